Source: an optimization exercise on an open RTL-to-GDS flow (aim: small area, a short achievable clock period and few clock cycles per item). Production flows keep margins and buffers that such runs may drop.
Where RTL was checked, it was by simulation tests only, not by an equivalence proof against the original.
The runs stand in the order in which they began. Some may have run side by side, so a run need not build on the results above it, and the first need not be the original design.
The series may have gaps, and a smaller design here may also do less where the tests do not look.
The RTL of run 13 was laid out without a check of its function.
No activity file was given, so power comes from the tool's default toggle rates.

==> flow/design.v <==
`timescale 1ns / 1ps
module transition_detect #(
        parameter NA = 6
    )(
        input   wire [NA-1:0]     A_in,                              
        output  wire [NA-1:0]     P_out,                             
        output  wire [NA-1:0]     N_out                              
    );
    assign P_out[0] = 0;                                             
    assign N_out[0] = A_in[0];                                       
    genvar i;
    generate
        for (i = 1; i < NA; i = i + 1) begin : MSB
            assign P_out[i] = ~A_in[i] &  A_in[i-1];                 
            assign N_out[i] =  A_in[i] & ~A_in[i-1];                 
        end
    endgenerate
endmodule
`timescale 1ns / 1ps
module ripple_penf_last #(
        parameter integer WIDTH = 4
    )( 
        input  wire                 stop_in,
        input  wire [WIDTH-1:0]     A_in,
        input  wire                 trailing1_in,
        output wire [WIDTH-1:0]     B_out,
        output wire                 stop_out,
        output wire                 last_out,
        output wire                 slicestop_out
    );
    wire [WIDTH-1:0] stop;
    wire [WIDTH-1:0] trailing;
    wire [WIDTH-1:0] last;
    genvar i;
    generate
        assign stop[WIDTH-1] = stop_in;
        for (i = WIDTH-1; i > 0; i = i - 1) begin
        assign B_out[i] = A_in[i] & ~stop[i];
        assign stop[i-1] = stop[i] | A_in[i];
        end
        assign B_out[0] = A_in[0] & ~stop[0];
        assign slicestop_out = stop[0] | A_in[0];
        assign stop_out = |A_in;
        assign trailing[0] = trailing1_in;
        assign last[0] = B_out[0] & ~trailing[0];
        for (i = 1; i < WIDTH; i = i + 1) begin
            assign trailing[i] = A_in[i-1] | trailing[i-1];
            assign last[i] = B_out[i] & ~trailing[i];
        end
        assign last_out = |last;
    endgenerate
endmodule
module lookahead_penf_last #(
        parameter integer WIDTH = 29
    )(
        input  wire [WIDTH-1:0] A_in,
        output wire [WIDTH-1:0] OH_out,
        output wire last
    );
    localparam integer NUM_4BIT_MODULES = WIDTH / 4;
    localparam integer REMAINING_BITS = WIDTH % 4;
    wire [NUM_4BIT_MODULES:0] stop;
    wire [NUM_4BIT_MODULES:0] lastSlice;
    wire finalStop;
    genvar i;
    generate
        if (REMAINING_BITS > 0) begin
        ripple_penf_last #(.WIDTH(REMAINING_BITS))
        u0 (.stop_in(1'b0),
            .A_in(A_in[WIDTH-1 -: REMAINING_BITS]),
            .B_out(OH_out[WIDTH-1 -: REMAINING_BITS]),
            .stop_out(stop[NUM_4BIT_MODULES]),
            .slicestop_out(),
            .trailing1_in(|stop[NUM_4BIT_MODULES-1:0]),
            .last_out(lastSlice[NUM_4BIT_MODULES])
            );
        end else begin
        assign stop[NUM_4BIT_MODULES] = 1'b0;
        assign lastSlice[NUM_4BIT_MODULES] = 1'b0;
        end
        for (i = NUM_4BIT_MODULES-1; i >= 0; i = i - 1) begin : gen4bslice
        if (i > 0) begin
            ripple_penf_last #(.WIDTH(4))
            u4b (.stop_in(|stop[NUM_4BIT_MODULES:i+1]),
                .A_in(A_in[i*4 +: 4]),
                .B_out(OH_out[i*4 +: 4]),
                .stop_out(stop[i]),
                .slicestop_out(),   
                .trailing1_in(|stop[i-1:0]),
                .last_out(lastSlice[i])
                );
        end else begin
            ripple_penf_last #(.WIDTH(4))
            u4b (.stop_in(|stop[NUM_4BIT_MODULES:i+1]),
                .A_in(A_in[i*4 +: 4]),
                .B_out(OH_out[i*4 +: 4]),
                .stop_out(stop[i]),
                .slicestop_out(finalStop),
                .trailing1_in(1'b0),
                .last_out(lastSlice[i])
                );
        end
        end
        assign last = |lastSlice | ~finalStop;
    endgenerate
endmodule
`timescale 1ns / 1ps
module barrel_shifter #(
        parameter integer NA=8,
        parameter integer NB=8
    )(
        input  wire [NB-1:0]      B_in,
        input  wire [NA-1:0]      S_in,
        output wire [NA+NB-2:0]   N_out
    );
    wire [NA+NB-2:0] B_ext = {{(NA-1){B_in[NB-1]}}, B_in};           
    wire [NA+NB-2:0] shift_results[0:NA-1];                          
    reg  [NA+NB-2:0] shifted_value;                                  
    genvar i;
    generate
        for (i = 0; i < NA; i = i + 1) begin : Shift_Logic           
            assign shift_results[i] = B_ext << i;
        end
    endgenerate
    integer j;
    always @(*) begin                                                
        shifted_value = {NA+NB-1{1'b0}};                             
        for (j = 0; j < NA; j = j + 1) begin
            if (S_in[j]) begin                                       
                shifted_value = shifted_value | shift_results[j];
            end
        end
    end
    assign N_out = shifted_value;
endmodule
`timescale 1ns / 1ps
module axc_booth #(
        parameter integer NA=32,                                     
        parameter integer NB=32,                                     
        parameter integer NC=$clog2(NA)+1                            
    )(
        input   wire                 CLK,                            
        input   wire                 RST,                            
        input   wire                 START,                          
        input   wire  [NA-1:0]       A_in,                           
        input   wire  [NB-1:0]       B_in,                           
        input   wire  [NC-1:0]       C_in,                           
        output  wire  [NA+NB-1:0]    N_out,                          
        output  wire                 Done_out                        
    );
reg  [NB-1:0]       B_reg;                                           
reg  [NC-1:0]       C_reg;                                           
wire [NA-1:0]       Pos_trans_wire;                                  
wire [NA-1:0]       Neg_trans_wire;                                  
reg  [NA-1:0]       Pos_trans_reg;                                   
reg  [NA-1:0]       Neg_trans_reg;                                   
wire [NA-1:0]       PE_in_wire;                                      
wire [NA-1:0]       OH_wire;                                         
reg                 Polarity_reg;                                    
reg  [NA-1:0]       PE_mask_reg;                                     
wire [NA+NB-2:0]    PP_wire;                                         
reg  [NA+NB-1:0]    Res_reg;                                         
localparam integer SC = 3;                                           
localparam STATE_IDLE   = 3'b001;
localparam STATE_START  = 3'b010;
localparam STATE_MULT   = 3'b100;
reg  [SC-1:0]       State_reg;                                       
transition_detect #( .NA(NA) ) TD_inst (.A_in(A_in), .P_out(Pos_trans_wire), .N_out(Neg_trans_wire));
wire                PE_last;                                         
reg [1:0]           Prev_PE_done;                                    
reg                 Done_reg;                                        
assign PE_in_wire = Polarity_reg ? Neg_trans_reg & PE_mask_reg : Pos_trans_reg & PE_mask_reg;
lookahead_penf_last #( .WIDTH(NA) ) PE_inst (.A_in(PE_in_wire), .OH_out(OH_wire), .last(PE_last));
assign Done_out = Done_reg;
always @( posedge CLK ) begin
    if(RST) begin                                                    
        Prev_PE_done <= 0;
        Done_reg <= 0;
    end
    else case(State_reg) 
        STATE_IDLE: begin                                            
            Prev_PE_done <= 0; 
            if(START) Done_reg <= 0;
        end
        STATE_MULT: begin                                            
            if(Prev_PE_done[0]==0 & PE_last==1) begin                
                Prev_PE_done[0] <= 1;                                
                Prev_PE_done[1] <= Polarity_reg;                     
            end                                                      
            Done_reg <= Done_reg | ((C_reg==0) | (Prev_PE_done[0] & PE_last & (Polarity_reg!=Prev_PE_done[1])));
        end
        default: Prev_PE_done <= 0;  
    endcase
end
barrel_shifter #( .NA(NA), .NB(NB) ) BS_inst (.B_in(B_reg), .S_in(OH_wire), .N_out(PP_wire));
always @( posedge CLK ) begin
    if(START) begin                                                  
        Res_reg <= 0;
    end
    else if(State_reg==STATE_MULT) begin                             
        if(!Polarity_reg) begin                                      
            Res_reg <= Res_reg + {PP_wire[NA+NB-2], PP_wire};       
        end
        else begin
            Res_reg <= Res_reg - {PP_wire[NA+NB-2], PP_wire};
        end
    end
end
assign N_out = Res_reg;
always @( posedge CLK ) begin
    if(RST) begin                                                    
        State_reg <= STATE_IDLE;
    end
    else case(State_reg) 
        STATE_IDLE: begin                                       
            if(START) begin                                          
                State_reg <= STATE_START;                            
                B_reg <= B_in;                                       
                C_reg <= C_in;
                PE_mask_reg <= {NA{1'b1}};                           
                Polarity_reg <= 0;
            end
        end
        STATE_START: begin                                           
            State_reg <= STATE_MULT;                                 
            Pos_trans_reg <= Pos_trans_wire;                         
            Neg_trans_reg <= Neg_trans_wire;                    
        end
        STATE_MULT: begin                                       
            if(Done_out) begin                                       
                State_reg <= STATE_IDLE;                             
                Pos_trans_reg <= 0;
                Neg_trans_reg <= 0;
                C_reg <= 0;                                          
            end
            else begin
                PE_mask_reg <= ~OH_wire & PE_mask_reg;
                Polarity_reg <= !Polarity_reg;                       
                C_reg <= C_reg - 1;                                  
            end
        end
        default: State_reg <= STATE_IDLE;                            
    endcase
end
endmodule
==> flow/run.sh <==
#!/bin/bash
# synth_recipe.tcl (not shown) runs the flow's synth.tcl, then flattens the netlist and writes it again
# the make line also repeats each setting of config.mk as NAME=value (left out here)
make -C /OpenROAD-flow-scripts/flow DESIGN_CONFIG=/design/flow/config.mk WORK_HOME=/design/flow/orfs CLKGATE_MAP_FILE= SYNTH_SCRIPT=/design/flow/synth_recipe.tcl finish
==> flow/config.mk <==
export PLATFORM = sky130hd
export DESIGN_NAME = axc_booth
export DESIGN_NICKNAME = axc_booth
export VERILOG_FILES = /design/flow/design.v
export SDC_FILE = /design/flow/constraint.sdc
export NUM_CORES = 4
export LEC_CHECK = 0
export CAP_MARGIN = 20
export CORE_MARGIN = 2
export CORE_UTILIZATION = 40
export SLEW_MARGIN = 20
==> flow/constraint.sdc <==
create_clock -name core_clock -period 11.0 [get_ports {CLK}]
set_input_delay 2.2000 -clock core_clock [delete_from_list [all_inputs] [get_ports {CLK}]]
set_output_delay 2.2000 -clock core_clock [all_outputs]
set_load 0.01 [all_outputs]
==> impl_metrics.tcl, run 1 <==
set metrics [dict create \
    status "finished clean" \
    dp_hpwl_um 69500 \
    ctsHoldBuffers 0 \
    nets 2980 \
    numCtsBuffers 24 \
    ys_seq_elements 204 \
    htreeDepth 1 \
    wire_per_inst_um 29.0 \
    pwr-share-comb_pct 20.5 \
    io_buffers 137 \
    fp.coreArea_sq_um 55000 \
    yosys.area_share.xor_xnor_pct 4.49 \
    antenna_found_initial 4 \
    power_density_nw_per_um2 81.4 \
    async_reset_ff_share_pct 0 \
    critPathArrivalTime_ps 9820 \
    grt_pass1_wl_um 155000 \
    power_frac_seq_pct 40.9 \
    layout_commonest_cell "nand2_1" \
    die_x_um 240 \
    dp.cells 3561 \
    post_cts_buffers 0 \
    cpMostUsedCell "buf_4" \
    power.leakage_nw 8.81 \
    cp.required_ps 11500 \
    final_cell_mix "nand2_1 (312), a21oi_1 (210), nor2_1 (176), clkdlybuf4s50_1 (136), edfxtp_1 (134)" \
    synth_area_sq_um 22200 \
    clock.fmax_mhz 107 \
    yosys_warnings 2 \
    critPathLaunchType "register" \
    place_ws_ps 1930 \
    first_global_vias 24300 \
    synth_adder_area_share_pct 3.81 \
    worst_pin_slew_ps 1270 \
    synthSimpleGateAreaFrac_pct 24.0 \
    cts_tree "built" \
    synthCells 2854 \
    clock_power_share_pct 38.7 \
    finalSetupViolCount 0 \
    drtPass1Iterations 14 \
    ant_nets 0 \
    avgSynthCellArea_sq_um 7.79 \
    power_mw 2.04 \
    clock_skew_ps 15.8 \
    hold_violations 0 \
    fp.dieH_um 240 \
    hold_class "reg2reg" \
    min_path_cells 2 \
    syn_nets 2994 \
    vdd_drop_max_mv 0.0797 \
    worstRegToRegCells 30 \
    cts_root_buf "clkbuf_16" \
    synth_compound_area_share_pct 33.8 \
    grt.overflow.total 0 \
    worst-path-max-fanout 58 \
    period_needed_ps 9330 \
    cts_buffer_depth 3 \
    pin_count 138 \
    synth_top_family_by_area "compound AO/OA/AOI/OAI gates" \
    synth_mux_area_share_pct 2.79 \
    setup_ws_ps 1670 \
    synth_seq_area_share_pct 24.4 \
    grt_use_total_pct 35.2 \
    grt_max_degree 88 \
    dieArea_sq_um 57500 \
    max_slew_margin_pct 15.1 \
    rsz0062_at_grt "no" \
    routed_wirelength_um 105000 \
    swShare_pct 30.0 \
    initial_core_util_pct 40.4 \
    drtIter0Drc 4076 \
    largest_reg_flops 64 \
    hold_path_startpoint "Res_reg[39]$_SDFFE_PP0P_" \
    fin_crit_sh_pct 84.8 \
    slowest_delay_ps 760 \
    drive_gt1_share_pct 8.58 \
    final.setup.tns_ps 0 \
    cts_resized 0 \
    r2r_slack_ps 1670 \
    p_sw_mw 0.611 \
    crit_path_end_kind "register" \
    fin_hold_ws_ps 481 \
    synth-main-ff-cell "edfxtp_1" \
    clk_latency_ps 560 \
    synth-edff-count 134 \
    stdcell_count 3605 \
    whs_endpoint "Res_reg[39]$_SDFFE_PP0P_" \
    p_int_mw 1.43 \
    cap_violations 0 \
    synthDistinctLibCells 110 \
    vias 25700 \
    numClockSinks 204 \
    globalplace.congestion 1.05 \
    area_delta_synth_final_pct 12.5 \
    drcViolationCount 0 \
    cts.clk_slew.worst_paths_ps 60 \
    r2r-end "Res_reg[62]$_SDFFE_PP0P_" \
    rows 86 \
    cp_slowest_cell "nand4_2" \
    drv_slew 0 \
    viasPerCell 7.13 \
    critPathKind "reg2reg" \
    r2r-start "Polarity_reg$_SDFFCE_PN0P_" \
]
==> logic make-up after synthesis <==
kind of cell | count (synthesis)
AOI/OAI and AO/OA | 1035
and+or+nand+nor | 1025
buffers and inverters | 358
DFF | 204
xor gates and xnor gates | 114
adders and majority gates | 67
muxes | 51
==> power groups by stage <==
| stage | combinational [mW] | clock, mW | sequential [mW] |
|---|---|---|---|
| after floorplan | 0.250 | 0 | 0.851 |
| after global placement | 0.392 | 0 | 0.848 |
| after detailed placement | 0.395 | 0 | 0.849 |
| after CTS | 0.396 | 0.807 | 0.832 |
| after global routing | 0.433 | 0.831 | 0.833 |
| final | 0.417 | 0.788 | 0.832 |
==> cell type report <==
cell class	instances	area [sq um]
Sequential cell	204	5430
Inverter	81	304
Antenna cell	1	2.50
Timing Repair Buffer	237	2130
Clock inverter	11	101
Clock buffer	31	648
Fill cell	5470	30000
Tap cell	748	936
Multi-Input combinational cell	2292	15500
==> per-stage QoR <==
stage | area, sq um | util, %
after floorplan | 22200 | -
after global placement | 24200 | 44.0
after detailed placement | 24200 | 44.1
after CTS | 25000 | 45.4
after global routing | 25000 | 45.5
final | 25000 | 45.5
==> worst max-delay path, delay by kind of cell (launching register included) <==
kind,cells,cell delay (ps)
compound gates,15,3570
xor+xnor,1,100
buf+inv,4,1780
flops,1,510
simple gates,8,2550
fa+ha+maj,1,250
mux,1,430
==> routing by layer <==
metal  up-vias  global-route usage [%]  routed length, um
met5         -                       0                 47
met1     12100                    46.5              41800
met2      2003                    50.5              42200
met3       555                    10.6              13700
met4         8                    19.8               6950
li1      11100                       -                  -
==> Yosys cell counts, types with 59 or more instances <==
cell	number	area, sq um
a21oi_1	210	1050
a22o_1	59	517
a22oi_1	124	931
clkbuf_1	211	792
dfxtp_1	70	1400
edfxtp_1	134	4020
ha_1	66	826
inv_1	80	300
nand2_1	312	1170
nand3_1	115	576
nor2_1	180	676
nor3_1	70	350
nor3b_1	61	458
o21ai_0	122	611
xnor2_1	76	666
==> worst max-delay path by stage <==
stage	from	endpoint	slack [ps]	cells after the start
3_5_place_dp	Polarity_reg$_SDFFCE_PN0P_	Res_reg[62]$_SDFFE_PP0P_	1930	30
6_report	Polarity_reg$_SDFFCE_PN0P_	Res_reg[62]$_SDFFE_PP0P_	1670	30
4_1_cts	Polarity_reg$_SDFFCE_PN0P_	Res_reg[62]$_SDFFE_PP0P_	1890	30
3_3_place_gp	Polarity_reg$_SDFFCE_PN0P_	Res_reg[62]$_SDFFE_PP0P_	1910	27
2_1_floorplan	RST	Neg_trans_reg[0]$_SDFFCE_PP0P_	3710	2
5_1_grt	Polarity_reg$_SDFFCE_PN0P_	Res_reg[62]$_SDFFE_PP0P_	1120	28
Testbench counts, summed over its fixed seeds: cycles 209,141, items 12,000.
==> inputs of run 2 (changes only) <==
==> flow/design.v (replaced) <==
module transition_detect (
        input  wire [15:0] a,         
        input  wire        a_below,   
        input  wire [5:0]  q,
        input  wire        skip,
        output wire [7:0]  one,
        output wire [7:0]  two,
        output wire [7:0]  neg,
        output wire [5:0]  q_next
    );
    wire [15:0] t = a ^ {a[14:0], a_below};
    wire [2:0] c3 = t[15] + t[14] + t[13] + t[12];
    wire [2:0] c2 = t[11] + t[10] + t[9] + t[8];
    wire [2:0] c1 = t[7] + t[6] + t[5] + t[4];
    wire [2:0] c0 = t[3] + t[2] + t[1] + t[0];
    wire [3:0] e1 = c3 + c2;
    wire [3:0] e0 = e1 + c1;
    wire [4:0] cnt = e0 + c0;
    assign q_next = (q > cnt) ? q - cnt : 6'd0;
    wire [6:0] d3 = q + 7'd16;
    wire [6:0] d2 = q + 7'd16 - c3;
    wire [6:0] d1 = q + 7'd16 - e1;
    wire [6:0] d0 = q + 7'd16 - e0;
    function [3:0] win;
        input [6:0] d;
        input       s;
        integer u;
        begin
            for (u = 0; u < 4; u = u + 1)
                win[u] = s ? ((d >= u + 19) | (d == u + 17)) : (d >= u + 18);
        end
    endfunction
    function [3:0] nib;
        input [3:0] tt;
        input [3:0] w;
        begin
            nib[3] = tt[3] & w[0];
            nib[2] = tt[2] & (tt[3] ? w[1] : w[0]);
            case ({tt[3], tt[2]})
                2'b00: nib[1] = tt[1] & w[0];
                2'b11: nib[1] = tt[1] & w[2];
                default: nib[1] = tt[1] & w[1];
            endcase
            case ({tt[3], tt[2], tt[1]})
                3'b000: nib[0] = tt[0] & w[0];
                3'b111: nib[0] = tt[0] & w[3];
                3'b001, 3'b010, 3'b100: nib[0] = tt[0] & w[1];
                default: nib[0] = tt[0] & w[2];
            endcase
        end
    endfunction
    wire [15:0] keep = {nib(t[15:12], win(d3, skip)), nib(t[11:8], win(d2, skip)),
                        nib(t[7:4], win(d1, skip)), nib(t[3:0], win(d0, skip))};
    genvar j;
    generate
        for (j = 0; j < 8; j = j + 1) begin : pairs
            assign two[j] = keep[2*j+1] & ~keep[2*j];
            assign one[j] = keep[2*j];
            assign neg[j] = keep[2*j+1] ? a[2*j+1] : (keep[2*j] & a[2*j]);
        end
    endgenerate
endmodule
module barrel_shifter (
        input  wire [31:0] b,
        input  wire        one,
        input  wire        two,
        input  wire        neg,
        output wire [33:0] row
    );
    wire [32:0] bx = {b[31], b};
    wire [32:0] m  = ({33{one}} & bx) | ({33{two}} & {bx[31:0], 1'b0});
    wire [32:0] x  = m ^ {33{neg}};
    assign row = {~x[32], x};
endmodule
module axc_booth #(
        parameter integer NA=32,
        parameter integer NB=32,
        parameter integer NC=$clog2(NA)+1
    )(
        input   wire                 CLK,
        input   wire                 RST,
        input   wire                 START,
        input   wire  [NA-1:0]       A_in,
        input   wire  [NB-1:0]       B_in,
        input   wire  [NC-1:0]       C_in,
        output  wire  [NA+NB-1:0]    N_out,
        output  wire                 Done_out
    );
    localparam [63:0] Z = 64'hffff555555560000;
    reg  [31:0] A_reg;                   
    reg  [5:0]  C_reg;
    reg  [31:0] B_reg;
    reg  [5:0]  qlo_reg;                 
    reg  [7:0]  one_reg, two_reg, neg_reg;
    reg         pre, st1, st2, Done_reg;
    reg  [63:0] acc;
    wire fast = (C_in >= 6'd31);
    wire        skip = A_reg[31] & C_reg[0];
    wire [5:0]  q0   = (C_reg > 6'd32) ? 6'd35 : C_reg + 6'd3;
    wire [7:0]  d_one, d_two, d_neg;
    wire [5:0]  d_q;
    transition_detect TD (.a(pre ? A_reg[31:16] : A_reg[15:0]), .a_below(pre & A_reg[15]),
                          .q(pre ? q0 : qlo_reg), .skip(skip),
                          .one(d_one), .two(d_two), .neg(d_neg), .q_next(d_q));
    wire [7:0] r_one, r_two, r_neg;
    genvar j;
    generate
        for (j = 0; j < 8; j = j + 1) begin : raw
            wire b1 = A_in[17+2*j], b0 = A_in[16+2*j], bm = A_in[15+2*j];
            assign r_one[j] = b0 ^ bm;
            assign r_two[j] = (b1 ^ b0) & ~(b0 ^ bm);
            assign r_neg[j] = b1 & ~(b0 & bm);
        end
    endgenerate
    always @(posedge CLK) begin
        A_reg <= A_in;
        C_reg <= C_in;
        if (START) begin
            B_reg    <= B_in;
            qlo_reg  <= 6'd35;
            one_reg  <= r_one; two_reg <= r_two; neg_reg <= r_neg;
        end else begin
            if (pre) qlo_reg <= d_q;
            one_reg  <= d_one; two_reg <= d_two; neg_reg <= d_neg;
        end
    end
    wire [33:0] row [0:7];
    generate
        for (j = 0; j < 8; j = j + 1) begin : rows
            barrel_shifter BS (.b(B_reg), .one(one_reg[j]), .two(two_reg[j]), .neg(neg_reg[j]), .row(row[j]));
        end
    endgenerate
    wire [15:0] negbits = {1'b0, neg_reg[7], 1'b0, neg_reg[6], 1'b0, neg_reg[5], 1'b0, neg_reg[4],
                           1'b0, neg_reg[3], 1'b0, neg_reg[2], 1'b0, neg_reg[1], 1'b0, neg_reg[0]};
    wire [63:0] acc_in = {(st1 ? Z[63:16] : acc[47:0]), negbits};
    wire [63:0] sum = acc_in + {30'd0, row[0]} + {28'd0, row[1], 2'd0} + {26'd0, row[2], 4'd0}
                    + {24'd0, row[3], 6'd0} + {22'd0, row[4], 8'd0} + {20'd0, row[5], 10'd0}
                    + {18'd0, row[6], 12'd0} + {16'd0, row[7], 14'd0};
    always @(posedge CLK) begin
        if (st1 | st2) acc <= sum;
    end
    always @(posedge CLK) begin
        if (RST) begin
            pre <= 1'b0; st1 <= 1'b0; st2 <= 1'b0; Done_reg <= 1'b0;
        end else if (START) begin
            pre <= ~fast; st1 <= fast; st2 <= 1'b0; Done_reg <= 1'b0;
        end else begin
            pre <= 1'b0;
            st1 <= pre;
            st2 <= st1;
            if (st1) Done_reg <= 1'b1;
        end
    end
    assign N_out = acc;
    assign Done_out = Done_reg;
endmodule
==> impl_metrics.tcl, run 2 <==
set metrics [dict create \
    critPathArrivalTime_ps 7560 \
    cts_resized 0 \
    place_ws_ps 3810 \
    critPathKind "reg2reg" \
    clk_latency_ps 500 \
    ctsHoldBuffers 0 \
    avgSynthCellArea_sq_um 9.71 \
    syn_nets 2687 \
    cts_tree "built" \
    globalplace.congestion 0.924 \
    clock_skew_ps 21.8 \
    drive_gt1_share_pct 6.05 \
    max_slew_margin_pct 33.2 \
    wire_per_inst_um 23.2 \
    rsz0062_at_grt "no" \
    ys_seq_elements 168 \
    routed_wirelength_um 68400 \
    fillers 5080 \
    synthTopCellsByArea "fa_1 (21%), edfxtp_1 (13%), xnor2_1 (9.1%), ha_1 (8.9%), a22oi_1 (8.7%)" \
    critPathLaunchType "register" \
    dp.cells 2913 \
    fin_crit_sh_pct 66.4 \
    fin_hold_ws_ps 483 \
    area_delta_synth_final_pct 10.9 \
    drtPass1Iterations 8 \
    synth_seq_area_share_pct 19.9 \
    cts.clk_slew.worst_paths_ps 80 \
    multi_input_area_sq_um 16000 \
    synth_commonest_cells "a22oi_1 (251), fa_1 (227), xnor2_1 (226)" \
    die_x_um 237 \
    numClockSinks 168 \
    cp.required_ps 11250 \
    ff_latch_area_sq_um 4340 \
    clock.fmax_mhz 137 \
    fp.coreArea_sq_um 53700 \
    drv_slew 0 \
    largest_reg_flops 64 \
    period_needed_ps 7300 \
    whs_endpoint "qlo_reg[2]$_SDFFE_PP0P_" \
    synthMostInstantiatedCell "a22oi_1" \
    r2r_slack_ps 3700 \
    first_global_vias 18300 \
    synthCells 2233 \
    status "finished clean" \
    synth-main-ff-cell "edfxtp_1" \
    worst_pin_slew_ps 1000 \
    pin_count 138 \
    worst-path-max-fanout 16 \
    stdcell_count 2945 \
    post_cts_buffers 0 \
    antenna_found_initial 0 \
    rows 85 \
    grt_max_degree 65 \
    synth_area_sq_um 21700 \
    cts_root_buf "clkbuf_16" \
    initial_core_util_pct 40.4 \
    insertedDiodeCount 0 \
    layout_commonest_cell "a22oi_1" \
    cts_buffer_depth 2 \
    cap_violations 0 \
    grt_use_total_pct 24.6 \
    synth_top_area_share_pct 21.0 \
    ant_nets 0 \
    vias 17500 \
    cp-startpoint "B_reg[30]$_DFFE_PP_" \
    hold_class "reg2reg" \
    hold_path_startpoint "qlo_reg[2]$_SDFFE_PP0P_" \
    yosys_warnings 2 \
    r2r-start "B_reg[30]$_DFFE_PP_" \
    min_path_cells 2 \
    dieArea_sq_um 56100 \
    drcViolationCount 0 \
    io_buffers 137 \
    viasPerCell 5.94 \
    final.setup.tns_ps 0 \
    grt_pass1_wl_um 106000 \
    async_reset_ff_share_pct 0 \
    hold_violations 0 \
    nets 2690 \
    final_cell_mix "a22oi_1 (251), fa_1 (227), xnor2_1 (226), inv_1 (181), ha_1 (154)" \
    synth-edff-count 96 \
    setup_ws_ps 3700 \
    finalSetupViolCount 0 \
    crit_path_end_kind "register" \
    htreeDepth 4 \
    fp.dieH_um 237 \
    synth.largest_area_cell "fa_1" \
    drtIter0Drc 1508 \
    synthDistinctLibCells 92 \
    grt.overflow.total 0 \
    worstRegToRegCells 16 \
    r2r-end "acc[56]$_DFFE_PP_" \
    dp_hpwl_um 48900 \
    numCtsBuffers 17 \
]
run 2: cell count changes after synthesis, sizes merged, moves of 62 or more:
cell and change:
nand2 -227, fa +226, xnor2 +152, a21oi -130, a22oi +126, nor2 -117, inv +108, xor2 +91
nand3 -90, ha +88, o21ai -62
run 2: logic make-up (layout without fill, tap and decap cells):
group | Yosys count | count (layout) | synth area share, %
AO/OA/AOI/OAI | 592 | 592 | 19.4
XOR/XNOR | 357 | 357 | 14.5
adder cells (fa/ha/maj) | 381 | 381 | 29.9
buffers and inverters | 366 | 382 | 6.47
flip-flops | 168 | 168 | 19.9
multiplexers | 30 | 30 | 1.62
AND/OR/NAND/NOR | 339 | 339 | 8.18
run 2: layer usage:
layer	share of wire [%]	track usage, %	vias to the layer above
li1	-	-	7822
met1	40	30.6	8716
met2	48	41.4	812
met3	7.8	5.00	154
met4	3.7	10.8	0
met5	0	0	-
run 2: worst max path at each step:
stage	end	slack, ps	cells after the start
detailed placement	acc[56]$_DFFE_PP_	3810	16
CTS	acc[56]$_DFFE_PP_	3770	16
finish	acc[56]$_DFFE_PP_	3700	16
global route	neg_reg[0]$_DFF_P_	3260	23
floorplan	neg_reg[0]$_DFF_P_	4640	25
global placement	acc[59]$_DFFE_PP_	3530	18
run 2: layout make-up:
cell class,instances,area share [%]
Multi-Input combinational cell,1699,66.4
Sequential cell,168,18.1
Tap cell,696,3.62
Clock inverter,14,0.625
Clock buffer,18,1.83
Timing Repair Buffer,162,6.53
Inverter,188,2.95
run 2: worst max-delay path: stages, from the launching register on:
cell and delay (ps):
edfxtp_1 850, a22oi_1 300, xnor2_1 610, fa_1 570
fa_1 520, fa_1 530, fa_1 570, ha_1 440
and3_1 190, nand4_1 240, or2_2 390, a2111oi_1 750
nor3_2 150, nor2_1 190, o41a_1 510, o21a_1 200
nor2_1 40
run 2: per-stage QoR:
stage                     util, %  instance area (sq um)
after floorplan                 -                  21700
after CTS                    44.7                  24000
after global routing         44.7                  24000
after detailed placement     43.6                  23400
final                        44.7                  24000
after global placement       43.6                  23400
Testbench counts for the RTL of run 2, summed over its fixed seeds: cycles 41,712, items 12,000.
Power of run 2 is left out: the tool's default activity adds up to more than one toggle a clock period on the data nets, which glitch-free logic cannot reach.
==> inputs of run 3 (changes only) <==
--- a/flow/config.mk
+++ b/flow/config.mk
@@ -6,4 +6,5 @@
 export NUM_CORES = 4
 export LEC_CHECK = 0
+export ABC_CLOCK_PERIOD_IN_PS = 5000
 export CAP_MARGIN = 20
 export CORE_MARGIN = 2
==> impl_metrics.tcl, run 3 <==
set metrics [dict create \
    first_global_vias 18300 \
    fp.coreArea_sq_um 53700 \
    crit_path_end_kind "register" \
    fp.dieH_um 237 \
    fin_crit_sh_pct 66.4 \
    status "finished clean" \
    initial_core_util_pct 40.4 \
    clock_skew_ps 21.8 \
    synth_top_area_share_pct 21.0 \
    grt.overflow.total 0 \
    ys_seq_elements 168 \
    critPathArrivalTime_ps 7560 \
    vias 17500 \
    viasPerCell 5.94 \
    dieArea_sq_um 56100 \
    synth_area_sq_um 21700 \
    synthTopCellsByArea "fa_1 (21%), edfxtp_1 (13%), xnor2_1 (9.1%), ha_1 (8.9%), a22oi_1 (8.7%)" \
    worst_pin_slew_ps 1000 \
    critPathKind "reg2reg" \
    synth-main-ff-cell "edfxtp_1" \
    final.setup.tns_ps 0 \
    cts.clk_slew.worst_paths_ps 80 \
    critPathLaunchType "register" \
    cts_tree "built" \
    async_reset_ff_share_pct 0 \
    final_cell_mix "a22oi_1 (251), fa_1 (227), xnor2_1 (226), inv_1 (181), ha_1 (154)" \
    synth.largest_area_cell "fa_1" \
    finalSetupViolCount 0 \
    yosys_warnings 2 \
    hold_path_startpoint "qlo_reg[2]$_SDFFE_PP0P_" \
    ant_nets 0 \
    worst-path-max-fanout 16 \
    antenna_found_initial 0 \
    syn_nets 2687 \
    drv_slew 0 \
    synth_commonest_cells "a22oi_1 (251), fa_1 (227), xnor2_1 (226)" \
    grt_pass1_wl_um 106000 \
    drtPass1Iterations 8 \
    cap_violations 0 \
    insertedDiodeCount 0 \
    numCtsBuffers 17 \
    die_x_um 237 \
    cts_root_buf "clkbuf_16" \
    cp.required_ps 11250 \
    grt_max_degree 65 \
    layout_commonest_cell "a22oi_1" \
    period_needed_ps 7300 \
    clock.fmax_mhz 137 \
    hold_class "reg2reg" \
    cts_buffer_depth 2 \
    max_slew_margin_pct 33.2 \
    wire_per_inst_um 23.2 \
    rows 85 \
    hold_violations 0 \
    io_buffers 137 \
    synth-edff-count 96 \
    synth_seq_area_share_pct 19.9 \
    avgSynthCellArea_sq_um 9.71 \
    cts_resized 0 \
    synthCells 2233 \
    synthDistinctLibCells 92 \
    dp_hpwl_um 48900 \
    drtIter0Drc 1508 \
    routed_wirelength_um 68400 \
    r2r-start "B_reg[30]$_DFFE_PP_" \
    globalplace.congestion 0.924 \
    largest_reg_flops 64 \
    rsz0062_at_grt "no" \
    numClockSinks 168 \
    area_delta_synth_final_pct 10.9 \
    drcViolationCount 0 \
    nets 2690 \
    grt_use_total_pct 24.6 \
    pin_count 138 \
    post_cts_buffers 0 \
    drive_gt1_share_pct 6.05 \
    synthMostInstantiatedCell "a22oi_1" \
    fillers 5080 \
    clk_latency_ps 500 \
    htreeDepth 4 \
    cp-startpoint "B_reg[30]$_DFFE_PP_" \
    ctsHoldBuffers 0 \
]
==> run 3: cell counts in the layout (fill, tap and decap cells not counted) <==
No cell type changed its count.
==> run 3: final cells by class <==
type / instances / area [sq um] / share of cell area (%)
multi-input cells: 1699 / 16000 / 66.4
flip-flops and latches: 168 / 4340 / 18.1
repair buffers: 162 / 1570 / 6.53
well taps: 696 / 871 / 3.62
inverters: 188 / 708 / 2.95
clock buffers: 18 / 439 / 1.83
clock inverters: 14 / 150 / 0.625
==> run 3: metal layers <==
| layer | up-vias | track usage (%) | share of wire [%] |
|---|---|---|---|
| met1 | 8716 | 30.6 | 40 |
| met2 | 812 | 41.4 | 48 |
| met3 | 154 | 5.00 | 7.8 |
| met5 | - | 0 | 0 |
| met4 | 0 | 10.8 | 3.7 |
| li1 | 7822 | - | - |
==> run 3: worst max-delay path, cell delays in order (launching register included) <==
cell       delay (ps)
edfxtp_1          850
a22oi_1           300
xnor2_1           610
fa_1              570
fa_1              520
fa_1              530
fa_1              570
ha_1              440
and3_1            190
nand4_1           240
or2_2             390
a2111oi_1         750
nor3_2            150
nor2_1            190
o41a_1            510
o21a_1            200
nor2_1             40
==> run 3: per-stage QoR <==
stage | area (sq um) | setup slack [ps] | util, % | std cells | hold slack [ps]
after floorplan | 21700 | 4640 | - | 2233 | 444
after global placement | 23400 | 3530 | 43.6 | 2912 | 455
after detailed placement | 23400 | 3810 | 43.6 | 2913 | 476
after CTS | 24000 | 3770 | 44.7 | 2945 | 488
after global routing | 24000 | 3260 | 44.7 | 2945 | 502
final | 24000 | 3700 | 44.7 | 2945 | 483
==> run 3: kinds of logic after synthesis <==
kind of cell               share of synthesized area [%]
AOI/OAI and AO/OA                                   19.4
xor gates and xnor gates                            14.5
adders and majority gates                           29.9
buffers and inverters                               6.47
DFF                                                 19.9
muxes                                               1.62
and+or+nand+nor                                     8.18
==> run 3: worst paths after layout <==
path / slack (ps) / end / depth (start not counted)
max: 3700 / acc[56]$_DFFE_PP_ / 16
min: 480 / qlo_reg[2]$_SDFFE_PP0P_ / 2
max reg2reg: 3700 / acc[56]$_DFFE_PP_ / 16
min reg2reg: 480 / qlo_reg[2]$_SDFFE_PP0P_ / 2
Power of run 3 is left out for the same reason.
==> inputs of run 4 (changes only) <==
--- a/flow/config.mk
+++ b/flow/config.mk
@@ -10,3 +10,4 @@
 export CORE_MARGIN = 2
 export CORE_UTILIZATION = 40
+export SETUP_SLACK_MARGIN = 5
 export SLEW_MARGIN = 20
==> impl_metrics.tcl, run 4 <==
set metrics [dict create \
    status "finished clean" \
    worst-path-max-fanout 5 \
    critPathLaunchType "register" \
    synthMostInstantiatedCell "a22oi_1" \
    pin_count 138 \
    synth.largest_area_cell "fa_1" \
    worstRegToRegCells 21 \
    clk_latency_ps 510 \
    clock_skew_ps 21.8 \
    rsz0062_at_grt "yes" \
    dieArea_sq_um 56100 \
    die_x_um 237 \
    synth_top_area_share_pct 21.0 \
    cts.clk_slew.worst_paths_ps 80 \
    min_path_cells 2 \
    fin_crit_sh_pct 54.7 \
    fin_util_pct 51.0 \
    viasPerCell 6.01 \
    grt_use_total_pct 26.6 \
    area_delta_synth_final_pct 26.3 \
    ant_nets 0 \
    cp-startpoint "B_reg[5]$_DFFE_PP_" \
    synthDistinctLibCells 92 \
    critPathArrivalTime_ps 6270 \
    grtUsageMet1_pct 33.1 \
    synthCells 2233 \
    r2r-end "acc[54]$_DFFE_PP_" \
    htreeDepth 4 \
    r2r-start "B_reg[5]$_DFFE_PP_" \
    finalSetupViolCount 0 \
    fillers 4728 \
    drive_gt1_share_pct 19.4 \
    io_buffers 137 \
    rows 85 \
    first_global_vias 19000 \
    hold_class "reg2reg" \
    avgSynthCellArea_sq_um 9.71 \
    use_met2_pct 43.2 \
    fp.dieH_um 237 \
    hold_violations 0 \
    whs_endpoint "qlo_reg[2]$_SDFFE_PP0P_" \
    busiest_layer "met2" \
    drv_slew 0 \
    largest_reg_flops 64 \
    numCtsBuffers 17 \
    insertedDiodeCount 0 \
    final.setup.tns_ps 0 \
    syn_nets 2687 \
    cts_root_buf "clkbuf_16" \
    cts_tree "built" \
    synth_commonest_cells "a22oi_1 (251), fa_1 (227), xnor2_1 (226)" \
    layout_commonest_cell "a22oi_1" \
    ff_latch_area_sq_um 4380 \
    crit_path_end_kind "register" \
    fp.coreArea_sq_um 53700 \
    multi_input_area_sq_um 17000 \
    synth-main-ff-cell "edfxtp_1" \
    grt.overflow.total 0 \
    synth_area_sq_um 21700 \
    hold_path_startpoint "qlo_reg[2]$_SDFFE_PP0P_" \
    drtPass1Iterations 6 \
    critPathKind "reg2reg" \
    vias 18800 \
    worst_pin_slew_ps 985 \
    clock.fmax_mhz 166 \
    antenna_found_initial 1 \
    max_slew_margin_pct 34.3 \
    ctsHoldBuffers 0 \
    nets 2876 \
    async_reset_ff_share_pct 0 \
    synth-edff-count 96 \
    routed_wirelength_um 76700 \
    yosys_warnings 2 \
    r2r_slack_ps 4980 \
    synthTopCellsByArea "fa_1 (21%), edfxtp_1 (13%), xnor2_1 (9.1%), ha_1 (8.9%), a22oi_1 (8.7%)" \
    cts_buffer_depth 2 \
    final_cell_mix "a22oi_1 (227), xnor2_1 (215), fa_1 (214), inv_1 (176), buf_4 (138)" \
    period_needed_ps 6020 \
    dp_hpwl_um 48600 \
    synth_seq_area_share_pct 19.9 \
    drcViolationCount 0 \
    drtIter0Drc 1767 \
    grt_pass1_wl_um 113000 \
    ys_seq_elements 168 \
    wire_per_inst_um 24.5 \
    cp.required_ps 11250 \
    initial_core_util_pct 40.4 \
    numClockSinks 168 \
    grtUsageMet3_pct 6.40 \
    globalplace.congestion 0.963 \
    grt_max_degree 65 \
    cap_violations 0 \
]
run 4: cell counts after synthesis:
Identical to the previous run, type by type.
run 4: layout make-up:
| type | instances | area share (%) |
|---|---|---|
| Clock buffer | 17 | 1.55 |
| Clock inverter | 15 | 0.759 |
| Inverter | 188 | 2.64 |
| Multi-Input combinational cell | 1699 | 61.9 |
| Sequential cell | 168 | 16.0 |
| Tap cell | 696 | 3.18 |
| Timing Repair Buffer | 348 | 14.0 |
run 4: how the worst max path moves through the flow:
stage,endpoint,slack (ps)
after global placement,acc[56]$_DFFE_PP_,3850
final,acc[54]$_DFFE_PP_,4980
after global routing,neg_reg[0]$_DFF_P_,4810
after floorplan,neg_reg[0]$_DFF_P_,4980
after detailed placement,neg_reg[0]$_DFF_P_,3840
after CTS,neg_reg[0]$_DFF_P_,4890
run 4: metrics by stage:
step | hold slack, ps | cell area [sq um] | setup slack [ps] | cells
after CTS | 500 | 26000 | 4890 | 3070
after detailed placement | 485 | 23500 | 3840 | 2914
final | 494 | 27400 | 4980 | 3131
after global routing | 528 | 27400 | 4810 | 3131
after floorplan | 444 | 21700 | 4980 | 2233
after global placement | 470 | 23500 | 3850 | 2914
run 4: timing repair:
item	CTS	global route
gates resized for setup	119	167
buffers inserted	118	54
endpoints found under the hold margin	0	0
gates cloned	6	7
pin swaps	17	95
setup endpoints to repair	47	26
run 4: metal layers:
metal  up-vias  part of all wire, %  routed length (um)
li1       8213                    -                   -
met1      9331                   38               29400
met2      1007                   47               36000
met3       249                  9.4                7190
met4         2                  5.3                4070
met5         -                0.017                  13
run 4: cell families after synthesis:
family          Yosys count  share of synthesized area, %
buf+inv                 366                          6.47
flops                   168                          19.9
mux                      30                          1.62
xor+xnor                357                          14.5
fa+ha+maj               381                          29.9
compound gates          592                          19.4
simple gates            339                          8.18
run 4: worst max-delay path, cell delays in order, from the launching register on:
cell and delay [ps]:
edfxtp_1 490, buf_4 190, a22oi_2 220, xnor2_2 100, fa_1 490, inv_1 60, fa_1 510, inv_2 50
fa_1 480, fa_1 550, ha_4 230, and2_4 150, a221o_1 290, o21a_2 220, o31ai_4 270, a2111oi_4 130
nor3_2 280, nor2_2 90, o41a_4 470, buf_4 150, a311oi_2 240, a21oi_1 70
Power of run 4 is left out for the same reason.
==> inputs of run 5 (changes only) <==
==> flow/design.v (replaced) <==
module transition_detect (
        input  wire [7:0]  a,         
        input  wire        a_below,   
        input  wire [5:0]  q,
        input  wire        skip,
        output wire [3:0]  one,
        output wire [3:0]  two,
        output wire [3:0]  neg,
        output wire [3:0]  cnt
    );
    wire [7:0] t = a ^ {a[6:0], a_below};
    wire [2:0] c1 = {2'b00, t[7]} + {2'b00, t[6]} + {2'b00, t[5]} + {2'b00, t[4]};
    wire [2:0] c0 = {2'b00, t[3]} + {2'b00, t[2]} + {2'b00, t[1]} + {2'b00, t[0]};
    assign cnt = {1'b0, c1} + {1'b0, c0};
    wire [5:0] q1 = q;
    wire [5:0] q0 = (q > {3'b000, c1}) ? q - {3'b000, c1} : 6'd0;
    function [3:0] win;
        input [5:0] qq;
        input       s;
        integer u;
        begin
            for (u = 0; u < 4; u = u + 1)
                win[u] = s ? ((qq >= u + 3) | (qq == u + 1)) : (qq >= u + 2);
        end
    endfunction
    function [3:0] nib;
        input [3:0] tt;
        input [3:0] w;
        begin
            nib[3] = tt[3] & w[0];
            nib[2] = tt[2] & (tt[3] ? w[1] : w[0]);
            case ({tt[3], tt[2]})
                2'b00: nib[1] = tt[1] & w[0];
                2'b11: nib[1] = tt[1] & w[2];
                default: nib[1] = tt[1] & w[1];
            endcase
            case ({tt[3], tt[2], tt[1]})
                3'b000: nib[0] = tt[0] & w[0];
                3'b111: nib[0] = tt[0] & w[3];
                3'b001, 3'b010, 3'b100: nib[0] = tt[0] & w[1];
                default: nib[0] = tt[0] & w[2];
            endcase
        end
    endfunction
    wire [7:0] keep = {nib(t[7:4], win(q1, skip)), nib(t[3:0], win(q0, skip))};
    genvar j;
    generate
        for (j = 0; j < 4; j = j + 1) begin : pairs
            assign two[j] = keep[2*j+1] & ~keep[2*j];
            assign one[j] = keep[2*j];
            assign neg[j] = keep[2*j+1] ? a[2*j+1] : (keep[2*j] & a[2*j]);
        end
    endgenerate
endmodule
module barrel_shifter (
        input  wire [31:0] b,
        input  wire        one,
        input  wire        two,
        input  wire        neg,
        output wire [33:0] row
    );
    wire [32:0] bx = {b[31], b};
    wire [32:0] m  = ({33{one}} & bx) | ({33{two}} & {bx[31:0], 1'b0});
    wire [32:0] x  = m ^ {33{neg}};
    assign row = {~x[32], x};
endmodule
module axc_booth #(
        parameter integer NA=32,
        parameter integer NB=32,
        parameter integer NC=$clog2(NA)+1
    )(
        input   wire                 CLK,
        input   wire                 RST,
        input   wire                 START,
        input   wire  [NA-1:0]       A_in,
        input   wire  [NB-1:0]       B_in,
        input   wire  [NC-1:0]       C_in,
        output  wire  [NA+NB-1:0]    N_out,
        output  wire                 Done_out
    );
    localparam [63:0] Z = 64'hffffff5555555600;
    reg  [31:0] B_reg;
    reg  [31:0] A_reg;                   
    reg  [5:0]  q_reg;                   
    reg  [3:0]  cnt_reg;                 
    reg         skip_reg;
    reg  [3:0]  one_reg, two_reg, neg_reg;
    reg         pre;                     
    reg  [3:0]  st;                      
    reg         Done_reg;
    reg  [63:0] acc;
    wire        fast    = (C_in >= 6'd7);
    wire        skip_in = A_in[31] & C_in[0];
    wire [5:0]  q_in    = (C_in > 6'd32) ? 6'd35 : C_in + 6'd3;
    wire [7:0]  t_top   = A_in[31:24] ^ A_in[30:23];
    wire [3:0]  cnt_top = {3'b000, t_top[0]} + {3'b000, t_top[1]} + {3'b000, t_top[2]} + {3'b000, t_top[3]}
                        + {3'b000, t_top[4]} + {3'b000, t_top[5]} + {3'b000, t_top[6]} + {3'b000, t_top[7]};
    wire [3:0]  a_one, a_two, a_neg;
    genvar j;
    generate
        for (j = 0; j < 4; j = j + 1) begin : raw
            wire b1 = A_in[25+2*j], b0 = A_in[24+2*j], bm = A_in[23+2*j];
            assign a_one[j] = b0 ^ bm;
            assign a_two[j] = (b1 ^ b0) & ~(b0 ^ bm);
            assign a_neg[j] = b1 & ~(b0 & bm);
        end
    endgenerate
    wire [5:0]  q_run = (q_reg > {2'b00, cnt_reg}) ? q_reg - {2'b00, cnt_reg} : 6'd0;
    wire [3:0]  r_one, r_two, r_neg, r_cnt;
    transition_detect TD (.a(A_reg[31:24]), .a_below(A_reg[23]), .q(q_run), .skip(skip_reg),
                          .one(r_one), .two(r_two), .neg(r_neg), .cnt(r_cnt));
    always @(posedge CLK) begin
        if (START) begin
            B_reg    <= B_in;
            A_reg    <= fast ? {A_in[23:0], 8'd0} : A_in;
            skip_reg <= skip_in;
            q_reg    <= q_in;
            cnt_reg  <= fast ? cnt_top : 4'd0;
            one_reg  <= a_one; two_reg <= a_two; neg_reg <= a_neg;
        end else begin
            A_reg    <= {A_reg[23:0], 8'd0};
            q_reg    <= q_run;
            cnt_reg  <= r_cnt;
            one_reg  <= r_one; two_reg <= r_two; neg_reg <= r_neg;
        end
    end
    wire [33:0] row [0:3];
    generate
        for (j = 0; j < 4; j = j + 1) begin : rows
            barrel_shifter BS (.b(B_reg), .one(one_reg[j]), .two(two_reg[j]), .neg(neg_reg[j]), .row(row[j]));
        end
    endgenerate
    wire [7:0]  negbits = {1'b0, neg_reg[3], 1'b0, neg_reg[2], 1'b0, neg_reg[1], 1'b0, neg_reg[0]};
    wire [63:0] acc_in  = {(st[0] ? Z[63:8] : acc[55:0]), negbits};
    wire [63:0] sum = acc_in + {30'd0, row[0]} + {28'd0, row[1], 2'd0} + {26'd0, row[2], 4'd0}
                    + {24'd0, row[3], 6'd0};
    always @(posedge CLK) begin
        if (|st) acc <= sum;
    end
    always @(posedge CLK) begin
        if (RST) begin
            pre <= 1'b0;
            st <= 4'd0;
            Done_reg <= 1'b0;
        end else if (START) begin
            pre <= ~fast;
            st <= {3'b000, fast};
            Done_reg <= 1'b0;
        end else begin
            pre <= 1'b0;
            st <= {st[2:0], pre};
            if (st[2]) Done_reg <= 1'b1;
        end
    end
    assign N_out = acc;
    assign Done_out = Done_reg;
endmodule
--- a/flow/config.mk
+++ b/flow/config.mk
@@ -6,5 +6,4 @@
 export NUM_CORES = 4
 export LEC_CHECK = 0
-export ABC_CLOCK_PERIOD_IN_PS = 5000
 export CAP_MARGIN = 20
 export CORE_MARGIN = 2
==> impl_metrics.tcl, run 5 <==
set metrics [dict create \
    status "finished clean" \
    synth_top_area_share_pct 20.0 \
    rsz0062_at_grt "no" \
    synthMostInstantiatedCell "xnor2_1" \
    critPathLaunchType "register" \
    wl_met1_um 17700 \
    fp.coreArea_sq_um 35700 \
    grt.overflow.total 0 \
    finalSetupViolCount 0 \
    cp-startpoint "one_reg[0]$_DFF_P_" \
    numCtsBuffers 17 \
    stdcell_count 2020 \
    initial_core_util_pct 40.7 \
    worstRegToRegCells 16 \
    critPathKind "reg2reg" \
    vias 11500 \
    dp.cells 1977 \
    synth_area_sq_um 14600 \
    routed_wirelength_um 40300 \
    grt_pass1_wl_um 62700 \
    final_cell_mix "xnor2_1 (137), clkdlybuf4s50_1 (136), a22oi_1 (126), fa_1 (101), edfxtp_1 (97)" \
    globalplace.congestion 0.939 \
    clk_latency_ps 460 \
    drive_gt1_share_pct 7.44 \
    grt_use_total_pct 21.0 \
    cts_root_buf "clkbuf_16" \
    synth_commonest_cells "xnor2_1 (138), a22oi_1 (126), fa_1 (101)" \
    die_x_um 195 \
    drtPass1Iterations 5 \
    avgSynthCellArea_sq_um 9.84 \
    max_slew_margin_pct 32.6 \
    r2r-start "one_reg[0]$_DFF_P_" \
    rows 69 \
    layout_commonest_cell "xnor2_1" \
    final.setup.tns_ps 0 \
    cts.clk_slew.worst_paths_ps 70 \
    fin_util_pct 47.2 \
    yosys_warnings 2 \
    area_delta_synth_final_pct 15.9 \
    synth-main-ff-cell "edfxtp_1" \
    hold_violations 0 \
    clock.fmax_mhz 174 \
    drtIter0Drc 906 \
    dr.max_layer_used "met4" \
    dp_hpwl_um 29900 \
    io_buffers 137 \
    wl_met2_um 18900 \
    nets 1810 \
    ys_seq_elements 157 \
    wire_per_inst_um 19.9 \
    setup_ws_ps 5240 \
    first_global_vias 11400 \
    fillers 3405 \
    pin_count 138 \
    async_reset_ff_share_pct 0 \
    htreeDepth 4 \
    hold_class "reg2reg" \
    fin_crit_sh_pct 52.4 \
    ant_nets 0 \
    synth.largest_area_cell "edfxtp_1" \
    clock_skew_ps 11.8 \
    r2r_slack_ps 5240 \
    period_needed_ps 5760 \
    syn_nets 1744 \
    crit_path_end_kind "register" \
    synthDistinctLibCells 84 \
    drcViolationCount 0 \
    cp.required_ps 11210 \
    dieArea_sq_um 37900 \
    critPathCapture "acc[57]$_DFFE_PP_" \
    synth_seq_area_share_pct 28.3 \
    place_ws_ps 4640 \
    synthTopCellsByArea "edfxtp_1 (20%), fa_1 (14%), xnor2_1 (8.3%), dfxtp_1 (8.3%), ha_1 (7.7%)" \
    r2r-end "acc[57]$_DFFE_PP_" \
    viasPerCell 5.69 \
    cap_violations 0 \
    cts_tree "built" \
    worst_pin_slew_ps 1010 \
    worst-path-max-fanout 31 \
    numClockSinks 157 \
    antenna_found_initial 0 \
    synthCells 1480 \
    drv_slew 0 \
    synth-edff-count 97 \
    cts_buffer_depth 2 \
    insertedDiodeCount 0 \
    grt_max_degree 102 \
    fp.dieH_um 195 \
    critPathArrivalTime_ps 5970 \
    wl_met3_um 2070 \
    largest_reg_flops 64 \
]
## run 5: changes by cell type in the layout (fill, tap and decap cells not counted), sizes merged, moves of 64 or more
cell / before / now
buf: 200 / 23
fa: 227 / 101
a22oi: 251 / 126
xnor2: 228 / 138
inv: 194 / 106
xor2: 129 / 52
ha: 154 / 90
## run 5: repair_timing
action | 4_1_cts | 5_1_grt
setup buffers | 0 | 10
hold buffers | 0 | 0
gates cloned | 0 | 1
hold endpoints to repair | 0 | 0
setup endpoints to repair | 24 | 24
resized for setup | 4 | 11
pin swaps | 0 | 1
## run 5: worst min path at each step
stage | startpoint | slack (ps) | to | cells after the start
after floorplan | st[1]$_SDFF_PP0_ | 420 | st[2]$_SDFF_PP0_ | 1
after global placement | st[1]$_SDFF_PP0_ | 430 | st[2]$_SDFF_PP0_ | 1
after detailed placement | A_reg[7]$_SDFF_PP0_ | 450 | A_reg[15]$_DFF_P_ | 2
after CTS | A_reg[9]$_DFF_P_ | 460 | A_reg[17]$_DFF_P_ | 2
after global routing | A_reg[2]$_SDFF_PP0_ | 470 | A_reg[10]$_DFF_P_ | 2
final | A_reg[9]$_DFF_P_ | 450 | A_reg[17]$_DFF_P_ | 2
## run 5: logic make-up (layout without fill, tap and decap cells)
| kind of cell | Yosys count | after routing | share of synthesized area [%] |
|---|---|---|---|
| muxes | 34 | 34 | 2.36 |
| xor gates and xnor gates | 190 | 190 | 11.4 |
| and+or+nand+nor | 301 | 301 | 10.8 |
| adders and majority gates | 192 | 192 | 21.7 |
| buffers and inverters | 211 | 289 | 5.82 |
| AOI/OAI and AO/OA | 395 | 396 | 19.7 |
| DFF | 157 | 157 | 28.3 |
## run 5: area by class of cell
type	count	area, sq um	area share (%)
multi-input combinational	1113	9630	57.1
sequential	157	4130	24.5
timing repair buffer	159	1570	9.31
tap	461	577	3.42
clock buffer	17	425	2.52
inverter	98	372	2.20
clock inverter	15	170	1.01
## run 5: worst max-delay path: stages (launching register included)
cell and delay (ps):
dfxtp_1 360, buf_4 340, a22oi_1 140, xnor2_1 240
fa_1 490, fa_1 520, fa_1 490, ha_1 400
a21o_1 200, a221o_1 360, a31o_1 250, a221oi_2 330
o41ai_1 150, o31a_1 360, a31oi_4 420, nor3_1 130
o32a_1 310
## run 5: stage by stage
| step | area [sq um] | hold WS [ps] |
|---|---|---|
| floorplan | 14600 | 422 |
| global placement | 16100 | 433 |
| detailed placement | 16100 | 446 |
| CTS | 16700 | 459 |
| global route | 16900 | 472 |
| finish | 16900 | 455 |
## run 5: per-layer routing
| layer | track usage (%) | vias up |
|---|---|---|
| met4 | 9.98 | 0 |
| li1 | - | 5410 |
| met1 | 28.0 | 5607 |
| met5 | 0 | - |
| met2 | 33.6 | 397 |
| met3 | 3.31 | 87 |
Testbench counts for the RTL of run 5, summed over its fixed seeds: cycles 61,294, items 12,000.
Power of run 5 is left out for the same reason.
==> inputs of run 6 (changes only) <==
--- a/flow/config.mk
+++ b/flow/config.mk
@@ -9,4 +9,3 @@
 export CORE_MARGIN = 2
 export CORE_UTILIZATION = 40
-export SETUP_SLACK_MARGIN = 5
 export SLEW_MARGIN = 20
==> impl_metrics.tcl, run 6 <==
set metrics [dict create \
    fillers 3420 \
    yosys_warnings 2 \
    synthDistinctLibCells 84 \
    fin_crit_sh_pct 55.6 \
    cp.required_ps 11210 \
    first_global_vias 11400 \
    r2r-end "acc[57]$_DFFE_PP_" \
    synth_area_sq_um 14600 \
    cap_violations 0 \
    synth-main-ff-cell "edfxtp_1" \
    hold_class "reg2reg" \
    nets 1799 \
    multi_input_area_sq_um 9610 \
    htreeDepth 4 \
    clock.fmax_mhz 163 \
    final_cell_mix "xnor2_1 (138), clkdlybuf4s50_1 (136), a22oi_1 (126), fa_1 (101), edfxtp_1 (97)" \
    critPathKind "reg2reg" \
    worst_pin_slew_ps 1090 \
    grt_max_degree 102 \
    wire_per_inst_um 19.7 \
    synthMostInstantiatedCell "xnor2_1" \
    numCtsBuffers 17 \
    r2r_slack_ps 4880 \
    insertedDiodeCount 0 \
    cts_tree "built" \
    grt.overflow.total 0 \
    status "finished clean" \
    clock_skew_ps 12.1 \
    worstRegToRegCells 14 \
    globalplace.congestion 0.939 \
    initial_core_util_pct 40.7 \
    area_delta_synth_final_pct 14.9 \
    whs_endpoint "A_reg[17]$_DFF_P_" \
    cts.clk_slew.worst_paths_ps 70 \
    critPathArrivalTime_ps 6330 \
    ctsHoldBuffers 0 \
    grt_use_total_pct 21.0 \
    antenna_found_initial 0 \
    drive_gt1_share_pct 6.59 \
    max_slew_margin_pct 27.3 \
    final.setup.tns_ps 0 \
    r2r-start "neg_reg[0]$_DFF_P_" \
    finalSetupViolCount 0 \
    synthCells 1480 \
    synthTopCellsByArea "edfxtp_1 (20%), fa_1 (14%), xnor2_1 (8.3%), dfxtp_1 (8.3%), ha_1 (7.7%)" \
    rsz0062_at_grt "no" \
    viasPerCell 5.67 \
    dp_hpwl_um 29900 \
    grt_pass1_wl_um 62700 \
    fp.dieH_um 195 \
    synth-edff-count 97 \
    synth_seq_area_share_pct 28.3 \
    crit_path_end_kind "register" \
    async_reset_ff_share_pct 0 \
    critPathLaunchType "register" \
    routed_wirelength_um 39600 \
    rows 69 \
    fp.coreArea_sq_um 35700 \
    clk_latency_ps 460 \
    syn_nets 1744 \
    die_x_um 195 \
    synth_commonest_cells "xnor2_1 (138), a22oi_1 (126), fa_1 (101)" \
    worst-path-max-fanout 34 \
    period_needed_ps 6120 \
    pin_count 138 \
    synth_top_area_share_pct 20.0 \
    hold_violations 0 \
    cts_root_buf "clkbuf_16" \
    ff_latch_area_sq_um 4120 \
    io_buffers 137 \
    post_cts_buffers 0 \
    drv_slew 0 \
    avgSynthCellArea_sq_um 9.84 \
    dieArea_sq_um 37900 \
    synth.largest_area_cell "edfxtp_1" \
    largest_reg_flops 64 \
    vias 11400 \
    ant_nets 0 \
    drtIter0Drc 989 \
    cts_buffer_depth 2 \
    drtPass1Iterations 5 \
    min_path_cells 2 \
    hold_path_startpoint "A_reg[9]$_DFF_P_" \
    drcViolationCount 0 \
    numClockSinks 157 \
    layout_commonest_cell "xnor2_1" \
    ys_seq_elements 157 \
    cts_resized 0 \
]
[run 6: cell counts after synthesis]
No cell type changed its count.
[run 6: stage by stage]
step	cells	hold WS, ps	setup WS, ps	utilization, %	cell area (sq um)
global placement	1977	433	4740	45.1	16100
floorplan	1480	422	5610	-	14600
CTS	2009	459	4590	46.8	16700
global route	2009	472	4570	46.8	16700
detailed placement	1977	446	4640	45.1	16100
finish	2009	455	4880	46.8	16700
[run 6: layout make-up]
cell class              instances  share of cell area, %
well taps                     461                   3.45
flip-flops and latches        157                   24.6
clock buffers                  17                   2.54
repair buffers                149                   8.72
clock inverters                15                   1.02
inverters                      98                   2.20
multi-input cells            1112                   57.4
[run 6: cell families (layout without fill, tap and decap cells)]
family	Yosys count	in the layout	synth area share, %
AOI/OAI and AO/OA	395	395	19.7
and+or+nand+nor	301	301	10.8
DFF	157	157	28.3
muxes	34	34	2.36
xor gates and xnor gates	190	190	11.4
adders and majority gates	192	192	21.7
buffers and inverters	211	279	5.82
[run 6: layer usage]
layer	global-route usage, %	routed length, um	vias to the layer above	share of wire [%]
li1	-	-	5377	-
met1	28.0	17500	5537	44
met2	33.6	18500	385	47
met3	3.31	1980	92	5.0
met4	9.98	1580	0	4.0
met5	0	0	-	0
[run 6: worst max path at each step]
stage	depth (start not counted)	slack (ps)	startpoint	to
after floorplan	19	5610	neg_reg[0]$_DFF_P_	acc[40]$_DFFE_PP_
after global placement	18	4740	two_reg[0]$_DFF_P_	acc[59]$_DFFE_PP_
after detailed placement	16	4640	two_reg[0]$_DFF_P_	acc[59]$_DFFE_PP_
after CTS	16	4590	two_reg[0]$_DFF_P_	acc[59]$_DFFE_PP_
after global routing	15	4570	neg_reg[0]$_DFF_P_	acc[57]$_DFFE_PP_
final	14	4880	neg_reg[0]$_DFF_P_	acc[57]$_DFFE_PP_
[run 6: critical path: stages (launching register included)]
cell,delay [ps]
dfxtp_2,1040
xnor2_1,230
fa_1,540
fa_1,520
fa_1,480
ha_1,400
a21o_1,200
a221o_1,360
a31o_1,250
a221oi_2,330
o41ai_1,150
o31a_1,310
a31oi_4,560
nor3_1,150
o32a_1,320
Power of run 6 is left out for the same reason.
==> inputs of run 7 (changes only) <==
==> flow/flow/run.sh (new file) <==
#!/bin/bash
# Standard layout, with timing repair aiming at a setup slack of 6 ns
# (the clock and constraints are the design's, unchanged).
bash standard.sh SETUP_SLACK_MARGIN=6 finish > standard.log 2>&1
==> flow/standard.sh (new file) <==
#!/bin/bash
# synth_recipe.tcl (not shown) runs the flow's synth.tcl, then flattens the netlist and writes it again
# the make line also repeats each setting of config.mk as NAME=value (left out here)
make -C /OpenROAD-flow-scripts/flow DESIGN_CONFIG=/design/flow/config.mk WORK_HOME=/design/flow/orfs CLKGATE_MAP_FILE= SYNTH_SCRIPT=/design/flow/synth_recipe.tcl "${@:-finish}"
removed: flow/run.sh
==> impl_metrics.tcl, run 7 <==
set metrics [dict create \
    numClockSinks 157 \
    worst-path-max-fanout 6 \
    synth_commonest_cells "xnor2_1 (138), a22oi_1 (126), fa_1 (101)" \
    htreeDepth 4 \
    fin_hold_ws_ps 454 \
    synth-edff-count 97 \
    rsz0062_at_grt "yes" \
    grt_use_total_pct 21.9 \
    status "finished clean" \
    fin_crit_sh_pct 48.6 \
    r2r-end "acc[59]$_DFFE_PP_" \
    path_delay_family "compound AO/OA/AOI/OAI gates" \
    final_cell_mix "xnor2_1 (132), clkdlybuf4s50_1 (131), a22oi_1 (107), edfxtp_1 (97), fa_1 (95)" \
    grt_pass1_wl_um 64800 \
    drtPass1Iterations 5 \
    clock.fmax_mhz 187 \
    hold_violations 0 \
    syn_nets 1744 \
    dp_hpwl_um 29400 \
    clock_skew_ps 14.7 \
    cp_num_buf_inv 4 \
    critPathKind "reg2reg" \
    cts_root_buf "clkbuf_16" \
    fp.dieH_um 195 \
    io_buffers 137 \
    synth-main-ff-cell "edfxtp_1" \
    antenna_found_initial 1 \
    period_needed_ps 5340 \
    cts_buffer_depth 2 \
    insertedDiodeCount 0 \
    layout_commonest_cell "xnor2_1" \
    synthMostInstantiatedCell "xnor2_1" \
    clk_latency_ps 460 \
    pin_count 138 \
    grt_max_degree 78 \
    initial_core_util_pct 40.7 \
    numCtsBuffers 17 \
    max_slew_margin_pct 38.8 \
    drcViolationCount 0 \
    cts.clk_slew.worst_paths_ps 70 \
    fp.coreArea_sq_um 35700 \
    drv_slew 0 \
    r2r-start "B_reg[9]$_DFFE_PP_" \
    rows 69 \
    synth_top_area_share_pct 20.0 \
    cpMostUsedCell "fa_1" \
    first_global_vias 11700 \
    worst_pin_slew_ps 917 \
    synthCells 1480 \
    cap_violations 0 \
    routed_wirelength_um 41700 \
    synth.largest_area_cell "edfxtp_1" \
    slowest_delay_ps 600 \
    final.setup.tns_ps 0 \
    dp.cells 1978 \
    ant_nets 0 \
    drtIter0Drc 786 \
    fin_util_pct 51.2 \
    synth_seq_area_share_pct 28.3 \
    finalSetupViolCount 0 \
    grt.overflow.total 0 \
    synthTopCellsByArea "edfxtp_1 (20%), fa_1 (14%), xnor2_1 (8.3%), dfxtp_1 (8.3%), ha_1 (7.7%)" \
    dieArea_sq_um 37900 \
    critPathCapture "acc[59]$_DFFE_PP_" \
    critPathLaunchType "register" \
    die_x_um 195 \
    cp_num_cells 19 \
    vias 11800 \
    async_reset_ff_share_pct 0 \
    area_delta_synth_final_pct 25.7 \
    drive_gt1_share_pct 17.2 \
    cp.required_ps 11210 \
    stdcell_count 2081 \
    synth_area_sq_um 14600 \
    cts_tree "built" \
    wire_per_inst_um 20.0 \
    largest_reg_flops 64 \
    crit_path_end_kind "register" \
    avgSynthCellArea_sq_um 9.84 \
    worstRegToRegCells 19 \
    r2r_slack_ps 5660 \
    hold_class "reg2reg" \
    critPathArrivalTime_ps 5550 \
    synthDistinctLibCells 84 \
    ctsHoldBuffers 0 \
    cp_slowest_cell "fa_1" \
    ys_seq_elements 157 \
    nets 1871 \
    globalplace.congestion 0.924 \
    cp-startpoint "B_reg[9]$_DFFE_PP_" \
    viasPerCell 5.69 \
    crit_chain "buf_4 > a22oi_2 > xor2_1 > fa_1 > inv_2 > fa_1 > fa_1 > ha_4 > and3_4 > a221o_1 > a31o_4 > a221oi_4 > o41ai_2 > o31a_1 > a31oi_4 > buf_6 > buf_12 > nor4_1 > o32a_1" \
    yosys_warnings 2 \
]
run 7: cell counts after synthesis:
Identical to the previous run, type by type.
run 7: worst min path at each step:
stage / start / endpoint / cells after the start
after detailed placement: A_reg[20]$_DFF_P_ / A_reg[28]$_DFF_P_ / 2
after CTS: A_reg[15]$_DFF_P_ / A_reg[23]$_DFF_P_ / 2
after global placement: st[1]$_SDFF_PP0_ / st[2]$_SDFF_PP0_ / 1
final: A_reg[15]$_DFF_P_ / A_reg[23]$_DFF_P_ / 2
after floorplan: st[1]$_SDFF_PP0_ / st[2]$_SDFF_PP0_ / 1
after global routing: A_reg[20]$_DFF_P_ / A_reg[28]$_DFF_P_ / 2
run 7: worst reg2reg max path: cells and delay by family, from the launching register on:
| family | cells | cell delay, ps |
|---|---|---|
| compound gates | 8 | 1990 |
| xor+xnor | 1 | 200 |
| fa+ha+maj | 4 | 1700 |
| buf+inv | 4 | 500 |
| flops | 1 | 500 |
| simple gates | 2 | 220 |
run 7: cells by family (layout without fill, tap and decap cells):
kind of cell / after synthesis / count (layout) / synth area share, %
and+or+nand+nor: 301 / 301 / 10.8
xor gates and xnor gates: 190 / 190 / 11.4
muxes: 34 / 34 / 2.36
adders and majority gates: 192 / 192 / 21.7
AOI/OAI and AO/OA: 395 / 397 / 19.7
DFF: 157 / 157 / 28.3
buffers and inverters: 211 / 349 / 5.82
run 7: layer usage:
| metal | share of wire, % | routed length [um] | vias up | global-route usage (%) |
|---|---|---|---|---|
| met5 | 0.034 | 14 | - | 0 |
| met4 | 3.4 | 1400 | 2 | 8.91 |
| met3 | 5.7 | 2360 | 84 | 4.81 |
| met2 | 48 | 19900 | 435 | 36.0 |
| met1 | 43 | 18000 | 5793 | 28.2 |
| li1 | - | - | 5529 | - |
run 7: final cells by class:
cell class,instances,area (sq um)
well taps,461,577
flip-flops and latches,157,4150
repair buffers,219,2270
inverters,98,372
fillers,3261,17400
clock inverters,13,150
clock buffers,19,454
multi-input cells,1114,10300
run 7: through the flow:
step,setup slack [ps],instance area (sq um)
2_1_floorplan,6000,14700
3_3_place_gp,4990,16200
3_5_place_dp,4850,16200
4_1_cts,5710,17900
5_1_grt,5550,18300
6_report,5660,18300
run 7: timing repair:
action	4_1_cts	5_1_grt
buffers inserted	45	19
gates cloned	6	1
pin swaps	38	39
resized for setup	112	66
setup endpoints to repair	49	43
Power of run 7 is left out for the same reason.
==> inputs of run 8 (changes only) <==
==> flow/flow/run.sh (replaced) <==
#!/bin/bash
# Standard layout, with timing repair aiming at a setup slack of 7 ns
# (the clock and constraints are the design's, unchanged).
bash standard.sh SETUP_SLACK_MARGIN=7 finish > standard.log 2>&1
==> impl_metrics.tcl, run 8 <==
set metrics [dict create \
    drive_gt1_share_pct 25.7 \
    routed_wirelength_um 44700 \
    rsz0062_at_grt "yes" \
    final_cell_mix "clkdlybuf4s50_1 (131), xnor2_1 (120), buf_4 (106), a22oi_1 (105), edfxtp_1 (97)" \
    layout_commonest_cell "clkdlybuf4s50_1" \
    crit_chain "buf_6 > buf_16 > buf_4 > a22oi_2 > xnor2_2 > fa_1 > fa_1 > fa_1 > ha_4 > a21o_1 > a21oi_1 > a21oi_4 > a221oi_4 > o41ai_2 > o31a_1 > a31oi_4 > buf_4 > nor2_1 > o32a_1" \
    insertedDiodeCount 0 \
    grt_max_degree 73 \
    grt.overflow.total 0 \
    final.setup.tns_ps 0 \
    io_buffers 137 \
    async_reset_ff_share_pct 0 \
    synthTopCellsByArea "edfxtp_1 (20%), fa_1 (14%), xnor2_1 (8.3%), dfxtp_1 (8.3%), ha_1 (7.7%)" \
    clock_skew_ps 15.0 \
    cts_buffer_depth 2 \
    cp.required_ps 11210 \
    synth_area_sq_um 14600 \
    cp_num_cells 19 \
    viasPerCell 5.73 \
    cap_violations 0 \
    synth_commonest_cells "xnor2_1 (138), a22oi_1 (126), fa_1 (101)" \
    critPathKind "reg2reg" \
    worst-path-max-fanout 8 \
    vias 12300 \
    grt_pass1_wl_um 68400 \
    largest_reg_flops 64 \
    cp_slowest_cell "fa_1" \
    critPathLaunchType "register" \
    drtPass1Iterations 6 \
    synth-main-ff-cell "edfxtp_1" \
    drcViolationCount 0 \
    synth_seq_area_share_pct 28.3 \
    cts_root_buf "clkbuf_16" \
    ctsHoldBuffers 0 \
    numClockSinks 157 \
    clock.fmax_mhz 188 \
    nets 1943 \
    cts.clk_slew.worst_paths_ps 70 \
    synthDistinctLibCells 84 \
    worst_pin_slew_ps 921 \
    die_x_um 195 \
    drv_slew 0 \
    antenna_found_initial 0 \
    htreeDepth 4 \
    grt_use_total_pct 23.0 \
    cp_num_buf_inv 4 \
    critPathArrivalTime_ps 5540 \
    max_slew_margin_pct 38.6 \
    hold_class "reg2reg" \
    synthCells 1480 \
    globalplace.congestion 0.912 \
    clk_latency_ps 460 \
    finalSetupViolCount 0 \
    drtIter0Drc 776 \
    wire_per_inst_um 20.7 \
    dp_hpwl_um 29500 \
    cts_tree "built" \
    yosys_warnings 2 \
    ys_seq_elements 157 \
    first_global_vias 12200 \
    fp.coreArea_sq_um 35700 \
    fin_crit_sh_pct 48.5 \
    worstRegToRegCells 19 \
    synth.largest_area_cell "edfxtp_1" \
    cpMostUsedCell "fa_1" \
    pin_count 138 \
    numCtsBuffers 17 \
    synth-edff-count 97 \
    avgSynthCellArea_sq_um 9.84 \
    hold_violations 0 \
    dieArea_sq_um 37900 \
    area_delta_synth_final_pct 34.0 \
    slowest_delay_ps 600 \
    ant_nets 0 \
    crit_path_end_kind "register" \
    min_path_cells 1 \
    period_needed_ps 5330 \
    synth_top_area_share_pct 20.0 \
    syn_nets 1744 \
    rows 69 \
    status "finished clean" \
    initial_core_util_pct 40.7 \
    fp.dieH_um 195 \
    fin_util_pct 54.6 \
    path_delay_family "compound AO/OA/AOI/OAI gates" \
    synthMostInstantiatedCell "xnor2_1" \
]
run 8: cell counts after synthesis:
No cell type changed its count.
run 8: stage by stage:
step	setup WS (ps)	cell area (sq um)	instances	hold WS [ps]
2_1_floorplan	6080	14900	1480	422
3_3_place_gp	4820	16300	1979	435
3_5_place_dp	4670	16300	1979	441
4_1_cts	5740	18500	2097	454
5_1_grt	5500	19500	2153	471
6_report	5670	19500	2153	448
run 8: logic make-up (layout without fill, tap and decap cells):
logic type / Yosys count / after routing / share of synthesized area (%)
compound gates: 395 / 397 / 19.7
simple gates: 301 / 301 / 10.8
buf+inv: 211 / 421 / 5.82
fa+ha+maj: 192 / 192 / 21.7
xor+xnor: 190 / 190 / 11.4
flops: 157 / 157 / 28.3
mux: 34 / 34 / 2.36
run 8: worst paths after layout:
path / endpoint / slack (ps) / from
worst max register to register: acc[45]$_DFFE_PP_ / 5670 / two_reg[0]$_DFF_P_
worst min-delay path: st[2]$_SDFF_PP0_ / 450 / st[1]$_SDFF_PP0_
worst max-delay path: acc[45]$_DFFE_PP_ / 5670 / two_reg[0]$_DFF_P_
worst min register to register: st[2]$_SDFF_PP0_ / 450 / st[1]$_SDFF_PP0_
run 8: timing repair:
| item | CTS | global route |
|---|---|---|
| resized for setup | 199 | 115 |
| cloned | 5 | 0 |
| pin swaps | 63 | 82 |
| buffers inserted | 81 | 56 |
| endpoints found under the hold margin | 0 | 0 |
| endpoints found under the setup margin | 88 | 89 |
run 8: area by class of cell:
class,count,area [sq um]
Fill cell,3079,16200
Clock inverter,11,111
Inverter,98,377
Tap cell,461,577
Clock buffer,21,493
Multi-Input combinational cell,1114,10900
Timing Repair Buffer,291,2890
Sequential cell,157,4150
run 8: layer usage:
layer  GRT usage [%]  up-vias  routed length (um)
li1                -     5684                   -
met1            29.6     6070               18700
met2            39.0      479               22000
met3            3.54      103                2470
met4            8.82        0                1470
met5               0        -                   0
Power of run 8 is left out for the same reason.
==> inputs of run 9 (changes only) <==
==> flow/run.sh (new file) <==
#!/bin/bash
# synth_recipe.tcl (not shown) runs the flow's synth.tcl, then flattens the netlist and writes it again
# the make line also repeats each setting of config.mk as NAME=value (left out here)
make -C /OpenROAD-flow-scripts/flow DESIGN_CONFIG=/design/flow/config.mk WORK_HOME=/design/flow/orfs CLKGATE_MAP_FILE= SYNTH_SCRIPT=/design/flow/synth_recipe.tcl finish
--- a/flow/config.mk
+++ b/flow/config.mk
@@ -8,4 +8,5 @@
 export CAP_MARGIN = 20
 export CORE_MARGIN = 2
-export CORE_UTILIZATION = 40
+export CORE_UTILIZATION = 60
+export SETUP_SLACK_MARGIN = 5
 export SLEW_MARGIN = 20
removed: flow/flow/run.sh
removed: flow/standard.sh
==> impl_metrics.tcl, run 9 <==
set metrics [dict create \
    path_delay_family "compound AO/OA/AOI/OAI gates" \
    fin_hold_ws_ps 455 \
    htreeDepth 4 \
    ff_latch_area_sq_um 4120 \
    vias 11500 \
    async_reset_ff_share_pct 0 \
    insertedDiodeCount 0 \
    synth-main-ff-cell "edfxtp_1" \
    stdcell_count 1878 \
    cts_buffer_depth 2 \
    synthTopCellsByArea "edfxtp_1 (20%), fa_1 (14%), xnor2_1 (8.3%), dfxtp_1 (8.3%), ha_1 (7.7%)" \
    avgSynthCellArea_sq_um 9.84 \
    synth_commonest_cells "xnor2_1 (138), a22oi_1 (126), fa_1 (101)" \
    cts_root_buf "clkbuf_16" \
    nets 1805 \
    dieArea_sq_um 25500 \
    critPathKind "reg2reg" \
    cts_tree "built" \
    multi_input_area_sq_um 9620 \
    grt_use_total_pct 28.7 \
    synth_top_area_share_pct 20.0 \
    synthDistinctLibCells 84 \
    cp_slowest_cell "edfxtp_1" \
    synthMostInstantiatedCell "xnor2_1" \
    largest_reg_flops 64 \
    crit_chain "a22oi_1 > xor2_1 > fa_1 > fa_1 > fa_1 > inv_1 > ha_1 > and3_1 > a221o_1 > a31o_1 > a221oi_2 > o41ai_1 > o31a_1 > a31oi_4 > nor3_1 > o32a_1" \
    syn_nets 1744 \
    viasPerCell 6.10 \
    pin_count 138 \
    slowest_delay_ps 570 \
    status "finished clean" \
    yosys_warnings 2 \
    crit_path_end_kind "register" \
    drive_gt1_share_pct 7.01 \
    initial_core_util_pct 60.6 \
    grt_pass1_wl_um 58400 \
    cpMostUsedCell "fa_1" \
    drtPass1Iterations 5 \
    synth_seq_area_share_pct 28.3 \
    fp.coreArea_sq_um 24000 \
    worst_pin_slew_ps 989 \
    clock.fmax_mhz 173 \
    numClockSinks 157 \
    grt.overflow.total 0 \
    dp_hpwl_um 27000 \
    rsz0062_at_grt "no" \
    finalSetupViolCount 0 \
    cts.clk_slew.worst_paths_ps 90 \
    fin_util_pct 69.2 \
    synthCells 1480 \
    first_global_vias 11000 \
    fp.dieH_um 160 \
    routed_wirelength_um 36700 \
    area_delta_synth_final_pct 14.3 \
    cp.required_ps 11180 \
    synth-edff-count 97 \
    period_needed_ps 5770 \
    synth.largest_area_cell "edfxtp_1" \
    clock_skew_ps 24.3 \
    io_buffers 137 \
    final_cell_mix "xnor2_1 (138), clkdlybuf4s50_1 (136), a22oi_1 (126), fa_1 (101), edfxtp_1 (97)" \
    antenna_found_initial 0 \
    synth_area_sq_um 14600 \
    worst-path-max-fanout 11 \
    hold_violations 0 \
    fin_crit_sh_pct 52.4 \
    ant_nets 0 \
    numCtsBuffers 17 \
    max_slew_margin_pct 34.1 \
    critPathLaunchType "register" \
    cp_num_buf_inv 1 \
    die_x_um 160 \
    drcViolationCount 0 \
    wire_per_inst_um 19.5 \
    layout_commonest_cell "xnor2_1" \
    rows 57 \
    ctsHoldBuffers 0 \
    fillers 1960 \
    drtIter0Drc 1043 \
    final.setup.tns_ps 0 \
    grt_max_degree 103 \
    drv_slew 0 \
    critPathArrivalTime_ps 5950 \
    globalplace.congestion 0.934 \
    cap_violations 0 \
    clk_latency_ps 450 \
    hold_class "reg2reg" \
    ys_seq_elements 157 \
    dp.cells 1844 \
]
run 9: tightest hold or removal path: stages, from the launching register on:
cell and delay, ps:
dfxtp_1 300, nor2_1 70, a21oi_1 40
run 9: layout make-up:
type	count	share of cell area (%)
well taps	324	2.44
repair buffers	154	9.11
multi-input cells	1113	57.8
inverters	98	2.21
clock inverters	14	1.01
clock buffers	18	2.64
flip-flops and latches	157	24.8
run 9: routing by layer:
metal	GRT usage, %	part of all wire, %	wire length, um	vias up
met1	39.3	43	15700	5504
met3	4.78	7.0	2550	74
met5	0	0	0	-
met4	10.9	3.3	1210	0
met2	46.1	47	17200	469
li1	-	-	-	5413
run 9: path summary, 6_finish.rpt:
path / start / to / slack, ps / depth (start not counted)
max reg2reg: B_reg[9]$_DFFE_PP_ / acc[55]$_DFFE_PP_ / 5230 / 16
max: B_reg[9]$_DFFE_PP_ / acc[55]$_DFFE_PP_ / 5230 / 16
min reg2reg: A_reg[13]$_DFF_P_ / A_reg[21]$_DFF_P_ / 450 / 2
min: A_reg[13]$_DFF_P_ / A_reg[21]$_DFF_P_ / 450 / 2
run 9: logic make-up (layout without fill, tap and decap cells):
group                    Yosys count  count (layout)  synth area share, %
multiplexers                      34              34                 2.36
buffers and inverters            211             284                 5.82
adder cells (fa/ha/maj)          192             192                 21.7
AO/OA/AOI/OAI                    395             396                 19.7
flip-flops                       157             157                 28.3
AND/OR/NAND/NOR                  301             301                 10.8
XOR/XNOR                         190             190                 11.4
run 9: what timing repair did:
action                                  4_1_cts  5_1_grt
buffers inserted                              0        1
endpoints found under the setup margin        0       22
gates resized for setup                       0        8
run 9: through the flow:
step,cell area (sq um),setup slack [ps]
2_1_floorplan,14600,5610
3_3_place_gp,16000,5230
3_5_place_dp,16000,5130
4_1_cts,16600,5100
5_1_grt,16600,5010
6_report,16600,5230
Power of run 9 is left out for the same reason.
==> inputs of run 10 (changes only) <==
--- a/flow/config.mk
+++ b/flow/config.mk
@@ -8,5 +8,5 @@
 export CAP_MARGIN = 20
 export CORE_MARGIN = 2
-export CORE_UTILIZATION = 60
+export CORE_UTILIZATION = 75
 export SETUP_SLACK_MARGIN = 5
 export SLEW_MARGIN = 20
==> impl_metrics.tcl, run 10 <==
set metrics [dict create \
    grt_use_total_pct 39.9 \
    min_path_cells 2 \
    cts.clk_slew.worst_paths_ps 80 \
    path_delay_family "adder cells" \
    synthTopCellsByArea "edfxtp_1 (20%), fa_1 (14%), xnor2_1 (8.3%), dfxtp_1 (8.3%), ha_1 (7.7%)" \
    drtPass1Iterations 7 \
    synth-main-ff-cell "edfxtp_1" \
    synth_seq_area_share_pct 28.3 \
    grt_pass1_wl_um 63300 \
    worst-path-max-fanout 19 \
    slowest_delay_ps 560 \
    cp-startpoint "one_reg[0]$_DFF_P_" \
    finalSetupViolCount 0 \
    synthMostInstantiatedCell "xnor2_1" \
    stdcell_count 1812 \
    final.setup.tns_ps 0 \
    hold_class "reg2reg" \
    viasPerCell 6.93 \
    period_needed_ps 5950 \
    dieArea_sq_um 20500 \
    pin_count 138 \
    wire_per_inst_um 23.0 \
    worst_pin_slew_ps 1010 \
    whs_endpoint "A_reg[17]$_DFF_P_" \
    cp_num_buf_inv 1 \
    synth_top_area_share_pct 20.0 \
    initial_core_util_pct 77.1 \
    cp_slowest_cell "fa_1" \
    hold_path_startpoint "A_reg[9]$_DFF_P_" \
    clock_skew_ps 20.6 \
    hold_violations 0 \
    routed_wirelength_um 41800 \
    rsz0062_at_grt "no" \
    layout_commonest_cell "xnor2_1" \
    fillers 964 \
    vias 12600 \
    cts_buffer_depth 2 \
    area_delta_synth_final_pct 13.8 \
    globalplace.congestion 0.946 \
    fin_crit_sh_pct 54.1 \
    drcViolationCount 0 \
    synthCells 1480 \
    grt_max_degree 105 \
    critPathLaunchType "register" \
    synthDistinctLibCells 84 \
    numClockSinks 157 \
    insertedDiodeCount 0 \
    max_slew_margin_pct 32.8 \
    drive_gt1_share_pct 6.70 \
    ant_nets 0 \
    fp.coreArea_sq_um 18900 \
    r2r-start "one_reg[0]$_DFF_P_" \
    first_global_vias 12300 \
    cpMostUsedCell "fa_1" \
    largest_reg_flops 64 \
    r2r_slack_ps 5050 \
    antenna_found_initial 0 \
    final_cell_mix "xnor2_1 (138), clkdlybuf4s50_1 (136), a22oi_1 (126), fa_1 (101), edfxtp_1 (97)" \
    drtIter0Drc 1547 \
    ctsHoldBuffers 0 \
    critPathArrivalTime_ps 6270 \
    synth_commonest_cells "xnor2_1 (138), a22oi_1 (126), fa_1 (101)" \
    grt.overflow.total 0 \
    critPathKind "reg2reg" \
    avgSynthCellArea_sq_um 9.84 \
    numCtsBuffers 17 \
    synth.largest_area_cell "edfxtp_1" \
    nets 1803 \
    synth_area_sq_um 14600 \
    yosys_warnings 2 \
    fp.dieH_um 143 \
    dp.cells 1778 \
    cts_root_buf "clkbuf_16" \
    status "finished clean" \
    cts_tree "built" \
    drv_slew 0 \
    htreeDepth 4 \
    async_reset_ff_share_pct 0 \
    syn_nets 1744 \
    ys_seq_elements 157 \
    worstRegToRegCells 15 \
    cp.required_ps 11320 \
    clock.fmax_mhz 168 \
    clk_latency_ps 460 \
    dp_hpwl_um 28000 \
    r2r-end "acc[56]$_DFFE_PP_" \
    io_buffers 137 \
    cap_violations 0 \
    synth-edff-count 97 \
    die_x_um 143 \
    crit_chain "buf_4 > a22oi_1 > xnor2_1 > fa_1 > fa_1 > fa_1 > ha_1 > nand4_1 > nor3_1 > o21ai_1 > a211oi_1 > o21ai_0 > a21oi_2 > and3_1 > o32a_1" \
    crit_path_end_kind "register" \
    rows 50 \
]
## run 10: cell counts after synthesis
Identical to the previous run, type by type.
## run 10: per-layer routing
layer	vias to the layer above	track usage (%)	routed length [um]
met3	262	10.2	4890
met5	-	0	0
li1	5411	-	-
met2	1023	64.5	19900
met1	5860	48.4	14500
met4	0	24.1	2540
## run 10: final cells by class
| class | count | area (sq um) | area share, % |
|---|---|---|---|
| clock buffer | 18 | 450 | 2.72 |
| timing repair buffer | 152 | 1520 | 9.15 |
| inverter | 98 | 368 | 2.22 |
| clock inverter | 14 | 160 | 0.967 |
| tap | 260 | 325 | 1.96 |
| sequential | 157 | 4120 | 24.9 |
| multi-input combinational | 1113 | 9620 | 58.1 |
## run 10: how the worst max path moves through the flow
stage | end | slack, ps | depth (start not counted)
after global placement | acc[59]$_DFFE_PP_ | 5170 | 15
after floorplan | acc[40]$_DFFE_PP_ | 5610 | 19
after detailed placement | acc[53]$_DFFE_PP_ | 4970 | 14
final | acc[56]$_DFFE_PP_ | 5050 | 15
after global routing | acc[56]$_DFFE_PP_ | 4860 | 15
after CTS | acc[53]$_DFFE_PP_ | 5020 | 17
## run 10: kinds of logic (layout without fill, tap and decap cells)
family | after synthesis | count (layout) | synth area share [%]
multiplexers | 34 | 34 | 2.36
buffers and inverters | 211 | 282 | 5.82
adder cells (fa/ha/maj) | 192 | 192 | 21.7
flip-flops | 157 | 157 | 28.3
XOR/XNOR | 190 | 190 | 11.4
AND/OR/NAND/NOR | 301 | 301 | 10.8
AO/OA/AOI/OAI | 395 | 396 | 19.7
## run 10: timing repair
item                                    in CTS  in global routing
pin swaps                                    1                  2
setup buffers                                0                  1
resized for setup                            2                  8
endpoints found under the setup margin      10                 22
gates cloned                                 0                  1
## run 10: through the flow
step	cell area, sq um	setup slack, ps	hold WS (ps)	utilization, %
floorplan	14600	5610	422	-
global placement	15900	5170	436	84.1
detailed placement	15900	4970	448	84.1
CTS	16500	5020	463	87.4
global route	16600	4860	484	87.7
finish	16600	5050	464	87.7
## run 10: worst min-delay path: cells and delay by family, from the launching register on
family | cells | cell delay, ps
flops | 1 | 300
compound gates | 1 | 40
simple gates | 1 | 70
Power of run 10 is left out for the same reason.
==> inputs of run 11 (changes only) <==
==> flow/flow/run.sh (new file) <==
#!/bin/bash
# Standard layout, with Yosys's full-adder extraction turned off (ABC maps
# the adder logic itself) and timing repair aiming at 5 ns of setup slack.
bash standard.sh ADDER_MAP_FILE= SETUP_SLACK_MARGIN=5 finish > standard.log 2>&1
==> flow/standard.sh (new file) <==
#!/bin/bash
# synth_recipe.tcl (not shown) runs the flow's synth.tcl, then flattens the netlist and writes it again
# the make line also repeats each setting of config.mk as NAME=value (left out here)
make -C /OpenROAD-flow-scripts/flow DESIGN_CONFIG=/design/flow/config.mk WORK_HOME=/design/flow/orfs CLKGATE_MAP_FILE= SYNTH_SCRIPT=/design/flow/synth_recipe.tcl "${@:-finish}"
--- a/flow/config.mk
+++ b/flow/config.mk
@@ -8,5 +8,4 @@
 export CAP_MARGIN = 20
 export CORE_MARGIN = 2
-export CORE_UTILIZATION = 75
-export SETUP_SLACK_MARGIN = 5
+export CORE_UTILIZATION = 40
 export SLEW_MARGIN = 20
removed: flow/run.sh
==> impl_metrics.tcl, run 11 <==
set metrics [dict create \
    final.setup.tns_ps 0 \
    syn_nets 1968 \
    rsz0062_at_grt "no" \
    cp.required_ps 11240 \
    ant_nets 0 \
    fillers 4128 \
    viasPerCell 5.72 \
    initial_core_util_pct 40.6 \
    synthDistinctLibCells 101 \
    finalSetupViolCount 0 \
    yosys_warnings 2 \
    use_met2_pct 35.3 \
    area_delta_synth_final_pct 11.7 \
    drv_slew 0 \
    antenna_found_initial 0 \
    synth_area_sq_um 17100 \
    io_buffers 137 \
    grt_use_total_pct 21.7 \
    drcViolationCount 0 \
    crit_path_end_kind "register" \
    synth_commonest_cells "xnor2_1 (269), nand2_1 (162), nor2_1 (145)" \
    final_cell_mix "xnor2_1 (269), nand2_1 (162), nor2_1 (145), clkdlybuf4s50_1 (136), a22oi_1 (106)" \
    numCtsBuffers 17 \
    critPathArrivalTime_ps 5680 \
    fp.dieH_um 211 \
    synthMostInstantiatedCell "xnor2_1" \
    grt_pass1_wl_um 75800 \
    clk_latency_ps 490 \
    status "finished clean" \
    first_global_vias 13600 \
    cts.clk_slew.worst_paths_ps 70 \
    insertedDiodeCount 0 \
    grt.overflow.total 0 \
    grtUsageMet3_pct 3.24 \
    worst-path-max-fanout 36 \
    vias 14300 \
    critPathKind "reg2reg" \
    post_cts_buffers 0 \
    synthTopCellsByArea "edfxtp_1 (17%), xnor2_1 (14%), dfxtp_1 (7.0%), xnor3_1 (5.1%), a22oi_1 (4.7%)" \
    largest_reg_flops 64 \
    cts_tree "built" \
    avgSynthCellArea_sq_um 9.02 \
    fp.coreArea_sq_um 42000 \
    numClockSinks 157 \
    htreeDepth 4 \
    place_ws_ps 5540 \
    layout_commonest_cell "xnor2_1" \
    max_slew_margin_pct 30.4 \
    busiest_layer "met2" \
    clock.fmax_mhz 184 \
    clock_skew_ps 15.4 \
    ff_latch_area_sq_um 4120 \
    fin_crit_sh_pct 49.5 \
    dp_hpwl_um 35100 \
    drive_gt1_share_pct 9.25 \
    async_reset_ff_share_pct 0 \
    synth_top_area_share_pct 17.0 \
    drtPass1Iterations 5 \
    synth-main-ff-cell "edfxtp_1" \
    ctsHoldBuffers 0 \
    cts_buffer_depth 2 \
    grt_max_degree 90 \
    hold_class "reg2reg" \
    multi_input_area_sq_um 12100 \
    wire_per_inst_um 19.4 \
    synth-edff-count 97 \
    routed_wirelength_um 48300 \
    drtIter0Drc 1238 \
    synthCells 1895 \
    hold_violations 0 \
    nets 2016 \
    die_x_um 211 \
    globalplace.congestion 0.902 \
    synth_seq_area_share_pct 24.1 \
    period_needed_ps 5440 \
    setup_ws_ps 5560 \
    rows 75 \
    cts_root_buf "clkbuf_16" \
    grtUsageMet1_pct 29.7 \
    ys_seq_elements 157 \
    pin_count 138 \
    cap_violations 0 \
    dieArea_sq_um 44400 \
    critPathLaunchType "register" \
    worst_pin_slew_ps 1040 \
    synth.largest_area_cell "edfxtp_1" \
    cts_resized 0 \
]
## run 11: changes by cell type after synthesis, moves of 37 or more
cell     previous run  this run
nand2_1            56       162
maj3_2              0        41
inv_1              96        44
ha_1               90         0
xnor3_1             0        39
buf_2               1        42
xnor2_1           138       269
o21ai_0            30        67
maj3_1              1        67
nor2_1             79       145
fa_1              101         0
## run 11: final timing paths
kind                           start           endpoint  slack (ps)  cells past startpoint
hold reg to reg    A_reg[14]$_DFF_P_  A_reg[22]$_DFF_P_         450                      2
hold / removal     A_reg[14]$_DFF_P_  A_reg[22]$_DFF_P_         450                      2
setup / recovery  neg_reg[0]$_DFF_P_  acc[55]$_DFFE_PP_        5560                     15
setup reg to reg  neg_reg[0]$_DFF_P_  acc[55]$_DFFE_PP_        5560                     15
## run 11: area by class of cell
cell class	count	share of cell area (%)
Inverter	46	0.905
Clock inverter	12	0.498
Multi-Input combinational cell	1569	63.3
Clock buffer	20	2.45
Tap cell	539	3.53
Timing Repair Buffer	152	7.76
Sequential cell	157	21.6
## run 11: worst max-delay path, cell delays in order, from the launching register on
cell and delay [ps]:
dfxtp_2 310, buf_4 330, xnor2_4 840, xnor2_2 210
xnor3_1 410, xnor3_1 400, xor2_2 200, and2_1 170
or4_1 530, a211oi_2 290, o21ai_1 140, a21oi_1 310
o211ai_1 270, a21boi_2 330, o22ai_2 210, o32a_1 250
## run 11: logic make-up after synthesis
logic type      Yosys count  share of synthesized area, %
flops                   157                          24.1
compound gates          490                          20.8
xor+xnor                424                          27.6
fa+ha+maj               108                          6.63
mux                       7                         0.417
simple gates            540                          15.2
buf+inv                 169                          5.25
## run 11: metal layers
metal | routed length (um) | up-vias
met1 | 22300 | 6853
met3 | 2360 | 47
met4 | 817 | 0
met5 | 0 | -
met2 | 22800 | 428
li1 | - | 6950
## run 11: stage by stage
stage                     hold slack, ps  util (%)  std cells  area, sq um
after floorplan                      422         -       1895        17100
after CTS                            456      45.4       2495        19100
final                                454      45.4       2495        19100
after detailed placement             446      44.1       2463        18500
after global routing                 474      45.4       2495        19100
after global placement               432      44.1       2463        18500
Power of run 11 is left out for the same reason.
==> inputs of run 12 (changes only) <==
==> flow/run.sh (new file) <==
#!/bin/bash
# synth_recipe.tcl (not shown) runs the flow's synth.tcl, then flattens the netlist and writes it again
# the make line also repeats each setting of config.mk as NAME=value (left out here)
make -C /OpenROAD-flow-scripts/flow DESIGN_CONFIG=/design/flow/config.mk WORK_HOME=/design/flow/orfs CLKGATE_MAP_FILE= SYNTH_SCRIPT=/design/flow/synth_recipe.tcl finish
--- a/flow/config.mk
+++ b/flow/config.mk
@@ -6,6 +6,8 @@
 export NUM_CORES = 4
 export LEC_CHECK = 0
+export ABC_AREA = 1
 export CAP_MARGIN = 20
 export CORE_MARGIN = 2
 export CORE_UTILIZATION = 40
+export SETUP_SLACK_MARGIN = 5
 export SLEW_MARGIN = 20
removed: flow/flow/run.sh
removed: flow/standard.sh
==> impl_metrics.tcl, run 12 <==
set metrics [dict create \
    clock.fmax_mhz 172 \
    routed_wirelength_um 42900 \
    cpMostUsedCell "nand3_1" \
    fin_area_sq_um 17000 \
    worst-path-max-fanout 16 \
    grt_use_total_pct 22.4 \
    fp.coreArea_sq_um 35700 \
    cts_root_buf "clkbuf_16" \
    path_delay_family "adder cells" \
    synthMostInstantiatedCell "inv_1" \
    worstRegToRegCells 20 \
    cts_tree "built" \
    synth-main-ff-cell "edfxtp_1" \
    vias 12300 \
    cts_buffer_depth 2 \
    fin_crit_sh_pct 52.7 \
    hold_class "reg2reg" \
    synth_area_sq_um 14500 \
    ys_seq_elements 157 \
    io_buffers 137 \
    synth_commonest_cells "inv_1 (255), nand2_1 (202), xor2_1 (167)" \
    dieArea_sq_um 37900 \
    ant_nets 0 \
    layout_commonest_cell "inv_1" \
    fin_util_pct 47.6 \
    final.setup.tns_ps 0 \
    area_delta_synth_final_pct 16.9 \
    cp.required_ps 11200 \
    drv_slew 0 \
    viasPerCell 5.42 \
    wire_per_inst_um 18.8 \
    rsz0062_at_grt "no" \
    finalSetupViolCount 0 \
    cp_num_buf_inv 3 \
    synth-edff-count 97 \
    grt.overflow.total 0 \
    crit_chain "clkinvlp_4 > o22ai_1 > xor2_1 > fa_1 > fa_1 > inv_1 > fa_1 > inv_1 > ha_1 > nand3_1 > nand2_1 > nand3_1 > nand2_1 > a21oi_1 > o21ai_1 > nand3_1 > nand3_1 > nor3b_2 > nand3_1 > xor2_1" \
    drcViolationCount 0 \
    drtPass1Iterations 5 \
    crit_path_end_kind "register" \
    synth.largest_area_cell "edfxtp_1" \
    drtIter0Drc 920 \
    pin_count 138 \
    grt_max_degree 65 \
    critPathArrivalTime_ps 6000 \
    grt_pass1_wl_um 65900 \
    fp.dieH_um 195 \
    numCtsBuffers 17 \
    critPathLaunchType "register" \
    insertedDiodeCount 0 \
    cp_slowest_cell "dfxtp_1" \
    dp_hpwl_um 33500 \
    max_slew_margin_pct 33.3 \
    clock_skew_ps 16.4 \
    rows 69 \
    fin_hold_ws_ps 435 \
    drive_gt1_share_pct 7.11 \
    cp_num_cells 20 \
    final_cell_mix "inv_1 (250), nand2_1 (202), xor2_1 (167), nor2_1 (136), clkdlybuf4s50_1 (136)" \
    yosys.area_share.xor_xnor_pct 12.5 \
    first_global_vias 12100 \
    largest_reg_flops 64 \
    async_reset_ff_share_pct 0 \
    synth_compound_area_share_pct 13.6 \
    cts.clk_slew.worst_paths_ps 70 \
    synth_seq_area_share_pct 28.3 \
    cap_violations 0 \
    antenna_found_initial 0 \
    yosys_warnings 2 \
    avgSynthCellArea_sq_um 8.62 \
    hold_violations 0 \
    globalplace.congestion 0.921 \
    slowest_delay_ps 580 \
    synth_adder_area_share_pct 21.7 \
    critPathKind "reg2reg" \
    status "finished clean" \
    worst_pin_slew_ps 1000 \
    clk_latency_ps 460 \
    synth_top_family_by_area "adder cells" \
    synthCells 1686 \
    initial_core_util_pct 40.8 \
    synthTopCellsByArea "edfxtp_1 (20%), fa_1 (14%), xor2_1 (10%), dfxtp_1 (8.3%), ha_1 (7.7%)" \
    synth_mux_area_share_pct 0.0775 \
    synthSimpleGateAreaFrac_pct 15.6 \
    min_path_cells 2 \
    synth_top_area_share_pct 20.0 \
    nets 2065 \
    numClockSinks 157 \
    dpl_cell_area_sq_um 16300 \
    die_x_um 195 \
    period_needed_ps 5800 \
    htreeDepth 4 \
    synthDistinctLibCells 52 \
    syn_nets 1950 \
]
-- run 12: area by class of cell --
type                            instances  area, sq um
Sequential cell                       157         4120
Clock inverter                         14          141
Inverter                              262         1000
Tap cell                              461          577
Clock buffer                           18          439
Multi-Input combinational cell       1210         9230
Timing Repair inverter                  3         17.5
Timing Repair Buffer                  150         1460
Fill cell                            3505        18700
-- run 12: stage by stage --
step / cells / setup WS (ps)
after global placement: 2237 / 5180
after detailed placement: 2237 / 5060
final: 2275 / 5200
after CTS: 2269 / 5030
after global routing: 2275 / 5000
after floorplan: 1686 / 5970
-- run 12: tightest hold or removal path, stage by stage (launching register included) --
cell and delay, ps:
dfxtp_1 320, inv_1 50, nor2_1 30
-- run 12: worst paths after layout --
check / startpoint / to / slack (ps)
max: one_reg[2]$_DFF_P_ / acc[61]$_DFFE_PP_ / 5200
min: st[1]$_SDFF_PP0_ / st[2]$_SDFF_PP0_ / 430
max reg2reg: one_reg[2]$_DFF_P_ / acc[61]$_DFFE_PP_ / 5200
min reg2reg: st[1]$_SDFF_PP0_ / st[2]$_SDFF_PP0_ / 430
-- run 12: repair_timing --
action                                  CTS  global route
setup buffers                             0             3
hold buffers                              0             0
endpoints found under the setup margin    0            25
gates resized for setup                   0             7
-- run 12: logic make-up (layout without fill, tap and decap cells) --
| logic type | after synthesis | after routing |
|---|---|---|
| AND/OR/NAND/NOR | 493 | 493 |
| flip-flops | 157 | 157 |
| XOR/XNOR | 207 | 207 |
| multiplexers | 1 | 1 |
| adder cells (fa/ha/maj) | 191 | 191 |
| AO/OA/AOI/OAI | 318 | 318 |
| buffers and inverters | 319 | 447 |
-- run 12: metal layers --
metal  part of all wire [%]  global-route usage, %  routed length [um]  vias to the layer above
met3                    6.0                   3.97                2560                       81
met2                     47                   36.6               20000                      467
met4                    3.8                   10.2                1650                        0
met1                     44                   29.0               18700                     5913
li1                       -                      -                   -                     5868
met5                      0                  0.255                   0                        -
Power of run 12 is left out for the same reason.
==> inputs of run 13 (changes only) <==
--- a/flow/design.v
+++ b/flow/design.v
@@ -90,5 +90,4 @@
     reg         Done_reg;
     reg  [63:0] acc;
-    wire        fast    = (C_in >= 6'd7);
     wire        skip_in = A_in[31] & C_in[0];
     wire [5:0]  q_in    = (C_in > 6'd32) ? 6'd35 : C_in + 6'd3;
@@ -96,4 +95,5 @@
     wire [3:0]  cnt_top = {3'b000, t_top[0]} + {3'b000, t_top[1]} + {3'b000, t_top[2]} + {3'b000, t_top[3]}
                         + {3'b000, t_top[4]} + {3'b000, t_top[5]} + {3'b000, t_top[6]} + {3'b000, t_top[7]};
+    wire        fast    = (C_in >= 6'd7) | ({2'b00, cnt_top} + {5'd0, skip_in} <= {1'b0, C_in} + 7'd2);
     wire [3:0]  a_one, a_two, a_neg;
     genvar j;
--- a/flow/config.mk
+++ b/flow/config.mk
@@ -6,5 +6,4 @@
 export NUM_CORES = 4
 export LEC_CHECK = 0
-export ABC_AREA = 1
 export CAP_MARGIN = 20
 export CORE_MARGIN = 2
==> impl_metrics.tcl, run 13 <==
set metrics [dict create \
    avgSynthCellArea_sq_um 9.63 \
    cp.required_ps 11290 \
    cp_slowest_cell "fa_2" \
    drtPass1Iterations 5 \
    synth_area_sq_um 14800 \
    worst_pin_slew_ps 957 \
    clk_latency_ps 460 \
    path_delay_family "adder cells" \
    die_x_um 196 \
    cp-startpoint "A_in[25]" \
    ys_seq_elements 157 \
    cts_root_buf "clkbuf_16" \
    drcViolationCount 0 \
    pin_count 138 \
    clock_skew_ps 12.2 \
    whs_endpoint "st[2]$_SDFF_PP0_" \
    nets 1900 \
    viasPerCell 5.69 \
    synthTopCellsByArea "edfxtp_1 (20%), fa_1 (14%), xnor2_1 (8.4%), ha_1 (8.4%), dfxtp_1 (8.1%)" \
    cts_buffer_depth 2 \
    drive_gt1_share_pct 10.4 \
    first_global_vias 11700 \
    synth.largest_area_cell "edfxtp_1" \
    fin_util_pct 48.4 \
    synth-main-ff-cell "edfxtp_1" \
    io_buffers 137 \
    finalSetupViolCount 0 \
    rsz0062_at_grt "yes" \
    hold_class "reg2reg" \
    yosys_warnings 2 \
    worst-path-max-fanout 7 \
    critPathKind "in2reg" \
    synth-edff-count 97 \
    dieArea_sq_um 38500 \
    grt_max_degree 98 \
    ant_nets 0 \
    synthCells 1534 \
    grt.overflow.total 0 \
    vias 12000 \
    layout_commonest_cell "xnor2_1" \
    grt_use_total_pct 21.3 \
    crit_path_end_kind "register" \
    dp_hpwl_um 29500 \
    final.setup.tns_ps 0 \
    insertedDiodeCount 0 \
    fillers 3369 \
    synth_top_area_share_pct 19.7 \
    drv_slew 0 \
    final_cell_mix "xnor2_1 (141), clkdlybuf4s50_1 (129), a22oi_1 (125), fa_1 (100), edfxtp_1 (97)" \
    synth_commonest_cells "xnor2_1 (142), a22oi_1 (125), fa_1 (101)" \
    cap_violations 0 \
    rows 70 \
    max_slew_margin_pct 36.2 \
    min_path_cells 1 \
    critPathLaunchType "input pin" \
    antenna_found_initial 0 \
    r2r-end "acc[48]$_DFFE_PP_" \
    numCtsBuffers 17 \
    initial_core_util_pct 40.4 \
    period_needed_ps 6270 \
    numClockSinks 157 \
    largest_reg_flops 64 \
    htreeDepth 4 \
    r2r_slack_ps 5250 \
    cp_num_buf_inv 5 \
    fp.coreArea_sq_um 36500 \
    synth_seq_area_share_pct 27.9 \
    area_delta_synth_final_pct 19.7 \
    r2r-start "neg_reg[0]$_DFF_P_" \
    routed_wirelength_um 41100 \
    slowest_delay_ps 570 \
    hold_violations 0 \
    synthDistinctLibCells 75 \
    grt_pass1_wl_um 64600 \
    worstRegToRegCells 17 \
    critPathArrivalTime_ps 6560 \
    fp.dieH_um 196 \
    dp.cells 2038 \
    crit_chain "buf_4 > xor2_4 > inv_2 > fa_1 > fa_1 > fa_1 > inv_2 > ha_4 > fa_2 > ha_4 > ha_4 > nor2b_1 > o21a_1 > o21ai_2 > nand2b_1 > a21oi_2 > nor2_4 > buf_12 > buf_12 > mux2i_1 > a21oi_1" \
    drtIter0Drc 915 \
    cts.clk_slew.worst_paths_ps 70 \
    hold_path_startpoint "st[1]$_SDFF_PP0_" \
    globalplace.congestion 0.912 \
    stdcell_count 2108 \
    async_reset_ff_share_pct 0 \
    synthMostInstantiatedCell "xnor2_1" \
    fin_crit_sh_pct 57.0 \
    cts_tree "built" \
    wire_per_inst_um 19.5 \
    status "finished clean" \
    clock.fmax_mhz 159 \
    syn_nets 1807 \
]
[run 13: how the worst max path moves through the flow]
stage	slack, ps	to	cells after the start
6_report	4730	A_reg[17]$_DFF_P_	21
5_1_grt	4580	A_reg[27]$_DFF_P_	21
4_1_cts	4530	A_reg[8]$_DFF_P_	21
3_5_place_dp	3430	A_reg[12]$_DFF_P_	20
3_3_place_gp	3220	A_reg[30]$_DFF_P_	18
2_1_floorplan	4560	A_reg[25]$_DFF_P_	20
[run 13: cells by family after synthesis]
family                   synth area share (%)
multiplexers                             1.84
flip-flops                               27.9
adder cells (fa/ha/maj)                  22.1
buffers and inverters                    5.63
AO/OA/AOI/OAI                            19.4
AND/OR/NAND/NOR                          11.4
XOR/XNOR                                 11.8
[run 13: final cells by class]
class / instances / area (sq um) / share of cell area (%)
clock inverter: 12 / 93.8 / 0.531
tap: 468 / 586 / 3.31
inverter: 93 / 352 / 1.99
timing repair buffer: 190 / 1930 / 10.9
sequential: 157 / 4130 / 23.3
multi-input combinational: 1168 / 10100 / 57.3
clock buffer: 20 / 468 / 2.65
[run 13: worst reg2reg max path: stages (launching register included)]
cell,delay (ps)
dfxtp_2,320
buf_6,350
xor2_1,220
fa_1,520
inv_1,60
fa_1,520
fa_1,490
ha_1,400
a21oi_2,230
o2111ai_1,220
a221oi_2,430
o41ai_4,180
a31oi_2,310
o31ai_2,170
a311oi_4,440
o21a_2,290
nor2_1,70
o32a_1,280
[run 13: routing by layer]
metal  track usage, %  up-vias  share of wire (%)
met4             6.43        0                2.0
met5                0        -                  0
met2             35.0      386                 49
li1                 -     5653                  -
met1             28.8     5896                 45
met3             3.49       55                4.9
[run 13: repair_timing]
action,in CTS,in global routing
setup buffers,13,21
hold buffers,0,0
resized for setup,48,49
endpoints found under the setup margin,66,61
pin swaps,24,22
cloned,3,1
[run 13: metrics by stage]
| stage | setup slack (ps) | cell area (sq um) | hold WS (ps) |
|---|---|---|---|
| floorplan | 4560 | 14800 | 422 |
| global placement | 3220 | 16400 | 432 |
| detailed placement | 3430 | 16400 | 441 |
| CTS | 4530 | 17300 | 460 |
| global route | 4580 | 17700 | 470 |
| finish | 4730 | 17700 | 455 |
Power of run 13 is left out for the same reason.
==> inputs of run 14 (changes only) <==
--- a/flow/design.v
+++ b/flow/design.v
@@ -90,4 +90,5 @@
     reg         Done_reg;
     reg  [63:0] acc;
+    wire        fast    = (C_in >= 6'd7);
     wire        skip_in = A_in[31] & C_in[0];
     wire [5:0]  q_in    = (C_in > 6'd32) ? 6'd35 : C_in + 6'd3;
@@ -95,5 +96,4 @@
     wire [3:0]  cnt_top = {3'b000, t_top[0]} + {3'b000, t_top[1]} + {3'b000, t_top[2]} + {3'b000, t_top[3]}
                         + {3'b000, t_top[4]} + {3'b000, t_top[5]} + {3'b000, t_top[6]} + {3'b000, t_top[7]};
-    wire        fast    = (C_in >= 6'd7) | ({2'b00, cnt_top} + {5'd0, skip_in} <= {1'b0, C_in} + 7'd2);
     wire [3:0]  a_one, a_two, a_neg;
     genvar j;
==> flow/flow/run.sh (new file) <==
#!/bin/bash
# Standard layout; the port buffers use the smallest buffer cell, the clock
# tree uses mid-size clock buffers, and timing repair aims at 5 ns of setup
# slack (the clock and constraints are unchanged).
bash standard.sh "BUFFER_PORTS_ARGS=-buffer_cell sky130_fd_sc_hd__buf_1" \
    "CTS_BUF_LIST=sky130_fd_sc_hd__clkbuf_4 sky130_fd_sc_hd__clkbuf_8" \
    SETUP_SLACK_MARGIN=5 finish > standard.log 2>&1
==> flow/standard.sh (new file) <==
#!/bin/bash
# synth_recipe.tcl (not shown) runs the flow's synth.tcl, then flattens the netlist and writes it again
# the make line also repeats each setting of config.mk as NAME=value (left out here)
make -C /OpenROAD-flow-scripts/flow DESIGN_CONFIG=/design/flow/config.mk WORK_HOME=/design/flow/orfs CLKGATE_MAP_FILE= SYNTH_SCRIPT=/design/flow/synth_recipe.tcl "${@:-finish}"
--- a/flow/config.mk
+++ b/flow/config.mk
@@ -9,4 +9,3 @@
 export CORE_MARGIN = 2
 export CORE_UTILIZATION = 40
-export SETUP_SLACK_MARGIN = 5
 export SLEW_MARGIN = 20
removed: flow/run.sh
==> impl_metrics.tcl, run 14 <==
set metrics [dict create \
    rsz0062_at_grt "no" \
    cts.clk_slew.worst_paths_ps 110 \
    synth_area_sq_um 14600 \
    first_global_vias 11100 \
    clock.fmax_mhz 175 \
    rows 69 \
    fp.dieH_um 195 \
    crit_chain "buf_4 > or2_2 > fa_1 > fa_1 > fa_1 > ha_1 > a21o_1 > a21o_1 > a21o_1 > a2111oi_0 > nor3_1 > o31a_1 > a31oi_4 > buf_12 > nor3_1 > o32a_1" \
    insertedDiodeCount 0 \
    hold_violations 0 \
    numCtsBuffers 17 \
    synth.largest_area_cell "edfxtp_1" \
    cts_root_buf "clkbuf_8" \
    syn_nets 1744 \
    avgSynthCellArea_sq_um 9.84 \
    vias 11300 \
    critPathLaunchType "register" \
    cp_num_buf_inv 2 \
    ys_seq_elements 157 \
    ant_nets 0 \
    slowest_delay_ps 560 \
    crit_path_end_kind "register" \
    place_ws_ps 4550 \
    routed_wirelength_um 39400 \
    cts_tree "built" \
    dp_hpwl_um 29200 \
    drive_gt1_share_pct 6.95 \
    wl_met2_um 18900 \
    cts_buffer_depth 2 \
    pin_count 138 \
    finalSetupViolCount 0 \
    drcViolationCount 0 \
    max_slew_margin_pct 29.2 \
    final_cell_mix "xnor2_1 (138), buf_1 (136), a22oi_1 (126), fa_1 (101), edfxtp_1 (97)" \
    period_needed_ps 5710 \
    grt_pass1_wl_um 61800 \
    initial_core_util_pct 40.7 \
    wl_met1_um 17600 \
    die_x_um 195 \
    critPathArrivalTime_ps 5970 \
    grt_use_total_pct 20.8 \
    setup_ws_ps 5290 \
    path_delay_family "compound AO/OA/AOI/OAI gates" \
    grt.overflow.total 0 \
    yosys_warnings 2 \
    critPathKind "reg2reg" \
    synth_top_area_share_pct 20.0 \
    ctsHoldBuffers 0 \
    synth-edff-count 97 \
    cp_slowest_cell "buf_4" \
    fp.coreArea_sq_um 35700 \
    synthTopCellsByArea "edfxtp_1 (20%), fa_1 (14%), xnor2_1 (8.3%), dfxtp_1 (8.3%), ha_1 (7.7%)" \
    drv_slew 0 \
    antenna_found_initial 0 \
    synth_commonest_cells "xnor2_1 (138), a22oi_1 (126), fa_1 (101)" \
    cap_violations 0 \
    synth_seq_area_share_pct 28.3 \
    worst-path-max-fanout 65 \
    drtPass1Iterations 5 \
    synthCells 1480 \
    dr.max_layer_used "met4" \
    fin_hold_ws_ps 459 \
    wire_per_inst_um 19.6 \
    io_buffers 137 \
    dieArea_sq_um 37900 \
    drtIter0Drc 881 \
    htreeDepth 4 \
    wl_met3_um 2000 \
    async_reset_ff_share_pct 0 \
    numClockSinks 157 \
    worst_pin_slew_ps 1060 \
    layout_commonest_cell "xnor2_1" \
    globalplace.congestion 0.882 \
    viasPerCell 5.63 \
    status "finished clean" \
    largest_reg_flops 64 \
    synth-main-ff-cell "edfxtp_1" \
    fin_crit_sh_pct 51.9 \
    final.setup.tns_ps 0 \
    clk_latency_ps 510 \
    synthDistinctLibCells 84 \
    cp.required_ps 11260 \
    nets 1804 \
    r2r_slack_ps 5290 \
    clock_skew_ps 23.7 \
    hold_class "reg2reg" \
    grt_max_degree 107 \
    synthMostInstantiatedCell "xnor2_1" \
    area_delta_synth_final_pct 8.41 \
]
[run 14: cell types whose count changed after synthesis, sizes merged, moves of 7 or more]
cell	change
a211o	-10
a211oi	-11
clkbuf	-11
ha	-9
nand2	-17
nor2	-13
nor3b	-7
o21bai	+7
o32a	+7
[run 14: metal layers]
layer	track usage, %	vias to the layer above
met2	34.4	350
li1	-	5401
met5	0	-
met3	4.10	43
met4	6.33	0
met1	27.4	5538
[run 14: final timing paths]
check | start | depth (start not counted) | endpoint
setup / recovery | st[0]$_SDFF_PP0_ | 16 | acc[55]$_DFFE_PP_
hold / removal | st[1]$_SDFF_PP0_ | 1 | st[2]$_SDFF_PP0_
setup reg to reg | st[0]$_SDFF_PP0_ | 16 | acc[55]$_DFFE_PP_
hold reg to reg | st[1]$_SDFF_PP0_ | 1 | st[2]$_SDFF_PP0_
[run 14: metrics by stage]
step | cell area [sq um] | std cells | utilization (%)
finish | 15800 | 2014 | 44.2
global placement | 15300 | 1978 | 42.8
CTS | 15700 | 2011 | 44.0
detailed placement | 15300 | 1978 | 42.8
floorplan | 14600 | 1480 | -
global route | 15800 | 2014 | 44.2
[run 14: final cells by class]
type | instances | area (sq um)
fillers | 3431 | 20000
inverters | 98 | 368
clock inverters | 15 | 190
clock buffers | 17 | 234
repair buffers | 153 | 666
multi-input cells | 1113 | 9620
well taps | 461 | 577
flip-flops and latches | 157 | 4130
[run 14: what timing repair did]
action                                 4_1_cts  5_1_grt
endpoints found under the hold margin        0        0
pin swaps                                    1        2
buffers inserted                             0        3
setup endpoints to repair                   25       23
gates resized for setup                      3        9
gates cloned                                 1        0
[run 14: kinds of logic (layout without fill, tap and decap cells)]
logic type | Yosys count | in the layout | synth area share (%)
xor gates and xnor gates | 190 | 190 | 11.4
adders and majority gates | 192 | 192 | 21.7
buffers and inverters | 211 | 283 | 5.82
DFF | 157 | 157 | 28.3
muxes | 34 | 34 | 2.36
and+or+nand+nor | 301 | 301 | 10.8
AOI/OAI and AO/OA | 395 | 396 | 19.7
Testbench counts for the RTL of run 14, summed over its fixed seeds: cycles 61,294, items 12,000.
Power of run 14 is left out for the same reason.
==> inputs of run 15 (changes only) <==
==> flow/flow/run.sh (replaced) <==
#!/bin/bash
# Standard layout; the port buffers use the smallest buffer cell, and timing
# repair aims at 5 ns of setup slack (the clock and constraints are unchanged).
bash standard.sh "BUFFER_PORTS_ARGS=-buffer_cell sky130_fd_sc_hd__buf_1" SETUP_SLACK_MARGIN=5 finish > standard.log 2>&1
==> impl_metrics.tcl, run 15 <==
set metrics [dict create \
    status "finished clean" \
    fin_util_pct 44.7 \
    drcViolationCount 0 \
    synth_area_sq_um 14600 \
    globalplace.congestion 0.882 \
    fp.coreArea_sq_um 35700 \
    synthCells 1480 \
    period_needed_ps 5710 \
    numClockSinks 157 \
    grt_pass1_wl_um 61900 \
    critPathArrivalTime_ps 5920 \
    multi_input_area_sq_um 9620 \
    pin_count 138 \
    r2r_slack_ps 5290 \
    synthMostInstantiatedCell "xnor2_1" \
    clk_latency_ps 460 \
    finalSetupViolCount 0 \
    rsz0062_at_grt "no" \
    cts_buffer_depth 2 \
    avgSynthCellArea_sq_um 9.84 \
    cp_num_cells 18 \
    slowest_delay_ps 520 \
    min_path_cells 1 \
    fin_crit_sh_pct 51.9 \
    drtIter0Drc 823 \
    synth_commonest_cells "xnor2_1 (138), a22oi_1 (126), fa_1 (101)" \
    cts_root_buf "clkbuf_16" \
    async_reset_ff_share_pct 0 \
    initial_core_util_pct 40.7 \
    critPathLaunchType "register" \
    yosys_warnings 2 \
    antenna_found_initial 0 \
    dieArea_sq_um 37900 \
    fp.dieH_um 195 \
    ys_seq_elements 157 \
    place_ws_ps 4550 \
    synthTopCellsByArea "edfxtp_1 (20%), fa_1 (14%), xnor2_1 (8.3%), dfxtp_1 (8.3%), ha_1 (7.7%)" \
    wire_per_inst_um 19.7 \
    ant_nets 0 \
    numCtsBuffers 17 \
    grt_max_degree 107 \
    cts.clk_slew.worst_paths_ps 80 \
    fillers 3413 \
    drv_slew 0 \
    drive_gt1_share_pct 6.95 \
    r2r-start "one_reg[0]$_DFF_P_" \
    setup_ws_ps 5290 \
    grt_use_total_pct 20.8 \
    final.setup.tns_ps 0 \
    area_delta_synth_final_pct 9.69 \
    hold_violations 0 \
    synth-edff-count 97 \
    synth.largest_area_cell "edfxtp_1" \
    worst-path-max-fanout 27 \
    cp_num_buf_inv 3 \
    cp.required_ps 11210 \
    cap_violations 0 \
    vias 11300 \
    crit_path_end_kind "register" \
    hold_class "reg2reg" \
    r2r-end "acc[55]$_DFFE_PP_" \
    synthDistinctLibCells 84 \
    hold_path_startpoint "st[1]$_SDFF_PP0_" \
    max_slew_margin_pct 29.6 \
    nets 1804 \
    synth_seq_area_share_pct 28.3 \
    final_cell_mix "xnor2_1 (138), buf_1 (136), a22oi_1 (126), fa_1 (101), edfxtp_1 (97)" \
    dp_hpwl_um 29200 \
    cp_slowest_cell "fa_1" \
    cpMostUsedCell "fa_1" \
    routed_wirelength_um 39600 \
    die_x_um 195 \
    htreeDepth 4 \
    layout_commonest_cell "xnor2_1" \
    insertedDiodeCount 0 \
    io_buffers 137 \
    path_delay_family "compound AO/OA/AOI/OAI gates" \
    cts_tree "built" \
    rows 69 \
    synth-main-ff-cell "edfxtp_1" \
    drtPass1Iterations 5 \
    worst_pin_slew_ps 1060 \
    viasPerCell 5.60 \
    whs_endpoint "st[2]$_SDFF_PP0_" \
    clock.fmax_mhz 175 \
    first_global_vias 11200 \
    worstRegToRegCells 18 \
    ff_latch_area_sq_um 4130 \
    largest_reg_flops 64 \
    synth_top_area_share_pct 20.0 \
    clock_skew_ps 14.6 \
    critPathKind "reg2reg" \
    grt.overflow.total 0 \
    syn_nets 1744 \
    crit_chain "buf_6 > a22oi_1 > xor2_1 > fa_1 > inv_1 > fa_1 > fa_1 > ha_1 > and3_1 > a221o_1 > a31o_1 > a221oi_2 > o41ai_1 > o31a_1 > a31oi_4 > buf_12 > nor3_1 > o32a_1" \
]
[run 15: metal layers]
metal  part of all wire (%)  up-vias  global-route usage, %
li1                       -     5401                      -
met3                    4.9       53                   4.22
met5                      0        -                      0
met2                     48      337                   34.2
met4                    2.7        0                   7.18
met1                     45     5496                   27.4
[run 15: kinds of logic after synthesis]
group | count (synthesis) | synth area share (%)
compound gates | 395 | 19.7
xor+xnor | 190 | 11.4
fa+ha+maj | 192 | 21.7
buf+inv | 211 | 5.82
flops | 157 | 28.3
mux | 34 | 2.36
simple gates | 301 | 10.8
[run 15: how the worst max path moves through the flow]
stage | start | end | slack, ps
2_1_floorplan | neg_reg[0]$_DFF_P_ | acc[40]$_DFFE_PP_ | 5610
3_3_place_gp | two_reg[0]$_DFF_P_ | acc[59]$_DFFE_PP_ | 4680
3_5_place_dp | two_reg[0]$_DFF_P_ | acc[59]$_DFFE_PP_ | 4550
4_1_cts | neg_reg[3]$_DFF_P_ | acc[60]$_DFFE_PP_ | 5050
5_1_grt | one_reg[0]$_DFF_P_ | acc[55]$_DFFE_PP_ | 5000
6_report | one_reg[0]$_DFF_P_ | acc[55]$_DFFE_PP_ | 5290
[run 15: cell type report]
cell class | count | area share, %
clock inverters | 15 | 1.19
multi-input cells | 1113 | 60.3
inverters | 98 | 2.30
repair buffers | 153 | 4.12
clock buffers | 17 | 2.66
flip-flops and latches | 157 | 25.9
well taps | 461 | 3.61
[run 15: through the flow]
step	hold WS (ps)	area (sq um)	std cells
finish	453	16000	2014
global route	481	16000	2014
CTS	456	15900	2011
detailed placement	434	15300	1978
global placement	434	15300	1978
floorplan	422	14600	1480
[run 15: what timing repair did]
action                     in CTS  in global routing
setup endpoints to repair      25                 23
hold buffers                    0                  0
setup buffers                   0                  3
gates resized for setup         4                  5
pin swaps                       1                  2
gates cloned                    1                  0
Power of run 15 is left out for the same reason.
==> inputs of run 16 (changes only) <==
==> flow/flow/run.sh (replaced) <==
#!/bin/bash
# Standard layout with the settings of config.mk; the port buffers use the
# smallest buffer cell (the clock and constraints are unchanged).
bash standard.sh "BUFFER_PORTS_ARGS=-buffer_cell sky130_fd_sc_hd__buf_1" finish > standard.log 2>&1
--- a/flow/config.mk
+++ b/flow/config.mk
@@ -8,4 +8,5 @@
 export CAP_MARGIN = 20
 export CORE_MARGIN = 2
-export CORE_UTILIZATION = 40
+export CORE_UTILIZATION = 55
+export SETUP_SLACK_MARGIN = 5
 export SLEW_MARGIN = 20
==> impl_metrics.tcl, run 16 <==
set metrics [dict create \
    synthMostInstantiatedCell "xnor2_1" \
    grt_max_degree 95 \
    synthDistinctLibCells 84 \
    dieArea_sq_um 27800 \
    syn_nets 1744 \
    critPathLaunchType "register" \
    drtIter0Drc 1210 \
    antenna_found_initial 0 \
    clock_skew_ps 17.0 \
    nets 1806 \
    grt_pass1_wl_um 60000 \
    synthTopCellsByArea "edfxtp_1 (20%), fa_1 (14%), xnor2_1 (8.3%), dfxtp_1 (8.3%), ha_1 (7.7%)" \
    grt.overflow.total 0 \
    synthCells 1480 \
    crit_chain "a22oi_1 > xor2_1 > fa_1 > inv_1 > fa_1 > inv_1 > fa_1 > inv_1 > ha_1 > a21o_1 > a221oi_2 > and3b_1 > o21ai_1 > a21oi_1 > o41ai_2 > o21ai_0 > a21oi_1 > o311ai_1" \
    ctsHoldBuffers 0 \
    rsz0062_at_grt "yes" \
    synth_top_area_share_pct 20.0 \
    routed_wirelength_um 37900 \
    async_reset_ff_share_pct 0 \
    dp_hpwl_um 27500 \
    clock.fmax_mhz 172 \
    fp.coreArea_sq_um 26100 \
    crit_path_end_kind "register" \
    cts.clk_slew.worst_paths_ps 80 \
    rows 59 \
    synth_area_sq_um 14600 \
    synth.largest_area_cell "edfxtp_1" \
    htreeDepth 4 \
    synth-main-ff-cell "edfxtp_1" \
    ff_latch_area_sq_um 4120 \
    synth_commonest_cells "xnor2_1 (138), a22oi_1 (126), fa_1 (101)" \
    initial_core_util_pct 55.9 \
    drcViolationCount 0 \
    largest_reg_flops 64 \
    hold_class "reg2reg" \
    vias 11300 \
    cts_root_buf "clkbuf_16" \
    ys_seq_elements 157 \
    worst-path-max-fanout 8 \
    numClockSinks 157 \
    layout_commonest_cell "xnor2_1" \
    slowest_delay_ps 560 \
    cap_violations 0 \
    cp.required_ps 11180 \
    max_slew_margin_pct 40.3 \
    yosys_warnings 2 \
    period_needed_ps 5810 \
    clk_latency_ps 450 \
    status "finished clean" \
    synth-edff-count 97 \
    synth_seq_area_share_pct 28.3 \
    fp.dieH_um 167 \
    avgSynthCellArea_sq_um 9.84 \
    final_cell_mix "xnor2_1 (138), buf_1 (136), a22oi_1 (126), fa_1 (101), edfxtp_1 (97)" \
    cp_slowest_cell "edfxtp_1" \
    finalSetupViolCount 0 \
    grt_use_total_pct 27.1 \
    viasPerCell 6.00 \
    io_buffers 137 \
    fin_crit_sh_pct 52.8 \
    area_delta_synth_final_pct 8.70 \
    worst_pin_slew_ps 896 \
    final.setup.tns_ps 0 \
    critPathArrivalTime_ps 5980 \
    numCtsBuffers 17 \
    hold_violations 0 \
    die_x_um 167 \
    wire_per_inst_um 20.0 \
    drtPass1Iterations 5 \
    first_global_vias 10900 \
    multi_input_area_sq_um 9630 \
    cts_tree "built" \
    critPathKind "reg2reg" \
    cts_buffer_depth 2 \
    globalplace.congestion 0.915 \
    drive_gt1_share_pct 7.01 \
    pin_count 138 \
    drv_slew 0 \
    insertedDiodeCount 0 \
    ant_nets 0 \
    fillers 2292 \
]
run 16: cell type report:
type                       count  share of cell area [%]
clock inverter                15                    1.12
clock buffer                  17                    2.69
timing repair buffer         155                    4.32
sequential                   157                    26.1
tap                          335                    2.65
inverter                      98                    2.32
multi-input combinational   1113                    60.8
run 16: layer usage:
layer / wire length, um / track usage (%) / share of wire, %
met5: 0 / 0 / 0
met4: 923 / 8.70 / 2.4
met3: 2050 / 3.92 / 5.4
met2: 17800 / 43.2 / 47
met1: 17100 / 38.2 / 45
run 16: cells by family after synthesis:
family          after synthesis  synth area share, %
compound gates              395                 19.7
simple gates                301                 10.8
buf+inv                     211                 5.82
fa+ha+maj                   192                 21.7
xor+xnor                    190                 11.4
flops                       157                 28.3
mux                          34                 2.36
run 16: worst max-delay path: cells and delay by family (launching register included):
kind	cells	cell delay [ps]
xor+xnor	1	130
simple gates	1	280
flops	1	560
fa+ha+maj	4	1940
buf+inv	3	150
compound gates	9	2460
run 16: worst paths after layout:
path                                    startpoint           endpoint  slack [ps]  cells past startpoint
worst min register to register    st[1]$_SDFF_PP0_   st[2]$_SDFF_PP0_         450                      1
worst min-delay path              st[1]$_SDFF_PP0_   st[2]$_SDFF_PP0_         450                      1
worst max register to register  B_reg[5]$_DFFE_PP_  acc[40]$_DFFE_PP_        5190                     18
worst max-delay path            B_reg[5]$_DFFE_PP_  acc[40]$_DFFE_PP_        5190                     18
run 16: timing repair:
item	4_1_cts	5_1_grt
endpoints found under the setup margin	0	24
resized for setup	0	10
setup buffers	0	3
run 16: through the flow:
| step | cells | setup WS, ps | utilization [%] | area (sq um) | hold slack (ps) |
|---|---|---|---|---|---|
| final | 1890 | 5190 | 60.7 | 15800 | 447 |
| after global placement | 1854 | 5120 | 58.1 | 15100 | 435 |
| after CTS | 1886 | 5010 | 60.4 | 15700 | 459 |
| after global routing | 1890 | 4890 | 60.7 | 15800 | 472 |
| after floorplan | 1480 | 5610 | - | 14600 | 422 |
| after detailed placement | 1854 | 5040 | 58.1 | 15100 | 447 |
Power of run 16 is left out for the same reason.
==> inputs of run 17 (changes only) <==
--- a/flow/design.v
+++ b/flow/design.v
@@ -90,5 +90,5 @@
     reg         Done_reg;
     reg  [63:0] acc;
-    wire        fast    = (C_in >= 6'd7);
+    wire        fast    = (C_in >= 6'd6);
     wire        skip_in = A_in[31] & C_in[0];
     wire [5:0]  q_in    = (C_in > 6'd32) ? 6'd35 : C_in + 6'd3;
==> flow/flow/run.sh (replaced) <==
#!/bin/bash
# Standard layout; the port buffers use the smallest buffer cell, and timing
# repair aims at 5.5 ns of setup slack (the clock and constraints are unchanged).
bash standard.sh "BUFFER_PORTS_ARGS=-buffer_cell sky130_fd_sc_hd__buf_1" SETUP_SLACK_MARGIN=5.5 finish > standard.log 2>&1
--- a/flow/config.mk
+++ b/flow/config.mk
@@ -8,5 +8,4 @@
 export CAP_MARGIN = 20
 export CORE_MARGIN = 2
-export CORE_UTILIZATION = 55
-export SETUP_SLACK_MARGIN = 5
+export CORE_UTILIZATION = 40
 export SLEW_MARGIN = 20
==> impl_metrics.tcl, run 17 <==
set metrics [dict create \
    cts.clk_slew.worst_paths_ps 80 \
    largest_reg_flops 64 \
    antenna_found_initial 0 \
    crit_chain "a22oi_2 > xor2_2 > fa_1 > inv_2 > fa_1 > inv_2 > fa_1 > inv_2 > ha_4 > buf_4 > and3_1 > a221oi_4 > o21ai_2 > a21o_1 > a2111oi_4 > nor2_1 > a21oi_2 > o221a_2 > o21ai_1 > a2111oi_2 > xnor2_1" \
    avgSynthCellArea_sq_um 9.57 \
    grt.overflow.total 0 \
    drive_gt1_share_pct 14.2 \
    fp.coreArea_sq_um 35400 \
    cts_tree "built" \
    dieArea_sq_um 37200 \
    fin_hold_ws_ps 452 \
    crit_path_end_kind "register" \
    clk_latency_ps 460 \
    numCtsBuffers 17 \
    io_buffers 137 \
    synth-main-ff-cell "edfxtp_1" \
    cp.required_ps 11200 \
    final_cell_mix "xnor2_1 (141), buf_1 (136), nand2_1 (129), a22oi_1 (106)" \
    grt_pass1_wl_um 64200 \
    first_global_vias 11300 \
    rsz0062_at_grt "yes" \
    worst_pin_slew_ps 1020 \
    routed_wirelength_um 41800 \
    htreeDepth 4 \
    insertedDiodeCount 0 \
    cp-startpoint "B_reg[6]$_DFFE_PP_" \
    critPathArrivalTime_ps 5720 \
    wl_met1_um 18200 \
    clock_skew_ps 12.6 \
    cp_slowest_cell "fa_1" \
    wl_met3_um 2700 \
    period_needed_ps 5520 \
    vias 11900 \
    drcViolationCount 0 \
    synth_seq_area_share_pct 28.8 \
    drtIter0Drc 1248 \
    globalplace.congestion 0.858 \
    critPathKind "reg2reg" \
    ys_seq_elements 157 \
    area_delta_synth_final_pct 18.2 \
    yosys_warnings 2 \
    synthMostInstantiatedCell "xnor2_1" \
    r2r-start "B_reg[6]$_DFFE_PP_" \
    synthCells 1492 \
    status "finished clean" \
    cap_violations 0 \
    wl_met2_um 19700 \
    clock.fmax_mhz 181 \
    grt_use_total_pct 22.4 \
    layout_commonest_cell "xnor2_1" \
    dr.max_layer_used "met4" \
    synth_area_sq_um 14300 \
    numClockSinks 157 \
    synthDistinctLibCells 78 \
    finalSetupViolCount 0 \
    drv_slew 0 \
    worst-path-max-fanout 4 \
    cts_buffer_depth 2 \
    hold_path_startpoint "A_reg[9]$_DFF_P_" \
    die_x_um 193 \
    ant_nets 0 \
    synth.largest_area_cell "edfxtp_1" \
    drtPass1Iterations 7 \
    dp.cells 1991 \
    max_slew_margin_pct 32.0 \
    stdcell_count 2080 \
    initial_core_util_pct 40.3 \
    hold_class "reg2reg" \
    viasPerCell 5.70 \
    fin_crit_sh_pct 50.2 \
    wire_per_inst_um 20.1 \
    slowest_delay_ps 580 \
    async_reset_ff_share_pct 0 \
    final.setup.tns_ps 0 \
    grt_max_degree 102 \
    critPathLaunchType "register" \
    synthTopCellsByArea "edfxtp_1 (20%), fa_1 (14%), xnor2_1 (8.7%), dfxtp_1 (8.4%), ha_1 (7.9%)" \
    dp_hpwl_um 28200 \
    synth_commonest_cells "xnor2_1 (142), nand2_1 (130), a22oi_1 (124)" \
    hold_violations 0 \
    syn_nets 1756 \
    synth-edff-count 97 \
    synth_top_area_share_pct 20.4 \
    pin_count 138 \
    fp.dieH_um 193 \
    nets 1870 \
    rows 69 \
    cts_root_buf "clkbuf_16" \
]
run 17: changes by cell type after synthesis, sizes merged, moves of 6 or more:
cell    before  now
nand2       56  130
a21o        32   43
inv         98   90
a21oi       85   71
o32a        16    9
and3        25   15
a31oi        9   38
mux2i       31    2
nand2b      21    5
o21ai       33   47
o211ai       9    3
nor2        79   73
run 17: per-layer routing:
metal	vias to the layer above	GRT usage [%]
li1	5507	-
met1	5781	30.3
met2	480	35.8
met3	86	3.58
met4	0	9.27
met5	-	0
run 17: logic make-up after synthesis:
| kind of cell | count (synthesis) | share of synthesized area [%] |
|---|---|---|
| and+or+nand+nor | 331 | 11.0 |
| muxes | 3 | 0.219 |
| buffers and inverters | 207 | 5.73 |
| DFF | 157 | 28.8 |
| adders and majority gates | 191 | 22.1 |
| xor gates and xnor gates | 197 | 12.1 |
| AOI/OAI and AO/OA | 406 | 20.1 |
run 17: final timing paths:
kind / to / slack [ps] / cells past startpoint
max: acc[41]$_DFFE_PP_ / 5480 / 21
min: A_reg[17]$_DFF_P_ / 450 / 2
max reg2reg: acc[41]$_DFFE_PP_ / 5480 / 21
min reg2reg: A_reg[17]$_DFF_P_ / 450 / 2
run 17: through the flow:
| stage | cell area, sq um | setup slack, ps | util (%) |
|---|---|---|---|
| finish | 16900 | 5480 | 47.7 |
| detailed placement | 15000 | 4300 | 42.4 |
| CTS | 16200 | 5460 | 45.9 |
| global placement | 15000 | 4440 | 42.4 |
| floorplan | 14300 | 5500 | - |
| global route | 16900 | 5310 | 47.7 |
run 17: layout make-up:
cell class / count / area, sq um
Tap cell: 461 / 577
Clock buffer: 20 / 479
Sequential cell: 157 / 4130
Clock inverter: 12 / 134
Fill cell: 3335 / 18500
Timing Repair Buffer: 210 / 1350
Inverter: 92 / 354
Multi-Input combinational cell: 1128 / 9840
run 17: critical path: cells and delay by family (launching register included):
family / cells / cell delay [ps]
buffers and inverters: 4 / 270
AOI/OAI and AO/OA: 9 / 2180
and+or+nand+nor: 2 / 260
adders and majority gates: 4 / 1840
xor gates and xnor gates: 2 / 230
DFF: 1 / 480
run 17: what timing repair did:
action	CTS	global route
hold buffers	0	0
gates cloned	5	0
resized for setup	54	88
pin swaps	17	43
setup endpoints to repair	42	28
setup buffers	27	25
Testbench counts for the RTL of run 17, summed over its fixed seeds: cycles 61,116, items 12,000.
Power of run 17 is left out for the same reason.
==> inputs of run 18 (changes only) <==
==> flow/flow/run.sh (replaced) <==
#!/bin/bash
# Standard layout; the port buffers use the smallest buffer cell, and timing
# repair aims at 5 ns of setup slack (the clock and constraints are unchanged).
bash standard.sh "BUFFER_PORTS_ARGS=-buffer_cell sky130_fd_sc_hd__buf_1" SETUP_SLACK_MARGIN=5 finish > standard.log 2>&1
==> impl_metrics.tcl, run 18 <==
set metrics [dict create \
    antenna_found_initial 0 \
    cap_violations 0 \
    fp.coreArea_sq_um 35400 \
    numCtsBuffers 17 \
    die_x_um 193 \
    wire_per_inst_um 19.1 \
    hold_class "reg2reg" \
    cp.required_ps 11200 \
    drtIter0Drc 867 \
    synth_top_family_by_area "adder cells" \
    synthMostInstantiatedCell "xnor2_1" \
    synthTopCellsByArea "edfxtp_1 (20%), fa_1 (14%), xnor2_1 (8.7%), dfxtp_1 (8.4%), ha_1 (7.9%)" \
    synth-main-ff-cell "edfxtp_1" \
    synth_compound_area_share_pct 20.1 \
    synthSimpleGateAreaFrac_pct 11.0 \
    syn_nets 1756 \
    io_buffers 137 \
    async_reset_ff_share_pct 0 \
    synth.largest_area_cell "edfxtp_1" \
    initial_core_util_pct 40.3 \
    crit_chain "buf_12 > a22oi_1 > xor2_1 > fa_1 > inv_1 > fa_1 > inv_1 > fa_1 > inv_1 > ha_1 > a21oi_1 > o221ai_4 > a21oi_2 > or4b_4 > a32oi_4 > a221o_2 > a21oi_2 > o31a_4 > nor3_4 > o21ai_1 > o31a_1" \
    yosys_warnings 2 \
    numClockSinks 157 \
    yosys.area_share.xor_xnor_pct 12.1 \
    cts_root_buf "clkbuf_16" \
    period_needed_ps 5780 \
    drcViolationCount 0 \
    vias 11500 \
    rsz0062_at_grt "no" \
    routed_wirelength_um 38900 \
    largest_reg_flops 64 \
    insertedDiodeCount 0 \
    ant_nets 0 \
    avgSynthCellArea_sq_um 9.57 \
    drtPass1Iterations 6 \
    pin_count 138 \
    fp.dieH_um 193 \
    synth-edff-count 97 \
    finalSetupViolCount 0 \
    synth_mux_area_share_pct 0.219 \
    grt_pass1_wl_um 60400 \
    synth_commonest_cells "xnor2_1 (142), nand2_1 (130), a22oi_1 (124)" \
    synth_top_area_share_pct 20.4 \
    synth_seq_area_share_pct 28.8 \
    clk_latency_ps 450 \
    cts_buffer_depth 2 \
    fin_crit_sh_pct 52.6 \
    first_global_vias 11000 \
    r2r-end "acc[56]$_DFFE_PP_" \
    critPathLaunchType "register" \
    drive_gt1_share_pct 7.36 \
    path_delay_family "adder cells" \
    cts_tree "built" \
    crit_path_end_kind "register" \
    dieArea_sq_um 37200 \
    r2r_slack_ps 5220 \
    viasPerCell 5.66 \
    grt_max_degree 65 \
    area_delta_synth_final_pct 10.8 \
    slowest_delay_ps 590 \
    rows 69 \
    layout_commonest_cell "xnor2_1" \
    hold_violations 0 \
    r2r-start "one_reg[1]$_DFF_P_" \
    grt_use_total_pct 20.9 \
    synth_area_sq_um 14300 \
    dp_hpwl_um 28200 \
    clock_skew_ps 14.6 \
    hold_path_startpoint "A_reg[7]$_SDFF_PP0_" \
    critPathArrivalTime_ps 5980 \
    min_path_cells 2 \
    ys_seq_elements 157 \
    whs_endpoint "A_reg[15]$_DFF_P_" \
    synthDistinctLibCells 78 \
    worst_pin_slew_ps 1010 \
    worstRegToRegCells 21 \
    globalplace.congestion 0.891 \
    final.setup.tns_ps 0 \
    synthCells 1492 \
    worst-path-max-fanout 33 \
    synth_adder_area_share_pct 22.1 \
    final_cell_mix "xnor2_1 (142), buf_1 (136), nand2_1 (130), a22oi_1 (124), fa_1 (101)" \
    cp_slowest_cell "or4b_4" \
    cp_num_buf_inv 4 \
    drv_slew 0 \
    status "finished clean" \
    nets 1828 \
    max_slew_margin_pct 32.4 \
    htreeDepth 4 \
    clock.fmax_mhz 173 \
    grt.overflow.total 0 \
    critPathKind "reg2reg" \
    cts.clk_slew.worst_paths_ps 70 \
]
==> run 18: layout make-up <==
class,count,area [sq um]
repair buffers,168,822
well taps,461,577
clock buffers,19,454
clock inverters,13,104
inverters,92,354
fillers,3494,19600
flip-flops and latches,157,4120
multi-input cells,1128,9380
==> run 18: kinds of logic after synthesis <==
kind of cell | after synthesis
AOI/OAI and AO/OA | 406
buffers and inverters | 207
xor gates and xnor gates | 197
DFF | 157
adders and majority gates | 191
muxes | 3
and+or+nand+nor | 331
==> run 18: worst min-delay path, stage by stage (launching register included) <==
cell and delay [ps]:
dfxtp_1 300, nor2_1 70, a31oi_1 40
==> run 18: timing repair <==
action	CTS	global route
hold buffers	0	0
endpoints found under the setup margin	27	13
buffers inserted	1	13
pin swaps	0	2
gates resized for setup	14	14
==> run 18: how the worst max path moves through the flow <==
stage / from / endpoint / slack (ps) / cells past startpoint
global placement: st[0]$_SDFF_PP0_ / acc[51]$_DFFE_PP_ / 4470 / 19
CTS: one_reg[0]$_DFF_P_ / acc[56]$_DFFE_PP_ / 5010 / 21
floorplan: neg_reg[0]$_DFF_P_ / acc[56]$_DFFE_PP_ / 5340 / 21
detailed placement: st[0]$_SDFF_PP0_ / acc[51]$_DFFE_PP_ / 4230 / 19
global route: B_reg[3]$_DFFE_PP_ / acc[41]$_DFFE_PP_ / 4960 / 20
finish: one_reg[1]$_DFF_P_ / acc[56]$_DFFE_PP_ / 5220 / 21
==> run 18: per-layer routing <==
metal  track usage (%)  vias up  share of wire, %
met1              28.5     5618                44
li1                  -     5415                 -
met2              33.5      437                47
met3              3.18       56               6.4
met5                 0        -                 0
met4              7.95        0               2.6
==> run 18: per-stage QoR <==
step / util [%] / instances / cell area, sq um / worst slack, ps / hold WS, ps
6_report: 44.7 / 2038 / 15800 / 5220 / 454
5_1_grt: 44.7 / 2038 / 15800 / 4960 / 468
4_1_cts: 44.2 / 2025 / 15600 / 5010 / 455
3_5_place_dp: 42.5 / 1992 / 15000 / 4230 / 445
3_3_place_gp: 42.5 / 1992 / 15000 / 4470 / 432
2_1_floorplan: - / 1492 / 14300 / 5340 / 422
Power of run 18 is left out for the same reason.
==> inputs of run 19 (changes only) <==
==> flow/flow/run.sh (replaced) <==
#!/bin/bash
# Standard layout, but Yosys maps adders with its default (Brent-Kung) carry
# tree; the port buffers use the smallest buffer cell, and timing repair aims
# at 5 ns of setup slack (the clock and constraints are unchanged).
bash standard.sh "SYNTH_OPERATIONS_ARGS=-noshare" "BUFFER_PORTS_ARGS=-buffer_cell sky130_fd_sc_hd__buf_1" SETUP_SLACK_MARGIN=5 finish > standard.log 2>&1
==> impl_metrics.tcl, run 19 <==
set metrics [dict create \
    finalSetupViolCount 0 \
    synth_area_sq_um 13900 \
    final.setup.tns_ps 0 \
    synth-main-ff-cell "edfxtp_1" \
    cpMostUsedCell "fa_1" \
    cp_num_buf_inv 2 \
    whs_endpoint "A_reg[19]$_DFF_P_" \
    synthTopCellsByArea "edfxtp_1 (21%), fa_1 (18%), ha_1 (9.2%), dfxtp_1 (8.6%), xnor2_1 (7.0%)" \
    path_delay_family "adder cells" \
    routed_wirelength_um 35000 \
    synth_top_area_share_pct 20.9 \
    critPathKind "reg2reg" \
    hold_violations 0 \
    clock_skew_ps 12.6 \
    worst-path-max-fanout 33 \
    yosys_warnings 2 \
    grt_max_degree 107 \
    fp.dieH_um 191 \
    period_needed_ps 5790 \
    drcViolationCount 0 \
    cp.required_ps 11210 \
    drive_gt1_share_pct 6.98 \
    layout_commonest_cell "buf_1" \
    final_cell_mix "buf_1 (136), inv_1 (133), a22oi_1 (124), fa_1 (123), xnor2_1 (112)" \
    numClockSinks 157 \
    first_global_vias 10200 \
    drtPass1Iterations 5 \
    synthMostInstantiatedCell "inv_1" \
    grt_use_total_pct 19.4 \
    async_reset_ff_share_pct 0 \
    cts_buffer_depth 2 \
    globalplace.congestion 0.872 \
    ys_seq_elements 157 \
    worstRegToRegCells 18 \
    io_buffers 137 \
    synth.largest_area_cell "edfxtp_1" \
    area_delta_synth_final_pct 9.83 \
    initial_core_util_pct 40.5 \
    cap_violations 0 \
    syn_nets 1686 \
    hold_path_startpoint "A_reg[11]$_DFF_P_" \
    r2r_slack_ps 5210 \
    viasPerCell 5.40 \
    grt.overflow.total 0 \
    critPathArrivalTime_ps 6000 \
    synth_commonest_cells "inv_1 (133), a22oi_1 (124), fa_1 (123)" \
    min_path_cells 2 \
    worst_pin_slew_ps 971 \
    insertedDiodeCount 0 \
    r2r-end "acc[35]$_DFFE_PP_" \
    numCtsBuffers 17 \
    antenna_found_initial 0 \
    crit_path_end_kind "register" \
    rows 68 \
    ant_nets 0 \
    clk_latency_ps 450 \
    largest_reg_flops 64 \
    dp_hpwl_um 25800 \
    fp.coreArea_sq_um 34400 \
    wire_per_inst_um 18.3 \
    cp_slowest_cell "dfxtp_2" \
    dieArea_sq_um 36300 \
    cts_tree "built" \
    synthDistinctLibCells 75 \
    synth_seq_area_share_pct 29.6 \
    critPathLaunchType "register" \
    die_x_um 191 \
    status "finished clean" \
    rsz0062_at_grt "no" \
    drv_slew 0 \
    avgSynthCellArea_sq_um 10.0 \
    r2r-start "one_reg[1]$_DFF_P_" \
    slowest_delay_ps 820 \
    fin_crit_sh_pct 52.6 \
    drtIter0Drc 689 \
    synth-edff-count 97 \
    nets 1746 \
    hold_class "reg2reg" \
    clock.fmax_mhz 173 \
    crit_chain "a22oi_1 > xor2_1 > fa_1 > inv_1 > fa_1 > fa_1 > ha_1 > a21o_1 > a21oi_1 > o22ai_1 > a211o_1 > or2_1 > a21oi_2 > inv_2 > a21o_1 > a21o_1 > fa_1 > xor2_1" \
    pin_count 138 \
    vias 10300 \
    synthCells 1388 \
    max_slew_margin_pct 35.3 \
    cts.clk_slew.worst_paths_ps 70 \
    grt_pass1_wl_um 54700 \
    cts_root_buf "clkbuf_16" \
    ctsHoldBuffers 0 \
    htreeDepth 4 \
]
==> run 19: cell count changes after synthesis, sizes merged, moves of 9 or more <==
cell / change
ha: +12
xnor2: -29
fa: +22
xor2: +13
inv: +45
o32a: -9
nor3: -15
a21oi: -38
a21o: -20
a31oi: -9
o21ai: -11
nand2: -35
==> run 19: how the worst max path moves through the flow <==
| stage | start | cells after the start | slack, ps | endpoint |
|---|---|---|---|---|
| after floorplan | neg_reg[0]$_DFF_P_ | 20 | 5550 | acc[35]$_DFFE_PP_ |
| after global placement | one_reg[1]$_DFF_P_ | 18 | 4870 | acc[35]$_DFFE_PP_ |
| after detailed placement | neg_reg[0]$_DFF_P_ | 17 | 5140 | acc[35]$_DFFE_PP_ |
| after CTS | neg_reg[0]$_DFF_P_ | 17 | 5120 | acc[35]$_DFFE_PP_ |
| after global routing | one_reg[1]$_DFF_P_ | 17 | 5020 | acc[23]$_DFFE_PP_ |
| final | one_reg[1]$_DFF_P_ | 18 | 5210 | acc[35]$_DFFE_PP_ |
==> run 19: cell type report <==
cell class | count | area [sq um]
inverter | 135 | 507
sequential | 157 | 4130
fill | 3310 | 19100
timing repair buffer | 150 | 616
clock buffer | 20 | 489
clock inverter | 12 | 141
tap | 455 | 569
multi-input combinational | 987 | 8840
==> run 19: worst reg2reg max path: cells and delay by family, from the launching register on <==
family	cells	cell delay (ps)
xor gates and xnor gates	2	350
DFF	1	820
and+or+nand+nor	1	360
AOI/OAI and AO/OA	8	1610
buffers and inverters	2	110
adders and majority gates	5	2300
==> run 19: repair_timing <==
action                                  CTS  global route
resized for setup                         0             1
setup buffers                             0             0
endpoints found under the setup margin    0             2
==> run 19: layer usage <==
| layer | routed length [um] | share of wire (%) | vias to the layer above | global-route usage, % |
|---|---|---|---|---|
| li1 | - | - | 4873 | - |
| met1 | 15800 | 45 | 5086 | 26.0 |
| met2 | 16500 | 47 | 336 | 31.5 |
| met3 | 1890 | 5.4 | 53 | 3.83 |
| met4 | 823 | 2.4 | 0 | 6.38 |
| met5 | 0 | 0 | - | 0 |
==> run 19: through the flow <==
| step | setup WS [ps] | hold WS (ps) | util (%) | instances | cell area (sq um) |
|---|---|---|---|---|---|
| 2_1_floorplan | 5550 | 422 | - | 1388 | 13900 |
| 3_3_place_gp | 4870 | 436 | 42.6 | 1884 | 14700 |
| 3_5_place_dp | 5140 | 447 | 42.6 | 1884 | 14700 |
| 4_1_cts | 5120 | 451 | 44.5 | 1916 | 15300 |
| 5_1_grt | 5020 | 465 | 44.5 | 1916 | 15300 |
| 6_report | 5210 | 449 | 44.5 | 1916 | 15300 |
==> run 19: logic make-up (layout without fill, tap and decap cells) <==
family          after synthesis  count (layout)  share of synthesized area [%]
compound gates              303             303                           15.6
simple gates                275             275                           9.32
buf+inv                     244             317                           6.95
fa+ha+maj                   225             225                           26.9
xor+xnor                    181             181                           11.4
flops                       157             157                           29.6
mux                           3               3                          0.234
Power of run 19 is left out for the same reason.
==> inputs of run 20 (changes only) <==
--- a/flow/config.mk
+++ b/flow/config.mk
@@ -6,4 +6,5 @@
 export NUM_CORES = 4
 export LEC_CHECK = 0
+export ABC_AREA = 1
 export CAP_MARGIN = 20
 export CORE_MARGIN = 2
==> impl_metrics.tcl, run 20 <==
set metrics [dict create \
    status "finished clean" \
    cpMostUsedCell "nand2_1" \
    synthDistinctLibCells 48 \
    fp.coreArea_sq_um 33500 \
    grt_max_degree 65 \
    initial_core_util_pct 40.7 \
    busiest_layer "met2" \
    worstRegToRegCells 23 \
    grtUsageMet3_pct 4.15 \
    globalplace.congestion 0.878 \
    cts_buffer_depth 2 \
    fillers 3323 \
    synthMostInstantiatedCell "inv_1" \
    grt_pass1_wl_um 55300 \
    largest_reg_flops 64 \
    fp.dieH_um 189 \
    drive_gt1_share_pct 6.12 \
    insertedDiodeCount 0 \
    critPathKind "reg2reg" \
    final_cell_mix "inv_1 (256), nand2_1 (151), xor2_1 (149), buf_1 (136), o22ai_1 (126)" \
    hold_class "reg2reg" \
    period_needed_ps 5580 \
    ys_seq_elements 157 \
    whs_endpoint "st[2]$_SDFF_PP0_" \
    antenna_found_initial 0 \
    multi_input_area_sq_um 8330 \
    layout_commonest_cell "inv_1" \
    vias 10400 \
    avgSynthCellArea_sq_um 9.35 \
    nets 1869 \
    slowest_delay_ps 580 \
    rows 67 \
    wire_per_inst_um 16.8 \
    synthTopCellsByArea "edfxtp_1 (21%), fa_1 (18%), xor2_1 (9.6%), ha_1 (9.4%), dfxtp_1 (8.8%)" \
    hold_path_startpoint "st[1]$_SDFF_PP0_" \
    final.setup.tns_ps 0 \
    crit_chain "buf_4 > inv_1 > nand2_1 > fa_1 > inv_1 > fa_1 > fa_1 > ha_1 > a21o_1 > nand3_1 > nand2_1 > inv_1 > nor2_1 > nor3_1 > nor3_1 > nor2_1 > nand2_1 > nand3_1 > nand2_1 > nand2_1 > nor3_1 > ha_1 > xnor2_1" \
    clock.fmax_mhz 179 \
    grt.overflow.total 0 \
    viasPerCell 5.14 \
    area_delta_synth_final_pct 11.5 \
    r2r_slack_ps 5420 \
    synth_seq_area_share_pct 30.1 \
    pin_count 138 \
    io_buffers 137 \
    worst-path-max-fanout 56 \
    critPathLaunchType "register" \
    r2r-start "st[0]$_SDFF_PP0_" \
    synth.largest_area_cell "edfxtp_1" \
    cts.clk_slew.worst_paths_ps 80 \
    synthCells 1459 \
    clock_skew_ps 11.7 \
    async_reset_ff_share_pct 0 \
    cp.required_ps 11210 \
    critPathArrivalTime_ps 5790 \
    synth_area_sq_um 13600 \
    synth-edff-count 97 \
    rsz0062_at_grt "no" \
    cts_tree "built" \
    use_met2_pct 31.3 \
    numClockSinks 157 \
    dp_hpwl_um 25600 \
    synth_top_area_share_pct 21.3 \
    fin_crit_sh_pct 50.8 \
    synth_commonest_cells "inv_1 (258), nand2_1 (151), xor2_1 (149)" \
    cp_slowest_cell "inv_1" \
    cap_violations 0 \
    numCtsBuffers 17 \
    max_slew_margin_pct 23.9 \
    grt_use_total_pct 19.7 \
    htreeDepth 4 \
    r2r-end "acc[63]$_DFFE_PP_" \
    die_x_um 189 \
    ff_latch_area_sq_um 4120 \
    first_global_vias 10500 \
    yosys_warnings 2 \
    finalSetupViolCount 0 \
    routed_wirelength_um 34100 \
    drtIter0Drc 664 \
    grtUsageMet1_pct 27.0 \
    syn_nets 1757 \
    worst_pin_slew_ps 1140 \
    ant_nets 0 \
    clk_latency_ps 460 \
    cts_root_buf "clkbuf_16" \
    synth-main-ff-cell "edfxtp_1" \
    dieArea_sq_um 35600 \
    drv_slew 0 \
    hold_violations 0 \
    crit_path_end_kind "register" \
    drcViolationCount 0 \
    drtPass1Iterations 5 \
    min_path_cells 2 \
]
[run 20: changes by cell type in the layout (fill, tap and decap cells not counted), sizes merged, moves of 25 or more]
cell,before,now
xnor2,113,27
nand3,15,49
o22ai,4,126
inv,141,270
nand2,95,156
a22oi,124,2
xor2,68,149
a31oi,29,4
[run 20: worst max-delay path by stage]
| stage | startpoint | end | cells after the start |
|---|---|---|---|
| 5_1_grt | one_reg[2]$_DFF_P_ | acc[63]$_DFFE_PP_ | 23 |
| 6_report | st[0]$_SDFF_PP0_ | acc[63]$_DFFE_PP_ | 23 |
| 2_1_floorplan | A_in[23] | cnt_reg[2]$_DFF_P_ | 11 |
| 4_1_cts | neg_reg[2]$_DFF_P_ | acc[63]$_DFFE_PP_ | 23 |
| 3_3_place_gp | neg_reg[2]$_DFF_P_ | acc[63]$_DFFE_PP_ | 23 |
| 3_5_place_dp | neg_reg[2]$_DFF_P_ | acc[63]$_DFFE_PP_ | 23 |
[run 20: metal layers]
metal  vias up  routed length (um)
li1       5045                   -
met1      4996               15700
met2       363               15500
met3        44                2160
met4         0                 732
met5         -                   0
[run 20: layout make-up]
class,count,area share [%]
Sequential cell,157,27.0
Inverter,267,6.63
Clock inverter,15,1.13
Multi-Input combinational cell,979,54.7
Timing Repair Buffer,149,3.98
Tap cell,448,3.68
Clock buffer,17,2.80
[run 20: timing repair]
action                                  CTS  global route
buffers inserted                          0             0
hold buffers                              0             0
resized for setup                         0             2
endpoints found under the setup margin    0            13
[run 20: through the flow]
stage	worst slack [ps]	cell area, sq um	cells	utilization (%)	hold WS [ps]
after floorplan	5820	13600	1459	-	409
after global placement	5410	14600	2000	43.6	417
after detailed placement	5230	14600	2000	43.6	421
after CTS	5200	15200	2032	45.4	437
after global routing	5010	15200	2032	45.4	452
final	5420	15200	2032	45.4	435
[run 20: logic make-up (layout without fill, tap and decap cells)]
group                    after synthesis  count (layout)  synth area share [%]
AND/OR/NAND/NOR                      343             343                  11.2
multiplexers                           1               1                0.0825
XOR/XNOR                             176             176                  11.3
flip-flops                           157             157                  30.1
AO/OA/AOI/OAI                        234             234                  11.0
buffers and inverters                323             448                  8.90
adder cells (fa/ha/maj)              225             225                  27.4
[run 20: worst max-delay path: cells and delay by family (launching register included)]
kind / cells / cell delay [ps]
xor+xnor: 1 / 120
buf+inv: 4 / 1000
simple gates: 12 / 1520
flops: 1 / 310
compound gates: 1 / 210
fa+ha+maj: 5 / 2140
Power of run 20 is left out for the same reason.
==> inputs of run 21 (changes only) <==
--- a/flow/config.mk
+++ b/flow/config.mk
@@ -7,6 +7,6 @@
 export LEC_CHECK = 0
 export ABC_AREA = 1
-export CAP_MARGIN = 20
+export CAP_MARGIN = 5
 export CORE_MARGIN = 2
 export CORE_UTILIZATION = 40
-export SLEW_MARGIN = 20
+export SLEW_MARGIN = 5
==> impl_metrics.tcl, run 21 <==
set metrics [dict create \
    synth_top_area_share_pct 21.3 \
    synth_commonest_cells "inv_1 (258), nand2_1 (151), xor2_1 (149)" \
    globalplace.congestion 0.878 \
    async_reset_ff_share_pct 0 \
    worst_pin_slew_ps 1150 \
    synth-edff-count 97 \
    synthTopCellsByArea "edfxtp_1 (21%), fa_1 (18%), xor2_1 (9.6%), ha_1 (9.4%), dfxtp_1 (8.8%)" \
    worst-path-max-fanout 56 \
    ant_nets 0 \
    fp.coreArea_sq_um 33500 \
    fp.dieH_um 189 \
    final_cell_mix "inv_1 (257), nand2_1 (151), xor2_1 (149), buf_1 (136), o22ai_1 (126)" \
    rows 67 \
    cp-startpoint "st[0]$_SDFF_PP0_" \
    hold_violations 0 \
    drive_gt1_share_pct 6.12 \
    r2r_slack_ps 5420 \
    dr.max_layer_used "met4" \
    ys_seq_elements 157 \
    crit_path_end_kind "register" \
    grt_max_degree 65 \
    viasPerCell 5.14 \
    synth_area_sq_um 13600 \
    worstRegToRegCells 23 \
    wl_met3_um 2200 \
    synth_seq_area_share_pct 30.1 \
    pin_count 138 \
    initial_core_util_pct 40.7 \
    numCtsBuffers 17 \
    grt.overflow.total 0 \
    vias 10400 \
    yosys_warnings 2 \
    max_slew_margin_pct 23.4 \
    rsz0062_at_grt "no" \
    cts_root_buf "clkbuf_16" \
    period_needed_ps 5580 \
    layout_commonest_cell "inv_1" \
    first_global_vias 10500 \
    critPathKind "reg2reg" \
    synth.largest_area_cell "edfxtp_1" \
    clock_skew_ps 11.7 \
    min_path_cells 2 \
    drv_slew 0 \
    hold_path_startpoint "st[1]$_SDFF_PP0_" \
    drcViolationCount 0 \
    hold_class "reg2reg" \
    clk_latency_ps 460 \
    whs_endpoint "st[2]$_SDFF_PP0_" \
    clock.fmax_mhz 179 \
    dp_hpwl_um 25600 \
    insertedDiodeCount 0 \
    wl_met2_um 15500 \
    finalSetupViolCount 0 \
    wire_per_inst_um 16.8 \
    area_delta_synth_final_pct 11.5 \
    numClockSinks 157 \
    r2r-start "st[0]$_SDFF_PP0_" \
    die_x_um 189 \
    status "finished clean" \
    drtPass1Iterations 5 \
    grt_pass1_wl_um 55300 \
    syn_nets 1757 \
    antenna_found_initial 0 \
    htreeDepth 4 \
    fin_crit_sh_pct 50.8 \
    cap_violations 0 \
    routed_wirelength_um 34100 \
    cts_tree "built" \
    cp.required_ps 11210 \
    drtIter0Drc 661 \
    ctsHoldBuffers 0 \
    largest_reg_flops 64 \
    synthDistinctLibCells 48 \
    wl_met1_um 15600 \
    cts_buffer_depth 2 \
    synthMostInstantiatedCell "inv_1" \
    post_cts_buffers 0 \
    r2r-end "acc[63]$_DFFE_PP_" \
    critPathArrivalTime_ps 5790 \
    cts.clk_slew.worst_paths_ps 80 \
    io_buffers 137 \
    dieArea_sq_um 35600 \
    synth-main-ff-cell "edfxtp_1" \
    critPathLaunchType "register" \
    avgSynthCellArea_sq_um 9.35 \
    fin_hold_ws_ps 435 \
    synthCells 1459 \
    nets 1869 \
    final.setup.tns_ps 0 \
    grt_use_total_pct 19.7 \
]
-- run 21: area by class of cell --
type / instances / area (sq um)
Inverter: 267 / 1010
Clock buffer: 17 / 425
Clock inverter: 15 / 173
Fill cell: 3323 / 18300
Tap cell: 448 / 561
Multi-Input combinational cell: 979 / 8330
Timing Repair Buffer: 149 / 606
Sequential cell: 157 / 4120
-- run 21: worst max-delay path by stage --
| stage | to | slack, ps |
|---|---|---|
| after detailed placement | acc[63]$_DFFE_PP_ | 5230 |
| final | acc[63]$_DFFE_PP_ | 5420 |
| after global placement | acc[63]$_DFFE_PP_ | 5410 |
| after floorplan | cnt_reg[2]$_DFF_P_ | 5820 |
| after CTS | acc[63]$_DFFE_PP_ | 5200 |
| after global routing | acc[63]$_DFFE_PP_ | 5010 |
-- run 21: per-stage QoR --
step                utilization [%]  area (sq um)  setup WS [ps]  instances
floorplan                         -         13600           5820       1459
global placement               43.6         14600           5410       2000
detailed placement             43.6         14600           5230       2000
CTS                            45.4         15200           5200       2032
global route                   45.4         15200           5010       2032
finish                         45.4         15200           5420       2032
-- run 21: cells by family after synthesis --
family                   count (synthesis)  share of synthesized area [%]
multiplexers                             1                         0.0825
AO/OA/AOI/OAI                          234                           11.0
buffers and inverters                  323                           8.90
adder cells (fa/ha/maj)                225                           27.4
flip-flops                             157                           30.1
AND/OR/NAND/NOR                        343                           11.2
XOR/XNOR                               176                           11.3
-- run 21: timing repair --
action | in CTS | in global routing
hold endpoints to repair | 0 | 0
resized for setup | 0 | 2
endpoints found under the setup margin | 0 | 13
-- run 21: metal layers --
| layer | vias to the layer above | track usage, % |
|---|---|---|
| li1 | 5044 | - |
| met1 | 4990 | 27.0 |
| met2 | 370 | 31.3 |
| met3 | 44 | 4.15 |
| met4 | 0 | 6.34 |
| met5 | - | 0 |
-- run 21: critical path: stages (launching register included) --
cell and delay, ps:
dfxtp_2 310, buf_4 290, inv_1 580, nand2_1 190, fa_1 580, inv_1 60, fa_1 520, fa_1 490
ha_1 350, a21o_1 210, nand3_1 70, nand2_1 50, inv_1 70, nor2_1 40, nor3_1 310, nor3_1 80
nor2_1 110, nand2_1 180, nand3_1 160, nand2_1 110, nand2_1 150, nor3_1 70, ha_1 200, xnor2_1 120
Power of run 21 is left out for the same reason.
==> inputs of run 22 (changes only) <==
--- a/flow/config.mk
+++ b/flow/config.mk
@@ -7,6 +7,7 @@
 export LEC_CHECK = 0
 export ABC_AREA = 1
-export CAP_MARGIN = 5
+export CAP_MARGIN = 20
 export CORE_MARGIN = 2
 export CORE_UTILIZATION = 40
-export SLEW_MARGIN = 5
+export GPL_TIMING_DRIVEN = 0
+export SLEW_MARGIN = 20
==> impl_metrics.tcl, run 22 <==
set metrics [dict create \
    nets 1915 \
    fp.dieH_um 189 \
    syn_nets 1757 \
    ys_seq_elements 157 \
    hold_violations 0 \
    drtIter0Drc 798 \
    grt_max_degree 42 \
    critPathLaunchType "register" \
    globalplace.congestion 0.911 \
    numCtsBuffers 17 \
    synth_seq_area_share_pct 30.1 \
    clk_latency_ps 460 \
    cp_slowest_cell "fa_1" \
    worst_pin_slew_ps 1030 \
    period_needed_ps 5700 \
    routed_wirelength_um 37200 \
    grt_use_total_pct 21.5 \
    synth.largest_area_cell "edfxtp_1" \
    cts_root_buf "clkbuf_16" \
    area_delta_synth_final_pct 12.8 \
    cts_tree "built" \
    status "finished clean" \
    critPathArrivalTime_ps 5910 \
    io_buffers 137 \
    grt.overflow.total 0 \
    max_slew_margin_pct 31.5 \
    fin_crit_sh_pct 51.8 \
    avgSynthCellArea_sq_um 9.35 \
    cp.required_ps 11210 \
    synthDistinctLibCells 48 \
    synthTopCellsByArea "edfxtp_1 (21%), fa_1 (18%), xor2_1 (9.6%), ha_1 (9.4%), dfxtp_1 (8.8%)" \
    synth-main-ff-cell "edfxtp_1" \
    crit_path_end_kind "register" \
    fp.coreArea_sq_um 33500 \
    htreeDepth 4 \
    viasPerCell 5.19 \
    final.setup.tns_ps 0 \
    layout_commonest_cell "inv_1" \
    worst-path-max-fanout 10 \
    rsz0062_at_grt "no" \
    synth_top_area_share_pct 21.3 \
    slowest_delay_ps 510 \
    ctsHoldBuffers 0 \
    largest_reg_flops 64 \
    fillers 3327 \
    cts.clk_slew.worst_paths_ps 70 \
    clock.fmax_mhz 175 \
    synth-edff-count 97 \
    cap_violations 0 \
    synthMostInstantiatedCell "inv_1" \
    antenna_found_initial 0 \
    async_reset_ff_share_pct 0 \
    hold_class "reg2reg" \
    dp_hpwl_um 29500 \
    numClockSinks 157 \
    drtPass1Iterations 5 \
    pin_count 138 \
    final_cell_mix "inv_1 (258), nand2_1 (151), xor2_1 (149), buf_1 (142), o22ai_1 (126)" \
    ant_nets 0 \
    vias 10800 \
    critPathKind "reg2reg" \
    finalSetupViolCount 0 \
    cpMostUsedCell "nand2_1" \
    drv_slew 0 \
    synth_area_sq_um 13600 \
    dieArea_sq_um 35600 \
    synth_commonest_cells "inv_1 (258), nand2_1 (151), xor2_1 (149)" \
    multi_input_area_sq_um 8330 \
    wire_per_inst_um 17.9 \
    crit_chain "clkbuf_2 > inv_2 > clkbuf_2 > xor2_1 > fa_1 > fa_1 > inv_1 > ha_1 > ha_1 > nand2_1 > inv_1 > a221oi_1 > nand2_1 > a21o_1 > nand2_1 > nand2_1 > nand3_1 > nand2_1 > nand3_1 > nand2_1 > nand2_1 > nor3_1 > ha_1 > xnor2_1" \
    drcViolationCount 0 \
    grt_pass1_wl_um 59100 \
    first_global_vias 10900 \
    die_x_um 189 \
    synthCells 1459 \
    rows 67 \
    post_cts_buffers 0 \
    drive_gt1_share_pct 6.13 \
    initial_core_util_pct 40.7 \
    insertedDiodeCount 0 \
    yosys_warnings 2 \
    clock_skew_ps 13.3 \
    cts_buffer_depth 2 \
    ff_latch_area_sq_um 4110 \
]
## run 22: cell counts after synthesis
Identical to the previous run, type by type.
## run 22: metrics by stage
stage	setup WS, ps	area, sq um	hold slack (ps)	instances	utilization, %
floorplan	5820	13600	409	1459	-
global placement	4950	14700	416	2044	43.9
detailed placement	4920	14800	422	2046	44.1
CTS	5020	15400	438	2078	45.9
global route	5000	15400	449	2078	45.9
finish	5300	15400	433	2078	45.9
## run 22: cells by family after synthesis
logic type                 Yosys count  synth area share [%]
xor gates and xnor gates           176                  11.3
and+or+nand+nor                    343                  11.2
buffers and inverters              323                  8.90
adders and majority gates          225                  27.4
DFF                                157                  30.1
muxes                                1                0.0825
AOI/OAI and AO/OA                  234                  11.0
## run 22: what timing repair did
| item | 4_1_cts | 5_1_grt |
|---|---|---|
| cloned | 0 | 0 |
| gates resized for setup | 4 | 18 |
| setup endpoints to repair | 16 | 42 |
## run 22: metal layers
| layer | share of wire, % | up-vias | global-route usage, % |
|---|---|---|---|
| met3 | 7.8 | 63 | 4.64 |
| met1 | 44 | 5152 | 29.0 |
| met4 | 2.4 | 0 | 7.54 |
| li1 | - | 5142 | - |
| met5 | 0 | - | 0 |
| met2 | 45 | 428 | 34.1 |
## run 22: worst max-delay path: cells and delay by family (launching register included)
family	cells	cell delay [ps]
xor gates and xnor gates	2	370
AOI/OAI and AO/OA	2	530
DFF	1	320
and+or+nand+nor	10	1420
buffers and inverters	5	1020
adders and majority gates	5	1780
## run 22: cell type report
type / instances / share of cell area [%]
plain buffers: 56 / 1.50
clock buffers: 17 / 2.76
clock inverters: 15 / 1.14
inverters: 267 / 6.51
multi-input cells: 979 / 54.1
flip-flops and latches: 157 / 26.7
well taps: 448 / 3.64
repair buffers: 139 / 3.61
## run 22: worst paths after layout
path | start | endpoint | slack, ps | cells past startpoint
max reg2reg | neg_reg[0]$_DFF_P_ | acc[63]$_DFFE_PP_ | 5300 | 24
min | A_reg[3]$_SDFF_PP0_ | A_reg[11]$_DFF_P_ | 430 | 2
max | neg_reg[0]$_DFF_P_ | acc[63]$_DFFE_PP_ | 5300 | 24
min reg2reg | A_reg[3]$_SDFF_PP0_ | A_reg[11]$_DFF_P_ | 430 | 2
Power of run 22 is left out for the same reason.
==> inputs of run 23 (changes only) <==
--- a/flow/config.mk
+++ b/flow/config.mk
@@ -9,5 +9,4 @@
 export CAP_MARGIN = 20
 export CORE_MARGIN = 2
-export CORE_UTILIZATION = 40
-export GPL_TIMING_DRIVEN = 0
+export CORE_UTILIZATION = 55
 export SLEW_MARGIN = 20
==> impl_metrics.tcl, run 23 <==
set metrics [dict create \
    crit_chain "inv_1 > o22ai_1 > xor2_1 > fa_1 > inv_1 > fa_1 > fa_1 > inv_1 > ha_1 > nand2_1 > o21ai_0 > a21o_1 > nand2_1 > nand2_1 > nand3_1 > nand2_1 > nand2_1 > nand2_1 > a31oi_1 > fa_1 > xor2_1" \
    drcViolationCount 0 \
    cp_slowest_cell "inv_1" \
    hold_path_startpoint "st[1]$_SDFF_PP0_" \
    pin_count 138 \
    rows 57 \
    finalSetupViolCount 0 \
    synth_area_sq_um 13600 \
    worstRegToRegCells 21 \
    io_buffers 137 \
    insertedDiodeCount 0 \
    syn_nets 1757 \
    synthDistinctLibCells 48 \
    clock_skew_ps 19.3 \
    clk_latency_ps 440 \
    drv_slew 0 \
    cts_buffer_depth 2 \
    initial_core_util_pct 56.1 \
    crit_path_end_kind "register" \
    cp_num_buf_inv 3 \
    nets 1869 \
    grt_pass1_wl_um 54400 \
    cts.clk_slew.worst_paths_ps 80 \
    busiest_layer "met2" \
    slowest_delay_ps 730 \
    min_path_cells 2 \
    grtUsageMet3_pct 4.47 \
    cp_num_cells 21 \
    hold_violations 0 \
    dp.cells 1876 \
    cpMostUsedCell "nand2_1" \
    synthMostInstantiatedCell "inv_1" \
    r2r-start "one_reg[1]$_DFF_P_" \
    post_cts_buffers 0 \
    dp_hpwl_um 24800 \
    antenna_found_initial 0 \
    layout_commonest_cell "inv_1" \
    async_reset_ff_share_pct 0 \
    drtPass1Iterations 5 \
    viasPerCell 5.46 \
    path_delay_family "adder cells" \
    synthTopCellsByArea "edfxtp_1 (21%), fa_1 (18%), xor2_1 (9.6%), ha_1 (9.4%), dfxtp_1 (8.8%)" \
    critPathKind "reg2reg" \
    cp.required_ps 11170 \
    critPathArrivalTime_ps 5880 \
    fin_util_pct 61.9 \
    synth-edff-count 97 \
    ys_seq_elements 157 \
    yosys_warnings 2 \
    final_cell_mix "inv_1 (257), nand2_1 (151), xor2_1 (149), buf_1 (136), o22ai_1 (126)" \
    stdcell_count 1908 \
    drive_gt1_share_pct 6.19 \
    avgSynthCellArea_sq_um 9.35 \
    synth_top_area_share_pct 21.3 \
    synthCells 1459 \
    first_global_vias 10500 \
    largest_reg_flops 64 \
    drtIter0Drc 901 \
    rsz0062_at_grt "no" \
    synth.largest_area_cell "edfxtp_1" \
    use_met2_pct 42.0 \
    hold_class "reg2reg" \
    grt.overflow.total 0 \
    period_needed_ps 5710 \
    clock.fmax_mhz 175 \
    worst_pin_slew_ps 1000 \
    cts_tree "built" \
    cp-startpoint "one_reg[1]$_DFF_P_" \
    fp.dieH_um 162 \
    vias 10400 \
    synth-main-ff-cell "edfxtp_1" \
    ant_nets 0 \
    grt_max_degree 65 \
    max_slew_margin_pct 32.9 \
    area_delta_synth_final_pct 10.4 \
    routed_wirelength_um 33200 \
    numCtsBuffers 17 \
    cts_root_buf "clkbuf_16" \
    globalplace.congestion 0.895 \
    cap_violations 0 \
    synth_commonest_cells "inv_1 (258), nand2_1 (151), xor2_1 (149)" \
    fin_crit_sh_pct 51.9 \
    dieArea_sq_um 26100 \
    critPathLaunchType "register" \
    grt_use_total_pct 26.6 \
    htreeDepth 4 \
    final.setup.tns_ps 0 \
    fp.coreArea_sq_um 24300 \
    wire_per_inst_um 17.4 \
    die_x_um 162 \
    status "finished clean" \
    synth_seq_area_share_pct 30.1 \
    grtUsageMet1_pct 38.1 \
    fin_hold_ws_ps 427 \
    worst-path-max-fanout 31 \
    numClockSinks 157 \
]
## run 23: changes by cell type in the layout (fill, tap and decap cells not counted), moves of 5 or more
cell | before | now
clkbuf_2 | 12 | 1
buf_2 | 5 | 0
buf_1 | 142 | 136
buf_4 | 0 | 12
clkbuf_1 | 34 | 0
## run 23: tightest hold or removal path: stages, from the launching register on
cell	delay [ps]
dfxtp_1	310
inv_1	50
nor2_1	30
## run 23: final timing paths
check                                          to  slack [ps]
worst max-delay path            acc[43]$_DFFE_PP_        5290
worst min-delay path             st[2]$_SDFF_PP0_         430
worst min register to register   st[2]$_SDFF_PP0_         430
worst max register to register  acc[43]$_DFFE_PP_        5290
## run 23: cell type report
type	instances	area, sq um
fill	2178	9260
timing repair buffer	149	606
clock buffer	19	464
clock inverter	13	134
multi-input combinational	979	8330
tap	324	405
sequential	157	4120
inverter	267	1010
## run 23: logic make-up (layout without fill, tap and decap cells)
family / count (synthesis) / in the layout / synth area share [%]
fa+ha+maj: 225 / 225 / 27.4
buf+inv: 323 / 448 / 8.90
xor+xnor: 176 / 176 / 11.3
simple gates: 343 / 343 / 11.2
compound gates: 234 / 234 / 11.0
flops: 157 / 157 / 30.1
mux: 1 / 1 / 0.0825
## run 23: layer usage
layer / routed length, um / share of wire (%)
met4: 582 / 1.8
met1: 15700 / 47
met5: 0 / 0
met2: 14800 / 44
met3: 2220 / 6.7
## run 23: timing repair
item,CTS,global route
setup endpoints to repair,0,27
hold buffers,0,0
gates resized for setup,0,3
## run 23: metrics by stage
stage | setup slack, ps | cell area, sq um
after global routing | 5000 | 15100
after floorplan | 5820 | 13600
after CTS | 5080 | 15100
final | 5290 | 15100
after global placement | 5250 | 14500
after detailed placement | 5120 | 14500
Power of run 23 is left out for the same reason.
==> inputs of run 24 (changes only) <==
--- a/flow/config.mk
+++ b/flow/config.mk
@@ -9,4 +9,5 @@
 export CAP_MARGIN = 20
 export CORE_MARGIN = 2
-export CORE_UTILIZATION = 55
+export CORE_UTILIZATION = 40
+export CTS_CLUSTER_SIZE = 30
 export SLEW_MARGIN = 20
==> impl_metrics.tcl, run 24 <==
set metrics [dict create \
    drive_gt1_share_pct 6.12 \
    max_slew_margin_pct 23.9 \
    synth-edff-count 97 \
    clock.fmax_mhz 179 \
    dieArea_sq_um 35600 \
    nets 1869 \
    cap_violations 0 \
    crit_path_end_kind "register" \
    cp_slowest_cell "inv_1" \
    die_x_um 189 \
    clock_skew_ps 11.7 \
    insertedDiodeCount 0 \
    dpl_cell_area_sq_um 14600 \
    grt.overflow.total 0 \
    clk_latency_ps 460 \
    fp.coreArea_sq_um 33500 \
    final.setup.tns_ps 0 \
    synthCells 1459 \
    area_delta_synth_final_pct 11.5 \
    wire_per_inst_um 16.8 \
    yosys_warnings 2 \
    dp_hpwl_um 25600 \
    drtIter0Drc 664 \
    worstRegToRegCells 23 \
    stdcell_count 2032 \
    drv_slew 0 \
    synth-main-ff-cell "edfxtp_1" \
    fin_area_sq_um 15200 \
    worst_pin_slew_ps 1140 \
    synth_commonest_cells "inv_1 (258), nand2_1 (151), xor2_1 (149)" \
    crit_chain "buf_4 > inv_1 > nand2_1 > fa_1 > inv_1 > fa_1 > fa_1 > ha_1 > a21o_1 > nand3_1 > nand2_1 > inv_1 > nor2_1 > nor3_1 > nor3_1 > nor2_1 > nand2_1 > nand3_1 > nand2_1 > nand2_1 > nor3_1 > ha_1 > xnor2_1" \
    critPathKind "reg2reg" \
    synth.largest_area_cell "edfxtp_1" \
    pin_count 138 \
    rows 67 \
    synth_seq_area_share_pct 30.1 \
    vias 10400 \
    critPathLaunchType "register" \
    synth_top_area_share_pct 21.3 \
    synth_area_sq_um 13600 \
    rsz0062_at_grt "no" \
    ant_nets 0 \
    routed_wirelength_um 34100 \
    cp.required_ps 11210 \
    ctsHoldBuffers 0 \
    initial_core_util_pct 40.7 \
    grt_max_degree 65 \
    synthDistinctLibCells 48 \
    viasPerCell 5.14 \
    drcViolationCount 0 \
    first_global_vias 10500 \
    slowest_delay_ps 580 \
    layout_commonest_cell "inv_1" \
    synthTopCellsByArea "edfxtp_1 (21%), fa_1 (18%), xor2_1 (9.6%), ha_1 (9.4%), dfxtp_1 (8.8%)" \
    dp.cells 2000 \
    finalSetupViolCount 0 \
    period_needed_ps 5580 \
    fp.dieH_um 189 \
    hold_violations 0 \
    grt_pass1_wl_um 55300 \
    final_cell_mix "inv_1 (256), nand2_1 (151), xor2_1 (149), buf_1 (136), o22ai_1 (126)" \
    status "finished clean" \
    cts_root_buf "clkbuf_16" \
    syn_nets 1757 \
    cts_buffer_depth 2 \
    min_path_cells 2 \
    worst-path-max-fanout 56 \
    fin_crit_sh_pct 50.8 \
    cts.clk_slew.worst_paths_ps 80 \
    numCtsBuffers 17 \
    htreeDepth 4 \
    largest_reg_flops 64 \
    cts_tree "built" \
    place_ws_ps 5230 \
    antenna_found_initial 0 \
    numClockSinks 157 \
    drtPass1Iterations 5 \
    avgSynthCellArea_sq_um 9.35 \
    fillers 3323 \
    io_buffers 137 \
    globalplace.congestion 0.878 \
    grt_use_total_pct 19.7 \
    setup_ws_ps 5420 \
    critPathArrivalTime_ps 5790 \
    cpMostUsedCell "nand2_1" \
    synthMostInstantiatedCell "inv_1" \
    hold_class "reg2reg" \
    async_reset_ff_share_pct 0 \
    ys_seq_elements 157 \
]
## run 24: timing repair
item                       in CTS  in global routing
gates resized for setup         0                  2
setup buffers                   0                  0
setup endpoints to repair       0                 13
hold endpoints to repair        0                  0
## run 24: cell type report
class                           instances  area [sq um]  area share, %
Clock buffer                           17           425           2.80
Clock inverter                         15           173           1.13
Inverter                              267          1010           6.63
Multi-Input combinational cell        979          8330           54.7
Sequential cell                       157          4120           27.0
Tap cell                              448           561           3.68
Timing Repair Buffer                  149           606           3.98
## run 24: metal layers
| metal | up-vias | part of all wire (%) | GRT usage (%) |
|---|---|---|---|
| met5 | - | 0 | 0 |
| met4 | 0 | 2.1 | 6.34 |
| met3 | 44 | 6.3 | 4.15 |
| li1 | 5045 | - | - |
| met1 | 4996 | 46 | 27.0 |
| met2 | 363 | 46 | 31.3 |
## run 24: path summary, 6_finish.rpt
| path | slack, ps | to | from |
|---|---|---|---|
| max reg2reg | 5420 | acc[63]$_DFFE_PP_ | st[0]$_SDFF_PP0_ |
| max | 5420 | acc[63]$_DFFE_PP_ | st[0]$_SDFF_PP0_ |
| min | 430 | st[2]$_SDFF_PP0_ | st[1]$_SDFF_PP0_ |
| min reg2reg | 430 | st[2]$_SDFF_PP0_ | st[1]$_SDFF_PP0_ |
## run 24: through the flow
step           hold slack [ps]  utilization [%]
3_3_place_gp               417             43.6
3_5_place_dp               421             43.6
4_1_cts                    437             45.4
2_1_floorplan              409                -
6_report                   435             45.4
5_1_grt                    452             45.4
## run 24: critical path: cells and delay by family, from the launching register on
kind,cells,cell delay (ps)
and+or+nand+nor,12,1520
xor gates and xnor gates,1,120
DFF,1,310
AOI/OAI and AO/OA,1,210
buffers and inverters,4,1000
adders and majority gates,5,2140
## run 24: cells by family after synthesis
logic type	share of synthesized area (%)
muxes	0.0825
xor gates and xnor gates	11.3
and+or+nand+nor	11.2
AOI/OAI and AO/OA	11.0
DFF	30.1
buffers and inverters	8.90
adders and majority gates	27.4
Power of run 24 is left out for the same reason.
==> inputs of run 25 (changes only) <==
--- a/flow/config.mk
+++ b/flow/config.mk
@@ -10,4 +10,4 @@
 export CORE_MARGIN = 2
 export CORE_UTILIZATION = 40
-export CTS_CLUSTER_SIZE = 30
+export CTS_CLUSTER_SIZE = 60
 export SLEW_MARGIN = 20
==> impl_metrics.tcl, run 25 <==
set metrics [dict create \
    status "finished clean" \
    cts_tree "built" \
    critPathLaunchType "register" \
    worst-path-max-fanout 56 \
    grt_pass1_wl_um 55300 \
    ff_latch_area_sq_um 4120 \
    antenna_found_initial 0 \
    numCtsBuffers 17 \
    yosys_warnings 2 \
    nets 1869 \
    ant_nets 0 \
    largest_reg_flops 64 \
    synth-edff-count 97 \
    hold_violations 0 \
    drive_gt1_share_pct 6.12 \
    grt.overflow.total 0 \
    clock.fmax_mhz 179 \
    finalSetupViolCount 0 \
    final_cell_mix "inv_1 (256), nand2_1 (151), xor2_1 (149), buf_1 (136), o22ai_1 (126)" \
    rows 67 \
    numClockSinks 157 \
    cp_slowest_cell "inv_1" \
    synthCells 1459 \
    fin_crit_sh_pct 50.8 \
    crit_chain "buf_4 > inv_1 > nand2_1 > fa_1 > inv_1 > fa_1 > fa_1 > ha_1 > a21o_1 > nand3_1 > nand2_1 > inv_1 > nor2_1 > nor3_1 > nor3_1 > nor2_1 > nand2_1 > nand3_1 > nand2_1 > nand2_1 > nor3_1 > ha_1 > xnor2_1" \
    synth.largest_area_cell "edfxtp_1" \
    post_cts_buffers 0 \
    synth_top_family_by_area "adder cells" \
    avgSynthCellArea_sq_um 9.35 \
    fillers 3323 \
    globalplace.congestion 0.878 \
    io_buffers 137 \
    cp.required_ps 11210 \
    cpMostUsedCell "nand2_1" \
    synth_commonest_cells "inv_1 (258), nand2_1 (151), xor2_1 (149)" \
    synthDistinctLibCells 48 \
    crit_path_end_kind "register" \
    synth_mux_area_share_pct 0.0825 \
    synth_area_sq_um 13600 \
    cts_buffer_depth 2 \
    initial_core_util_pct 40.7 \
    area_delta_synth_final_pct 11.5 \
    clock_skew_ps 11.7 \
    critPathArrivalTime_ps 5790 \
    hold_class "reg2reg" \
    worst_pin_slew_ps 1140 \
    period_needed_ps 5580 \
    grt_max_degree 65 \
    synthMostInstantiatedCell "inv_1" \
    cts_root_buf "clkbuf_16" \
    dieArea_sq_um 35600 \
    min_path_cells 2 \
    synth_top_area_share_pct 21.3 \
    pin_count 138 \
    synthSimpleGateAreaFrac_pct 11.2 \
    first_global_vias 10500 \
    multi_input_area_sq_um 8330 \
    drtIter0Drc 664 \
    async_reset_ff_share_pct 0 \
    routed_wirelength_um 34100 \
    yosys.area_share.xor_xnor_pct 11.3 \
    critPathKind "reg2reg" \
    worstRegToRegCells 23 \
    die_x_um 189 \
    insertedDiodeCount 0 \
    synth_adder_area_share_pct 27.4 \
    layout_commonest_cell "inv_1" \
    drtPass1Iterations 5 \
    drv_slew 0 \
    synth_seq_area_share_pct 30.1 \
    slowest_delay_ps 580 \
    rsz0062_at_grt "no" \
    max_slew_margin_pct 23.9 \
    drcViolationCount 0 \
    grt_use_total_pct 19.7 \
    stdcell_count 2032 \
    syn_nets 1757 \
    synth_compound_area_share_pct 11.0 \
    cts.clk_slew.worst_paths_ps 80 \
    clk_latency_ps 460 \
    viasPerCell 5.14 \
    fp.coreArea_sq_um 33500 \
    vias 10400 \
    synthTopCellsByArea "edfxtp_1 (21%), fa_1 (18%), xor2_1 (9.6%), ha_1 (9.4%), dfxtp_1 (8.8%)" \
    htreeDepth 4 \
    fp.dieH_um 189 \
    ys_seq_elements 157 \
    synth-main-ff-cell "edfxtp_1" \
    wire_per_inst_um 16.8 \
    dp_hpwl_um 25600 \
    final.setup.tns_ps 0 \
    cap_violations 0 \
    dp.cells 2000 \
]
[run 25: cell counts after synthesis]
No cell type changed its count.
[run 25: path summary, 6_finish.rpt]
check                                      start  slack (ps)                 to
worst max-delay path            st[0]$_SDFF_PP0_        5420  acc[63]$_DFFE_PP_
worst min-delay path            st[1]$_SDFF_PP0_         430   st[2]$_SDFF_PP0_
worst max register to register  st[0]$_SDFF_PP0_        5420  acc[63]$_DFFE_PP_
worst min register to register  st[1]$_SDFF_PP0_         430   st[2]$_SDFF_PP0_
[run 25: per-stage QoR]
stage	area [sq um]	worst slack, ps	hold slack (ps)	util, %
6_report	15200	5420	435	45.4
2_1_floorplan	13600	5820	409	-
4_1_cts	15200	5200	437	45.4
5_1_grt	15200	5010	452	45.4
3_5_place_dp	14600	5230	421	43.6
3_3_place_gp	14600	5410	417	43.6
[run 25: timing repair]
| action | 4_1_cts | 5_1_grt |
|---|---|---|
| gates resized for setup | 0 | 2 |
| setup endpoints to repair | 0 | 13 |
| hold buffers | 0 | 0 |
[run 25: kinds of logic (layout without fill, tap and decap cells)]
group | count (synthesis) | after routing
compound gates | 234 | 234
xor+xnor | 176 | 176
fa+ha+maj | 225 | 225
buf+inv | 323 | 448
flops | 157 | 157
mux | 1 | 1
simple gates | 343 | 343
[run 25: final cells by class]
cell class | count | area share [%]
Tap cell | 448 | 3.68
Sequential cell | 157 | 27.0
Timing Repair Buffer | 149 | 3.98
Multi-Input combinational cell | 979 | 54.7
Inverter | 267 | 6.63
Clock buffer | 17 | 2.80
Clock inverter | 15 | 1.13
[run 25: metal layers]
metal	routed length (um)	GRT usage, %	up-vias
met5	0	0	-
met4	732	6.34	0
met3	2160	4.15	44
met2	15500	31.3	363
met1	15700	27.0	4996
li1	-	-	5045
[run 25: critical path: cells and delay by family, from the launching register on]
| kind | cells | cell delay (ps) |
|---|---|---|
| adders and majority gates | 5 | 2140 |
| buffers and inverters | 4 | 1000 |
| AOI/OAI and AO/OA | 1 | 210 |
| xor gates and xnor gates | 1 | 120 |
| DFF | 1 | 310 |
| and+or+nand+nor | 12 | 1520 |
Power of run 25 is left out for the same reason.
==> inputs of run 26 (changes only) <==
--- a/flow/config.mk
+++ b/flow/config.mk
@@ -10,4 +10,4 @@
 export CORE_MARGIN = 2
 export CORE_UTILIZATION = 40
-export CTS_CLUSTER_SIZE = 60
 export SLEW_MARGIN = 20
+export TNS_END_PERCENT = 5
==> impl_metrics.tcl, run 26 <==
set metrics [dict create \
    r2r-start "st[0]$_SDFF_PP0_" \
    cts.clk_slew.worst_paths_ps 80 \
    status "finished clean" \
    critPathLaunchType "register" \
    initial_core_util_pct 40.7 \
    crit_path_end_kind "register" \
    htreeDepth 4 \
    area_delta_synth_final_pct 11.5 \
    synth_commonest_cells "inv_1 (258), nand2_1 (151), xor2_1 (149)" \
    synthDistinctLibCells 48 \
    synthMostInstantiatedCell "inv_1" \
    fillers 3323 \
    drive_gt1_share_pct 6.12 \
    cts_tree "built" \
    drtPass1Iterations 5 \
    post_cts_buffers 0 \
    r2r_slack_ps 5420 \
    worst-path-max-fanout 56 \
    pin_count 138 \
    syn_nets 1757 \
    antenna_found_initial 0 \
    rows 67 \
    cts_resized 0 \
    critPathArrivalTime_ps 5790 \
    max_slew_margin_pct 23.9 \
    whs_endpoint "st[2]$_SDFF_PP0_" \
    synth-main-ff-cell "edfxtp_1" \
    dp_hpwl_um 25600 \
    synth.largest_area_cell "edfxtp_1" \
    hold_path_startpoint "st[1]$_SDFF_PP0_" \
    nets 1869 \
    viasPerCell 5.14 \
    ys_seq_elements 157 \
    hold_violations 0 \
    cp.required_ps 11210 \
    dr.max_layer_used "met4" \
    insertedDiodeCount 0 \
    yosys_warnings 2 \
    clock.fmax_mhz 179 \
    synth_top_area_share_pct 21.3 \
    min_path_cells 2 \
    cts_root_buf "clkbuf_16" \
    dieArea_sq_um 35600 \
    grt_use_total_pct 19.7 \
    r2r-end "acc[63]$_DFFE_PP_" \
    async_reset_ff_share_pct 0 \
    clock_skew_ps 11.7 \
    wire_per_inst_um 16.8 \
    critPathKind "reg2reg" \
    fin_crit_sh_pct 50.8 \
    synthCells 1459 \
    die_x_um 189 \
    wl_met3_um 2160 \
    grt_pass1_wl_um 55300 \
    numCtsBuffers 17 \
    avgSynthCellArea_sq_um 9.35 \
    routed_wirelength_um 34100 \
    hold_class "reg2reg" \
    drv_slew 0 \
    finalSetupViolCount 0 \
    fp.dieH_um 189 \
    ant_nets 0 \
    synth_area_sq_um 13600 \
    final.setup.tns_ps 0 \
    period_needed_ps 5580 \
    first_global_vias 10500 \
    worstRegToRegCells 23 \
    drcViolationCount 0 \
    io_buffers 137 \
    globalplace.congestion 0.878 \
    fp.coreArea_sq_um 33500 \
    synth_seq_area_share_pct 30.1 \
    cap_violations 0 \
    cts_buffer_depth 2 \
    worst_pin_slew_ps 1140 \
    grt_max_degree 65 \
    wl_met1_um 15700 \
    clk_latency_ps 460 \
    final_cell_mix "inv_1 (256), nand2_1 (151), xor2_1 (149), buf_1 (136), o22ai_1 (126)" \
    layout_commonest_cell "inv_1" \
    numClockSinks 157 \
    grt.overflow.total 0 \
    ctsHoldBuffers 0 \
    vias 10400 \
    largest_reg_flops 64 \
    rsz0062_at_grt "no" \
    synth-edff-count 97 \
    synthTopCellsByArea "edfxtp_1 (21%), fa_1 (18%), xor2_1 (9.6%), ha_1 (9.4%), dfxtp_1 (8.8%)" \
    drtIter0Drc 664 \
    wl_met2_um 15500 \
]
-- run 26: cell counts after synthesis --
Identical to the previous run, type by type.
-- run 26: how the worst max path moves through the flow --
stage,startpoint,to,cells after the start
floorplan,A_in[23],cnt_reg[2]$_DFF_P_,11
global placement,neg_reg[2]$_DFF_P_,acc[63]$_DFFE_PP_,23
detailed placement,neg_reg[2]$_DFF_P_,acc[63]$_DFFE_PP_,23
CTS,neg_reg[2]$_DFF_P_,acc[63]$_DFFE_PP_,23
global route,one_reg[2]$_DFF_P_,acc[63]$_DFFE_PP_,23
finish,st[0]$_SDFF_PP0_,acc[63]$_DFFE_PP_,23
-- run 26: critical path, stage by stage, from the launching register on --
cell,delay (ps)
dfxtp_2,310
buf_4,290
inv_1,580
nand2_1,190
fa_1,580
inv_1,60
fa_1,520
fa_1,490
ha_1,350
a21o_1,210
nand3_1,70
nand2_1,50
inv_1,70
nor2_1,40
nor3_1,310
nor3_1,80
nor2_1,110
nand2_1,180
nand3_1,160
nand2_1,110
nand2_1,150
nor3_1,70
ha_1,200
xnor2_1,120
-- run 26: cell families after synthesis --
| logic type | Yosys count | synth area share [%] |
|---|---|---|
| fa+ha+maj | 225 | 27.4 |
| simple gates | 343 | 11.2 |
| mux | 1 | 0.0825 |
| compound gates | 234 | 11.0 |
| flops | 157 | 30.1 |
| xor+xnor | 176 | 11.3 |
| buf+inv | 323 | 8.90 |
-- run 26: layout make-up --
cell class	count	area, sq um	share of cell area [%]
flip-flops and latches	157	4120	27.0
repair buffers	149	606	3.98
clock buffers	17	425	2.80
well taps	448	561	3.68
inverters	267	1010	6.63
multi-input cells	979	8330	54.7
clock inverters	15	173	1.13
-- run 26: through the flow --
| stage | utilization, % | hold WS [ps] | cell area [sq um] | cells | worst slack (ps) |
|---|---|---|---|---|---|
| final | 45.4 | 435 | 15200 | 2032 | 5420 |
| after global routing | 45.4 | 452 | 15200 | 2032 | 5010 |
| after CTS | 45.4 | 437 | 15200 | 2032 | 5200 |
| after detailed placement | 43.6 | 421 | 14600 | 2000 | 5230 |
| after global placement | 43.6 | 417 | 14600 | 2000 | 5410 |
| after floorplan | - | 409 | 13600 | 1459 | 5820 |
-- run 26: per-layer routing --
metal,vias up,global-route usage [%]
met2,363,31.3
met3,44,4.15
met1,4996,27.0
met5,-,0
met4,0,6.34
li1,5045,-
Power of run 26 is left out for the same reason.
==> inputs of run 27 (changes only) <==
--- a/flow/config.mk
+++ b/flow/config.mk
@@ -11,3 +11,3 @@
 export CORE_UTILIZATION = 40
 export SLEW_MARGIN = 20
-export TNS_END_PERCENT = 5
+export TNS_END_PERCENT = 30
==> impl_metrics.tcl, run 27 <==
set metrics [dict create \
    htreeDepth 4 \
    period_needed_ps 5580 \
    cts_resized 0 \
    ff_latch_area_sq_um 4120 \
    finalSetupViolCount 0 \
    numClockSinks 157 \
    synth_area_sq_um 13600 \
    slowest_delay_ps 580 \
    worst-path-max-fanout 56 \
    synthTopCellsByArea "edfxtp_1 (21%), fa_1 (18%), xor2_1 (9.6%), ha_1 (9.4%), dfxtp_1 (8.8%)" \
    insertedDiodeCount 0 \
    area_delta_synth_final_pct 11.5 \
    cp_slowest_cell "inv_1" \
    grt_pass1_wl_um 55300 \
    fp.dieH_um 189 \
    rows 67 \
    cts_tree "built" \
    routed_wirelength_um 34100 \
    critPathArrivalTime_ps 5790 \
    final.setup.tns_ps 0 \
    clock_skew_ps 11.7 \
    die_x_um 189 \
    ys_seq_elements 157 \
    drv_slew 0 \
    grtUsageMet1_pct 27.0 \
    cts.clk_slew.worst_paths_ps 80 \
    cap_violations 0 \
    wire_per_inst_um 16.8 \
    hold_violations 0 \
    synth-main-ff-cell "edfxtp_1" \
    grt.overflow.total 0 \
    synth_commonest_cells "inv_1 (258), nand2_1 (151), xor2_1 (149)" \
    vias 10400 \
    globalplace.congestion 0.878 \
    cp.required_ps 11210 \
    synth_top_area_share_pct 21.3 \
    cts_root_buf "clkbuf_16" \
    drtIter0Drc 664 \
    yosys_warnings 2 \
    min_path_cells 2 \
    cpMostUsedCell "nand2_1" \
    synth_adder_area_share_pct 27.4 \
    cp-startpoint "st[0]$_SDFF_PP0_" \
    io_buffers 137 \
    clock.fmax_mhz 179 \
    initial_core_util_pct 40.7 \
    critPathKind "reg2reg" \
    final_cell_mix "inv_1 (256), nand2_1 (151), xor2_1 (149), buf_1 (136), o22ai_1 (126)" \
    crit_chain "buf_4 > inv_1 > nand2_1 > fa_1 > inv_1 > fa_1 > fa_1 > ha_1 > a21o_1 > nand3_1 > nand2_1 > inv_1 > nor2_1 > nor3_1 > nor3_1 > nor2_1 > nand2_1 > nand3_1 > nand2_1 > nand2_1 > nor3_1 > ha_1 > xnor2_1" \
    cts_buffer_depth 2 \
    synthMostInstantiatedCell "inv_1" \
    synth.largest_area_cell "edfxtp_1" \
    critPathLaunchType "register" \
    synth_compound_area_share_pct 11.0 \
    synth_top_family_by_area "adder cells" \
    fillers 3323 \
    dieArea_sq_um 35600 \
    ctsHoldBuffers 0 \
    viasPerCell 5.14 \
    ant_nets 0 \
    synthSimpleGateAreaFrac_pct 11.2 \
    antenna_found_initial 0 \
    numCtsBuffers 17 \
    syn_nets 1757 \
    r2r-start "st[0]$_SDFF_PP0_" \
    drive_gt1_share_pct 6.12 \
    rsz0062_at_grt "no" \
    synth_seq_area_share_pct 30.1 \
    worst_pin_slew_ps 1140 \
    use_met2_pct 31.3 \
    grtUsageMet3_pct 4.15 \
    fp.coreArea_sq_um 33500 \
    first_global_vias 10500 \
    multi_input_area_sq_um 8330 \
    drcViolationCount 0 \
    post_cts_buffers 0 \
    max_slew_margin_pct 23.9 \
    nets 1869 \
    fin_crit_sh_pct 50.8 \
    layout_commonest_cell "inv_1" \
    pin_count 138 \
    synthCells 1459 \
    yosys.area_share.xor_xnor_pct 11.3 \
    synth-edff-count 97 \
    worstRegToRegCells 23 \
    busiest_layer "met2" \
    clk_latency_ps 460 \
    status "finished clean" \
    crit_path_end_kind "register" \
    async_reset_ff_share_pct 0 \
    synthDistinctLibCells 48 \
    hold_path_startpoint "st[1]$_SDFF_PP0_" \
    largest_reg_flops 64 \
    avgSynthCellArea_sq_um 9.35 \
    grt_use_total_pct 19.7 \
    grt_max_degree 65 \
    drtPass1Iterations 5 \
    hold_class "reg2reg" \
    dp_hpwl_um 25600 \
    synth_mux_area_share_pct 0.0825 \
]
[run 27: cell counts after synthesis]
No cell type changed its count.
[run 27: area by class of cell]
class                   count  area share (%)
clock inverters            15            1.13
inverters                 267            6.63
multi-input cells         979            54.7
flip-flops and latches    157            27.0
clock buffers              17            2.80
repair buffers            149            3.98
well taps                 448            3.68
[run 27: logic make-up (layout without fill, tap and decap cells)]
logic type | count (synthesis) | count (layout)
multiplexers | 1 | 1
adder cells (fa/ha/maj) | 225 | 225
flip-flops | 157 | 157
buffers and inverters | 323 | 448
AND/OR/NAND/NOR | 343 | 343
AO/OA/AOI/OAI | 234 | 234
XOR/XNOR | 176 | 176
[run 27: worst max-delay path, delay by kind of cell, from the launching register on]
kind	cells	cell delay, ps
adder cells (fa/ha/maj)	5	2140
AND/OR/NAND/NOR	12	1520
buffers and inverters	4	1000
flip-flops	1	310
AO/OA/AOI/OAI	1	210
XOR/XNOR	1	120
[run 27: path summary, 6_finish.rpt]
kind / to / slack, ps
worst max-delay path: acc[63]$_DFFE_PP_ / 5420
worst min-delay path: st[2]$_SDFF_PP0_ / 430
worst max register to register: acc[63]$_DFFE_PP_ / 5420
worst min register to register: st[2]$_SDFF_PP0_ / 430
[run 27: per-stage QoR]
step | utilization [%] | hold slack [ps] | cells | setup slack, ps | instance area (sq um)
after floorplan | - | 409 | 1459 | 5820 | 13600
after global placement | 43.6 | 417 | 2000 | 5410 | 14600
after detailed placement | 43.6 | 421 | 2000 | 5230 | 14600
after CTS | 45.4 | 437 | 2032 | 5200 | 15200
after global routing | 45.4 | 452 | 2032 | 5010 | 15200
final | 45.4 | 435 | 2032 | 5420 | 15200
[run 27: metal layers]
| layer | up-vias | wire length, um |
|---|---|---|
| met4 | 0 | 732 |
| li1 | 5045 | - |
| met1 | 4996 | 15700 |
| met5 | - | 0 |
| met3 | 44 | 2160 |
| met2 | 363 | 15500 |
Power of run 27 is left out for the same reason.

## what the ideal ports hide
How much do the figures lean on ideal ports? The routed layouts below were timed once more, with nothing changed but the port constraints.
Step 1: set_driving_cell puts a clkbuf_16 on CLK and a buf_2 on each other input, an assumption about the parent block.
Step 2 adds t to the input delays and takes it off the output delays; t is the mean of the earliest and latest rising clock arrival at the registers after step 1. Input paths then give back, and output paths get back, about the clock's delay inside the block.
Slacks: ideal / step 1 / step 2; pairs: ideal / step 1.
run | shift t [ns] | setup slack, ns | hold slack, ns | cell pins on the clock port's net
run 1 | 0.616 | 1.673 / 1.673 / 1.673 | 0.481 / 0.481 / 0.481 | 1
run 2 | 0.552 | 3.698 / 3.698 / 3.698 | 0.483 / 0.483 / 0.483 | 1
run 3 | 0.552 | 3.698 / 3.698 / 3.698 | 0.483 / 0.483 / 0.483 | 1
run 4 | 0.560 | 4.981 / 4.981 / 4.981 | 0.494 / 0.494 / 0.494 | 1
run 5 | 0.508 | 5.241 / 5.241 / 5.200 | 0.455 / 0.455 / 0.455 | 1
run 6 | 0.509 | 4.882 / 4.882 / 4.882 | 0.455 / 0.455 / 0.455 | 1
run 7 | 0.509 | 5.658 / 5.658 / 5.646 | 0.454 / 0.454 / 0.454 | 1
run 8 | 0.506 | 5.669 / 5.669 / 5.669 | 0.448 / 0.448 / 0.448 | 1
run 9 | 0.489 | 5.234 / 5.234 / 5.214 | 0.455 / 0.455 / 0.455 | 1
run 10 | 0.495 | 5.051 / 5.051 / 5.051 | 0.464 / 0.464 / 0.464 | 1
run 11 | 0.534 | 5.557 / 5.557 / 5.557 | 0.454 / 0.454 / 0.454 | 1
run 12 | 0.508 | 5.201 / 5.201 / 5.201 | 0.435 / 0.435 / 0.435 | 1
run 13 | 0.501 | 4.728 / 4.737 / 4.236 | 0.455 / 0.455 / 0.455 | 1
run 14 | 0.550 | 5.286 / 5.286 / 5.286 | 0.459 / 0.459 / 0.459 | 1
run 15 | 0.508 | 5.288 / 5.288 / 5.288 | 0.453 / 0.453 / 0.453 | 1
run 16 | 0.490 | 5.193 / 5.193 / 5.193 | 0.447 / 0.447 / 0.447 | 1
run 17 | 0.499 | 5.481 / 5.481 / 5.481 | 0.452 / 0.452 / 0.452 | 1
run 18 | 0.496 | 5.218 / 5.218 / 5.218 | 0.454 / 0.454 / 0.454 | 1
run 19 | 0.496 | 5.210 / 5.210 / 5.210 | 0.449 / 0.449 / 0.449 | 1
run 20 | 0.504 | 5.417 / 5.417 / 5.417 | 0.435 / 0.435 / 0.435 | 1
run 21 | 0.504 | 5.417 / 5.417 / 5.417 | 0.435 / 0.435 / 0.435 | 1
run 22 | 0.508 | 5.300 / 5.300 / 5.300 | 0.433 / 0.433 / 0.433 | 1
run 23 | 0.480 | 5.292 / 5.292 / 5.292 | 0.427 / 0.427 / 0.427 | 1
run 24 | 0.504 | 5.417 / 5.417 / 5.417 | 0.435 / 0.435 / 0.435 | 1
run 25 | 0.504 | 5.417 / 5.417 / 5.417 | 0.435 / 0.435 / 0.435 | 1
run 26 | 0.504 | 5.417 / 5.417 / 5.417 | 0.435 / 0.435 / 0.435 | 1
run 27 | 0.504 | 5.417 / 5.417 / 5.417 | 0.435 / 0.435 / 0.435 | 1
After both steps setup and hold are still met in every run listed. For run 13, which loses most, drivers alone change the setup slack by +0.009 ns; drivers and shift together by -0.492 ns.
